From an optimization exercise on the open Yosys and OpenROAD flow, aimed at small area and a short achievable clock period; shortcuts taken in it are not production practice.
In this exercise RTL edits were held to simulation tests only and were not proved equivalent to the original.
Runs are listed by start time; runs that overlapped did not see each other's results, and the first one shown may already differ from the original design.
The series may have gaps, and a smaller design here may also do less where the tests do not look.
Power figures rest on the tool's default switching activity, not on a simulated workload.

`design/flow/config.mk`:
```
export PLATFORM = sky130hd
export DESIGN_NAME = cpu
export DESIGN_NICKNAME = cpu
export VERILOG_FILES = /design/flow/design.v
export SDC_FILE = /design/flow/constraint.sdc
export NUM_CORES = 4
export LEC_CHECK = 0
export CAP_MARGIN = 40
export CORE_MARGIN = 2
export CORE_UTILIZATION = 25
export PLACE_DENSITY = 0.4
export SLEW_MARGIN = 20
```
`design/flow/constraint.sdc`:
```
create_clock -name core_clock -period 12.0 [get_ports {clk}]
set_input_delay 2.4000 -clock core_clock [delete_from_list [all_inputs] [get_ports {clk}]]
set_output_delay 2.4000 -clock core_clock [all_outputs]
set_load 0.01 [all_outputs]
```
`design/flow/design.v`:
```
module cpu (
    input clk, 
    input reset,
    output reg [31:0] iaddr,
    input [31:0] idata,
    output reg [31:0] daddr,
    input [31:0] drdata,
    output reg [31:0] dwdata,
    output reg [3:0] dwe,
    output [32*32-1:0] registers
);
localparam case0 = 3'd0,
            case1 = 3'd1,
            case2 = 3'd2,
            case3 = 3'd3,
            case4 = 3'd4,
            case5 = 3'd5,
            case6 = 3'd6,
            case7 = 3'd7;
    reg [31:0] iaddr_b;
    reg [31:0] iaddr_q;
    reg [31:0] daddr_q;
    reg [31:0] dwdata_q;
    reg [3:0]  dwe_q;
    reg [31:0] gpr_data_in;
    reg [4:0] gpr_rd_add;
    reg [31:0] gpr_registers [0:31];
    reg [31:0] gpr_data_in_q;
    reg [4:0] gpr_rd_add_q;
    assign registers = {gpr_registers[31], gpr_registers[30], gpr_registers[29], gpr_registers[28], gpr_registers[27], gpr_registers[26], gpr_registers[25], gpr_registers[24], gpr_registers[23], gpr_registers[22], gpr_registers[21], gpr_registers[20], gpr_registers[19], gpr_registers[18], gpr_registers[17], gpr_registers[16], gpr_registers[15], gpr_registers[14], gpr_registers[13], gpr_registers[12], gpr_registers[11], gpr_registers[10], gpr_registers[9], gpr_registers[8], gpr_registers[7], gpr_registers[6], gpr_registers[5], gpr_registers[4], gpr_registers[3], gpr_registers[2], gpr_registers[1], gpr_registers[0]};
    integer i;
    reg we;
    reg we_q;
    reg flag_i;
    reg flag_r;
    reg flag_s;
    reg flag_b;
    reg flag_u;
    reg flag_i_q;
    reg flag_r_q;
    reg flag_s_q;
    reg flag_b_q;
    reg flag_u_q;
    always @(*) begin
        daddr = daddr_q;
        dwdata = dwdata_q;
        dwe = dwe_q;
        iaddr = iaddr_q;
        iaddr_b = iaddr_q;
        gpr_data_in = gpr_data_in_q;
        gpr_rd_add = gpr_rd_add_q;
        flag_i = flag_i_q;
        flag_r = flag_r_q;
        flag_s = flag_s_q;
        flag_b = flag_b_q;
        flag_u = flag_u_q;
        we = we_q;
        if (idata[6:0] == 7'b0000011 || ((idata[6:0] == 7'b0010011) && (idata[14:12] != 3'b001) && (idata[14:12] != 3'b101))) begin
            flag_i = 1;
            flag_r = 0;
            flag_s = 0;
            flag_b = 0;
            flag_u = 0;
        end
        else if (idata[6:4] == 3'b010) begin
            flag_s = 1;
            flag_i = 0;
            flag_r = 0;
            flag_b = 0;
            flag_u = 0;
        end
        else if (idata[6:0] == 7'b0010011 || idata[6:0] == 7'b0110011) begin
            flag_r = 1;
            flag_i = 0;
            flag_s = 0;
            flag_b = 0;
            flag_u = 0;
        end
        else if (idata[6:0] == 7'b1100011) begin
            flag_b = 1;
            flag_i = 0;
            flag_r = 0;
            flag_s = 0;
            flag_u = 0;
        end
        else if (idata[6:0] == 7'b0110111 || idata[6:0] == 7'b0010111) begin
            flag_b = 0;
            flag_i = 0;
            flag_r = 0;
            flag_s = 0;
            flag_u = 1;
        end
        else begin
            flag_b = 0;
            flag_i = 0;
            flag_r = 0;
            flag_s = 0;
            flag_u = 0;
        end
        if (flag_i == 1 && idata[6:4] == 3'b000) begin
            dwe = 0;
            case (idata[14:12])
                case0: begin
                    gpr_rd_add = idata[11:7];
                    daddr = gpr_registers[idata[19:15]] + {{20{idata[31]}}, idata[31:20]};
                    gpr_data_in = drdata >> {daddr[1:0], 3'b000};
                    gpr_data_in = {{24{gpr_data_in[7]}},gpr_data_in[7:0]};
                    we = 1;
                end
                case1: begin
                    gpr_rd_add = idata[11:7];
                    daddr = gpr_registers[idata[19:15]] + {{20{idata[31]}}, idata[31:20]};
                    gpr_data_in = drdata >> {daddr[1], 4'b0000};
                    gpr_data_in = {{16{gpr_data_in[15]}},gpr_data_in[15:0]};
                    we = 1;
                end
                case2: begin
                    gpr_rd_add = idata[11:7];
                    daddr = gpr_registers[idata[19:15]] + {{20{idata[31]}}, idata[31:20]};
                    gpr_data_in = drdata;
                    we = 1;
                end
                case4: begin
                    gpr_rd_add = idata[11:7];
                    daddr = gpr_registers[idata[19:15]] + {{20{idata[31]}}, idata[31:20]};
                    gpr_data_in = drdata >> {daddr[1:0], 3'b000};
                    gpr_data_in = {{24{1'b0}},gpr_data_in[7:0]};
                    we = 1;
                end
                case5: begin
                    gpr_rd_add = idata[11:7];
                    daddr = gpr_registers[idata[19:15]] + {{20{idata[31]}}, idata[31:20]};
                    gpr_data_in = drdata >> {daddr[1], 4'b0000};
                    gpr_data_in = {{16{1'b0}},gpr_data_in[15:0]};
                    we = 1;
                end
            endcase
        end
        else if (flag_i == 1 && idata[6:4] == 3'b001) begin
            dwe = 0;
            case (idata[14:12])
                case0: begin
                    gpr_rd_add = idata[11:7];
                    gpr_data_in = gpr_registers[idata[19:15]] + {{20{idata[31]}}, idata[31:20]};
                    we = 1;
                end
                case2: begin
                    gpr_rd_add = idata[11:7];
                    we = 1;
                    if(gpr_registers[idata[19:15]][31] == 0 && idata[31] == 0) begin
                        gpr_data_in = (gpr_registers[idata[19:15]] <  {{20{idata[31]}}, idata[31:20]}) ? 1 : 0;
                    end
                    else if(gpr_registers[idata[19:15]][31] == 0 && idata[31] == 1) begin
                        gpr_data_in = 0;
                    end
                    else if(gpr_registers[idata[19:15]][31] == 1 && idata[31] == 0) begin
                        gpr_data_in = 1;
                    end
                    else begin
                        gpr_data_in = (gpr_registers[idata[19:15]] <  {{20{idata[31]}}, idata[31:20]}) ? 1 : 0;
                    end
                end
                case3: begin
                    gpr_rd_add = idata[11:7];
                    we = 1;
                    gpr_data_in = (gpr_registers[idata[19:15]] <  {{20{idata[31]}}, idata[31:20]}) ? 1 : 0;
                end
                case4: begin
                    we = 1;
                    gpr_rd_add = idata[11:7];
                    gpr_data_in = (gpr_registers[idata[19:15]] ^  {{20{idata[31]}}, idata[31:20]});
                end
                case6: begin
                    we = 1;
                    gpr_rd_add = idata[11:7];
                    gpr_data_in = (gpr_registers[idata[19:15]] |  {{20{idata[31]}}, idata[31:20]});
                end
                case7: begin
                    we = 1;
                    gpr_rd_add = idata[11:7];
                    gpr_data_in = (gpr_registers[idata[19:15]] &  {{20{idata[31]}}, idata[31:20]});
                end
            endcase
        end
        else if (flag_s == 1) begin
            case(idata[14:12])
                case0: begin
                    we = 0;
                    daddr = gpr_registers[idata[19:15]] + {{20{idata[31]}}, idata[31:25], idata[11:7]};
                    dwdata = gpr_registers[idata[24:20]] << {daddr[1:0], 3'b000};
                    case(daddr[1:0])
                        0: dwe = 4'b0001;
                        1: dwe = 4'b0010;
                        2: dwe = 4'b0100;
                        3: dwe = 4'b1000;
                    endcase
                end
                case1: begin
                    we = 0;
                    daddr = gpr_registers[idata[19:15]] + {{20{idata[31]}}, idata[31:25], idata[11:7]};
                    dwdata = gpr_registers[idata[24:20]] << {daddr[1], 4'b0000};
                    dwe = 4'b0011;
                    case(daddr[1])
                        0: dwe = 4'b0011;
                        1: dwe = 4'b1100;
                    endcase
                end
                case2: begin
                    we = 0;
                    daddr = gpr_registers[idata[19:15]] + {{20{idata[31]}}, idata[31:25], idata[11:7]};
                    dwdata = gpr_registers[idata[24:20]];
                    dwe = 4'b1111;
                end
            endcase
        end
        else if (flag_r == 1) begin
            dwe = 0;
            if (idata[6:4] == 3'b001) begin
                case (idata[14:12])
                    case1: begin
                        gpr_rd_add = idata[11:7];
                        gpr_data_in = gpr_registers[idata[19:15]] << (idata[24:20]);
                        we = 1;
                    end
                    case5: begin
                        if(idata[30] == 0) begin
                            gpr_rd_add = idata[11:7];
                            gpr_data_in = gpr_registers[idata[19:15]] >> (idata[24:20]);
                            we = 1;
                        end
                        else begin
                            gpr_rd_add = idata[11:7];
                            gpr_data_in = $signed(gpr_registers[idata[19:15]]) >>> (idata[24:20]);
                            we = 1;
                        end
                    end
                endcase
            end
            else if(idata[6:4] == 3'b011) begin
                case(idata[14:12])
                    case0: begin
                        if(idata[30] == 0) begin
                            gpr_rd_add = idata[11:7];
                            gpr_data_in = gpr_registers[idata[19:15]] + gpr_registers[idata[24:20]];
                            we = 1;
                        end
                        else begin
                            gpr_rd_add = idata[11:7];
                            gpr_data_in = gpr_registers[idata[19:15]] - gpr_registers[idata[24:20]];
                            we = 1;
                        end
                    end
                    case1: begin
                        gpr_rd_add = idata[11:7];
                        gpr_data_in = gpr_registers[idata[19:15]] << (gpr_registers[idata[24:20]][4:0]);
                        we = 1;
                    end
                    case2: begin
                        we = 1;
                        gpr_rd_add = idata[11:7];
                        if(gpr_registers[idata[19:15]][31] == 0 && gpr_registers[idata[24:20]][31] == 0) begin
                            gpr_data_in = (gpr_registers[idata[19:15]] <  gpr_registers[idata[24:20]]) ? 1 : 0;
                        end
                        else if(gpr_registers[idata[19:15]][31] == 0 && gpr_registers[idata[24:20]][31] == 1) begin
                            gpr_data_in = 0;
                        end
                        else if(gpr_registers[idata[19:15]][31] == 1 && gpr_registers[idata[24:20]][31] == 0) begin
                            gpr_data_in = 1;
                        end
                        else begin
                            gpr_data_in = (gpr_registers[idata[19:15]] <  gpr_registers[idata[24:20]]) ? 1 : 0;
                        end
                    end
                    case3: begin
                        we = 1;
                        gpr_rd_add = idata[11:7];
                        gpr_data_in = (gpr_registers[idata[19:15]] <  gpr_registers[idata[24:20]]) ? 1 : 0;
                    end
                    case4: begin
                        we = 1;
                        gpr_rd_add = idata[11:7];
                        gpr_data_in = (gpr_registers[idata[19:15]] ^  gpr_registers[idata[24:20]]);
                    end
                    case5: begin
                        if(idata[30] == 0) begin
                            we = 1;
                            gpr_rd_add = idata[11:7];
                            gpr_data_in = gpr_registers[idata[19:15]] >>  (gpr_registers[idata[24:20]][4:0]);
                        end
                        else begin
                            we = 1;
                            gpr_rd_add = idata[11:7];
                            gpr_data_in = $signed(gpr_registers[idata[19:15]]) >>>  (gpr_registers[idata[24:20]][4:0]);
                        end
                    end
                    case6: begin
                        we = 1;
                        gpr_rd_add = idata[11:7];
                        gpr_data_in = (gpr_registers[idata[19:15]] |  gpr_registers[idata[24:20]]);
                    end
                    case7: begin
                        we = 1;
                        gpr_rd_add = idata[11:7];
                        gpr_data_in = (gpr_registers[idata[19:15]] & gpr_registers[idata[24:20]]);
                    end
                endcase
            end
        end
        else if (flag_b == 1) begin
            dwe = 0;
            case(idata[14:12])
                case0: begin
                    we = 0;
                    if(gpr_registers[idata[19:15]] == gpr_registers[idata[24:20]]) begin
                        iaddr_b = iaddr_q + {{20{idata[31]}}, idata[7], idata[30:25], idata[11:8], 1'b0};
                    end
                    else begin
                        iaddr_b = iaddr_q + 4;
                    end
                end
                case1: begin
                    we = 0;
                    if(gpr_registers[idata[19:15]] != gpr_registers[idata[24:20]]) begin
                        iaddr_b = iaddr_q + {{20{idata[31]}}, idata[7], idata[30:25], idata[11:8], 1'b0};
                    end
                    else begin
                        iaddr_b = iaddr_q + 4;
                    end
                end
                case4: begin
                    we = 0;
                    if(gpr_registers[idata[19:15]][31] == 0 && gpr_registers[idata[24:20]][31] == 0) begin
                        iaddr_b = (gpr_registers[idata[19:15]] <  gpr_registers[idata[24:20]]) ? (iaddr_q + {{20{idata[31]}}, idata[7], idata[30:25], idata[11:8], 1'b0}) : iaddr_q + 4;
                    end
                    else if(gpr_registers[idata[19:15]][31] == 1 && gpr_registers[idata[24:20]][31] == 0) begin
                        iaddr_b = iaddr_q + {{20{idata[31]}}, idata[7], idata[30:25], idata[11:8], 1'b0};
                    end
                    else if(gpr_registers[idata[19:15]][31] == 0 && gpr_registers[idata[24:20]][31] == 1) begin
                        iaddr_b = iaddr_q + 4;
                    end
                    else begin
                        iaddr_b = (gpr_registers[idata[19:15]] <  gpr_registers[idata[24:20]]) ? (iaddr_q + {{20{idata[31]}}, idata[7], idata[30:25], idata[11:8], 1'b0}) : iaddr_q + 4;
                    end
                end
                case5: begin
                    we = 0;
                    if(gpr_registers[idata[19:15]][31] == 0 && gpr_registers[idata[24:20]][31] == 0) begin
                        iaddr_b = (gpr_registers[idata[19:15]] >=  gpr_registers[idata[24:20]]) ? (iaddr_q + {{20{idata[31]}}, idata[7], idata[30:25], idata[11:8], 1'b0}) : iaddr_q + 4;
                    end
                    else if(gpr_registers[idata[19:15]][31] == 0 && gpr_registers[idata[24:20]][31] == 1) begin
                        iaddr_b = iaddr_q + {{20{idata[31]}}, idata[7], idata[30:25], idata[11:8], 1'b0};
                    end
                    else if(gpr_registers[idata[19:15]][31] == 1 && gpr_registers[idata[24:20]][31] == 0) begin
                        iaddr_b = iaddr_q + 4;
                    end
                    else begin
                        iaddr_b = (gpr_registers[idata[19:15]] >=  gpr_registers[idata[24:20]]) ? (iaddr_q + {{20{idata[31]}}, idata[7], idata[30:25], idata[11:8], 1'b0}) : iaddr_q + 4;
                    end
                end
                case6: begin
                    we = 0;
                    iaddr_b = (gpr_registers[idata[19:15]] <  gpr_registers[idata[24:20]]) ? (iaddr_q + {{20{idata[31]}}, idata[7], idata[30:25], idata[11:8], 1'b0}) : iaddr_q + 4;
                end
                case7: begin
                    we = 0;
                    iaddr_b = (gpr_registers[idata[19:15]] >=  gpr_registers[idata[24:20]]) ? (iaddr_q + {{20{idata[31]}}, idata[7], idata[30:25], idata[11:8], 1'b0}) : iaddr_q + 4;
                end
            endcase
        end
        else if (flag_u == 1) begin
            dwe = 0;
            if (idata[6:0] == 7'b0110111) begin
                gpr_rd_add = idata[11:7];
                gpr_data_in = {idata[31:12],{12{1'b0}}};
                we = 1;
            end
            else begin
                gpr_rd_add = idata[11:7];
                gpr_data_in = {idata[31:12],{12{1'b0}}} + iaddr_q;
                we = 1;
            end
        end
        else  if (idata[6:0] == 7'b1101111 || idata[6:0] == 7'b1100111) begin
            flag_b = 1;
            dwe = 0;
            if (idata[6:0] == 7'b1101111) begin
                gpr_rd_add = idata[11:7];
                gpr_data_in = iaddr_q + 4;
                iaddr_b = iaddr_q + ({{12{idata[31]}}, idata[19:12], idata[20], idata[30:21], 1'b0});
                we = 1;
            end
            else begin
                gpr_rd_add = idata[11:7];
                gpr_data_in = iaddr_q + 4;
                iaddr_b = (gpr_registers[idata[19:15]] + {{20{idata[31]}}, idata[31:20]})&(~(32'd1));
                we = 1;
            end
        end
    end
    always @(posedge clk) begin
        if (reset) begin
            daddr_q <= 0;
            dwdata_q <= 0;
            dwe_q <= 0;
            iaddr_q <= 0;
            gpr_data_in_q <= 0;
            gpr_rd_add_q <= 0;
            flag_i_q <= 0;
            flag_r_q <= 0;
            flag_s_q <= 0;
            flag_b_q <= 0;
            flag_u_q <= 0;
            we_q <= 0;
            for (i = 0; i < 32; i = i + 1) begin
                gpr_registers[i] <= 0;
            end
        end
        else begin
            if (flag_b == 0) begin
                iaddr_q <= iaddr + 4;
            end
            else begin
                iaddr_q <= iaddr_b;
            end
            if(gpr_rd_add == 0) begin
                gpr_registers[gpr_rd_add] <= 0;
            end
            else if (we) begin
                gpr_registers[gpr_rd_add] <= gpr_data_in;
            end
            else begin
            end           
            daddr_q <= daddr;
            dwdata_q <= dwdata;
            dwe_q <= dwe;
            gpr_data_in_q <= gpr_data_in;
            gpr_rd_add_q <= gpr_rd_add;
            flag_i_q <= flag_i;
            flag_r_q <= flag_r;
            flag_s_q <= flag_s;
            flag_b_q <= flag_b;
            flag_u_q <= flag_u;
            we_q <= we;
        end
    end
endmodule
```
`design/flow/run.sh`:
```
#!/bin/bash
# synth_recipe.tcl (not shown) runs the flow's synth.tcl, then flattens the netlist and writes it again
# the make line also repeats each setting of config.mk as NAME=value (left out here)
make -C /OpenROAD-flow-scripts/flow DESIGN_CONFIG=/design/flow/config.mk WORK_HOME=/design/flow/orfs CLKGATE_MAP_FILE= SYNTH_SCRIPT=/design/flow/synth_recipe.tcl finish
```
==> results of run 1 <==
[worst max-delay path: cells and delay by family]
kind,cells,cell delay (ns)
compound gates,7,2.54
xor+xnor,1,0.20
fa+ha+maj,1,0.56
buf+inv,9,2.92
simple gates,2,0.66
[cells in the final DEF (no fill, tap or decap), drive strengths merged, types with 279 or more instances in the layout]
cell type / synthesis / layout
nand2: 551 / 551
edfxtp: 1024 / 1024
a21oi: 606 / 606
mux2i: 542 / 542
ha: 279 / 279
o21ai: 472 / 472
clkdlybuf4s50: 0 / 1172
buf: 326 / 648
nor2: 1334 / 1334
mux4: 430 / 430
[per-layer routing]
layer	GRT usage, %	wire, microns
met2	59.2	309000
met5	0	462
met4	21.5	46400
met1	48.5	272000
met3	12.0	79600
[worst min-delay path by stage]
| stage | from | to | slack, ns | cells past startpoint |
|---|---|---|---|---|
| 2_1_floorplan | daddr_q[0] | daddr_q[0] | 0.48 | 2 |
| 3_3_place_gp | daddr_q[1] | daddr_q[1] | 0.49 | 2 |
| 3_5_place_dp | daddr_q[1] | daddr_q[1] | 0.50 | 2 |
| 4_1_cts | daddr_q[1] | daddr_q[1] | 0.51 | 2 |
| 5_1_grt | daddr_q[1] | daddr_q[1] | 0.54 | 2 |
| 6_report | daddr_q[1] | daddr_q[1] | 0.51 | 2 |
[what timing repair did]
| action | CTS | global route |
|---|---|---|
| hold buffers | 0 | 0 |
| gates resized for setup | 0 | 1 |
| setup endpoints to repair | 0 | 1 |
[logic make-up after synthesis]
| family | synth area share (%) |
|---|---|
| flip-flops | 38.7 |
| AND/OR/NAND/NOR | 14.4 |
| AO/OA/AOI/OAI | 18.0 |
| adder cells (fa/ha/maj) | 4.20 |
| XOR/XNOR | 1.79 |
| buffers and inverters | 5.15 |
| multiplexers | 17.8 |
| other | 0.00433 |
[area by class of cell]
| type | instances | area (sq um) |
|---|---|---|
| fill | 35600 | 233000 |
| multi-input combinational | 6644 | 49600 |
| sequential | 1161 | 33500 |
| timing repair buffer | 1827 | 17900 |
| tap | 4578 | 5730 |
| clock buffer | 187 | 4050 |
| clock inverter | 90 | 898 |
| inverter | 168 | 641 |
| antenna | 29 | 72.6 |
[flip-flops by register name, summed over array words and instances, names as in the netlist]
register / count
dwdata_q: 32
iaddr_q: 31
dwe_q: 4
gpr_rd_add_q: 5
gpr_registers: 1024
we_q: 1
gpr_data_in_q: 32
daddr_q: 32
[per-stage QoR]
stage	util, %	setup WS (ns)	instance area, sq um
after floorplan	-	2.81	86600
after global placement	30.6	-0.0403	106000
after detailed placement	31.0	0.102	107000
after CTS	32.5	0.0946	112000
after global routing	32.5	0.218	112000
final	32.5	0.211	112000
[power by group through the flow]
stage	logic (W)	registers [W]	clock network (W)
6_report	0.00511	0.00481	0.00483
5_1_grt	0.00517	0.00480	0.00497
4_1_cts	0.00492	0.00480	0.00486
3_5_place_dp	0.00489	0.00488	0
3_3_place_gp	0.00484	0.00489	0
2_1_floorplan	0.00228	0.00477	0
==> results_tabular.tex, run 1 <==
\begin{tabular}{lr}
\hline
Metric & Value \\
\hline
\multicolumn{2}{l}{\textbf{Synthesis}} \\
\quad Ys async rst share & 0\% \\
\quad Primary FF master, synth & sky130\_fd\_sc\_hd\_\_edfxtp\_1 \\
\quad Mapped Avg Cell Area & 9.86 sq um \\
\quad Most frequent cell after synthesis & sky130\_fd\_sc\_hd\_\_nor2\_1 \\
\quad Mapped cell area & a little under 90000 sq um \\
\quad Cell taking the most area after synthesis & sky130\_fd\_sc\_hd\_\_edfxtp\_1 \\
\quad Total of flip-flops plus latches after synthesis & around 1200 \\
\quad Yosys top cell area share & between 30\% and 40\% \\
\quad Synth unique cells & 110 \\
\quad Number of standard cells after synthesis & 8778 \\
\quad Number of enable flip-flop cells after synthesis & 1024 \\
\quad Yosys warnings & 1 \\
\quad Synth top area cells & sky130\_fd\_sc\_hd\_\_edfxtp\_1, sky130\_fd\_sc\_hd\_\_mux4\_2, sky130\_fd\_sc\_hd\_\_mux2i\_1 \\
\quad Sequential-to-total area share from yosys stat & between 30 and 40\% \\
\quad Commonest cells post-synth & sky130\_fd\_sc\_hd\_\_nor2\_1, sky130\_fd\_sc\_hd\_\_edfxtp\_1, sky130\_fd\_sc\_hd\_\_a21oi\_1 \\
\multicolumn{2}{l}{\textbf{Clock tree}} \\
\quad Clock buffers created by TritonCTS & 154 \\
\quad Clock H-tree levels & 4 \\
\quad Number of clock sinks & around 1200 \\
\quad Post-CTS setup buffer count & 0 \\
\quad CTS tree & done \\
\quad Clock transition at the registers of the reported paths & approximately 0.060 ns \\
\quad Skew-Pair Late Insertion Delay & $\sim$0.9 ns \\
\quad Clock Tree Root & sky130\_fd\_sc\_hd\_\_clkbuf\_16 \\
\quad Max Buffers Root-to-Sink & 4 \\
\multicolumn{2}{l}{\textbf{Critical path}} \\
\quad Worst reg-to-reg setup slack & approximately 4.3 ns \\
\quad Startpoint-to-endpoint class of the critical path & in2out \\
\quad Maximum net fanout on the critical path & 13 \\
\quad Sort of element at the end of the critical path & primary output \\
\quad Reg-to-Reg End & gpr\_registers[13][18] \\
\quad CP peak stage delay & 0.57 ns \\
\quad Critical Path Start Type & primary input \\
\quad CP required & $\sim$9.6 ns \\
\quad Arrival time of data at the critical path endpoint & $\sim$9.4 ns \\
\quad Timing startpoint of the critical path & idata[15] \\
\quad Worst setup path endpoint & daddr[29] \\
\quad Worst path cell trace & clkdlybuf4s50\_1 -> buf\_4 -> nor3b\_2 -> buf\_4 -> a22oi\_1 -> nand4\_1 -> buf\_4 -> inv\_1 -> ha\_1 -> a21oi\_1 -> o21ai\_0 -> a21oi\_1 -> inv\_1 -> a31oi\_1 -> buf\_4 -> o21ai\_0 -> xnor2\_1 -> a221oi\_1 -> buf\_4 -> clkdlybuf4s50\_1 \\
\quad Standard cell with the maximum stage delay on the critical path & sky130\_fd\_sc\_hd\_\_a221oi\_1 \\
\quad Worst r2r path cells & 21 \\
\quad Most Frequent Cell on Critical Path & sky130\_fd\_sc\_hd\_\_buf\_4 \\
\quad Worst R2R Start & gpr\_registers[4][0] \\
\multicolumn{2}{l}{\textbf{Layout}} \\
\quad Fraction of final layout cells with drive strength greater than 1 & roughly 16\% \\
\quad Number of nets in the layout & about 10000 \\
\quad Area Overhead vs Synth & 29.9\% \\
\quad Number of non-filler instances in the completed layout & between 10000 and 15000 \\
\multicolumn{2}{l}{\textbf{Floorplanning}} \\
\quad Starting density of the core & between 20\% and 30\% \\
\quad Height of the die & between 500 and 600 microns \\
\quad Floorplan die width & between 500 and 600 microns \\
\quad Area inside the core boundary & 345000 sq um \\
\quad Overall die area & 351000 sq um \\
\quad Boundary Pins & roughly 1200 \\
\quad Row count & roughly 220 \\
\multicolumn{2}{l}{\textbf{Global routing}} \\
\quad Maximum number of pins on one net before global-route repair & 124 \\
\quad Global router's overall resource usage & 38.8\% \\
\quad Global route total overflow & 0 \\
\quad Global-route wire length before repair & 905000 microns \\
\quad Number of antenna violations at the first check in global routing & 59 \\
\quad Number of global-route vias before repair & between 80000 and 90000 \\
\multicolumn{2}{l}{\textbf{Pwr}} \\
\quad P per Cell Area & between 100 and 150 nW/um\^{}2 \\
\quad Clock network fraction of total power & between 30 and 40\% \\
\quad Switching pwr & $\sim$0.006 W \\
\quad Post-layout power & around 0.015 W \\
\quad Proportion of total power due to net switching & 40.1\% \\
\quad Flop pwr share & approximately 33\% \\
\quad Max VDD drop & a little under 0.1 mV \\
\quad Part of the total power dissipated in combinational logic & between 30\% and 40\% \\
\quad Leak Pwr & 40.4 nW \\
\quad Internal cell power & 0.00883 W \\
\multicolumn{2}{l}{\textbf{STA}} \\
\quad Setup TNS Final & 0 ns \\
\quad Max Clk Rate & 84.8 MHz \\
\quad Actual transition at the worst max-transition pin & 1.14 ns \\
\quad Shortest period the worst path allows & 11.79 ns \\
\quad WHS & a little over 0.5 ns \\
\quad Worst Skew & $\sim$0.1 ns \\
\quad Unrepaired setup endpoints after global routing & false \\
\quad Headroom to the max-slew limit & $\sim$24\% \\
\quad Number of failing setup endpoints in the final timing report & 0 \\
\quad Final Hold Fails & 0 \\
\quad Share of the cycle needed by the critical path after routing & 98.2\% \\
\quad Final Max Slew Viols & 0 \\
\multicolumn{2}{l}{\textbf{Worst hold path}} \\
\quad Worst hold-check path type & reg2reg \\
\multicolumn{2}{l}{\textbf{Route}} \\
\quad Remaining DRCs & 0 \\
\quad Antenna violation net count after detailed routing & 0 \\
\quad Drt wl/cell & approximately 48 microns \\
\quad Drt first-iter violations & 14500 \\
\quad Total iterations of the first detailed-routing run & 9 \\
\quad Detailed-route wire length & around 710000 microns \\
\quad DR vias & slightly above 90000 \\
\quad Drt via density & between 6 and 7 \\
\multicolumn{2}{l}{\textbf{Run status}} \\
\quad Result of the run & timing/DRC/antenna clean \\
\multicolumn{2}{l}{\textbf{Placed design}} \\
\quad HPWL after detailed placement & 539000 microns \\
\quad Number of port buffers & approximately 1200 \\
\quad Total instance count after detailed placement & around 14000 \\
\quad Final RePlAce weighted congestion & about 1.0 \\
\multicolumn{2}{l}{\textbf{Flow run}} \\
\quad Max\_cap viols & 0 \\
\hline
\end{tabular}
==> run 2: changes to the inputs <==
==> design/flow/design.v (replaced) <==
module cpu (
    input clk,
    input reset,
    output reg [31:0] iaddr,
    input [31:0] idata,
    output reg [31:0] daddr,
    input [31:0] drdata,
    output reg [31:0] dwdata,
    output reg [3:0] dwe,
    output [32*32-1:0] registers
);
    genvar r, c;
    reg  [31:0] pc;
    wire [31:0] x [0:31];        
    generate
        for (r = 0; r < 32; r = r + 1) begin : g_out
            assign registers[32*r +: 32] = x[r];
        end
    endgenerate
    wire [4:0] op  = idata[6:2];
    wire [2:0] f3  = idata[14:12];
    wire       f7b = idata[30];
    wire [4:0] rd  = idata[11:7];
    wire [4:0] ra  = idata[19:15];
    wire [4:0] rb  = idata[24:20];
    wire is_load   = ~op[4] & ~op[3] & ~op[2];
    wire is_store  = ~op[4] &  op[3] & ~op[2];
    wire is_branch =  op[4] & ~op[0];
    wire is_jal    =  op[4] &  op[1];
    wire is_jalr   =  op[4] &  op[0] & ~op[1];
    wire is_alu    = ~op[4] &  op[2] & ~op[0];    
    wire is_op     = is_alu & op[3];
    wire is_lui    = ~op[4] &  op[3] & op[2] & op[0];
    wire is_auipc  = ~op[4] & ~op[3] & op[2] & op[0];
    wire writes_rd = ~(is_store | is_branch);
    wire [31:0] imm_i = {{20{idata[31]}}, idata[31:20]};
    wire [31:0] imm_s = {{20{idata[31]}}, idata[31:25], idata[11:7]};
    wire [31:0] imm_b = {{20{idata[31]}}, idata[7], idata[30:25], idata[11:8], 1'b0};
    wire [31:0] imm_u = {idata[31:12], 12'b0};
    wire [31:0] imm_j = {{12{idata[31]}}, idata[19:12], idata[20], idata[30:21], 1'b0};
    wire [31:0] rs1, rs2;
    wire [31:1] sa, sb;          
    generate
        for (r = 1; r < 32; r = r + 1) begin : g_sel
            assign sa[r] = (ra == r);
            assign sb[r] = (rb == r);
        end
        for (r = 0; r < 32; r = r + 1) begin : g_rd
            wire [31:1] col;
            for (c = 1; c < 32; c = c + 1) begin : g_col
                assign col[c] = x[c][r];
            end
            wire [3:0] oa, ob;
            wire [1:0] ma, mb;
            for (c = 0; c < 3; c = c + 1) begin : g_oct
                rf_read_oct u_a (.d(col[8*c+8:8*c+1]), .s(sa[8*c+8:8*c+1]), .y(oa[c]));
                rf_read_oct u_b (.d(col[8*c+8:8*c+1]), .s(sb[8*c+8:8*c+1]), .y(ob[c]));
            end
            rf_read_oct7 u_a3 (.d(col[31:25]), .s(sa[31:25]), .y(oa[3]));
            rf_read_oct7 u_b3 (.d(col[31:25]), .s(sb[31:25]), .y(ob[3]));
            rf_read_nor u_ma0 (.a(oa[0]), .b(oa[1]), .y(ma[0]));
            rf_read_nor u_ma1 (.a(oa[2]), .b(oa[3]), .y(ma[1]));
            rf_read_nor u_mb0 (.a(ob[0]), .b(ob[1]), .y(mb[0]));
            rf_read_nor u_mb1 (.a(ob[2]), .b(ob[3]), .y(mb[1]));
            rf_read_nand u_ya (.a(ma[0]), .b(ma[1]), .y(rs1[r]));
            rf_read_nand u_yb (.a(mb[0]), .b(mb[1]), .y(rs2[r]));
        end
    endgenerate
    wire [11:0] imm_ls = is_store ? {idata[31:25], idata[11:7]} : idata[31:20];
    wire [31:0] addr;
    add_imm12 u_addr (.a(rs1), .imm(imm_ls), .s(addr));
    wire [1:0] alo = {rs1[1] ^ imm_ls[1] ^ (rs1[0] & imm_ls[0]), rs1[0] ^ imm_ls[0]};
    wire [31:0] b   = (is_op | is_branch) ? rs2 : imm_i;
    wire        sub = is_branch | (f3[2:1] == 2'b01) | (is_op & (f3 == 3'b000) & f7b);
    wire [31:0] sum, ap, ag;
    wire        cout;
    add_sklansky u_alu (.a(rs1), .b(b ^ {32{sub}}), .cin(sub),
                        .s(sum), .cout(cout), .p(ap), .g(ag));
    wire        ltu = ~cout;
    wire        lt  = (rs1[31] ^ b[31]) ? rs1[31] : ltu;
    wire        eq  = (rs1 == rs2);
    wire [4:0]  shamt = b[4:0];
    wire [31:0] rs1_rev, sh_rev;
    wire [31:0] sh_in  = f3[2] ? rs1 : rs1_rev;
    wire        sh_ext = f3[2] & f7b & rs1[31];
    wire [32:0] sh_full = $signed({sh_ext, sh_in}) >>> shamt;
    wire [31:0] sh_out = sh_full[31:0];
    generate
        for (c = 0; c < 32; c = c + 1) begin : g_rev
            assign rs1_rev[c] = rs1[31-c];
            assign sh_rev[c]  = sh_out[31-c];
        end
    endgenerate
    reg [31:0] alu;
    always @(*) begin
        case (f3)
            3'b000: alu = sum;
            3'b001: alu = sh_rev;
            3'b010: alu = {31'b0, lt};
            3'b011: alu = {31'b0, ltu};
            3'b100: alu = ap;
            3'b101: alu = sh_out;
            3'b110: alu = ap | ag;
            default: alu = ag;
        endcase
    end
    wire [15:0] half  = alo[1] ? drdata[31:16] : drdata[15:0];
    wire [7:0]  byte_ = alo[0] ? half[15:8] : half[7:0];
    reg  [31:0] ld;
    always @(*) begin
        if (f3[1])      ld = drdata;
        else if (f3[0]) ld = {{16{~f3[2] & half[15]}}, half};
        else            ld = {{24{~f3[2] & byte_[7]}}, byte_};
    end
    always @(*) begin
        daddr = addr;
        if (f3[1])      dwdata = rs2;
        else if (f3[0]) dwdata = {2{rs2[15:0]}};
        else            dwdata = {4{rs2[7:0]}};
        if (~is_store)  dwe = 4'b0000;
        else if (f3[1]) dwe = 4'b1111;
        else if (f3[0]) dwe = alo[1] ? 4'b1100 : 4'b0011;
        else            dwe = 4'b0001 << alo;
    end
    wire [31:0] pc4 = pc + 32'd4;
    wire [31:0] pc_imm;
    add_brent_kung u_pc (.a(pc), .b(is_auipc ? imm_u : is_jal ? imm_j : imm_b),
                         .s(pc_imm));
    wire        cond  = f3[2] ? (f3[1] ? ltu : lt) : eq;
    wire        taken = is_branch & (cond ^ f3[0]);
    reg [31:0] npc;
    always @(*) begin
        if (is_jalr)              npc = {addr[31:1], 1'b0};
        else if (is_jal | taken)  npc = pc_imm;
        else                      npc = pc4;
    end
    reg [31:0] wd;
    always @(*) begin
        if (is_load)        wd = ld;
        else if (is_alu)    wd = alu;
        else if (is_lui)    wd = imm_u;
        else if (is_auipc)  wd = pc_imm;
        else                wd = pc4;
    end
    always @(*) iaddr = pc;
    wire [31:0] wd_r = reset ? 32'b0 : wd;
    always @(posedge clk) begin
        if (reset) pc <= 32'b0;
        else       pc <= npc;
    end
    assign x[0] = 32'b0;
    generate
        for (r = 1; r < 32; r = r + 1) begin : g_rf
            reg  [31:0] q;
            wire [31:0] d;
            wire we_r   = reset | (writes_rd & (rd == r));
            wire hold_r = ~we_r;
            for (c = 0; c < 32; c = c + 1) begin : g_bit
                rf_write_bit u_w (.q(q[c]), .wd(wd_r[c]), .we(we_r), .hold(hold_r), .d(d[c]));
            end
            always @(posedge clk) q <= d;
            assign x[r] = q;
        end
    endgenerate
endmodule
module rf_read_oct (
    input  [7:0] d,
    input  [7:0] s,
    output       y
);
    assign y = |(d & s);
endmodule
module rf_read_oct7 (
    input  [6:0] d,
    input  [6:0] s,
    output       y
);
    assign y = |(d & s);
endmodule
module rf_read_nor (
    input  a,
    input  b,
    output y
);
    assign y = ~(a | b);
endmodule
module rf_read_nand (
    input  a,
    input  b,
    output y
);
    assign y = ~(a & b);
endmodule
module rf_write_bit (
    input  q,
    input  wd,
    input  we,
    input  hold,
    output d
);
    assign d = (wd & we) | (q & hold);
endmodule
module add_imm12 (
    input  [31:0] a,
    input  [11:0] imm,
    output [31:0] s
);
    wire [11:0] p, g, c;
    bit_xor #(12) u_p (.a(a[11:0]), .b(imm), .y(p));
    bit_and #(12) u_g (.a(a[11:0]), .b(imm), .y(g));
    prefix_sklansky #(12, 4) u_c (.p(p), .g(g), .cin(1'b0), .c(c));
    bit_xor #(12) u_s (.a(p), .b({c[10:0], 1'b0}), .y(s[11:0]));
    add_imm12_hi u_hi (.h(a[31:12]), .sgn(imm[11]), .c12(c[11]), .s(s[31:12]));
endmodule
module add_imm12_hi (
    input  [19:0] h,
    input         sgn,
    input         c12,
    output [19:0] s
);
    wire [19:0] ones, zeros;     
    genvar i;
    generate
        for (i = 0; i < 20; i = i + 1) begin : g_hi
            if (i == 0) begin : g_0
                assign ones[i]  = 1'b1;
                assign zeros[i] = 1'b1;
            end else begin : g_n
                assign ones[i]  = &h[i-1:0];
                assign zeros[i] = ~|h[i-1:0];
            end
        end
    endgenerate
    wire [19:0] inc = h ^ ones;
    wire [19:0] dec = h ^ zeros;
    wire [19:0] hi_c0 = sgn ? dec : h;
    wire [19:0] hi_c1 = sgn ? h : inc;
    assign s = c12 ? hi_c1 : hi_c0;
endmodule
module add_sklansky (
    input  [31:0] a,
    input  [31:0] b,
    input         cin,
    output [31:0] s,
    output        cout,
    output [31:0] p,
    output [31:0] g
);
    wire [31:0] c;
    bit_xor #(32) u_p (.a(a), .b(b), .y(p));
    bit_and #(32) u_g (.a(a), .b(b), .y(g));
    prefix_sklansky #(32, 5) u_c (.p(p), .g(g), .cin(cin), .c(c));
    bit_xor #(32) u_s (.a(p), .b({c[30:0], cin}), .y(s));
    assign cout = c[31];
endmodule
module add_brent_kung (
    input  [31:0] a,
    input  [31:0] b,
    output [31:0] s
);
    wire [31:0] p, g, c;
    bit_xor #(32) u_p (.a(a), .b(b), .y(p));
    bit_and #(32) u_g (.a(a), .b(b), .y(g));
    prefix_brent_kung u_c (.p(p), .g(g), .c(c));
    bit_xor #(32) u_s (.a(p), .b({c[30:0], 1'b0}), .y(s));
endmodule
module bit_xor #(parameter W = 32) (
    input  [W-1:0] a,
    input  [W-1:0] b,
    output [W-1:0] y
);
    assign y = a ^ b;
endmodule
module bit_and #(parameter W = 32) (
    input  [W-1:0] a,
    input  [W-1:0] b,
    output [W-1:0] y
);
    assign y = a & b;
endmodule
module prefix_sklansky #(parameter W = 32, parameter L = 5) (
    input  [W-1:0] p,
    input  [W-1:0] g,
    input          cin,
    output [W-1:0] c
);
    wire [W-1:0] gl [0:L];
    wire [W-1:0] pl [0:L];
    assign gl[0] = {g[W-1:1], g[0] | (p[0] & cin)};
    assign pl[0] = p;
    genvar l, i;
    generate
        for (l = 0; l < L; l = l + 1) begin : g_lvl
            for (i = 0; i < W; i = i + 1) begin : g_bit
                if ((i >> l) & 1) begin : g_op
                    localparam integer J = ((i >> l) << l) - 1;
                    assign gl[l+1][i] = gl[l][i] | (pl[l][i] & gl[l][J]);
                    assign pl[l+1][i] = pl[l][i] & pl[l][J];
                end else begin : g_pass
                    assign gl[l+1][i] = gl[l][i];
                    assign pl[l+1][i] = pl[l][i];
                end
            end
        end
    endgenerate
    assign c = gl[L];
endmodule
module prefix_brent_kung (
    input  [31:0] p,
    input  [31:0] g,
    output [31:0] c
);
    wire [31:0] gl [0:9];
    wire [31:0] pl [0:9];
    assign gl[0] = g;
    assign pl[0] = p;
    genvar l, i;
    generate
        for (l = 0; l < 5; l = l + 1) begin : g_up
            for (i = 0; i < 32; i = i + 1) begin : g_bit
                if ((i % (1 << (l + 1))) == (1 << (l + 1)) - 1) begin : g_op
                    assign gl[l+1][i] = gl[l][i] | (pl[l][i] & gl[l][i - (1 << l)]);
                    assign pl[l+1][i] = pl[l][i] & pl[l][i - (1 << l)];
                end else begin : g_pass
                    assign gl[l+1][i] = gl[l][i];
                    assign pl[l+1][i] = pl[l][i];
                end
            end
        end
        for (l = 3; l >= 0; l = l - 1) begin : g_dn
            for (i = 0; i < 32; i = i + 1) begin : g_bit
                if (i >= (3 << l) - 1 && (i % (1 << (l + 1))) == (1 << l) - 1) begin : g_op
                    assign gl[9-l][i] = gl[8-l][i] | (pl[8-l][i] & gl[8-l][i - (1 << l)]);
                    assign pl[9-l][i] = pl[8-l][i] & pl[8-l][i - (1 << l)];
                end else begin : g_pass
                    assign gl[9-l][i] = gl[8-l][i];
                    assign pl[9-l][i] = pl[8-l][i];
                end
            end
        end
    endgenerate
    assign c = gl[9];
endmodule
==> design/flow/flow/run.sh (new file) <==
#!/bin/bash
# Standard ORFS layout (standard.sh), with the port buffers made of
# the smallest buffer cell instead of the default choice.
set -euo pipefail
bash standard.sh BUFFER_PORTS_ARGS="-buffer_cell sky130_fd_sc_hd__buf_1" finish > make_finish.log 2>&1
==> design/flow/standard.sh (new file) <==
#!/bin/bash
# synth_recipe.tcl (not shown) runs the flow's synth.tcl, then flattens the netlist and writes it again
# the make line also repeats each setting of config.mk as NAME=value (left out here)
make -C /OpenROAD-flow-scripts/flow DESIGN_CONFIG=/design/flow/config.mk WORK_HOME=/design/flow/orfs CLKGATE_MAP_FILE= SYNTH_SCRIPT=/design/flow/synth_recipe.tcl "${@:-finish}"
--- a/design/flow/config.mk
+++ b/design/flow/config.mk
@@ -7,6 +7,10 @@
 export LEC_CHECK = 0
 export CAP_MARGIN = 40
 export CORE_MARGIN = 2
-export CORE_UTILIZATION = 25
-export PLACE_DENSITY = 0.4
+export CORE_UTILIZATION = 32
+export CTS_BUF_LIST = sky130_fd_sc_hd__clkbuf_8
+export PLACE_DENSITY = 0.5
+export SETUP_SLACK_MARGIN = 5
 export SLEW_MARGIN = 20
+export SYNTH_HIERARCHICAL = 1
+export TNS_END_PERCENT = 5
removed: design/flow/run.sh
==> run 2 against run 1 <==
- still clean
- non-clock buffer count shrank 40
- final cell count down 32%
- global-route usage increased by 8.1 points
- sequential cell count decreased by 137
- combinational power decreased by 16%
- highest routed layer unchanged
==> results_tabular.tex, run 2 <==
\begin{tabular}{lr}
\hline
Metric & Value \\
\hline
\multicolumn{2}{l}{\textbf{Floorplanning}} \\
\quad Floorplan die width & 412 microns \\
\quad Starting density of the core & about a third \\
\quad Area inside the core boundary & between 150000 and 200000 sq um \\
\quad Height of the die & 412 microns \\
\quad Row count & between 100 and 150 \\
\quad Overall die area & 170000 sq um \\
\quad Boundary Pins & $\sim$1200 \\
\multicolumn{2}{l}{\textbf{Layout}} \\
\quad Final-layout fill cell count & $\sim$17000 \\
\quad Number of nets in the layout & 7682 \\
\quad Post-layout util & between 40\% and 50\% \\
\quad Commonest cells after routing, fill and taps aside & sky130\_fd\_sc\_hd\_\_buf\_1, sky130\_fd\_sc\_hd\_\_dfxtp\_1, sky130\_fd\_sc\_hd\_\_a22o\_1 \\
\quad Biggest registers after layout & g\_rf.q x992, pc x31 \\
\quad Area of the multi-input gates & between 30000 and 40000 sq um \\
\quad Area Overhead vs Synth & 37.3\% \\
\quad Fraction of final layout cells with drive strength greater than 1 & roughly a fifth \\
\quad Number of flip-flops under the largest register name & slightly below 1000 \\
\quad Register Area & around 20000 sq um \\
\quad Most common cell after layout, fill and taps aside & sky130\_fd\_sc\_hd\_\_buf\_1 \\
\quad Register ranked first by flip-flop count & g\_rf.q \\
\quad Number of non-filler instances in the completed layout & between 9000 and 10000 \\
\multicolumn{2}{l}{\textbf{Placed design}} \\
\quad Final RePlAce weighted congestion & around 1.0 \\
\quad HPWL after detailed placement & around 310000 microns \\
\quad Number of port buffers & between 1000 and 1500 \\
\quad Total instance count after detailed placement & a little over 9000 \\
\multicolumn{2}{l}{\textbf{Clock tree}} \\
\quad Number of clock sinks & slightly above 1000 \\
\quad Skew-Pair Late Insertion Delay & 1.02 ns \\
\quad Clock transition at the registers of the reported paths & 0.06 ns \\
\quad Cts hold-fix bufs & 0 \\
\quad Clock Tree Root & sky130\_fd\_sc\_hd\_\_clkbuf\_8 \\
\quad Clock buffers created by TritonCTS & roughly 180 \\
\quad Max Buffers Root-to-Sink & 3 \\
\quad Clock H-tree levels & 4 \\
\quad CTS tree & done \\
\multicolumn{2}{l}{\textbf{Synthesis}} \\
\quad Number of standard cells after synthesis & $\sim$5800 \\
\quad Yosys warnings & 10 \\
\quad Mapped Avg Cell Area & between 9 and 10 sq um \\
\quad Mapped cell area & between 50000 and 60000 sq um \\
\multicolumn{2}{l}{\textbf{Global routing}} \\
\quad Maximum number of pins on one net before global-route repair & 46 \\
\quad Number of global-route vias before repair & between 60000 and 70000 \\
\quad Global router's overall resource usage & approximately 47\% \\
\quad Global-route wire length before repair & between 500000 and 600000 microns \\
\quad Global route total overflow & 0 \\
\quad Number of antenna violations at the first check in global routing & 20 \\
\multicolumn{2}{l}{\textbf{STA}} \\
\quad Number of failing setup endpoints in the final timing report & 0 \\
\quad Unrepaired setup endpoints after global routing & true \\
\quad Shortest period the worst path allows & between 9 and 10 ns \\
\quad Max Clk Rate & about 110 MHz \\
\quad Setup TNS Final & 0 ns \\
\quad Share of the cycle needed by the critical path after routing & 78.8\% \\
\quad Final Max Slew Viols & 0 \\
\quad Headroom to the max-slew limit & between 20\% and 30\% \\
\quad Actual transition at the worst max-transition pin & between 1 and 1.5 ns \\
\quad Worst Skew & approximately 0.074 ns \\
\quad Final Hold Fails & 0 \\
\multicolumn{2}{l}{\textbf{Pwr}} \\
\quad Leak Pwr & 28.3 nW \\
\quad Max VDD drop & between 0.1 and 0.15 mV \\
\quad P per Cell Area & 169 nW/um\^{}2 \\
\multicolumn{2}{l}{\textbf{Critical path}} \\
\quad Startpoint-to-endpoint class of the critical path & in2out \\
\quad Critical Path Start Type & primary input \\
\quad CP required & 9.60 ns \\
\quad Sort of element at the end of the critical path & primary output \\
\quad CP peak stage delay & roughly 0.64 ns \\
\quad Most Frequent Cell on Critical Path & sky130\_fd\_sc\_hd\_\_buf\_4 \\
\quad Worst path cell trace & buf\_16 -> buf\_4 -> inv\_2 -> or3\_4 -> nor2\_4 -> buf\_4 -> a22oi\_1 -> nand4\_1 -> nor2\_1 -> nand2\_2 -> xor2\_2 -> nand2\_1 -> o31ai\_4 -> o21ai\_2 -> a32oi\_2 -> nand2b\_1 -> or4\_4 -> o22ai\_4 -> xor2\_4 -> buf\_6 \\
\quad Maximum net fanout on the critical path & 6 \\
\quad Standard cell with the maximum stage delay on the critical path & sky130\_fd\_sc\_hd\_\_or4\_4 \\
\quad Arrival time of data at the critical path endpoint & 7.06 ns \\
\multicolumn{2}{l}{\textbf{Flow run}} \\
\quad Max\_cap viols & 0 \\
\multicolumn{2}{l}{\textbf{Route}} \\
\quad Drt via density & 6.97 \\
\quad Remaining DRCs & 0 \\
\quad Drt wl/cell & 42.9 microns \\
\quad Antenna violation net count after detailed routing & 0 \\
\quad DR vias & just under 70000 \\
\quad Total iterations of the first detailed-routing run & 13 \\
\quad Detailed-route wire length & 427000 microns \\
\quad Drt first-iter violations & between 10000 and 15000 \\
\multicolumn{2}{l}{\textbf{Worst hold path}} \\
\quad Worst hold-check path type & reg2reg \\
\multicolumn{2}{l}{\textbf{Run status}} \\
\quad Result of the run & timing/DRC/antenna clean \\
\hline
\end{tabular}
[run 2: changes by cell type in the layout (fill, tap and decap cells not counted), moves of 422 or more]
cell / change
sky130_fd_sc_hd__a21oi_1: -452
sky130_fd_sc_hd__a22o_1: +956
sky130_fd_sc_hd__a22oi_1: +658
sky130_fd_sc_hd__buf_1: +1113
sky130_fd_sc_hd__clkdlybuf4s50_1: -1172
sky130_fd_sc_hd__dfxtp_1: +887
sky130_fd_sc_hd__edfxtp_1: -1024
sky130_fd_sc_hd__mux2i_1: -493
sky130_fd_sc_hd__mux4_2: -422
sky130_fd_sc_hd__nor2_1: -1103
[run 2: repair_timing]
item | 4_1_cts | 5_1_grt
gates resized for setup | 299 | 291
setup endpoints to repair | 1092 | 1092
buffers inserted | 173 | 124
cloned | 7 | 9
pin swaps | 133 | 124
[run 2: power by group]
part | leakage [nW] | internal, W | switching, W
clock network | 2.19 | 0.00193 | 0.00167
registers | 8.39 | 0.00385 | 0.000609
logic | 17.7 | 0.00140 | 0.00291
total | 28.3 | 0.00718 | 0.00519
[run 2: area by class of cell]
type / count / share of cell area (%)
sequential: 1024 / 28.0
clock buffer: 228 / 4.29
tap: 2189 / 3.74
multi-input combinational: 4525 / 47.6
timing repair buffer: 1787 / 14.8
antenna: 14 / 0.0479
inverter: 88 / 0.477
clock inverter: 98 / 1.04
[run 2: worst paths after layout]
check,startpoint,to,slack [ns],cells after the start
hold reg to reg,g_rf[8].q[13],g_rf[8].q[13],0.52,1
setup / recovery,idata[16],daddr[25],2.54,20
hold / removal,g_rf[8].q[13],g_rf[8].q[13],0.52,1
setup reg to reg,g_rf[25].q[31],g_rf[20].q[30],5.49,14
[run 2: routing by layer]
layer  vias to the layer above  routed length, microns  GRT usage (%)
met1                     34200                  147000           55.6
met2                      6382                  166000           65.3
li1                      27200                       -              -
met3                      1599                   67200           20.9
met4                        14                   46000           37.2
met5                         -                     194          0.509
[run 2: critical path, delay by kind of cell]
family,cells,cell delay (ns)
buf+inv,5,0.69
simple gates,8,2.25
compound gates,5,1.14
xor+xnor,2,0.55
[run 2: metrics by stage]
stage,cell area [sq um],worst slack [ns],total power (W),hold WS [ns]
2_1_floorplan,54600,3.59,0.00618,0.551
3_3_place_gp,63100,0.823,0.00810,0.505
3_5_place_dp,63700,0.845,0.00816,0.506
4_1_cts,70500,2.82,0.0119,0.527
5_1_grt,73100,2.58,0.0126,0.542
6_report,73100,2.54,0.0124,0.525
==> run 3: changes to the inputs <==
--- a/design/flow/design.v
+++ b/design/flow/design.v
@@ -78,7 +78,7 @@
                         .s(sum), .cout(cout), .p(ap), .g(ag));
     wire        ltu = ~cout;
     wire        lt  = (rs1[31] ^ b[31]) ? rs1[31] : ltu;
-    wire        eq  = (rs1 == rs2);
+    wire        eq  = &ap;       
     wire [4:0]  shamt = b[4:0];
     wire [31:0] rs1_rev, sh_rev;
     wire [31:0] sh_in  = f3[2] ? rs1 : rs1_rev;
@@ -91,19 +91,6 @@
             assign sh_rev[c]  = sh_out[31-c];
         end
     endgenerate
-    reg [31:0] alu;
-    always @(*) begin
-        case (f3)
-            3'b000: alu = sum;
-            3'b001: alu = sh_rev;
-            3'b010: alu = {31'b0, lt};
-            3'b011: alu = {31'b0, ltu};
-            3'b100: alu = ap;
-            3'b101: alu = sh_out;
-            3'b110: alu = ap | ag;
-            default: alu = ag;
-        endcase
-    end
     wire [15:0] half  = alo[1] ? drdata[31:16] : drdata[15:0];
     wire [7:0]  byte_ = alo[0] ? half[15:8] : half[7:0];
     reg  [31:0] ld;
@@ -122,7 +109,11 @@
         else if (f3[0]) dwe = alo[1] ? 4'b1100 : 4'b0011;
         else            dwe = 4'b0001 << alo;
     end
-    wire [31:0] pc4 = pc + 32'd4;
+    wire [31:0] pc4;
+    wire [29:0] pc_ones;
+    prefix_and #(30, 5) u_pc4c (.x(pc[31:2]), .y(pc_ones));
+    bit_xor #(30) u_pc4 (.a(pc[31:2]), .b(pc_ones), .y(pc4[31:2]));
+    assign pc4[1:0] = pc[1:0];
     wire [31:0] pc_imm;
     add_brent_kung u_pc (.a(pc), .b(is_auipc ? imm_u : is_jal ? imm_j : imm_b),
                          .s(pc_imm));
@@ -134,16 +125,33 @@
         else if (is_jal | taken)  npc = pc_imm;
         else                      npc = pc4;
     end
-    reg [31:0] wd;
+    wire s_sum = is_alu & (f3 == 3'b000);
+    wire s_slt = is_alu & (f3[2:1] == 2'b01);
+    wire s_shr = is_alu & (f3 == 3'b101);
+    wire s_shl = is_alu & (f3 == 3'b001);
+    reg [31:0] rest;
     always @(*) begin
-        if (is_load)        wd = ld;
-        else if (is_alu)    wd = alu;
-        else if (is_lui)    wd = imm_u;
-        else if (is_auipc)  wd = pc_imm;
-        else                wd = pc4;
+        if (is_load)        rest = ld;
+        else if (is_alu)    case (f3)
+                                3'b100:  rest = ap;
+                                3'b110:  rest = ap | ag;
+                                3'b111:  rest = ag;
+                                default: rest = 32'b0;
+                            endcase
+        else if (is_lui)    rest = imm_u;
+        else if (is_auipc)  rest = pc_imm;
+        else                rest = pc4;
     end
+    wire [31:0] wsum = {sum[31:1], s_sum ? sum[0] : (f3[0] ? ltu : lt)};
+    wire [31:0] wd;
+    generate
+        for (c = 0; c < 32; c = c + 1) begin : g_wb
+            wb_bit u_wb (.a(wsum[c]), .sa(c == 0 ? (s_sum | s_slt) : s_sum),
+                         .b(sh_out[c]), .sb(s_shr), .c(sh_rev[c]), .sc(s_shl),
+                         .d(rest[c]), .y(wd[c]));
+        end
+    endgenerate
     always @(*) iaddr = pc;
-    wire [31:0] wd_r = reset ? 32'b0 : wd;
     always @(posedge clk) begin
         if (reset) pc <= 32'b0;
         else       pc <= npc;
@@ -153,10 +161,11 @@
         for (r = 1; r < 32; r = r + 1) begin : g_rf
             reg  [31:0] q;
             wire [31:0] d;
-            wire we_r   = reset | (writes_rd & (rd == r));
-            wire hold_r = ~we_r;
+            wire wr_r   = writes_rd & (rd == r);
+            wire we_r   = ~reset & wr_r;
+            wire hold_r = ~reset & ~wr_r;
             for (c = 0; c < 32; c = c + 1) begin : g_bit
-                rf_write_bit u_w (.q(q[c]), .wd(wd_r[c]), .we(we_r), .hold(hold_r), .d(d[c]));
+                rf_write_bit u_w (.q(q[c]), .wd(wd[c]), .we(we_r), .hold(hold_r), .d(d[c]));
             end
             always @(posedge clk) q <= d;
             assign x[r] = q;
@@ -205,10 +214,9 @@
     input  [11:0] imm,
     output [31:0] s
 );
-    wire [11:0] p, g, c;
+    wire [11:0] p, c;
     bit_xor #(12) u_p (.a(a[11:0]), .b(imm), .y(p));
-    bit_and #(12) u_g (.a(a[11:0]), .b(imm), .y(g));
-    prefix_sklansky #(12, 4) u_c (.p(p), .g(g), .cin(1'b0), .c(c));
+    carry_sk12 u_c (.a(a[11:0]), .b(imm), .c(c));
     bit_xor #(12) u_s (.a(p), .b({c[10:0], 1'b0}), .y(s[11:0]));
     add_imm12_hi u_hi (.h(a[31:12]), .sgn(imm[11]), .c12(c[11]), .s(s[31:12]));
 endmodule
@@ -219,23 +227,52 @@
     output [19:0] s
 );
     wire [19:0] ones, zeros;     
-    genvar i;
+    prefix_and #(20, 5) u_o (.x(h), .y(ones));
+    prefix_and #(20, 5) u_z (.x(~h), .y(zeros));
+    wire [19:0] hi_c0, hi_c1;
+    bit_xor #(20) u_x0 (.a(h), .b(zeros & {20{sgn}}), .y(hi_c0));
+    bit_xor #(20) u_x1 (.a(h), .b(ones & {20{~sgn}}), .y(hi_c1));
+    bit_mux #(20) u_m (.a(hi_c0), .b(hi_c1), .s(c12), .y(s));
+endmodule
+module prefix_and #(parameter W = 32, parameter L = 5) (
+    input  [W-1:0] x,
+    output [W-1:0] y
+);
+    wire [W-1:0] al [0:L];
+    assign al[0] = x;
+    genvar l, i;
     generate
-        for (i = 0; i < 20; i = i + 1) begin : g_hi
-            if (i == 0) begin : g_0
-                assign ones[i]  = 1'b1;
-                assign zeros[i] = 1'b1;
-            end else begin : g_n
-                assign ones[i]  = &h[i-1:0];
-                assign zeros[i] = ~|h[i-1:0];
+        for (l = 0; l < L; l = l + 1) begin : g_lvl
+            for (i = 0; i < W; i = i + 1) begin : g_bit
+                if ((i >> l) & 1) begin : g_op
+                    assign al[l+1][i] = al[l][i] & al[l][((i >> l) << l) - 1];
+                end else begin : g_pass
+                    assign al[l+1][i] = al[l][i];
+                end
             end
         end
     endgenerate
-    wire [19:0] inc = h ^ ones;
-    wire [19:0] dec = h ^ zeros;
-    wire [19:0] hi_c0 = sgn ? dec : h;
-    wire [19:0] hi_c1 = sgn ? h : inc;
-    assign s = c12 ? hi_c1 : hi_c0;
+    assign y = {al[L][W-2:0], 1'b1};
+endmodule
+module bit_mux #(parameter W = 32) (
+    input  [W-1:0] a,
+    input  [W-1:0] b,
+    input          s,
+    output [W-1:0] y
+);
+    assign y = s ? b : a;
+endmodule
+module wb_bit (
+    input  a,
+    input  sa,
+    input  b,
+    input  sb,
+    input  c,
+    input  sc,
+    input  d,
+    output y
+);
+    assign y = (a & sa) | (b & sb) | (c & sc) | d;
 endmodule
 module add_sklansky (
     input  [31:0] a,
@@ -249,7 +286,7 @@
     wire [31:0] c;
     bit_xor #(32) u_p (.a(a), .b(b), .y(p));
     bit_and #(32) u_g (.a(a), .b(b), .y(g));
-    prefix_sklansky #(32, 5) u_c (.p(p), .g(g), .cin(cin), .c(c));
+    carry_sk32 u_c (.a(a), .b(b), .cin(cin), .c(c));
     bit_xor #(32) u_s (.a(p), .b({c[30:0], cin}), .y(s));
     assign cout = c[31];
 endmodule
@@ -278,33 +315,6 @@
 );
     assign y = a & b;
 endmodule
-module prefix_sklansky #(parameter W = 32, parameter L = 5) (
-    input  [W-1:0] p,
-    input  [W-1:0] g,
-    input          cin,
-    output [W-1:0] c
-);
-    wire [W-1:0] gl [0:L];
-    wire [W-1:0] pl [0:L];
-    assign gl[0] = {g[W-1:1], g[0] | (p[0] & cin)};
-    assign pl[0] = p;
-    genvar l, i;
-    generate
-        for (l = 0; l < L; l = l + 1) begin : g_lvl
-            for (i = 0; i < W; i = i + 1) begin : g_bit
-                if ((i >> l) & 1) begin : g_op
-                    localparam integer J = ((i >> l) << l) - 1;
-                    assign gl[l+1][i] = gl[l][i] | (pl[l][i] & gl[l][J]);
-                    assign pl[l+1][i] = pl[l][i] & pl[l][J];
-                end else begin : g_pass
-                    assign gl[l+1][i] = gl[l][i];
-                    assign pl[l+1][i] = pl[l][i];
-                end
-            end
-        end
-    endgenerate
-    assign c = gl[L];
-endmodule
 module prefix_brent_kung (
     input  [31:0] p,
     input  [31:0] g,
@@ -341,3 +351,518 @@
     endgenerate
     assign c = gl[9];
 endmodule
+module carry_sk12 (
+    input  [11:0] a,
+    input  [11:0] b,
+    output [11:0] c
+);
+    wire g0_0, t0_0;
+    g_nand2 u_g0_0 (.a(a[0]), .b(b[0]), .y(g0_0));
+    g_nor2  u_t0_0 (.a(a[0]), .b(b[0]), .y(t0_0));
+    wire g0_1, t0_1;
+    g_nand2 u_g0_1 (.a(a[1]), .b(b[1]), .y(g0_1));
+    g_nor2  u_t0_1 (.a(a[1]), .b(b[1]), .y(t0_1));
+    wire g0_2, t0_2;
+    g_nand2 u_g0_2 (.a(a[2]), .b(b[2]), .y(g0_2));
+    g_nor2  u_t0_2 (.a(a[2]), .b(b[2]), .y(t0_2));
+    wire g0_3, t0_3;
+    g_nand2 u_g0_3 (.a(a[3]), .b(b[3]), .y(g0_3));
+    g_nor2  u_t0_3 (.a(a[3]), .b(b[3]), .y(t0_3));
+    wire g0_4, t0_4;
+    g_nand2 u_g0_4 (.a(a[4]), .b(b[4]), .y(g0_4));
+    g_nor2  u_t0_4 (.a(a[4]), .b(b[4]), .y(t0_4));
+    wire g0_5, t0_5;
+    g_nand2 u_g0_5 (.a(a[5]), .b(b[5]), .y(g0_5));
+    g_nor2  u_t0_5 (.a(a[5]), .b(b[5]), .y(t0_5));
+    wire g0_6, t0_6;
+    g_nand2 u_g0_6 (.a(a[6]), .b(b[6]), .y(g0_6));
+    g_nor2  u_t0_6 (.a(a[6]), .b(b[6]), .y(t0_6));
+    wire g0_7, t0_7;
+    g_nand2 u_g0_7 (.a(a[7]), .b(b[7]), .y(g0_7));
+    g_nor2  u_t0_7 (.a(a[7]), .b(b[7]), .y(t0_7));
+    wire g0_8, t0_8;
+    g_nand2 u_g0_8 (.a(a[8]), .b(b[8]), .y(g0_8));
+    g_nor2  u_t0_8 (.a(a[8]), .b(b[8]), .y(t0_8));
+    wire g0_9, t0_9;
+    g_nand2 u_g0_9 (.a(a[9]), .b(b[9]), .y(g0_9));
+    g_nor2  u_t0_9 (.a(a[9]), .b(b[9]), .y(t0_9));
+    wire g0_10, t0_10;
+    g_nand2 u_g0_10 (.a(a[10]), .b(b[10]), .y(g0_10));
+    g_nor2  u_t0_10 (.a(a[10]), .b(b[10]), .y(t0_10));
+    wire g0_11, t0_11;
+    g_nand2 u_g0_11 (.a(a[11]), .b(b[11]), .y(g0_11));
+    g_nor2  u_t0_11 (.a(a[11]), .b(b[11]), .y(t0_11));
+    wire g1_1, t1_1;
+    g_oai21 u_g1_1 (.a1(t0_1), .a2(g0_0), .b1(g0_1), .y(g1_1));
+    wire g1_3, t1_3;
+    g_oai21 u_g1_3 (.a1(t0_3), .a2(g0_2), .b1(g0_3), .y(g1_3));
+    g_nor2  u_t1_3 (.a(t0_3), .b(t0_2), .y(t1_3));
+    wire g1_5, t1_5;
+    g_oai21 u_g1_5 (.a1(t0_5), .a2(g0_4), .b1(g0_5), .y(g1_5));
+    g_nor2  u_t1_5 (.a(t0_5), .b(t0_4), .y(t1_5));
+    wire g1_7, t1_7;
+    g_oai21 u_g1_7 (.a1(t0_7), .a2(g0_6), .b1(g0_7), .y(g1_7));
+    g_nor2  u_t1_7 (.a(t0_7), .b(t0_6), .y(t1_7));
+    wire g1_9, t1_9;
+    g_oai21 u_g1_9 (.a1(t0_9), .a2(g0_8), .b1(g0_9), .y(g1_9));
+    g_nor2  u_t1_9 (.a(t0_9), .b(t0_8), .y(t1_9));
+    wire g1_11, t1_11;
+    g_oai21 u_g1_11 (.a1(t0_11), .a2(g0_10), .b1(g0_11), .y(g1_11));
+    g_nor2  u_t1_11 (.a(t0_11), .b(t0_10), .y(t1_11));
+    wire n_g1_1;
+    g_inv   u_n_g1_1 (.a(g1_1), .y(n_g1_1));
+    wire g2_2, t2_2;
+    g_oai21 u_g2_2 (.a1(t0_2), .a2(n_g1_1), .b1(g0_2), .y(g2_2));
+    wire g2_3, t2_3;
+    g_aoi21 u_g2_3 (.a1(t1_3), .a2(g1_1), .b1(g1_3), .y(g2_3));
+    wire n_g1_5;
+    g_inv   u_n_g1_5 (.a(g1_5), .y(n_g1_5));
+    wire g2_6, t2_6;
+    g_oai21 u_g2_6 (.a1(t0_6), .a2(n_g1_5), .b1(g0_6), .y(g2_6));
+    wire n_t1_5;
+    g_inv   u_n_t1_5 (.a(t1_5), .y(n_t1_5));
+    g_nor2  u_t2_6 (.a(t0_6), .b(n_t1_5), .y(t2_6));
+    wire g2_7, t2_7;
+    g_aoi21 u_g2_7 (.a1(t1_7), .a2(g1_5), .b1(g1_7), .y(g2_7));
+    g_nand2 u_t2_7 (.a(t1_7), .b(t1_5), .y(t2_7));
+    wire n_g1_9;
+    g_inv   u_n_g1_9 (.a(g1_9), .y(n_g1_9));
+    wire g2_10, t2_10;
+    g_oai21 u_g2_10 (.a1(t0_10), .a2(n_g1_9), .b1(g0_10), .y(g2_10));
+    wire n_t1_9;
+    g_inv   u_n_t1_9 (.a(t1_9), .y(n_t1_9));
+    g_nor2  u_t2_10 (.a(t0_10), .b(n_t1_9), .y(t2_10));
+    wire g2_11, t2_11;
+    g_aoi21 u_g2_11 (.a1(t1_11), .a2(g1_9), .b1(g1_11), .y(g2_11));
+    g_nand2 u_t2_11 (.a(t1_11), .b(t1_9), .y(t2_11));
+    wire g3_4, t3_4;
+    g_oai21 u_g3_4 (.a1(t0_4), .a2(g2_3), .b1(g0_4), .y(g3_4));
+    wire n_g2_3;
+    g_inv   u_n_g2_3 (.a(g2_3), .y(n_g2_3));
+    wire g3_5, t3_5;
+    g_aoi21 u_g3_5 (.a1(t1_5), .a2(n_g2_3), .b1(g1_5), .y(g3_5));
+    wire g3_6, t3_6;
+    g_aoi21 u_g3_6 (.a1(t2_6), .a2(n_g2_3), .b1(g2_6), .y(g3_6));
+    wire g3_7, t3_7;
+    g_oai21 u_g3_7 (.a1(t2_7), .a2(g2_3), .b1(g2_7), .y(g3_7));
+    wire n_g3_7;
+    g_inv   u_n_g3_7 (.a(g3_7), .y(n_g3_7));
+    wire g4_8, t4_8;
+    g_oai21 u_g4_8 (.a1(t0_8), .a2(n_g3_7), .b1(g0_8), .y(g4_8));
+    wire g4_9, t4_9;
+    g_aoi21 u_g4_9 (.a1(t1_9), .a2(g3_7), .b1(g1_9), .y(g4_9));
+    wire g4_10, t4_10;
+    g_aoi21 u_g4_10 (.a1(t2_10), .a2(g3_7), .b1(g2_10), .y(g4_10));
+    wire g4_11, t4_11;
+    g_oai21 u_g4_11 (.a1(t2_11), .a2(n_g3_7), .b1(g2_11), .y(g4_11));
+    wire n_g4_10;
+    g_inv   u_n_g4_10 (.a(g4_10), .y(n_g4_10));
+    wire n_g4_9;
+    g_inv   u_n_g4_9 (.a(g4_9), .y(n_g4_9));
+    wire n_g3_6;
+    g_inv   u_n_g3_6 (.a(g3_6), .y(n_g3_6));
+    wire n_g3_5;
+    g_inv   u_n_g3_5 (.a(g3_5), .y(n_g3_5));
+    wire n_g0_0;
+    g_inv   u_n_g0_0 (.a(g0_0), .y(n_g0_0));
+    assign c = {g4_11, n_g4_10, n_g4_9, g4_8, g3_7, n_g3_6, n_g3_5, g3_4, n_g2_3, g2_2, g1_1, n_g0_0};
+endmodule
+module carry_sk32 (
+    input  [31:0] a,
+    input  [31:0] b,
+    input         cin,
+    output [31:0] c
+);
+    wire g0_0, t0_0;
+    g_maj3n u_g0_0 (.a(a[0]), .b(b[0]), .c(cin), .y(g0_0));
+    g_nor2  u_t0_0 (.a(a[0]), .b(b[0]), .y(t0_0));
+    wire g0_1, t0_1;
+    g_nand2 u_g0_1 (.a(a[1]), .b(b[1]), .y(g0_1));
+    g_nor2  u_t0_1 (.a(a[1]), .b(b[1]), .y(t0_1));
+    wire g0_2, t0_2;
+    g_nand2 u_g0_2 (.a(a[2]), .b(b[2]), .y(g0_2));
+    g_nor2  u_t0_2 (.a(a[2]), .b(b[2]), .y(t0_2));
+    wire g0_3, t0_3;
+    g_nand2 u_g0_3 (.a(a[3]), .b(b[3]), .y(g0_3));
+    g_nor2  u_t0_3 (.a(a[3]), .b(b[3]), .y(t0_3));
+    wire g0_4, t0_4;
+    g_nand2 u_g0_4 (.a(a[4]), .b(b[4]), .y(g0_4));
+    g_nor2  u_t0_4 (.a(a[4]), .b(b[4]), .y(t0_4));
+    wire g0_5, t0_5;
+    g_nand2 u_g0_5 (.a(a[5]), .b(b[5]), .y(g0_5));
+    g_nor2  u_t0_5 (.a(a[5]), .b(b[5]), .y(t0_5));
+    wire g0_6, t0_6;
+    g_nand2 u_g0_6 (.a(a[6]), .b(b[6]), .y(g0_6));
+    g_nor2  u_t0_6 (.a(a[6]), .b(b[6]), .y(t0_6));
+    wire g0_7, t0_7;
+    g_nand2 u_g0_7 (.a(a[7]), .b(b[7]), .y(g0_7));
+    g_nor2  u_t0_7 (.a(a[7]), .b(b[7]), .y(t0_7));
+    wire g0_8, t0_8;
+    g_nand2 u_g0_8 (.a(a[8]), .b(b[8]), .y(g0_8));
+    g_nor2  u_t0_8 (.a(a[8]), .b(b[8]), .y(t0_8));
+    wire g0_9, t0_9;
+    g_nand2 u_g0_9 (.a(a[9]), .b(b[9]), .y(g0_9));
+    g_nor2  u_t0_9 (.a(a[9]), .b(b[9]), .y(t0_9));
+    wire g0_10, t0_10;
+    g_nand2 u_g0_10 (.a(a[10]), .b(b[10]), .y(g0_10));
+    g_nor2  u_t0_10 (.a(a[10]), .b(b[10]), .y(t0_10));
+    wire g0_11, t0_11;
+    g_nand2 u_g0_11 (.a(a[11]), .b(b[11]), .y(g0_11));
+    g_nor2  u_t0_11 (.a(a[11]), .b(b[11]), .y(t0_11));
+    wire g0_12, t0_12;
+    g_nand2 u_g0_12 (.a(a[12]), .b(b[12]), .y(g0_12));
+    g_nor2  u_t0_12 (.a(a[12]), .b(b[12]), .y(t0_12));
+    wire g0_13, t0_13;
+    g_nand2 u_g0_13 (.a(a[13]), .b(b[13]), .y(g0_13));
+    g_nor2  u_t0_13 (.a(a[13]), .b(b[13]), .y(t0_13));
+    wire g0_14, t0_14;
+    g_nand2 u_g0_14 (.a(a[14]), .b(b[14]), .y(g0_14));
+    g_nor2  u_t0_14 (.a(a[14]), .b(b[14]), .y(t0_14));
+    wire g0_15, t0_15;
+    g_nand2 u_g0_15 (.a(a[15]), .b(b[15]), .y(g0_15));
+    g_nor2  u_t0_15 (.a(a[15]), .b(b[15]), .y(t0_15));
+    wire g0_16, t0_16;
+    g_nand2 u_g0_16 (.a(a[16]), .b(b[16]), .y(g0_16));
+    g_nor2  u_t0_16 (.a(a[16]), .b(b[16]), .y(t0_16));
+    wire g0_17, t0_17;
+    g_nand2 u_g0_17 (.a(a[17]), .b(b[17]), .y(g0_17));
+    g_nor2  u_t0_17 (.a(a[17]), .b(b[17]), .y(t0_17));
+    wire g0_18, t0_18;
+    g_nand2 u_g0_18 (.a(a[18]), .b(b[18]), .y(g0_18));
+    g_nor2  u_t0_18 (.a(a[18]), .b(b[18]), .y(t0_18));
+    wire g0_19, t0_19;
+    g_nand2 u_g0_19 (.a(a[19]), .b(b[19]), .y(g0_19));
+    g_nor2  u_t0_19 (.a(a[19]), .b(b[19]), .y(t0_19));
+    wire g0_20, t0_20;
+    g_nand2 u_g0_20 (.a(a[20]), .b(b[20]), .y(g0_20));
+    g_nor2  u_t0_20 (.a(a[20]), .b(b[20]), .y(t0_20));
+    wire g0_21, t0_21;
+    g_nand2 u_g0_21 (.a(a[21]), .b(b[21]), .y(g0_21));
+    g_nor2  u_t0_21 (.a(a[21]), .b(b[21]), .y(t0_21));
+    wire g0_22, t0_22;
+    g_nand2 u_g0_22 (.a(a[22]), .b(b[22]), .y(g0_22));
+    g_nor2  u_t0_22 (.a(a[22]), .b(b[22]), .y(t0_22));
+    wire g0_23, t0_23;
+    g_nand2 u_g0_23 (.a(a[23]), .b(b[23]), .y(g0_23));
+    g_nor2  u_t0_23 (.a(a[23]), .b(b[23]), .y(t0_23));
+    wire g0_24, t0_24;
+    g_nand2 u_g0_24 (.a(a[24]), .b(b[24]), .y(g0_24));
+    g_nor2  u_t0_24 (.a(a[24]), .b(b[24]), .y(t0_24));
+    wire g0_25, t0_25;
+    g_nand2 u_g0_25 (.a(a[25]), .b(b[25]), .y(g0_25));
+    g_nor2  u_t0_25 (.a(a[25]), .b(b[25]), .y(t0_25));
+    wire g0_26, t0_26;
+    g_nand2 u_g0_26 (.a(a[26]), .b(b[26]), .y(g0_26));
+    g_nor2  u_t0_26 (.a(a[26]), .b(b[26]), .y(t0_26));
+    wire g0_27, t0_27;
+    g_nand2 u_g0_27 (.a(a[27]), .b(b[27]), .y(g0_27));
+    g_nor2  u_t0_27 (.a(a[27]), .b(b[27]), .y(t0_27));
+    wire g0_28, t0_28;
+    g_nand2 u_g0_28 (.a(a[28]), .b(b[28]), .y(g0_28));
+    g_nor2  u_t0_28 (.a(a[28]), .b(b[28]), .y(t0_28));
+    wire g0_29, t0_29;
+    g_nand2 u_g0_29 (.a(a[29]), .b(b[29]), .y(g0_29));
+    g_nor2  u_t0_29 (.a(a[29]), .b(b[29]), .y(t0_29));
+    wire g0_30, t0_30;
+    g_nand2 u_g0_30 (.a(a[30]), .b(b[30]), .y(g0_30));
+    g_nor2  u_t0_30 (.a(a[30]), .b(b[30]), .y(t0_30));
+    wire g0_31, t0_31;
+    g_nand2 u_g0_31 (.a(a[31]), .b(b[31]), .y(g0_31));
+    g_nor2  u_t0_31 (.a(a[31]), .b(b[31]), .y(t0_31));
+    wire g1_1, t1_1;
+    g_oai21 u_g1_1 (.a1(t0_1), .a2(g0_0), .b1(g0_1), .y(g1_1));
+    wire g1_3, t1_3;
+    g_oai21 u_g1_3 (.a1(t0_3), .a2(g0_2), .b1(g0_3), .y(g1_3));
+    g_nor2  u_t1_3 (.a(t0_3), .b(t0_2), .y(t1_3));
+    wire g1_5, t1_5;
+    g_oai21 u_g1_5 (.a1(t0_5), .a2(g0_4), .b1(g0_5), .y(g1_5));
+    g_nor2  u_t1_5 (.a(t0_5), .b(t0_4), .y(t1_5));
+    wire g1_7, t1_7;
+    g_oai21 u_g1_7 (.a1(t0_7), .a2(g0_6), .b1(g0_7), .y(g1_7));
+    g_nor2  u_t1_7 (.a(t0_7), .b(t0_6), .y(t1_7));
+    wire g1_9, t1_9;
+    g_oai21 u_g1_9 (.a1(t0_9), .a2(g0_8), .b1(g0_9), .y(g1_9));
+    g_nor2  u_t1_9 (.a(t0_9), .b(t0_8), .y(t1_9));
+    wire g1_11, t1_11;
+    g_oai21 u_g1_11 (.a1(t0_11), .a2(g0_10), .b1(g0_11), .y(g1_11));
+    g_nor2  u_t1_11 (.a(t0_11), .b(t0_10), .y(t1_11));
+    wire g1_13, t1_13;
+    g_oai21 u_g1_13 (.a1(t0_13), .a2(g0_12), .b1(g0_13), .y(g1_13));
+    g_nor2  u_t1_13 (.a(t0_13), .b(t0_12), .y(t1_13));
+    wire g1_15, t1_15;
+    g_oai21 u_g1_15 (.a1(t0_15), .a2(g0_14), .b1(g0_15), .y(g1_15));
+    g_nor2  u_t1_15 (.a(t0_15), .b(t0_14), .y(t1_15));
+    wire g1_17, t1_17;
+    g_oai21 u_g1_17 (.a1(t0_17), .a2(g0_16), .b1(g0_17), .y(g1_17));
+    g_nor2  u_t1_17 (.a(t0_17), .b(t0_16), .y(t1_17));
+    wire g1_19, t1_19;
+    g_oai21 u_g1_19 (.a1(t0_19), .a2(g0_18), .b1(g0_19), .y(g1_19));
+    g_nor2  u_t1_19 (.a(t0_19), .b(t0_18), .y(t1_19));
+    wire g1_21, t1_21;
+    g_oai21 u_g1_21 (.a1(t0_21), .a2(g0_20), .b1(g0_21), .y(g1_21));
+    g_nor2  u_t1_21 (.a(t0_21), .b(t0_20), .y(t1_21));
+    wire g1_23, t1_23;
+    g_oai21 u_g1_23 (.a1(t0_23), .a2(g0_22), .b1(g0_23), .y(g1_23));
+    g_nor2  u_t1_23 (.a(t0_23), .b(t0_22), .y(t1_23));
+    wire g1_25, t1_25;
+    g_oai21 u_g1_25 (.a1(t0_25), .a2(g0_24), .b1(g0_25), .y(g1_25));
+    g_nor2  u_t1_25 (.a(t0_25), .b(t0_24), .y(t1_25));
+    wire g1_27, t1_27;
+    g_oai21 u_g1_27 (.a1(t0_27), .a2(g0_26), .b1(g0_27), .y(g1_27));
+    g_nor2  u_t1_27 (.a(t0_27), .b(t0_26), .y(t1_27));
+    wire g1_29, t1_29;
+    g_oai21 u_g1_29 (.a1(t0_29), .a2(g0_28), .b1(g0_29), .y(g1_29));
+    g_nor2  u_t1_29 (.a(t0_29), .b(t0_28), .y(t1_29));
+    wire g1_31, t1_31;
+    g_oai21 u_g1_31 (.a1(t0_31), .a2(g0_30), .b1(g0_31), .y(g1_31));
+    g_nor2  u_t1_31 (.a(t0_31), .b(t0_30), .y(t1_31));
+    wire n_g1_1;
+    g_inv   u_n_g1_1 (.a(g1_1), .y(n_g1_1));
+    wire g2_2, t2_2;
+    g_oai21 u_g2_2 (.a1(t0_2), .a2(n_g1_1), .b1(g0_2), .y(g2_2));
+    wire g2_3, t2_3;
+    g_aoi21 u_g2_3 (.a1(t1_3), .a2(g1_1), .b1(g1_3), .y(g2_3));
+    wire n_g1_5;
+    g_inv   u_n_g1_5 (.a(g1_5), .y(n_g1_5));
+    wire g2_6, t2_6;
+    g_oai21 u_g2_6 (.a1(t0_6), .a2(n_g1_5), .b1(g0_6), .y(g2_6));
+    wire n_t1_5;
+    g_inv   u_n_t1_5 (.a(t1_5), .y(n_t1_5));
+    g_nor2  u_t2_6 (.a(t0_6), .b(n_t1_5), .y(t2_6));
+    wire g2_7, t2_7;
+    g_aoi21 u_g2_7 (.a1(t1_7), .a2(g1_5), .b1(g1_7), .y(g2_7));
+    g_nand2 u_t2_7 (.a(t1_7), .b(t1_5), .y(t2_7));
+    wire n_g1_9;
+    g_inv   u_n_g1_9 (.a(g1_9), .y(n_g1_9));
+    wire g2_10, t2_10;
+    g_oai21 u_g2_10 (.a1(t0_10), .a2(n_g1_9), .b1(g0_10), .y(g2_10));
+    wire n_t1_9;
+    g_inv   u_n_t1_9 (.a(t1_9), .y(n_t1_9));
+    g_nor2  u_t2_10 (.a(t0_10), .b(n_t1_9), .y(t2_10));
+    wire g2_11, t2_11;
+    g_aoi21 u_g2_11 (.a1(t1_11), .a2(g1_9), .b1(g1_11), .y(g2_11));
+    g_nand2 u_t2_11 (.a(t1_11), .b(t1_9), .y(t2_11));
+    wire n_g1_13;
+    g_inv   u_n_g1_13 (.a(g1_13), .y(n_g1_13));
+    wire g2_14, t2_14;
+    g_oai21 u_g2_14 (.a1(t0_14), .a2(n_g1_13), .b1(g0_14), .y(g2_14));
+    wire n_t1_13;
+    g_inv   u_n_t1_13 (.a(t1_13), .y(n_t1_13));
+    g_nor2  u_t2_14 (.a(t0_14), .b(n_t1_13), .y(t2_14));
+    wire g2_15, t2_15;
+    g_aoi21 u_g2_15 (.a1(t1_15), .a2(g1_13), .b1(g1_15), .y(g2_15));
+    g_nand2 u_t2_15 (.a(t1_15), .b(t1_13), .y(t2_15));
+    wire n_g1_17;
+    g_inv   u_n_g1_17 (.a(g1_17), .y(n_g1_17));
+    wire g2_18, t2_18;
+    g_oai21 u_g2_18 (.a1(t0_18), .a2(n_g1_17), .b1(g0_18), .y(g2_18));
+    wire n_t1_17;
+    g_inv   u_n_t1_17 (.a(t1_17), .y(n_t1_17));
+    g_nor2  u_t2_18 (.a(t0_18), .b(n_t1_17), .y(t2_18));
+    wire g2_19, t2_19;
+    g_aoi21 u_g2_19 (.a1(t1_19), .a2(g1_17), .b1(g1_19), .y(g2_19));
+    g_nand2 u_t2_19 (.a(t1_19), .b(t1_17), .y(t2_19));
+    wire n_g1_21;
+    g_inv   u_n_g1_21 (.a(g1_21), .y(n_g1_21));
+    wire g2_22, t2_22;
+    g_oai21 u_g2_22 (.a1(t0_22), .a2(n_g1_21), .b1(g0_22), .y(g2_22));
+    wire n_t1_21;
+    g_inv   u_n_t1_21 (.a(t1_21), .y(n_t1_21));
+    g_nor2  u_t2_22 (.a(t0_22), .b(n_t1_21), .y(t2_22));
+    wire g2_23, t2_23;
+    g_aoi21 u_g2_23 (.a1(t1_23), .a2(g1_21), .b1(g1_23), .y(g2_23));
+    g_nand2 u_t2_23 (.a(t1_23), .b(t1_21), .y(t2_23));
+    wire n_g1_25;
+    g_inv   u_n_g1_25 (.a(g1_25), .y(n_g1_25));
+    wire g2_26, t2_26;
+    g_oai21 u_g2_26 (.a1(t0_26), .a2(n_g1_25), .b1(g0_26), .y(g2_26));
+    wire n_t1_25;
+    g_inv   u_n_t1_25 (.a(t1_25), .y(n_t1_25));
+    g_nor2  u_t2_26 (.a(t0_26), .b(n_t1_25), .y(t2_26));
+    wire g2_27, t2_27;
+    g_aoi21 u_g2_27 (.a1(t1_27), .a2(g1_25), .b1(g1_27), .y(g2_27));
+    g_nand2 u_t2_27 (.a(t1_27), .b(t1_25), .y(t2_27));
+    wire n_g1_29;
+    g_inv   u_n_g1_29 (.a(g1_29), .y(n_g1_29));
+    wire g2_30, t2_30;
+    g_oai21 u_g2_30 (.a1(t0_30), .a2(n_g1_29), .b1(g0_30), .y(g2_30));
+    wire n_t1_29;
+    g_inv   u_n_t1_29 (.a(t1_29), .y(n_t1_29));
+    g_nor2  u_t2_30 (.a(t0_30), .b(n_t1_29), .y(t2_30));
+    wire g2_31, t2_31;
+    g_aoi21 u_g2_31 (.a1(t1_31), .a2(g1_29), .b1(g1_31), .y(g2_31));
+    g_nand2 u_t2_31 (.a(t1_31), .b(t1_29), .y(t2_31));
+    wire g3_4, t3_4;
+    g_oai21 u_g3_4 (.a1(t0_4), .a2(g2_3), .b1(g0_4), .y(g3_4));
+    wire n_g2_3;
+    g_inv   u_n_g2_3 (.a(g2_3), .y(n_g2_3));
+    wire g3_5, t3_5;
+    g_aoi21 u_g3_5 (.a1(t1_5), .a2(n_g2_3), .b1(g1_5), .y(g3_5));
+    wire g3_6, t3_6;
+    g_aoi21 u_g3_6 (.a1(t2_6), .a2(n_g2_3), .b1(g2_6), .y(g3_6));
+    wire g3_7, t3_7;
+    g_oai21 u_g3_7 (.a1(t2_7), .a2(g2_3), .b1(g2_7), .y(g3_7));
+    wire g3_12, t3_12;
+    g_oai21 u_g3_12 (.a1(t0_12), .a2(g2_11), .b1(g0_12), .y(g3_12));
+    g_nor2  u_t3_12 (.a(t0_12), .b(t2_11), .y(t3_12));
+    wire n_g2_11;
+    g_inv   u_n_g2_11 (.a(g2_11), .y(n_g2_11));
+    wire g3_13, t3_13;
+    g_aoi21 u_g3_13 (.a1(t1_13), .a2(n_g2_11), .b1(g1_13), .y(g3_13));
+    wire n_t2_11;
+    g_inv   u_n_t2_11 (.a(t2_11), .y(n_t2_11));
+    g_nand2 u_t3_13 (.a(t1_13), .b(n_t2_11), .y(t3_13));
+    wire g3_14, t3_14;
+    g_aoi21 u_g3_14 (.a1(t2_14), .a2(n_g2_11), .b1(g2_14), .y(g3_14));
+    g_nand2 u_t3_14 (.a(t2_14), .b(n_t2_11), .y(t3_14));
+    wire g3_15, t3_15;
+    g_oai21 u_g3_15 (.a1(t2_15), .a2(g2_11), .b1(g2_15), .y(g3_15));
+    g_nor2  u_t3_15 (.a(t2_15), .b(t2_11), .y(t3_15));
+    wire g3_20, t3_20;
+    g_oai21 u_g3_20 (.a1(t0_20), .a2(g2_19), .b1(g0_20), .y(g3_20));
+    g_nor2  u_t3_20 (.a(t0_20), .b(t2_19), .y(t3_20));
+    wire n_g2_19;
+    g_inv   u_n_g2_19 (.a(g2_19), .y(n_g2_19));
+    wire g3_21, t3_21;
+    g_aoi21 u_g3_21 (.a1(t1_21), .a2(n_g2_19), .b1(g1_21), .y(g3_21));
+    wire n_t2_19;
+    g_inv   u_n_t2_19 (.a(t2_19), .y(n_t2_19));
+    g_nand2 u_t3_21 (.a(t1_21), .b(n_t2_19), .y(t3_21));
+    wire g3_22, t3_22;
+    g_aoi21 u_g3_22 (.a1(t2_22), .a2(n_g2_19), .b1(g2_22), .y(g3_22));
+    g_nand2 u_t3_22 (.a(t2_22), .b(n_t2_19), .y(t3_22));
+    wire g3_23, t3_23;
+    g_oai21 u_g3_23 (.a1(t2_23), .a2(g2_19), .b1(g2_23), .y(g3_23));
+    g_nor2  u_t3_23 (.a(t2_23), .b(t2_19), .y(t3_23));
+    wire g3_28, t3_28;
+    g_oai21 u_g3_28 (.a1(t0_28), .a2(g2_27), .b1(g0_28), .y(g3_28));
+    g_nor2  u_t3_28 (.a(t0_28), .b(t2_27), .y(t3_28));
+    wire n_g2_27;
+    g_inv   u_n_g2_27 (.a(g2_27), .y(n_g2_27));
+    wire g3_29, t3_29;
+    g_aoi21 u_g3_29 (.a1(t1_29), .a2(n_g2_27), .b1(g1_29), .y(g3_29));
+    wire n_t2_27;
+    g_inv   u_n_t2_27 (.a(t2_27), .y(n_t2_27));
+    g_nand2 u_t3_29 (.a(t1_29), .b(n_t2_27), .y(t3_29));
+    wire g3_30, t3_30;
+    g_aoi21 u_g3_30 (.a1(t2_30), .a2(n_g2_27), .b1(g2_30), .y(g3_30));
+    g_nand2 u_t3_30 (.a(t2_30), .b(n_t2_27), .y(t3_30));
+    wire g3_31, t3_31;
+    g_oai21 u_g3_31 (.a1(t2_31), .a2(g2_27), .b1(g2_31), .y(g3_31));
+    g_nor2  u_t3_31 (.a(t2_31), .b(t2_27), .y(t3_31));
+    wire n_g3_7;
+    g_inv   u_n_g3_7 (.a(g3_7), .y(n_g3_7));
+    wire g4_8, t4_8;
+    g_oai21 u_g4_8 (.a1(t0_8), .a2(n_g3_7), .b1(g0_8), .y(g4_8));
+    wire g4_9, t4_9;
+    g_aoi21 u_g4_9 (.a1(t1_9), .a2(g3_7), .b1(g1_9), .y(g4_9));
+    wire g4_10, t4_10;
+    g_aoi21 u_g4_10 (.a1(t2_10), .a2(g3_7), .b1(g2_10), .y(g4_10));
+    wire g4_11, t4_11;
+    g_oai21 u_g4_11 (.a1(t2_11), .a2(n_g3_7), .b1(g2_11), .y(g4_11));
+    wire g4_12, t4_12;
+    g_aoi21 u_g4_12 (.a1(t3_12), .a2(g3_7), .b1(g3_12), .y(g4_12));
+    wire g4_13, t4_13;
+    g_oai21 u_g4_13 (.a1(t3_13), .a2(n_g3_7), .b1(g3_13), .y(g4_13));
+    wire g4_14, t4_14;
+    g_oai21 u_g4_14 (.a1(t3_14), .a2(n_g3_7), .b1(g3_14), .y(g4_14));
+    wire g4_15, t4_15;
+    g_aoi21 u_g4_15 (.a1(t3_15), .a2(g3_7), .b1(g3_15), .y(g4_15));
+    wire n_g3_23;
+    g_inv   u_n_g3_23 (.a(g3_23), .y(n_g3_23));
+    wire g4_24, t4_24;
+    g_oai21 u_g4_24 (.a1(t0_24), .a2(n_g3_23), .b1(g0_24), .y(g4_24));
+    wire n_t3_23;
+    g_inv   u_n_t3_23 (.a(t3_23), .y(n_t3_23));
+    g_nor2  u_t4_24 (.a(t0_24), .b(n_t3_23), .y(t4_24));
+    wire g4_25, t4_25;
+    g_aoi21 u_g4_25 (.a1(t1_25), .a2(g3_23), .b1(g1_25), .y(g4_25));
+    g_nand2 u_t4_25 (.a(t1_25), .b(t3_23), .y(t4_25));
+    wire g4_26, t4_26;
+    g_aoi21 u_g4_26 (.a1(t2_26), .a2(g3_23), .b1(g2_26), .y(g4_26));
+    g_nand2 u_t4_26 (.a(t2_26), .b(t3_23), .y(t4_26));
+    wire g4_27, t4_27;
+    g_oai21 u_g4_27 (.a1(t2_27), .a2(n_g3_23), .b1(g2_27), .y(g4_27));
+    g_nor2  u_t4_27 (.a(t2_27), .b(n_t3_23), .y(t4_27));
+    wire g4_28, t4_28;
+    g_aoi21 u_g4_28 (.a1(t3_28), .a2(g3_23), .b1(g3_28), .y(g4_28));
+    g_nand2 u_t4_28 (.a(t3_28), .b(t3_23), .y(t4_28));
+    wire g4_29, t4_29;
+    g_oai21 u_g4_29 (.a1(t3_29), .a2(n_g3_23), .b1(g3_29), .y(g4_29));
+    g_nor2  u_t4_29 (.a(t3_29), .b(n_t3_23), .y(t4_29));
+    wire g4_30, t4_30;
+    g_oai21 u_g4_30 (.a1(t3_30), .a2(n_g3_23), .b1(g3_30), .y(g4_30));
+    g_nor2  u_t4_30 (.a(t3_30), .b(n_t3_23), .y(t4_30));
+    wire g4_31, t4_31;
+    g_aoi21 u_g4_31 (.a1(t3_31), .a2(g3_23), .b1(g3_31), .y(g4_31));
+    g_nand2 u_t4_31 (.a(t3_31), .b(t3_23), .y(t4_31));
+    wire g5_16, t5_16;
+    g_oai21 u_g5_16 (.a1(t0_16), .a2(g4_15), .b1(g0_16), .y(g5_16));
+    wire n_g4_15;
+    g_inv   u_n_g4_15 (.a(g4_15), .y(n_g4_15));
+    wire g5_17, t5_17;
+    g_aoi21 u_g5_17 (.a1(t1_17), .a2(n_g4_15), .b1(g1_17), .y(g5_17));
+    wire g5_18, t5_18;
+    g_aoi21 u_g5_18 (.a1(t2_18), .a2(n_g4_15), .b1(g2_18), .y(g5_18));
+    wire g5_19, t5_19;
+    g_oai21 u_g5_19 (.a1(t2_19), .a2(g4_15), .b1(g2_19), .y(g5_19));
+    wire g5_20, t5_20;
+    g_aoi21 u_g5_20 (.a1(t3_20), .a2(n_g4_15), .b1(g3_20), .y(g5_20));
+    wire g5_21, t5_21;
+    g_oai21 u_g5_21 (.a1(t3_21), .a2(g4_15), .b1(g3_21), .y(g5_21));
+    wire g5_22, t5_22;
+    g_oai21 u_g5_22 (.a1(t3_22), .a2(g4_15), .b1(g3_22), .y(g5_22));
+    wire g5_23, t5_23;
+    g_aoi21 u_g5_23 (.a1(t3_23), .a2(n_g4_15), .b1(g3_23), .y(g5_23));
+    wire g5_24, t5_24;
+    g_aoi21 u_g5_24 (.a1(t4_24), .a2(n_g4_15), .b1(g4_24), .y(g5_24));
+    wire g5_25, t5_25;
+    g_oai21 u_g5_25 (.a1(t4_25), .a2(g4_15), .b1(g4_25), .y(g5_25));
+    wire g5_26, t5_26;
+    g_oai21 u_g5_26 (.a1(t4_26), .a2(g4_15), .b1(g4_26), .y(g5_26));
+    wire g5_27, t5_27;
+    g_aoi21 u_g5_27 (.a1(t4_27), .a2(n_g4_15), .b1(g4_27), .y(g5_27));
+    wire g5_28, t5_28;
+    g_oai21 u_g5_28 (.a1(t4_28), .a2(g4_15), .b1(g4_28), .y(g5_28));
+    wire g5_29, t5_29;
+    g_aoi21 u_g5_29 (.a1(t4_29), .a2(n_g4_15), .b1(g4_29), .y(g5_29));
+    wire g5_30, t5_30;
+    g_aoi21 u_g5_30 (.a1(t4_30), .a2(n_g4_15), .b1(g4_30), .y(g5_30));
+    wire g5_31, t5_31;
+    g_oai21 u_g5_31 (.a1(t4_31), .a2(g4_15), .b1(g4_31), .y(g5_31));
+    wire n_g5_30;
+    g_inv   u_n_g5_30 (.a(g5_30), .y(n_g5_30));
+    wire n_g5_29;
+    g_inv   u_n_g5_29 (.a(g5_29), .y(n_g5_29));
+    wire n_g5_27;
+    g_inv   u_n_g5_27 (.a(g5_27), .y(n_g5_27));
+    wire n_g5_24;
+    g_inv   u_n_g5_24 (.a(g5_24), .y(n_g5_24));
+    wire n_g5_23;
+    g_inv   u_n_g5_23 (.a(g5_23), .y(n_g5_23));
+    wire n_g5_20;
+    g_inv   u_n_g5_20 (.a(g5_20), .y(n_g5_20));
+    wire n_g5_18;
+    g_inv   u_n_g5_18 (.a(g5_18), .y(n_g5_18));
+    wire n_g5_17;
+    g_inv   u_n_g5_17 (.a(g5_17), .y(n_g5_17));
+    wire n_g4_12;
+    g_inv   u_n_g4_12 (.a(g4_12), .y(n_g4_12));
+    wire n_g4_10;
+    g_inv   u_n_g4_10 (.a(g4_10), .y(n_g4_10));
+    wire n_g4_9;
+    g_inv   u_n_g4_9 (.a(g4_9), .y(n_g4_9));
+    wire n_g3_6;
+    g_inv   u_n_g3_6 (.a(g3_6), .y(n_g3_6));
+    wire n_g3_5;
+    g_inv   u_n_g3_5 (.a(g3_5), .y(n_g3_5));
+    wire n_g0_0;
+    g_inv   u_n_g0_0 (.a(g0_0), .y(n_g0_0));
+    assign c = {g5_31, n_g5_30, n_g5_29, g5_28, n_g5_27, g5_26, g5_25, n_g5_24, n_g5_23, g5_22, g5_21, n_g5_20, g5_19, n_g5_18, n_g5_17, g5_16, n_g4_15, g4_14, g4_13, n_g4_12, g4_11, n_g4_10, n_g4_9, g4_8, g3_7, n_g3_6, n_g3_5, g3_4, n_g2_3, g2_2, g1_1, n_g0_0};
+endmodule
+module g_inv   (input a, output y);                    assign y = ~a;                    endmodule
+module g_nand2 (input a, input b, output y);           assign y = ~(a & b);              endmodule
+module g_nor2  (input a, input b, output y);           assign y = ~(a | b);              endmodule
+module g_aoi21 (input a1, input a2, input b1, output y); assign y = ~((a1 & a2) | b1);  endmodule
+module g_oai21 (input a1, input a2, input b1, output y); assign y = ~((a1 | a2) & b1);  endmodule
+module g_maj3n (input a, input b, input c, output y);  assign y = ~((a & b) | (c & (a | b))); endmodule
==> design/flow/flow/run.sh (replaced) <==
#!/bin/bash
# Standard ORFS layout (standard.sh) with two changes: the port
# buffers use the smallest buffer cell, and global routing reserves more of
# met1/met2 (flow/fastroute.tcl) so that detailed routing converges sooner.
set -euo pipefail
HERE=$(pwd)
bash standard.sh BUFFER_PORTS_ARGS="-buffer_cell sky130_fd_sc_hd__buf_1" \
    FASTROUTE_TCL="$HERE/flow/fastroute.tcl" finish > make_finish.log 2>&1
==> design/flow/flow/fastroute.tcl (new file) <==
# Global routing resources: leave more of met1 and met2 free than the
# platform default, so that more wiring goes to the upper layers.
set_global_routing_layer_adjustment met1 0.5
set_global_routing_layer_adjustment met2 0.3
set_global_routing_layer_adjustment met3-$::env(MAX_ROUTING_LAYER) 0.15

set_routing_layers -clock $::env(MIN_CLK_ROUTING_LAYER)-$::env(MAX_ROUTING_LAYER)
set_routing_layers -signal $::env(MIN_ROUTING_LAYER)-$::env(MAX_ROUTING_LAYER)
--- a/design/flow/config.mk
+++ b/design/flow/config.mk
@@ -7,10 +7,10 @@
 export LEC_CHECK = 0
 export CAP_MARGIN = 40
 export CORE_MARGIN = 2
-export CORE_UTILIZATION = 32
+export CORE_UTILIZATION = 30
 export CTS_BUF_LIST = sky130_fd_sc_hd__clkbuf_8
 export PLACE_DENSITY = 0.5
-export SETUP_SLACK_MARGIN = 5
+export SETUP_SLACK_MARGIN = 4.5
 export SLEW_MARGIN = 20
 export SYNTH_HIERARCHICAL = 1
-export TNS_END_PERCENT = 5
+export TNS_END_PERCENT = 10
==> run 3 against run 2 <==
- clock-buffer cell count increased by 15
- clock skew increased by 0.017 ns
- critical endpoint is now daddr[16]
- still clean on timing, DRC and antenna
- largest power group is now the clock network
- sequential cell count unchanged
==> results_tabular.tex, run 3 <==
\begin{tabular}{lr}
\hline
Metric & Value \\
\hline
\multicolumn{2}{l}{\textbf{Run status}} \\
\quad Result of the run & timing/DRC/antenna clean \\
\multicolumn{2}{l}{\textbf{Pwr}} \\
\quad Switching pwr & $\sim$0.0030 W \\
\quad Max VDD drop & 0.0845 mV \\
\quad Proportion of total power due to net switching & between 30\% and 40\% \\
\quad Internal cell power & 0.00588 W \\
\quad Clock network fraction of total power & a little over two fifths \\
\quad Part of the total power dissipated in combinational logic & a little under a fifth \\
\quad Flop pwr share & just under 40\% \\
\quad Leak Pwr & about 28 nW \\
\quad P per Cell Area & 122 nW/um\^{}2 \\
\multicolumn{2}{l}{\textbf{Clock tree}} \\
\quad Number of clock sinks & roughly 1000 \\
\quad Cts hold-fix bufs & 0 \\
\quad Clock Tree Root & sky130\_fd\_sc\_hd\_\_clkbuf\_8 \\
\quad Clock H-tree levels & 4 \\
\quad Clock buffers created by TritonCTS & about 190 \\
\quad Clock transition at the registers of the reported paths & around 0.060 ns \\
\quad CTS tree & done \\
\quad Max Buffers Root-to-Sink & 3 \\
\quad Skew-Pair Late Insertion Delay & about 1.0 ns \\
\multicolumn{2}{l}{\textbf{Route}} \\
\quad Total iterations of the first detailed-routing run & 9 \\
\quad Drt first-iter violations & 6188 \\
\quad Drt wl/cell & $\sim$43 microns \\
\quad Remaining DRCs & 0 \\
\quad Detailed-route wire length & approximately 420000 microns \\
\quad Antenna violation net count after detailed routing & 0 \\
\quad DR vias & $\sim$64000 \\
\quad Drt via density & 6.54 \\
\multicolumn{2}{l}{\textbf{Synthesis}} \\
\quad Mapped Avg Cell Area & 9.38 sq um \\
\quad Yosys warnings & 10 \\
\quad Number of standard cells after synthesis & 5638 \\
\quad Mapped cell area & about 53000 sq um \\
\multicolumn{2}{l}{\textbf{Layout}} \\
\quad Most common cell after layout, fill and taps aside & sky130\_fd\_sc\_hd\_\_buf\_1 \\
\quad Register ranked first by flip-flop count & g\_rf.q \\
\quad Non-Filler Cell Area, Final & 72600 sq um \\
\quad Biggest registers after layout & g\_rf.q x992, pc x32 \\
\quad Number of nets in the layout & 7404 \\
\quad Area Overhead vs Synth & 37.2\% \\
\quad Commonest cells after routing, fill and taps aside & sky130\_fd\_sc\_hd\_\_buf\_1, sky130\_fd\_sc\_hd\_\_dfxtp\_1, sky130\_fd\_sc\_hd\_\_a22o\_1 \\
\quad Post-layout util & 41.3\% \\
\quad Number of flip-flops under the largest register name & around 990 \\
\quad Fraction of final layout cells with drive strength greater than 1 & around a fifth \\
\multicolumn{2}{l}{\textbf{STA}} \\
\quad Shortest period the worst path allows & around 8.5 ns \\
\quad Share of the cycle needed by the critical path after routing & between 70 and 80\% \\
\quad Setup TNS Final & 0 ns \\
\quad Max Clk Rate & 117 MHz \\
\quad Final Max Slew Viols & 0 \\
\quad Headroom to the max-slew limit & 36.5\% \\
\quad Number of failing setup endpoints in the final timing report & 0 \\
\quad Actual transition at the worst max-transition pin & around 0.96 ns \\
\quad Unrepaired setup endpoints after global routing & true \\
\quad Final Hold Fails & 0 \\
\quad Worst Skew & between 0.09 and 0.1 ns \\
\multicolumn{2}{l}{\textbf{Critical path}} \\
\quad CP peak stage delay & $\sim$0.57 ns \\
\quad Standard cell with the maximum stage delay on the critical path & sky130\_fd\_sc\_hd\_\_nand4\_1 \\
\quad Startpoint-to-endpoint class of the critical path & in2out \\
\quad CP delay by family, top & simple AND/OR/NAND/NOR gates \\
\quad Sort of element at the end of the critical path & primary output \\
\quad Reg-to-Reg End & g\_rf[22].q[19] \\
\quad Worst reg-to-reg setup slack & approximately 6.1 ns \\
\quad Maximum net fanout on the critical path & 32 \\
\quad Most Frequent Cell on Critical Path & sky130\_fd\_sc\_hd\_\_buf\_12 \\
\quad CP required & about 9.6 ns \\
\quad Worst r2r path cells & 21 \\
\quad Worst path cell trace & buf\_4 -> buf\_12 -> nand2b\_4 -> buf\_4 -> nor2\_2 -> buf\_8 -> a22oi\_1 -> nand4\_1 -> nor2\_4 -> nand2\_8 -> nor2\_2 -> nor2\_1 -> a21oi\_2 -> o21ai\_4 -> inv\_2 -> o21ai\_4 -> buf\_12 -> buf\_12 -> mux2\_4 -> buf\_6 \\
\quad Crit path depth & 20 \\
\quad Worst R2R Start & g\_rf[6].q[2] \\
\quad Buf/Inv on CP & 8 \\
\quad Arrival time of data at the critical path endpoint & $\sim$6 ns \\
\quad Critical Path Start Type & primary input \\
\multicolumn{2}{l}{\textbf{Floorplanning}} \\
\quad Height of the die & $\sim$420 microns \\
\quad Row count & 154 \\
\quad Floorplan die width & 424 microns \\
\quad Boundary Pins & $\sim$1200 \\
\quad Area inside the core boundary & 176000 sq um \\
\quad Starting density of the core & a little under a third \\
\quad Overall die area & about 180000 sq um \\
\multicolumn{2}{l}{\textbf{Global routing}} \\
\quad Global route total overflow & 0 \\
\quad Global router's overall resource usage & 52.8\% \\
\quad Number of antenna violations at the first check in global routing & 12 \\
\quad Maximum number of pins on one net before global-route repair & between 40 and 50 \\
\quad Number of global-route vias before repair & between 60000 and 70000 \\
\quad Global-route wire length before repair & between 500000 and 600000 microns \\
\multicolumn{2}{l}{\textbf{Worst hold path}} \\
\quad Sink of the worst hold path & g\_rf[12].q[16] \\
\quad HP Start & g\_rf[12].q[16] \\
\quad Depth of the worst hold-timing path & 1 \\
\quad Worst hold-check path type & reg2reg \\
\multicolumn{2}{l}{\textbf{Flow run}} \\
\quad Max\_cap viols & 0 \\
\multicolumn{2}{l}{\textbf{Placed design}} \\
\quad Number of port buffers & 1155 \\
\quad Total placed instance area & 62900 sq um \\
\quad HPWL after detailed placement & about 300000 microns \\
\quad Final RePlAce weighted congestion & 1.14 \\
\hline
\end{tabular}
-- run 3: what timing repair did --
item | CTS | global route
resized for setup | 561 | 182
buffers inserted | 189 | 72
setup endpoints to repair | 1073 | 680
gates cloned | 17 | 3
pin swaps | 153 | 87
-- run 3: layout make-up --
cell class | count | area (sq um)
clock inverters | 93 | 694
diodes | 12 | 30.0
clock buffers | 243 | 3340
inverters | 89 | 362
multi-input cells | 4346 | 34100
fillers | 17800 | 103000
well taps | 2340 | 2930
repair buffers | 1689 | 10700
flip-flops and latches | 1024 | 20500
-- run 3: how the worst max path moves through the flow --
stage,from,endpoint
floorplan,idata[17],daddr[12]
global placement,idata[22],g_rf[6].q[0]
detailed placement,idata[23],g_rf[9].q[18]
CTS,idata[17],daddr[12]
global route,idata[16],daddr[31]
finish,idata[17],daddr[16]
-- run 3: metrics by stage --
stage	cells	setup WS, ns	hold WS [ns]	total power, W
after floorplan	5671	4.11	0.532	0.00430
after global placement	9169	1.50	0.505	0.00498
after detailed placement	9202	1.99	0.504	0.00504
after CTS	9744	3.65	0.524	0.00875
after global routing	9829	3.47	0.547	0.00904
final	9836	3.46	0.527	0.00885
-- run 3: power groups by stage --
stage          registers (W)  logic (W)  clock network (W)
2_1_floorplan        0.00358   0.000715                  0
3_3_place_gp         0.00358    0.00140                  0
3_5_place_dp         0.00359    0.00146                  0
4_1_cts              0.00351    0.00155            0.00369
5_1_grt              0.00352    0.00168            0.00383
6_report             0.00351    0.00165            0.00369
-- run 3: per-layer routing --
layer | track usage, % | wire length, microns | vias to the layer above
met5 | 9.49 | 2110 | -
met3 | 36.2 | 75100 | 1962
li1 | - | - | 26100
met1 | 62.1 | 128000 | 30800
met4 | 44.3 | 54700 | 38
met2 | 69.3 | 161000 | 5417
==> run 4: changes to the inputs <==
--- a/design/flow/design.v
+++ b/design/flow/design.v
@@ -39,14 +39,22 @@
     wire [31:0] imm_u = {idata[31:12], 12'b0};
     wire [31:0] imm_j = {{12{idata[31]}}, idata[19:12], idata[20], idata[30:21], 1'b0};
     wire [31:0] rs1, rs2;
-    wire [31:1] sa, sb;          
+    wire [31:1] sa0, sb0, sa1, sb1;  
+    wire [7:0]  ra_hi_n, rb_hi_n;
+    wire [3:0]  ra_lo_n, rb_lo_n;
+    rf_predecode u_pa (.r(ra), .hi_n(ra_hi_n), .lo_n(ra_lo_n));
+    rf_predecode u_pb (.r(rb), .hi_n(rb_hi_n), .lo_n(rb_lo_n));
     generate
         for (r = 1; r < 32; r = r + 1) begin : g_sel
-            assign sa[r] = (ra == r);
-            assign sb[r] = (rb == r);
+            g_nor2 u_sa0 (.a(ra_hi_n[r >> 2]), .b(ra_lo_n[r & 3]), .y(sa0[r]));
+            g_nor2 u_sb0 (.a(rb_hi_n[r >> 2]), .b(rb_lo_n[r & 3]), .y(sb0[r]));
+            g_nor2_hi u_sa1 (.a(ra_hi_n[r >> 2]), .b(ra_lo_n[r & 3]), .y(sa1[r]));
+            g_nor2_hi u_sb1 (.a(rb_hi_n[r >> 2]), .b(rb_lo_n[r & 3]), .y(sb1[r]));
         end
         for (r = 0; r < 32; r = r + 1) begin : g_rd
             wire [31:1] col;
+            wire [31:1] sa = (r < 16) ? sa0 : sa1;
+            wire [31:1] sb = (r < 16) ? sb0 : sb1;
             for (c = 1; c < 32; c = c + 1) begin : g_col
                 assign col[c] = x[c][r];
             end
@@ -76,8 +84,7 @@
     wire        cout;
     add_sklansky u_alu (.a(rs1), .b(b ^ {32{sub}}), .cin(sub),
                         .s(sum), .cout(cout), .p(ap), .g(ag));
-    wire        ltu = ~cout;
-    wire        lt  = (rs1[31] ^ b[31]) ? rs1[31] : ltu;
+    wire        sdiff = rs1[31] ^ b[31];
     wire        eq  = &ap;       
     wire [4:0]  shamt = b[4:0];
     wire [31:0] rs1_rev, sh_rev;
@@ -111,14 +118,17 @@
     end
     wire [31:0] pc4;
     wire [29:0] pc_ones;
-    prefix_and #(30, 5) u_pc4c (.x(pc[31:2]), .y(pc_ones));
+    pfx_and30 u_pc4c (.x(pc[31:2]), .y(pc_ones));
     bit_xor #(30) u_pc4 (.a(pc[31:2]), .b(pc_ones), .y(pc4[31:2]));
     assign pc4[1:0] = pc[1:0];
     wire [31:0] pc_imm;
     add_brent_kung u_pc (.a(pc), .b(is_auipc ? imm_u : is_jal ? imm_j : imm_b),
                          .s(pc_imm));
-    wire        cond  = f3[2] ? (f3[1] ? ltu : lt) : eq;
-    wire        taken = is_branch & (cond ^ f3[0]);
+    wire        br_c  = is_branch & f3[2] & ~(~f3[1] & sdiff);
+    wire        br_e  = is_branch & ((f3[2] & ~f3[1] & sdiff & (rs1[31] ^ f3[0])) |
+                                     (~f3[2] & (eq ^ f3[0])));
+    wire        taken;
+    late_sel u_taken (.c_n(cout), .sel(br_c), .inv(f3[0]), .e(br_e), .y(taken));
     reg [31:0] npc;
     always @(*) begin
         if (is_jalr)              npc = {addr[31:1], 1'b0};
@@ -142,11 +152,15 @@
         else if (is_auipc)  rest = pc_imm;
         else                rest = pc4;
     end
-    wire [31:0] wsum = {sum[31:1], s_sum ? sum[0] : (f3[0] ? ltu : lt)};
+    wire        slt_c = s_slt & ~(~f3[0] & sdiff);
+    wire        slt_e = (s_slt & ~f3[0] & sdiff & rs1[31]) | (s_sum & sum[0]);
+    wire        slt0;
+    late_sel u_slt (.c_n(cout), .sel(slt_c), .inv(1'b0), .e(slt_e), .y(slt0));
+    wire [31:0] wsum = {sum[31:1], slt0};
     wire [31:0] wd;
     generate
         for (c = 0; c < 32; c = c + 1) begin : g_wb
-            wb_bit u_wb (.a(wsum[c]), .sa(c == 0 ? (s_sum | s_slt) : s_sum),
+            wb_bit u_wb (.a(wsum[c]), .sa(c == 0 ? 1'b1 : s_sum),
                          .b(sh_out[c]), .sb(s_shr), .c(sh_rev[c]), .sc(s_shl),
                          .d(rest[c]), .y(wd[c]));
         end
@@ -172,6 +186,26 @@
         end
     endgenerate
 endmodule
+module rf_predecode (
+    input  [4:0] r,
+    output [7:0] hi_n,
+    output [3:0] lo_n
+);
+    wire [4:0] rn;
+    genvar k;
+    generate
+        for (k = 0; k < 5; k = k + 1) begin : g_inv
+            g_inv u_i (.a(r[k]), .y(rn[k]));
+        end
+        for (k = 0; k < 8; k = k + 1) begin : g_hi
+            g_nand3 u_h (.a(k & 4 ? r[4] : rn[4]), .b(k & 2 ? r[3] : rn[3]),
+                         .c(k & 1 ? r[2] : rn[2]), .y(hi_n[k]));
+        end
+        for (k = 0; k < 4; k = k + 1) begin : g_lo
+            g_nand2 u_l (.a(k & 2 ? r[1] : rn[1]), .b(k & 1 ? r[0] : rn[0]), .y(lo_n[k]));
+        end
+    endgenerate
+endmodule
 module rf_read_oct (
     input  [7:0] d,
     input  [7:0] s,
@@ -227,40 +261,36 @@
     output [19:0] s
 );
     wire [19:0] ones, zeros;     
-    prefix_and #(20, 5) u_o (.x(h), .y(ones));
-    prefix_and #(20, 5) u_z (.x(~h), .y(zeros));
-    wire [19:0] hi_c0, hi_c1;
-    bit_xor #(20) u_x0 (.a(h), .b(zeros & {20{sgn}}), .y(hi_c0));
-    bit_xor #(20) u_x1 (.a(h), .b(ones & {20{~sgn}}), .y(hi_c1));
-    bit_mux #(20) u_m (.a(hi_c0), .b(hi_c1), .s(c12), .y(s));
+    pfx_and20 u_o (.x(h), .y(ones));
+    pfx_nor20 u_z (.x(h), .y(zeros));
+    wire [19:0] hi_c0_n, hi_c1_n;
+    bit_xnor #(20) u_x0 (.a(h), .b(zeros & {20{sgn}}), .y(hi_c0_n));
+    bit_xnor #(20) u_x1 (.a(h), .b(ones & {20{~sgn}}), .y(hi_c1_n));
+    bit_muxi #(20) u_m (.a(hi_c0_n), .b(hi_c1_n), .s(c12), .y(s));
 endmodule
-module prefix_and #(parameter W = 32, parameter L = 5) (
-    input  [W-1:0] x,
-    output [W-1:0] y
+module late_sel (
+    input  c_n,
+    input  sel,
+    input  inv,
+    input  e,
+    output y
 );
-    wire [W-1:0] al [0:L];
-    assign al[0] = x;
-    genvar l, i;
-    generate
-        for (l = 0; l < L; l = l + 1) begin : g_lvl
-            for (i = 0; i < W; i = i + 1) begin : g_bit
-                if ((i >> l) & 1) begin : g_op
-                    assign al[l+1][i] = al[l][i] & al[l][((i >> l) << l) - 1];
-                end else begin : g_pass
-                    assign al[l+1][i] = al[l][i];
-                end
-            end
-        end
-    endgenerate
-    assign y = {al[L][W-2:0], 1'b1};
+    assign y = (sel & (c_n ~^ inv)) | e;
 endmodule
-module bit_mux #(parameter W = 32) (
+module bit_muxi #(parameter W = 32) (
     input  [W-1:0] a,
     input  [W-1:0] b,
     input          s,
     output [W-1:0] y
 );
-    assign y = s ? b : a;
+    assign y = ~(s ? b : a);
+endmodule
+module bit_xnor #(parameter W = 32) (
+    input  [W-1:0] a,
+    input  [W-1:0] b,
+    output [W-1:0] y
+);
+    assign y = ~(a ^ b);
 endmodule
 module wb_bit (
     input  a,
@@ -860,9 +890,451 @@
     g_inv   u_n_g0_0 (.a(g0_0), .y(n_g0_0));
     assign c = {g5_31, n_g5_30, n_g5_29, g5_28, n_g5_27, g5_26, g5_25, n_g5_24, n_g5_23, g5_22, g5_21, n_g5_20, g5_19, n_g5_18, n_g5_17, g5_16, n_g4_15, g4_14, g4_13, n_g4_12, g4_11, n_g4_10, n_g4_9, g4_8, g3_7, n_g3_6, n_g3_5, g3_4, n_g2_3, g2_2, g1_1, n_g0_0};
 endmodule
+module pfx_and20 (
+    input  [19:0] x,
+    output [19:0] y
+);
+    wire a1_1;
+    g_nand2 u_a1_1 (.a(x[1]), .b(x[0]), .y(a1_1));
+    wire a1_3;
+    g_nand2 u_a1_3 (.a(x[3]), .b(x[2]), .y(a1_3));
+    wire a1_5;
+    g_nand2 u_a1_5 (.a(x[5]), .b(x[4]), .y(a1_5));
+    wire a1_7;
+    g_nand2 u_a1_7 (.a(x[7]), .b(x[6]), .y(a1_7));
+    wire a1_9;
+    g_nand2 u_a1_9 (.a(x[9]), .b(x[8]), .y(a1_9));
+    wire a1_11;
+    g_nand2 u_a1_11 (.a(x[11]), .b(x[10]), .y(a1_11));
+    wire a1_13;
+    g_nand2 u_a1_13 (.a(x[13]), .b(x[12]), .y(a1_13));
+    wire a1_15;
+    g_nand2 u_a1_15 (.a(x[15]), .b(x[14]), .y(a1_15));
+    wire a1_17;
+    g_nand2 u_a1_17 (.a(x[17]), .b(x[16]), .y(a1_17));
+    wire a1_19;
+    g_nand2 u_a1_19 (.a(x[19]), .b(x[18]), .y(a1_19));
+    wire n_a1_1;
+    g_inv   u_n_a1_1 (.a(a1_1), .y(n_a1_1));
+    wire a2_2;
+    g_nand2 u_a2_2 (.a(x[2]), .b(n_a1_1), .y(a2_2));
+    wire a2_3;
+    g_nor2  u_a2_3 (.a(a1_3), .b(a1_1), .y(a2_3));
+    wire n_a1_5;
+    g_inv   u_n_a1_5 (.a(a1_5), .y(n_a1_5));
+    wire a2_6;
+    g_nand2 u_a2_6 (.a(x[6]), .b(n_a1_5), .y(a2_6));
+    wire a2_7;
+    g_nor2  u_a2_7 (.a(a1_7), .b(a1_5), .y(a2_7));
+    wire n_a1_9;
+    g_inv   u_n_a1_9 (.a(a1_9), .y(n_a1_9));
+    wire a2_10;
+    g_nand2 u_a2_10 (.a(x[10]), .b(n_a1_9), .y(a2_10));
+    wire a2_11;
+    g_nor2  u_a2_11 (.a(a1_11), .b(a1_9), .y(a2_11));
+    wire n_a1_13;
+    g_inv   u_n_a1_13 (.a(a1_13), .y(n_a1_13));
+    wire a2_14;
+    g_nand2 u_a2_14 (.a(x[14]), .b(n_a1_13), .y(a2_14));
+    wire a2_15;
+    g_nor2  u_a2_15 (.a(a1_15), .b(a1_13), .y(a2_15));
+    wire n_a1_17;
+    g_inv   u_n_a1_17 (.a(a1_17), .y(n_a1_17));
+    wire a2_18;
+    g_nand2 u_a2_18 (.a(x[18]), .b(n_a1_17), .y(a2_18));
+    wire a2_19;
+    g_nor2  u_a2_19 (.a(a1_19), .b(a1_17), .y(a2_19));
+    wire a3_4;
+    g_nand2 u_a3_4 (.a(x[4]), .b(a2_3), .y(a3_4));
+    wire n_a2_3;
+    g_inv   u_n_a2_3 (.a(a2_3), .y(n_a2_3));
+    wire a3_5;
+    g_nor2  u_a3_5 (.a(a1_5), .b(n_a2_3), .y(a3_5));
+    wire a3_6;
+    g_nor2  u_a3_6 (.a(a2_6), .b(n_a2_3), .y(a3_6));
+    wire a3_7;
+    g_nand2 u_a3_7 (.a(a2_7), .b(a2_3), .y(a3_7));
+    wire a3_12;
+    g_nand2 u_a3_12 (.a(x[12]), .b(a2_11), .y(a3_12));
+    wire n_a2_11;
+    g_inv   u_n_a2_11 (.a(a2_11), .y(n_a2_11));
+    wire a3_13;
+    g_nor2  u_a3_13 (.a(a1_13), .b(n_a2_11), .y(a3_13));
+    wire a3_14;
+    g_nor2  u_a3_14 (.a(a2_14), .b(n_a2_11), .y(a3_14));
+    wire a3_15;
+    g_nand2 u_a3_15 (.a(a2_15), .b(a2_11), .y(a3_15));
+    wire n_a3_7;
+    g_inv   u_n_a3_7 (.a(a3_7), .y(n_a3_7));
+    wire a4_8;
+    g_nand2 u_a4_8 (.a(x[8]), .b(n_a3_7), .y(a4_8));
+    wire a4_9;
+    g_nor2  u_a4_9 (.a(a1_9), .b(a3_7), .y(a4_9));
+    wire a4_10;
+    g_nor2  u_a4_10 (.a(a2_10), .b(a3_7), .y(a4_10));
+    wire a4_11;
+    g_nand2 u_a4_11 (.a(a2_11), .b(n_a3_7), .y(a4_11));
+    wire a4_12;
+    g_nor2  u_a4_12 (.a(a3_12), .b(a3_7), .y(a4_12));
+    wire a4_13;
+    g_nand2 u_a4_13 (.a(a3_13), .b(n_a3_7), .y(a4_13));
+    wire a4_14;
+    g_nand2 u_a4_14 (.a(a3_14), .b(n_a3_7), .y(a4_14));
+    wire a4_15;
+    g_nor2  u_a4_15 (.a(a3_15), .b(a3_7), .y(a4_15));
+    wire a5_16;
+    g_nand2 u_a5_16 (.a(x[16]), .b(a4_15), .y(a5_16));
+    wire n_a4_15;
+    g_inv   u_n_a4_15 (.a(a4_15), .y(n_a4_15));
+    wire a5_17;
+    g_nor2  u_a5_17 (.a(a1_17), .b(n_a4_15), .y(a5_17));
+    wire a5_18;
+    g_nor2  u_a5_18 (.a(a2_18), .b(n_a4_15), .y(a5_18));
+    wire a5_19;
+    g_nand2 u_a5_19 (.a(a2_19), .b(a4_15), .y(a5_19));
+    wire n_a5_16;
+    g_inv   u_n_a5_16 (.a(a5_16), .y(n_a5_16));
+    wire n_a4_14;
+    g_inv   u_n_a4_14 (.a(a4_14), .y(n_a4_14));
+    wire n_a4_13;
+    g_inv   u_n_a4_13 (.a(a4_13), .y(n_a4_13));
+    wire n_a4_11;
+    g_inv   u_n_a4_11 (.a(a4_11), .y(n_a4_11));
+    wire n_a4_8;
+    g_inv   u_n_a4_8 (.a(a4_8), .y(n_a4_8));
+    wire n_a3_4;
+    g_inv   u_n_a3_4 (.a(a3_4), .y(n_a3_4));
+    wire n_a2_2;
+    g_inv   u_n_a2_2 (.a(a2_2), .y(n_a2_2));
+    assign y = {a5_18, a5_17, n_a5_16, a4_15, n_a4_14, n_a4_13, a4_12, n_a4_11, a4_10, a4_9, n_a4_8, n_a3_7, a3_6, a3_5, n_a3_4, a2_3, n_a2_2, n_a1_1, x[0], 1'b1};
+endmodule
+module pfx_nor20 (
+    input  [19:0] x,
+    output [19:0] y
+);
+    wire a1_1;
+    g_nor2  u_a1_1 (.a(x[1]), .b(x[0]), .y(a1_1));
+    wire a1_3;
+    g_nor2  u_a1_3 (.a(x[3]), .b(x[2]), .y(a1_3));
+    wire a1_5;
+    g_nor2  u_a1_5 (.a(x[5]), .b(x[4]), .y(a1_5));
+    wire a1_7;
+    g_nor2  u_a1_7 (.a(x[7]), .b(x[6]), .y(a1_7));
+    wire a1_9;
+    g_nor2  u_a1_9 (.a(x[9]), .b(x[8]), .y(a1_9));
+    wire a1_11;
+    g_nor2  u_a1_11 (.a(x[11]), .b(x[10]), .y(a1_11));
+    wire a1_13;
+    g_nor2  u_a1_13 (.a(x[13]), .b(x[12]), .y(a1_13));
+    wire a1_15;
+    g_nor2  u_a1_15 (.a(x[15]), .b(x[14]), .y(a1_15));
+    wire a1_17;
+    g_nor2  u_a1_17 (.a(x[17]), .b(x[16]), .y(a1_17));
+    wire a1_19;
+    g_nor2  u_a1_19 (.a(x[19]), .b(x[18]), .y(a1_19));
+    wire n_a1_1;
+    g_inv   u_n_a1_1 (.a(a1_1), .y(n_a1_1));
+    wire a2_2;
+    g_nor2  u_a2_2 (.a(x[2]), .b(n_a1_1), .y(a2_2));
+    wire a2_3;
+    g_nand2 u_a2_3 (.a(a1_3), .b(a1_1), .y(a2_3));
+    wire n_a1_5;
+    g_inv   u_n_a1_5 (.a(a1_5), .y(n_a1_5));
+    wire a2_6;
+    g_nor2  u_a2_6 (.a(x[6]), .b(n_a1_5), .y(a2_6));
+    wire a2_7;
+    g_nand2 u_a2_7 (.a(a1_7), .b(a1_5), .y(a2_7));
+    wire n_a1_9;
+    g_inv   u_n_a1_9 (.a(a1_9), .y(n_a1_9));
+    wire a2_10;
+    g_nor2  u_a2_10 (.a(x[10]), .b(n_a1_9), .y(a2_10));
+    wire a2_11;
+    g_nand2 u_a2_11 (.a(a1_11), .b(a1_9), .y(a2_11));
+    wire n_a1_13;
+    g_inv   u_n_a1_13 (.a(a1_13), .y(n_a1_13));
+    wire a2_14;
+    g_nor2  u_a2_14 (.a(x[14]), .b(n_a1_13), .y(a2_14));
+    wire a2_15;
+    g_nand2 u_a2_15 (.a(a1_15), .b(a1_13), .y(a2_15));
+    wire n_a1_17;
+    g_inv   u_n_a1_17 (.a(a1_17), .y(n_a1_17));
+    wire a2_18;
+    g_nor2  u_a2_18 (.a(x[18]), .b(n_a1_17), .y(a2_18));
+    wire a2_19;
+    g_nand2 u_a2_19 (.a(a1_19), .b(a1_17), .y(a2_19));
+    wire a3_4;
+    g_nor2  u_a3_4 (.a(x[4]), .b(a2_3), .y(a3_4));
+    wire n_a2_3;
+    g_inv   u_n_a2_3 (.a(a2_3), .y(n_a2_3));
+    wire a3_5;
+    g_nand2 u_a3_5 (.a(a1_5), .b(n_a2_3), .y(a3_5));
+    wire a3_6;
+    g_nand2 u_a3_6 (.a(a2_6), .b(n_a2_3), .y(a3_6));
+    wire a3_7;
+    g_nor2  u_a3_7 (.a(a2_7), .b(a2_3), .y(a3_7));
+    wire a3_12;
+    g_nor2  u_a3_12 (.a(x[12]), .b(a2_11), .y(a3_12));
+    wire n_a2_11;
+    g_inv   u_n_a2_11 (.a(a2_11), .y(n_a2_11));
+    wire a3_13;
+    g_nand2 u_a3_13 (.a(a1_13), .b(n_a2_11), .y(a3_13));
+    wire a3_14;
+    g_nand2 u_a3_14 (.a(a2_14), .b(n_a2_11), .y(a3_14));
+    wire a3_15;
+    g_nor2  u_a3_15 (.a(a2_15), .b(a2_11), .y(a3_15));
+    wire n_a3_7;
+    g_inv   u_n_a3_7 (.a(a3_7), .y(n_a3_7));
+    wire a4_8;
+    g_nor2  u_a4_8 (.a(x[8]), .b(n_a3_7), .y(a4_8));
+    wire a4_9;
+    g_nand2 u_a4_9 (.a(a1_9), .b(a3_7), .y(a4_9));
+    wire a4_10;
+    g_nand2 u_a4_10 (.a(a2_10), .b(a3_7), .y(a4_10));
+    wire a4_11;
+    g_nor2  u_a4_11 (.a(a2_11), .b(n_a3_7), .y(a4_11));
+    wire a4_12;
+    g_nand2 u_a4_12 (.a(a3_12), .b(a3_7), .y(a4_12));
+    wire a4_13;
+    g_nor2  u_a4_13 (.a(a3_13), .b(n_a3_7), .y(a4_13));
+    wire a4_14;
+    g_nor2  u_a4_14 (.a(a3_14), .b(n_a3_7), .y(a4_14));
+    wire a4_15;
+    g_nand2 u_a4_15 (.a(a3_15), .b(a3_7), .y(a4_15));
+    wire a5_16;
+    g_nor2  u_a5_16 (.a(x[16]), .b(a4_15), .y(a5_16));
+    wire n_a4_15;
+    g_inv   u_n_a4_15 (.a(a4_15), .y(n_a4_15));
+    wire a5_17;
+    g_nand2 u_a5_17 (.a(a1_17), .b(n_a4_15), .y(a5_17));
+    wire a5_18;
+    g_nand2 u_a5_18 (.a(a2_18), .b(n_a4_15), .y(a5_18));
+    wire a5_19;
+    g_nor2  u_a5_19 (.a(a2_19), .b(a4_15), .y(a5_19));
+    wire n_a5_18;
+    g_inv   u_n_a5_18 (.a(a5_18), .y(n_a5_18));
+    wire n_a5_17;
+    g_inv   u_n_a5_17 (.a(a5_17), .y(n_a5_17));
+    wire n_a4_12;
+    g_inv   u_n_a4_12 (.a(a4_12), .y(n_a4_12));
+    wire n_a4_10;
+    g_inv   u_n_a4_10 (.a(a4_10), .y(n_a4_10));
+    wire n_a4_9;
+    g_inv   u_n_a4_9 (.a(a4_9), .y(n_a4_9));
+    wire n_a3_6;
+    g_inv   u_n_a3_6 (.a(a3_6), .y(n_a3_6));
+    wire n_a3_5;
+    g_inv   u_n_a3_5 (.a(a3_5), .y(n_a3_5));
+    wire n_x_0;
+    g_inv   u_n_x_0 (.a(x[0]), .y(n_x_0));
+    assign y = {n_a5_18, n_a5_17, a5_16, n_a4_15, a4_14, a4_13, n_a4_12, a4_11, n_a4_10, n_a4_9, a4_8, a3_7, n_a3_6, n_a3_5, a3_4, n_a2_3, a2_2, a1_1, n_x_0, 1'b1};
+endmodule
+module pfx_and30 (
+    input  [29:0] x,
+    output [29:0] y
+);
+    wire a1_1;
+    g_nand2 u_a1_1 (.a(x[1]), .b(x[0]), .y(a1_1));
+    wire a1_3;
+    g_nand2 u_a1_3 (.a(x[3]), .b(x[2]), .y(a1_3));
+    wire a1_5;
+    g_nand2 u_a1_5 (.a(x[5]), .b(x[4]), .y(a1_5));
+    wire a1_7;
+    g_nand2 u_a1_7 (.a(x[7]), .b(x[6]), .y(a1_7));
+    wire a1_9;
+    g_nand2 u_a1_9 (.a(x[9]), .b(x[8]), .y(a1_9));
+    wire a1_11;
+    g_nand2 u_a1_11 (.a(x[11]), .b(x[10]), .y(a1_11));
+    wire a1_13;
+    g_nand2 u_a1_13 (.a(x[13]), .b(x[12]), .y(a1_13));
+    wire a1_15;
+    g_nand2 u_a1_15 (.a(x[15]), .b(x[14]), .y(a1_15));
+    wire a1_17;
+    g_nand2 u_a1_17 (.a(x[17]), .b(x[16]), .y(a1_17));
+    wire a1_19;
+    g_nand2 u_a1_19 (.a(x[19]), .b(x[18]), .y(a1_19));
+    wire a1_21;
+    g_nand2 u_a1_21 (.a(x[21]), .b(x[20]), .y(a1_21));
+    wire a1_23;
+    g_nand2 u_a1_23 (.a(x[23]), .b(x[22]), .y(a1_23));
+    wire a1_25;
+    g_nand2 u_a1_25 (.a(x[25]), .b(x[24]), .y(a1_25));
+    wire a1_27;
+    g_nand2 u_a1_27 (.a(x[27]), .b(x[26]), .y(a1_27));
+    wire a1_29;
+    g_nand2 u_a1_29 (.a(x[29]), .b(x[28]), .y(a1_29));
+    wire n_a1_1;
+    g_inv   u_n_a1_1 (.a(a1_1), .y(n_a1_1));
+    wire a2_2;
+    g_nand2 u_a2_2 (.a(x[2]), .b(n_a1_1), .y(a2_2));
+    wire a2_3;
+    g_nor2  u_a2_3 (.a(a1_3), .b(a1_1), .y(a2_3));
+    wire n_a1_5;
+    g_inv   u_n_a1_5 (.a(a1_5), .y(n_a1_5));
+    wire a2_6;
+    g_nand2 u_a2_6 (.a(x[6]), .b(n_a1_5), .y(a2_6));
+    wire a2_7;
+    g_nor2  u_a2_7 (.a(a1_7), .b(a1_5), .y(a2_7));
+    wire n_a1_9;
+    g_inv   u_n_a1_9 (.a(a1_9), .y(n_a1_9));
+    wire a2_10;
+    g_nand2 u_a2_10 (.a(x[10]), .b(n_a1_9), .y(a2_10));
+    wire a2_11;
+    g_nor2  u_a2_11 (.a(a1_11), .b(a1_9), .y(a2_11));
+    wire n_a1_13;
+    g_inv   u_n_a1_13 (.a(a1_13), .y(n_a1_13));
+    wire a2_14;
+    g_nand2 u_a2_14 (.a(x[14]), .b(n_a1_13), .y(a2_14));
+    wire a2_15;
+    g_nor2  u_a2_15 (.a(a1_15), .b(a1_13), .y(a2_15));
+    wire n_a1_17;
+    g_inv   u_n_a1_17 (.a(a1_17), .y(n_a1_17));
+    wire a2_18;
+    g_nand2 u_a2_18 (.a(x[18]), .b(n_a1_17), .y(a2_18));
+    wire a2_19;
+    g_nor2  u_a2_19 (.a(a1_19), .b(a1_17), .y(a2_19));
+    wire n_a1_21;
+    g_inv   u_n_a1_21 (.a(a1_21), .y(n_a1_21));
+    wire a2_22;
+    g_nand2 u_a2_22 (.a(x[22]), .b(n_a1_21), .y(a2_22));
+    wire a2_23;
+    g_nor2  u_a2_23 (.a(a1_23), .b(a1_21), .y(a2_23));
+    wire n_a1_25;
+    g_inv   u_n_a1_25 (.a(a1_25), .y(n_a1_25));
+    wire a2_26;
+    g_nand2 u_a2_26 (.a(x[26]), .b(n_a1_25), .y(a2_26));
+    wire a2_27;
+    g_nor2  u_a2_27 (.a(a1_27), .b(a1_25), .y(a2_27));
+    wire a3_4;
+    g_nand2 u_a3_4 (.a(x[4]), .b(a2_3), .y(a3_4));
+    wire n_a2_3;
+    g_inv   u_n_a2_3 (.a(a2_3), .y(n_a2_3));
+    wire a3_5;
+    g_nor2  u_a3_5 (.a(a1_5), .b(n_a2_3), .y(a3_5));
+    wire a3_6;
+    g_nor2  u_a3_6 (.a(a2_6), .b(n_a2_3), .y(a3_6));
+    wire a3_7;
+    g_nand2 u_a3_7 (.a(a2_7), .b(a2_3), .y(a3_7));
+    wire a3_12;
+    g_nand2 u_a3_12 (.a(x[12]), .b(a2_11), .y(a3_12));
+    wire n_a2_11;
+    g_inv   u_n_a2_11 (.a(a2_11), .y(n_a2_11));
+    wire a3_13;
+    g_nor2  u_a3_13 (.a(a1_13), .b(n_a2_11), .y(a3_13));
+    wire a3_14;
+    g_nor2  u_a3_14 (.a(a2_14), .b(n_a2_11), .y(a3_14));
+    wire a3_15;
+    g_nand2 u_a3_15 (.a(a2_15), .b(a2_11), .y(a3_15));
+    wire a3_20;
+    g_nand2 u_a3_20 (.a(x[20]), .b(a2_19), .y(a3_20));
+    wire n_a2_19;
+    g_inv   u_n_a2_19 (.a(a2_19), .y(n_a2_19));
+    wire a3_21;
+    g_nor2  u_a3_21 (.a(a1_21), .b(n_a2_19), .y(a3_21));
+    wire a3_22;
+    g_nor2  u_a3_22 (.a(a2_22), .b(n_a2_19), .y(a3_22));
+    wire a3_23;
+    g_nand2 u_a3_23 (.a(a2_23), .b(a2_19), .y(a3_23));
+    wire a3_28;
+    g_nand2 u_a3_28 (.a(x[28]), .b(a2_27), .y(a3_28));
+    wire n_a2_27;
+    g_inv   u_n_a2_27 (.a(a2_27), .y(n_a2_27));
+    wire a3_29;
+    g_nor2  u_a3_29 (.a(a1_29), .b(n_a2_27), .y(a3_29));
+    wire n_a3_7;
+    g_inv   u_n_a3_7 (.a(a3_7), .y(n_a3_7));
+    wire a4_8;
+    g_nand2 u_a4_8 (.a(x[8]), .b(n_a3_7), .y(a4_8));
+    wire a4_9;
+    g_nor2  u_a4_9 (.a(a1_9), .b(a3_7), .y(a4_9));
+    wire a4_10;
+    g_nor2  u_a4_10 (.a(a2_10), .b(a3_7), .y(a4_10));
+    wire a4_11;
+    g_nand2 u_a4_11 (.a(a2_11), .b(n_a3_7), .y(a4_11));
+    wire a4_12;
+    g_nor2  u_a4_12 (.a(a3_12), .b(a3_7), .y(a4_12));
+    wire a4_13;
+    g_nand2 u_a4_13 (.a(a3_13), .b(n_a3_7), .y(a4_13));
+    wire a4_14;
+    g_nand2 u_a4_14 (.a(a3_14), .b(n_a3_7), .y(a4_14));
+    wire a4_15;
+    g_nor2  u_a4_15 (.a(a3_15), .b(a3_7), .y(a4_15));
+    wire n_a3_23;
+    g_inv   u_n_a3_23 (.a(a3_23), .y(n_a3_23));
+    wire a4_24;
+    g_nand2 u_a4_24 (.a(x[24]), .b(n_a3_23), .y(a4_24));
+    wire a4_25;
+    g_nor2  u_a4_25 (.a(a1_25), .b(a3_23), .y(a4_25));
+    wire a4_26;
+    g_nor2  u_a4_26 (.a(a2_26), .b(a3_23), .y(a4_26));
+    wire a4_27;
+    g_nand2 u_a4_27 (.a(a2_27), .b(n_a3_23), .y(a4_27));
+    wire a4_28;
+    g_nor2  u_a4_28 (.a(a3_28), .b(a3_23), .y(a4_28));
+    wire a4_29;
+    g_nand2 u_a4_29 (.a(a3_29), .b(n_a3_23), .y(a4_29));
+    wire a5_16;
+    g_nand2 u_a5_16 (.a(x[16]), .b(a4_15), .y(a5_16));
+    wire n_a4_15;
+    g_inv   u_n_a4_15 (.a(a4_15), .y(n_a4_15));
+    wire a5_17;
+    g_nor2  u_a5_17 (.a(a1_17), .b(n_a4_15), .y(a5_17));
+    wire a5_18;
+    g_nor2  u_a5_18 (.a(a2_18), .b(n_a4_15), .y(a5_18));
+    wire a5_19;
+    g_nand2 u_a5_19 (.a(a2_19), .b(a4_15), .y(a5_19));
+    wire a5_20;
+    g_nor2  u_a5_20 (.a(a3_20), .b(n_a4_15), .y(a5_20));
+    wire a5_21;
+    g_nand2 u_a5_21 (.a(a3_21), .b(a4_15), .y(a5_21));
+    wire a5_22;
+    g_nand2 u_a5_22 (.a(a3_22), .b(a4_15), .y(a5_22));
+    wire a5_23;
+    g_nor2  u_a5_23 (.a(a3_23), .b(n_a4_15), .y(a5_23));
+    wire a5_24;
+    g_nor2  u_a5_24 (.a(a4_24), .b(n_a4_15), .y(a5_24));
+    wire a5_25;
+    g_nand2 u_a5_25 (.a(a4_25), .b(a4_15), .y(a5_25));
+    wire a5_26;
+    g_nand2 u_a5_26 (.a(a4_26), .b(a4_15), .y(a5_26));
+    wire a5_27;
+    g_nor2  u_a5_27 (.a(a4_27), .b(n_a4_15), .y(a5_27));
+    wire a5_28;
+    g_nand2 u_a5_28 (.a(a4_28), .b(a4_15), .y(a5_28));
+    wire a5_29;
+    g_nor2  u_a5_29 (.a(a4_29), .b(n_a4_15), .y(a5_29));
+    wire n_a5_28;
+    g_inv   u_n_a5_28 (.a(a5_28), .y(n_a5_28));
+    wire n_a5_26;
+    g_inv   u_n_a5_26 (.a(a5_26), .y(n_a5_26));
+    wire n_a5_25;
+    g_inv   u_n_a5_25 (.a(a5_25), .y(n_a5_25));
+    wire n_a5_22;
+    g_inv   u_n_a5_22 (.a(a5_22), .y(n_a5_22));
+    wire n_a5_21;
+    g_inv   u_n_a5_21 (.a(a5_21), .y(n_a5_21));
+    wire n_a5_19;
+    g_inv   u_n_a5_19 (.a(a5_19), .y(n_a5_19));
+    wire n_a5_16;
+    g_inv   u_n_a5_16 (.a(a5_16), .y(n_a5_16));
+    wire n_a4_14;
+    g_inv   u_n_a4_14 (.a(a4_14), .y(n_a4_14));
+    wire n_a4_13;
+    g_inv   u_n_a4_13 (.a(a4_13), .y(n_a4_13));
+    wire n_a4_11;
+    g_inv   u_n_a4_11 (.a(a4_11), .y(n_a4_11));
+    wire n_a4_8;
+    g_inv   u_n_a4_8 (.a(a4_8), .y(n_a4_8));
+    wire n_a3_4;
+    g_inv   u_n_a3_4 (.a(a3_4), .y(n_a3_4));
+    wire n_a2_2;
+    g_inv   u_n_a2_2 (.a(a2_2), .y(n_a2_2));
+    assign y = {n_a5_28, a5_27, n_a5_26, n_a5_25, a5_24, a5_23, n_a5_22, n_a5_21, a5_20, n_a5_19, a5_18, a5_17, n_a5_16, a4_15, n_a4_14, n_a4_13, a4_12, n_a4_11, a4_10, a4_9, n_a4_8, n_a3_7, a3_6, a3_5, n_a3_4, a2_3, n_a2_2, n_a1_1, x[0], 1'b1};
+endmodule
 module g_inv   (input a, output y);                    assign y = ~a;                    endmodule
 module g_nand2 (input a, input b, output y);           assign y = ~(a & b);              endmodule
 module g_nor2  (input a, input b, output y);           assign y = ~(a | b);              endmodule
+module g_nor2_hi (input a, input b, output y);         assign y = ~(a | b);              endmodule
+module g_nand3 (input a, input b, input c, output y);  assign y = ~(a & b & c);          endmodule
 module g_aoi21 (input a1, input a2, input b1, output y); assign y = ~((a1 & a2) | b1);  endmodule
 module g_oai21 (input a1, input a2, input b1, output y); assign y = ~((a1 | a2) & b1);  endmodule
 module g_maj3n (input a, input b, input c, output y);  assign y = ~((a & b) | (c & (a | b))); endmodule
==> design/flow/flow/run.sh (replaced) <==
#!/bin/bash
# Standard ORFS layout (standard.sh) with four changes: the port
# buffers use the smallest buffer cell, global routing reserves more of
# met1/met2 (flow/fastroute.tcl) so that detailed routing converges sooner,
# clock tree synthesis adds no dummy loads, and timing repair may resize
# cells to other footprints at every stage (the platform allows that only
# after global routing).
set -euo pipefail
HERE=$(pwd)
bash standard.sh BUFFER_PORTS_ARGS="-buffer_cell sky130_fd_sc_hd__buf_1" \
    FASTROUTE_TCL="$HERE/flow/fastroute.tcl" \
    CTS_ARGS="-sink_clustering_enable -repair_clock_nets -dont_use_dummy_load -buf_list sky130_fd_sc_hd__clkbuf_8 -sink_clustering_size 16 -sink_clustering_max_diameter 50" \
    MATCH_CELL_FOOTPRINT=0 \
    finish > make_finish.log 2>&1
--- a/design/flow/config.mk
+++ b/design/flow/config.mk
@@ -9,6 +9,8 @@
 export CORE_MARGIN = 2
 export CORE_UTILIZATION = 30
 export CTS_BUF_LIST = sky130_fd_sc_hd__clkbuf_8
+export CTS_CLUSTER_DIAMETER = 50
+export CTS_CLUSTER_SIZE = 16
 export PLACE_DENSITY = 0.5
 export SETUP_SLACK_MARGIN = 4.5
 export SLEW_MARGIN = 20
==> run 4 against run 3 <==
- non-clock buffer count down 38
- fmax increased by 3.1%
- global-route usage shrank 2.1 points
- clock power fell by 38%
- critical endpoint is now daddr[22]
==> results_tabular.tex, run 4 <==
\begin{tabular}{lr}
\hline
Metric & Value \\
\hline
\multicolumn{2}{l}{\textbf{Run status}} \\
\quad Result of the run & timing/DRC/antenna clean \\
\multicolumn{2}{l}{\textbf{Layout}} \\
\quad Register ranked first by flip-flop count & g\_rf.q \\
\quad Final-layout fill cell count & roughly 18000 \\
\quad Area of the multi-input gates & 34300 sq um \\
\quad Fraction of final layout cells with drive strength greater than 1 & between 15 and 20\% \\
\quad Post-layout util & 39.1\% \\
\quad Number of non-filler instances in the completed layout & slightly below 10000 \\
\quad Commonest cells after routing, fill and taps aside & sky130\_fd\_sc\_hd\_\_buf\_1, sky130\_fd\_sc\_hd\_\_dfxtp\_1, sky130\_fd\_sc\_hd\_\_a22o\_1 \\
\quad Biggest registers after layout & g\_rf.q x992, pc x32 \\
\quad Number of nets in the layout & approximately 7500 \\
\quad Area Overhead vs Synth & 29.4\% \\
\quad Most common cell after layout, fill and taps aside & sky130\_fd\_sc\_hd\_\_buf\_1 \\
\quad Register Area & 20500 sq um \\
\quad Number of flip-flops under the largest register name & roughly 990 \\
\multicolumn{2}{l}{\textbf{Critical path}} \\
\quad Buf/Inv on CP & 9 \\
\quad Arrival time of data at the critical path endpoint & approximately 6 ns \\
\quad CP required & $\sim$9.6 ns \\
\quad CP peak stage delay & about 0.44 ns \\
\quad Startpoint-to-endpoint class of the critical path & in2out \\
\quad Standard cell with the maximum stage delay on the critical path & sky130\_fd\_sc\_hd\_\_nand4\_1 \\
\quad Maximum net fanout on the critical path & 9 \\
\quad Worst path cell trace & buf\_8 -> buf\_12 -> clkinvlp\_4 -> nand3\_2 -> buf\_12 -> nor2\_4 -> buf\_12 -> buf\_12 -> a22oi\_2 -> nand4\_1 -> nor2\_2 -> nand2\_4 -> nor2\_4 -> nand2\_4 -> nor2\_4 -> buf\_4 -> nand2\_1 -> inv\_1 -> and2\_1 -> xnor2\_1 -> mux2i\_4 -> buf\_2 \\
\quad Critical Path Start Type & primary input \\
\quad Most Frequent Cell on Critical Path & sky130\_fd\_sc\_hd\_\_buf\_12 \\
\quad CP delay by family, top & simple AND/OR/NAND/NOR gates \\
\quad Sort of element at the end of the critical path & primary output \\
\multicolumn{2}{l}{\textbf{Floorplanning}} \\
\quad Floorplan die width & 428 microns \\
\quad Starting density of the core & a little under a third \\
\quad Area inside the core boundary & about 180000 sq um \\
\quad Height of the die & approximately 430 microns \\
\quad Overall die area & 183000 sq um \\
\quad Row count & roughly 160 \\
\quad Boundary Pins & $\sim$1200 \\
\multicolumn{2}{l}{\textbf{Global routing}} \\
\quad Number of global-route vias before repair & approximately 64000 \\
\quad Global route total overflow & 0 \\
\quad Global-route wire length before repair & between 500000 and 600000 microns \\
\quad Maximum number of pins on one net before global-route repair & 60 \\
\quad Global router's overall resource usage & 50.7\% \\
\quad Number of antenna violations at the first check in global routing & 9 \\
\multicolumn{2}{l}{\textbf{Route}} \\
\quad Drt wl/cell & a little over 40 microns \\
\quad Total iterations of the first detailed-routing run & 12 \\
\quad Drt first-iter violations & between 6000 and 7000 \\
\quad Detailed-route wire length & 408000 microns \\
\quad DR vias & roughly 65000 \\
\quad Antenna violation net count after detailed routing & 0 \\
\quad Drt via density & $\sim$6.6 \\
\quad Remaining DRCs & 0 \\
\multicolumn{2}{l}{\textbf{Clock tree}} \\
\quad Clock transition at the registers of the reported paths & 0.06 ns \\
\quad Clock buffers created by TritonCTS & 130 \\
\quad Number of clock sinks & 1024 \\
\quad Clock H-tree levels & 4 \\
\quad CTS tree & done \\
\quad Max Buffers Root-to-Sink & 3 \\
\quad Skew-Pair Late Insertion Delay & 1.03 ns \\
\quad Cts hold-fix bufs & 0 \\
\quad Clock Tree Root & sky130\_fd\_sc\_hd\_\_clkbuf\_8 \\
\multicolumn{2}{l}{\textbf{STA}} \\
\quad Headroom to the max-slew limit & between 30\% and 40\% \\
\quad Number of failing setup endpoints in the final timing report & 0 \\
\quad Shortest period the worst path allows & around 8.3 ns \\
\quad Max Clk Rate & about 120 MHz \\
\quad WHS & roughly 0.52 ns \\
\quad Unrepaired setup endpoints after global routing & true \\
\quad Actual transition at the worst max-transition pin & around 0.92 ns \\
\quad Worst Skew & around 0.22 ns \\
\quad Final Max Slew Viols & 0 \\
\quad Share of the cycle needed by the critical path after routing & around 69\% \\
\quad Final Hold Fails & 0 \\
\quad Setup TNS Final & 0 ns \\
\multicolumn{2}{l}{\textbf{Worst hold path}} \\
\quad Worst hold-check path type & reg2reg \\
\multicolumn{2}{l}{\textbf{Synthesis}} \\
\quad Yosys warnings & 8 \\
\quad Mapped Avg Cell Area & 9.06 sq um \\
\quad Number of standard cells after synthesis & 5941 \\
\quad Mapped cell area & around 54000 sq um \\
\multicolumn{2}{l}{\textbf{Placed design}} \\
\quad Final RePlAce weighted congestion & around 1.1 \\
\quad HPWL after detailed placement & 297000 microns \\
\quad Number of port buffers & between 1000 and 1500 \\
\quad Total instance count after detailed placement & 9524 \\
\multicolumn{2}{l}{\textbf{Pwr}} \\
\quad P per Cell Area & 108 nW/um\^{}2 \\
\quad Leak Pwr & between 20 and 30 nW \\
\quad Max VDD drop & just under 0.1 mV \\
\multicolumn{2}{l}{\textbf{Flow run}} \\
\quad Max\_cap viols & 0 \\
\hline
\end{tabular}
run 4: layer usage:
layer | GRT usage [%] | vias up | wire length [microns]
met1 | 63.7 | 30900 | 130000
met3 | 33.5 | 1820 | 70200
met2 | 64.5 | 5433 | 153000
met4 | 42.9 | 28 | 54200
met5 | 4.58 | - | 1080
li1 | - | 26400 | -
run 4: repair_timing:
item | in CTS | in global routing
pin swaps | 124 | 87
endpoints found under the hold margin | 0 | 0
gates resized for setup | 528 | 203
cloned | 6 | 0
setup endpoints to repair | 1092 | 1064
setup buffers | 125 | 35
run 4: where the power goes:
group / leakage (nW) / total [W] / switching, W / internal (W)
Sequential: 8.26 / 0.00352 / 0.0000729 / 0.00344
Clock: 0.935 / 0.00230 / 0.00134 / 0.000957
Combinational: 16.7 / 0.00172 / 0.00124 / 0.000478
run 4: path summary, 6_finish.rpt:
check / start / endpoint / cells past startpoint / slack, ns
min: g_rf[29].q[3] / g_rf[29].q[3] / 1 / 0.52
max reg2reg: g_rf[28].q[4] / g_rf[17].q[22] / 20 / 6.42
min reg2reg: g_rf[29].q[3] / g_rf[29].q[3] / 1 / 0.52
max: idata[18] / daddr[22] / 22 / 3.71
run 4: cell type report:
type	count	area share, %
multi-input combinational	4538	49.3
sequential	1024	29.4
timing repair buffer	1651	13.7
tap	2355	4.23
clock buffer	130	2.57
inverter	127	0.731
antenna	9	0.0323
run 4: through the flow:
stage | worst slack (ns) | power (W) | cell area [sq um]
6_report | 3.71 | 0.00754 | 69700
5_1_grt | 3.65 | 0.00772 | 69700
4_1_cts | 3.86 | 0.00744 | 68500
3_5_place_dp | 1.73 | 0.00514 | 63400
3_3_place_gp | 1.69 | 0.00505 | 62500
2_1_floorplan | 4.32 | 0.00435 | 54100
run 4: worst register-to-register path: cells and delay by family, from the launching register on:
family | cells | cell delay, ns
buf+inv | 4 | 1.14
flops | 1 | 0.40
mux | 1 | 0.18
compound gates | 6 | 1.67
xor+xnor | 2 | 0.38
simple gates | 7 | 1.64
==> run 5: changes to the inputs <==
--- a/design/flow/config.mk
+++ b/design/flow/config.mk
@@ -7,11 +7,11 @@
 export LEC_CHECK = 0
 export CAP_MARGIN = 40
 export CORE_MARGIN = 2
-export CORE_UTILIZATION = 30
+export CORE_UTILIZATION = 36
 export CTS_BUF_LIST = sky130_fd_sc_hd__clkbuf_8
 export CTS_CLUSTER_DIAMETER = 50
 export CTS_CLUSTER_SIZE = 16
-export PLACE_DENSITY = 0.5
+export PLACE_DENSITY = 0.6
 export SETUP_SLACK_MARGIN = 4.5
 export SLEW_MARGIN = 20
 export SYNTH_HIERARCHICAL = 1
==> run 5 against run 4 <==
- total power down 3.3%
- wire length down 5.4%
- sequential power about the same
- fmax down 0.74%
- sequential cell count unchanged
- design area down 0.93%
- synthesized cell count unchanged
==> results_tabular.tex, run 5 <==
\begin{tabular}{lr}
\hline
Metric & Value \\
\hline
\multicolumn{2}{l}{\textbf{Run status}} \\
\quad Result of the run & timing/DRC/antenna clean \\
\multicolumn{2}{l}{\textbf{Layout}} \\
\quad Commonest cells after routing, fill and taps aside & sky130\_fd\_sc\_hd\_\_buf\_1, sky130\_fd\_sc\_hd\_\_dfxtp\_1, sky130\_fd\_sc\_hd\_\_a22o\_1 \\
\quad Most common cell after layout, fill and taps aside & sky130\_fd\_sc\_hd\_\_buf\_1 \\
\quad Fraction of final layout cells with drive strength greater than 1 & between 15 and 20\% \\
\quad Post-layout util & between 40\% and 50\% \\
\quad Final-layout fill cell count & 14600 \\
\quad Number of nets in the layout & $\sim$7500 \\
\quad Number of flip-flops under the largest register name & $\sim$990 \\
\quad Number of non-filler instances in the completed layout & approximately 9400 \\
\quad Register ranked first by flip-flop count & g\_rf.q \\
\quad Biggest registers after layout & g\_rf.q x992, pc x32 \\
\quad Area Overhead vs Synth & 28.2\% \\
\multicolumn{2}{l}{\textbf{Placed design}} \\
\quad Number of port buffers & approximately 1200 \\
\quad Total instance count after detailed placement & 9089 \\
\quad HPWL after detailed placement & between 200000 and 300000 microns \\
\quad Final RePlAce weighted congestion & between 1 and 1.5 \\
\multicolumn{2}{l}{\textbf{Clock tree}} \\
\quad Skew-Pair Late Insertion Delay & between 0.9 and 1 ns \\
\quad Number of clock sinks & just over 1000 \\
\quad Clock transition at the registers of the reported paths & 0.05 ns \\
\quad Clock buffers created by TritonCTS & around 110 \\
\quad Clock Tree Root & sky130\_fd\_sc\_hd\_\_clkbuf\_8 \\
\quad Clock H-tree levels & 3 \\
\quad Max Buffers Root-to-Sink & 3 \\
\quad CTS tree & done \\
\quad Cts hold-fix bufs & 0 \\
\multicolumn{2}{l}{\textbf{STA}} \\
\quad WHS & roughly 0.53 ns \\
\quad Share of the cycle needed by the critical path after routing & a little over two thirds \\
\quad Max Clk Rate & 120 MHz \\
\quad Unrepaired setup endpoints after global routing & true \\
\quad Number of failing setup endpoints in the final timing report & 0 \\
\quad Final Max Slew Viols & 0 \\
\quad Shortest period the worst path allows & between 8 and 9 ns \\
\quad Actual transition at the worst max-transition pin & just under 0.9 ns \\
\quad Final Hold Fails & 0 \\
\quad Headroom to the max-slew limit & between 40\% and 50\% \\
\quad Setup TNS Final & 0 ns \\
\quad Worst Skew & 0.223 ns \\
\multicolumn{2}{l}{\textbf{Route}} \\
\quad DR vias & between 60000 and 70000 \\
\quad Detailed-route wire length & approximately 390000 microns \\
\quad Drt first-iter violations & around 6600 \\
\quad Drt via density & $\sim$7 \\
\quad Drt wl/cell & roughly 40 microns \\
\quad Antenna violation net count after detailed routing & 0 \\
\quad Remaining DRCs & 0 \\
\quad Total iterations of the first detailed-routing run & 10 \\
\multicolumn{2}{l}{\textbf{Critical path}} \\
\quad CP required & between 9 and 10 ns \\
\quad Startpoint-to-endpoint class of the critical path & in2out \\
\quad Critical Path Start Type & primary input \\
\quad Sort of element at the end of the critical path & primary output \\
\quad Arrival time of data at the critical path endpoint & 5.95 ns \\
\quad Maximum net fanout on the critical path & 16 \\
\multicolumn{2}{l}{\textbf{Floorplanning}} \\
\quad Area inside the core boundary & 148000 sq um \\
\quad Floorplan die width & $\sim$390 microns \\
\quad Row count & $\sim$140 \\
\quad Starting density of the core & 36.3\% \\
\quad Overall die area & about 150000 sq um \\
\quad Height of the die & approximately 390 microns \\
\quad Boundary Pins & roughly 1200 \\
\multicolumn{2}{l}{\textbf{Pwr}} \\
\quad Leak Pwr & about 26 nW \\
\quad Max VDD drop & just under 0.1 mV \\
\quad P per Cell Area & between 100 and 150 nW/um\^{}2 \\
\multicolumn{2}{l}{\textbf{Flow run}} \\
\quad Max\_cap viols & 0 \\
\multicolumn{2}{l}{\textbf{Worst hold path}} \\
\quad Worst hold-check path type & reg2reg \\
\multicolumn{2}{l}{\textbf{Synthesis}} \\
\quad Mapped Avg Cell Area & a little over 9 sq um \\
\quad Number of standard cells after synthesis & 5941 \\
\quad Yosys warnings & 8 \\
\quad Mapped cell area & approximately 54000 sq um \\
\multicolumn{2}{l}{\textbf{Global routing}} \\
\quad Maximum number of pins on one net before global-route repair & 60 \\
\quad Global route total overflow & 0 \\
\quad Number of antenna violations at the first check in global routing & 19 \\
\quad Global-route wire length before repair & between 500000 and 600000 microns \\
\quad Number of global-route vias before repair & 63900 \\
\quad Global router's overall resource usage & between 50\% and 60\% \\
\hline
\end{tabular}
## run 5: cell count changes in the layout (fill, tap and decap cells not counted), sizes merged
cell / change
nand2: -1
clkinvlp: -1
inv: +1
buf: +2
clkbuf: -15
diode: +2
## run 5: where the power goes
part           switching [W]  leakage, nW  total (W)  internal, W
sequential         0.0000712         8.26    0.00351      0.00344
combinational        0.00124         16.8    0.00169     0.000452
clock                0.00125        0.820    0.00209     0.000832
total                0.00257         25.8    0.00729      0.00473
## run 5: final timing paths
| check | cells after the start | to | slack, ns | from |
|---|---|---|---|---|
| setup reg to reg | 21 | g_rf[7].q[20] | 6.31 | g_rf[17].q[0] |
| hold reg to reg | 1 | g_rf[25].q[12] | 0.53 | g_rf[25].q[12] |
| hold / removal | 1 | g_rf[25].q[12] | 0.53 | g_rf[25].q[12] |
| setup / recovery | 20 | daddr[18] | 3.65 | idata[18] |
## run 5: per-stage QoR
step | total power, W | setup slack, ns | instance area (sq um)
finish | 0.00729 | 3.65 | 69000
global placement | 0.00502 | 1.30 | 61900
global route | 0.00744 | 3.68 | 69000
CTS | 0.00716 | 3.84 | 67700
detailed placement | 0.00508 | 1.22 | 62600
floorplan | 0.00435 | 4.32 | 54100
## run 5: critical path, stage by stage
cell	delay (ns)
sky130_fd_sc_hd__buf_6	0.19
sky130_fd_sc_hd__inv_2	0.15
sky130_fd_sc_hd__nand3_4	0.13
sky130_fd_sc_hd__buf_6	0.20
sky130_fd_sc_hd__nor2_2	0.07
sky130_fd_sc_hd__buf_12	0.16
sky130_fd_sc_hd__a22oi_2	0.13
sky130_fd_sc_hd__nand4_1	0.41
sky130_fd_sc_hd__nor2_4	0.40
sky130_fd_sc_hd__nand2_4	0.17
sky130_fd_sc_hd__nor2_4	0.19
sky130_fd_sc_hd__o21ai_2	0.10
sky130_fd_sc_hd__a21oi_4	0.16
sky130_fd_sc_hd__o21ai_4	0.09
sky130_fd_sc_hd__inv_2	0.09
sky130_fd_sc_hd__o21ai_4	0.06
sky130_fd_sc_hd__buf_12	0.15
sky130_fd_sc_hd__buf_12	0.16
sky130_fd_sc_hd__mux2i_4	0.28
sky130_fd_sc_hd__buf_2	0.19
## run 5: repair_timing
item / in CTS / in global routing
pin swaps: 119 / 104
endpoints found under the setup margin: 1092 / 955
gates resized for setup: 588 / 220
setup buffers: 126 / 48
gates cloned: 5 / 0
## run 5: layout make-up
type / count / area, sq um / area share, %
multi-input combinational: 4537 / 34500 / 50.0
clock buffer: 114 / 1570 / 2.27
timing repair buffer: 1654 / 9490 / 13.7
tap: 1930 / 2410 / 3.50
antenna: 11 / 27.5 / 0.0399
sequential: 1024 / 20500 / 29.7
inverter: 127 / 508 / 0.736
## run 5: routing by layer
layer	wire, microns	share of wire, %	GRT usage (%)
met1	119000	31	68.8
met2	142000	37	72.5
met3	75500	20	41.7
met4	48200	12	46.3
met5	1380	0.36	8.77
==> run 6: changes to the inputs <==
--- a/design/flow/design.v
+++ b/design/flow/design.v
@@ -39,7 +39,7 @@
     wire [31:0] imm_u = {idata[31:12], 12'b0};
     wire [31:0] imm_j = {{12{idata[31]}}, idata[19:12], idata[20], idata[30:21], 1'b0};
     wire [31:0] rs1, rs2;
-    wire [31:1] sa0, sb0, sa1, sb1;  
+    wire [31:1] sa0, sb0, sa1, sb1, sa2, sb2, sa3, sb3;  
     wire [7:0]  ra_hi_n, rb_hi_n;
     wire [3:0]  ra_lo_n, rb_lo_n;
     rf_predecode u_pa (.r(ra), .hi_n(ra_hi_n), .lo_n(ra_lo_n));
@@ -48,13 +48,17 @@
         for (r = 1; r < 32; r = r + 1) begin : g_sel
             g_nor2 u_sa0 (.a(ra_hi_n[r >> 2]), .b(ra_lo_n[r & 3]), .y(sa0[r]));
             g_nor2 u_sb0 (.a(rb_hi_n[r >> 2]), .b(rb_lo_n[r & 3]), .y(sb0[r]));
-            g_nor2_hi u_sa1 (.a(ra_hi_n[r >> 2]), .b(ra_lo_n[r & 3]), .y(sa1[r]));
-            g_nor2_hi u_sb1 (.a(rb_hi_n[r >> 2]), .b(rb_lo_n[r & 3]), .y(sb1[r]));
+            g_nor2_c1 u_sa1 (.a(ra_hi_n[r >> 2]), .b(ra_lo_n[r & 3]), .y(sa1[r]));
+            g_nor2_c1 u_sb1 (.a(rb_hi_n[r >> 2]), .b(rb_lo_n[r & 3]), .y(sb1[r]));
+            g_nor2_c2 u_sa2 (.a(ra_hi_n[r >> 2]), .b(ra_lo_n[r & 3]), .y(sa2[r]));
+            g_nor2_c2 u_sb2 (.a(rb_hi_n[r >> 2]), .b(rb_lo_n[r & 3]), .y(sb2[r]));
+            g_nor2_c3 u_sa3 (.a(ra_hi_n[r >> 2]), .b(ra_lo_n[r & 3]), .y(sa3[r]));
+            g_nor2_c3 u_sb3 (.a(rb_hi_n[r >> 2]), .b(rb_lo_n[r & 3]), .y(sb3[r]));
         end
         for (r = 0; r < 32; r = r + 1) begin : g_rd
             wire [31:1] col;
-            wire [31:1] sa = (r < 16) ? sa0 : sa1;
-            wire [31:1] sb = (r < 16) ? sb0 : sb1;
+            wire [31:1] sa = (r < 8) ? sa0 : (r < 16) ? sa1 : (r < 24) ? sa2 : sa3;
+            wire [31:1] sb = (r < 8) ? sb0 : (r < 16) ? sb1 : (r < 24) ? sb2 : sb3;
             for (c = 1; c < 32; c = c + 1) begin : g_col
                 assign col[c] = x[c][r];
             end
@@ -1333,7 +1337,9 @@
 module g_inv   (input a, output y);                    assign y = ~a;                    endmodule
 module g_nand2 (input a, input b, output y);           assign y = ~(a & b);              endmodule
 module g_nor2  (input a, input b, output y);           assign y = ~(a | b);              endmodule
-module g_nor2_hi (input a, input b, output y);         assign y = ~(a | b);              endmodule
+module g_nor2_c1 (input a, input b, output y);         assign y = ~(a | b);              endmodule
+module g_nor2_c2 (input a, input b, output y);         assign y = ~(a | b);              endmodule
+module g_nor2_c3 (input a, input b, output y);         assign y = ~(a | b);              endmodule
 module g_nand3 (input a, input b, input c, output y);  assign y = ~(a & b & c);          endmodule
 module g_aoi21 (input a1, input a2, input b1, output y); assign y = ~((a1 & a2) | b1);  endmodule
 module g_oai21 (input a1, input a2, input b1, output y); assign y = ~((a1 | a2) & b1);  endmodule
==> run 6 against run 5 <==
- largest power group unchanged
- synthesized cell count is 2.1% higher
- wire length is 4.2% higher
- die area is 0.85% higher
- fmax is 0.65% higher
- sequential power hardly changed
- global-route usage is 2.1 points higher
- critical path depth is 5 lower
- via count is 1.2% lower
- critical endpoint is now daddr[4]
- critical path type unchanged
- sequential share of layout area is 0.19 points lower
- final cell count is 1.0% higher
==> results_tabular.tex, run 6 <==
\begin{tabular}{lr}
\hline
Metric & Value \\
\hline
\multicolumn{2}{l}{\textbf{Run status}} \\
\quad Result of the run & timing/DRC/antenna clean \\
\multicolumn{2}{l}{\textbf{Placed design}} \\
\quad Final RePlAce weighted congestion & around 1.1 \\
\quad Number of port buffers & between 1000 and 1500 \\
\quad HPWL after detailed placement & between 300000 and 400000 microns \\
\quad Post-Place Setup Slack & roughly 1.6 ns \\
\multicolumn{2}{l}{\textbf{Route}} \\
\quad Drt wl/cell & 42.4 microns \\
\quad Remaining DRCs & 0 \\
\quad Total iterations of the first detailed-routing run & 14 \\
\quad Drt via density & 6.79 \\
\quad Detailed-route wire length & slightly above 400000 microns \\
\quad DR vias & between 60000 and 70000 \\
\quad Drt first-iter violations & between 5000 and 6000 \\
\quad Antenna violation net count after detailed routing & 0 \\
\multicolumn{2}{l}{\textbf{STA}} \\
\quad Number of failing setup endpoints in the final timing report & 0 \\
\quad Max Clk Rate & 121 MHz \\
\quad Final Hold Fails & 0 \\
\quad Worst setup slack after layout & $\sim$3.7 ns \\
\quad Final Max Slew Viols & 0 \\
\quad Worst Skew & approximately 0.14 ns \\
\quad WHS & between 0.5 and 0.6 ns \\
\quad Setup TNS Final & 0 ns \\
\quad Unrepaired setup endpoints after global routing & true \\
\quad Actual transition at the worst max-transition pin & between 0.9 and 1 ns \\
\quad Share of the cycle needed by the critical path after routing & between 60 and 70\% \\
\quad Headroom to the max-slew limit & a little under two fifths \\
\quad Shortest period the worst path allows & between 8 and 9 ns \\
\multicolumn{2}{l}{\textbf{Global routing}} \\
\quad Number of global-route vias before repair & 63400 \\
\quad Number of antenna violations at the first check in global routing & 22 \\
\quad Global router's overall resource usage & about three fifths \\
\quad Maximum number of pins on one net before global-route repair & a little under 70 \\
\quad Global-route wire length before repair & 532000 microns \\
\quad Global route total overflow & 0 \\
\multicolumn{2}{l}{\textbf{Synthesis}} \\
\quad Mapped Avg Cell Area & 8.95 sq um \\
\quad Yosys warnings & 8 \\
\quad Number of standard cells after synthesis & around 6100 \\
\quad Mapped cell area & between 50000 and 60000 sq um \\
\multicolumn{2}{l}{\textbf{Clock tree}} \\
\quad Clock Tree Root & sky130\_fd\_sc\_hd\_\_clkbuf\_8 \\
\quad CTS tree & done \\
\quad Clock transition at the registers of the reported paths & roughly 0.050 ns \\
\quad Clock buffers created by TritonCTS & 118 \\
\quad Skew-Pair Late Insertion Delay & 0.93 ns \\
\quad Max Buffers Root-to-Sink & 3 \\
\quad Clock H-tree levels & 3 \\
\quad Cts hold-fix bufs & 0 \\
\quad Number of clock sinks & between 1000 and 1500 \\
\multicolumn{2}{l}{\textbf{Layout}} \\
\quad Biggest registers after layout & g\_rf.q x992, pc x32 \\
\quad Fraction of final layout cells with drive strength greater than 1 & about 17\% \\
\quad Commonest cells after routing, fill and taps aside & sky130\_fd\_sc\_hd\_\_buf\_1, sky130\_fd\_sc\_hd\_\_dfxtp\_1, sky130\_fd\_sc\_hd\_\_a22o\_1 \\
\quad Number of nets in the layout & about 7500 \\
\quad Area Overhead vs Synth & 27.9\% \\
\quad Most common cell after layout, fill and taps aside & sky130\_fd\_sc\_hd\_\_buf\_1 \\
\quad Final-layout fill cell count & between 15000 and 20000 \\
\quad Number of flip-flops under the largest register name & $\sim$990 \\
\quad Register ranked first by flip-flop count & g\_rf.q \\
\multicolumn{2}{l}{\textbf{Worst hold path}} \\
\quad Worst hold-check path type & reg2reg \\
\quad Sink of the worst hold path & g\_rf[31].q[8] \\
\quad Depth of the worst hold-timing path & 1 \\
\quad HP Start & g\_rf[31].q[8] \\
\multicolumn{2}{l}{\textbf{Pwr}} \\
\quad Flop pwr share & a little under half \\
\quad Leak Pwr & about 25 nW \\
\quad P per Cell Area & 107 nW/um\^{}2 \\
\quad Max VDD drop & between 0.08 and 0.09 mV \\
\quad Proportion of total power due to net switching & between 30\% and 40\% \\
\quad Clock network fraction of total power & 28.7\% \\
\quad Internal cell power & 0.00478 W \\
\quad Switching pwr & roughly 0.0027 W \\
\quad Post-layout power & approximately 0.0074 W \\
\quad Part of the total power dissipated in combinational logic & between 20\% and 30\% \\
\multicolumn{2}{l}{\textbf{Critical path}} \\
\quad Arrival time of data at the critical path endpoint & around 5.9 ns \\
\quad Standard cell with the maximum stage delay on the critical path & sky130\_fd\_sc\_hd\_\_xor2\_1 \\
\quad Most Frequent Cell on Critical Path & sky130\_fd\_sc\_hd\_\_nor2\_4 \\
\quad CP required & 9.60 ns \\
\quad Worst path cell trace & buf\_8 -> nand2\_4 -> buf\_12 -> buf\_12 -> nor2\_4 -> a22oi\_1 -> nand4\_1 -> nor2\_4 -> nand2\_8 -> nor2\_4 -> nor2\_1 -> a21oi\_2 -> inv\_1 -> xor2\_1 -> clkbuf\_2 \\
\quad Worst R2R Start & g\_rf[11].q[1] \\
\quad Critical Path Start Type & primary input \\
\quad Startpoint-to-endpoint class of the critical path & in2out \\
\quad Maximum net fanout on the critical path & 10 \\
\quad Buf/Inv on CP & 5 \\
\quad CP delay by family, top & simple AND/OR/NAND/NOR gates \\
\quad Sort of element at the end of the critical path & primary output \\
\quad CP peak stage delay & approximately 0.45 ns \\
\quad Worst r2r path cells & 16 \\
\quad Worst reg-to-reg setup slack & 6.31 ns \\
\quad Reg-to-Reg End & g\_rf[4].q[3] \\
\multicolumn{2}{l}{\textbf{Flow run}} \\
\quad Max\_cap viols & 0 \\
\multicolumn{2}{l}{\textbf{Floorplanning}} \\
\quad Starting density of the core & 36.3\% \\
\quad Boundary Pins & 1190 \\
\quad Height of the die & $\sim$400 microns \\
\quad Row count & 142 \\
\quad Area inside the core boundary & 150000 sq um \\
\quad Overall die area & 154000 sq um \\
\quad Floorplan die width & 392 microns \\
\hline
\end{tabular}
## run 6: cell types whose count changed in the layout (fill, tap and decap cells not counted), moves of 16 or more
cell and change:
sky130_fd_sc_hd__buf_4 -106, sky130_fd_sc_hd__nor2_2 +76, sky130_fd_sc_hd__a22oi_1 -16, sky130_fd_sc_hd__nor2_4 +75, sky130_fd_sc_hd__buf_6 -25, sky130_fd_sc_hd__nor2_1 -27, sky130_fd_sc_hd__a22oi_2 +16
## run 6: power by group through the flow
stage / Clock (W) / Combinational, W / Sequential (W)
global route: 0.00226 / 0.00183 / 0.00352
detailed placement: 0 / 0.00153 / 0.00359
CTS: 0.00214 / 0.00164 / 0.00351
floorplan: 0 / 0.000769 / 0.00359
finish: 0.00213 / 0.00178 / 0.00352
global placement: 0 / 0.00146 / 0.00359
## run 6: metrics by stage
| stage | std cells | utilization (%) | area (sq um) |
|---|---|---|---|
| after floorplan | 6099 | - | 54600 |
| after global placement | 9145 | 41.2 | 61600 |
| after detailed placement | 9185 | 41.7 | 62400 |
| after CTS | 9404 | 45.0 | 67400 |
| after global routing | 9488 | 46.4 | 69500 |
| final | 9492 | 46.4 | 69500 |
## run 6: how the worst max path moves through the flow
stage,start,end,slack (ns),cells after the start
floorplan,idata[20],g_rf[2].q[24],4.51,27
global placement,idata[19],daddr[31],1.53,16
detailed placement,idata[20],g_rf[17].q[30],1.62,26
CTS,idata[18],daddr[21],3.92,23
global route,idata[18],daddr[21],3.68,21
finish,idata[16],daddr[4],3.71,15
## run 6: metal layers
metal | track usage, % | vias to the layer above | wire length [microns]
met5 | 6.41 | - | 1190
met4 | 51.9 | 42 | 53100
met3 | 40.8 | 1837 | 73400
met2 | 76.0 | 5167 | 152000
met1 | 70.6 | 30800 | 123000
li1 | - | 26600 | -
## run 6: repair_timing
item	in CTS	in global routing
resized for setup	609	340
setup endpoints to repair	1092	1056
pin swaps	109	80
buffers inserted	89	63
cloned	12	2
## run 6: final cells by class
type / count / area (sq um) / share of cell area, %
antenna: 13 / 32.5 / 0.0468
clock buffer: 118 / 1620 / 2.34
inverter: 127 / 510 / 0.735
multi-input combinational: 4666 / 35600 / 51.2
sequential: 1024 / 20500 / 29.5
tap: 2016 / 2520 / 3.63
timing repair buffer: 1528 / 8700 / 12.5
## run 6: worst register-to-register path, cell delays in order, from the launching register on
cell	delay [ns]
sky130_fd_sc_hd__dfxtp_1	0.37
sky130_fd_sc_hd__a22oi_1	0.31
sky130_fd_sc_hd__nand4_1	0.31
sky130_fd_sc_hd__nor2_4	0.35
sky130_fd_sc_hd__nand2_4	0.20
sky130_fd_sc_hd__nor2b_1	0.20
sky130_fd_sc_hd__nand2_1	0.08
sky130_fd_sc_hd__buf_4	0.24
sky130_fd_sc_hd__nand2_1	0.45
sky130_fd_sc_hd__a32oi_1	0.74
sky130_fd_sc_hd__mux2i_1	0.15
sky130_fd_sc_hd__o21ai_0	0.35
sky130_fd_sc_hd__o221ai_1	0.20
sky130_fd_sc_hd__a22oi_1	0.72
sky130_fd_sc_hd__nand2_1	0.15
sky130_fd_sc_hd__buf_4	0.33
sky130_fd_sc_hd__a22o_1	0.39
==> run 7: changes to the inputs <==
--- a/design/flow/design.v
+++ b/design/flow/design.v
@@ -253,15 +253,17 @@
     output [31:0] s
 );
     wire [11:0] p, c;
+    wire        c12b;
     bit_xor #(12) u_p (.a(a[11:0]), .b(imm), .y(p));
-    carry_sk12 u_c (.a(a[11:0]), .b(imm), .c(c));
+    carry_sk12 u_c (.a(a[11:0]), .b(imm), .c(c), .c_top_b(c12b));
     bit_xor #(12) u_s (.a(p), .b({c[10:0], 1'b0}), .y(s[11:0]));
-    add_imm12_hi u_hi (.h(a[31:12]), .sgn(imm[11]), .c12(c[11]), .s(s[31:12]));
+    add_imm12_hi u_hi (.h(a[31:12]), .sgn(imm[11]), .c12(c[11]), .c12b(c12b), .s(s[31:12]));
 endmodule
 module add_imm12_hi (
     input  [19:0] h,
     input         sgn,
     input         c12,
+    input         c12b,      
     output [19:0] s
 );
     wire [19:0] ones, zeros;     
@@ -270,7 +272,8 @@
     wire [19:0] hi_c0_n, hi_c1_n;
     bit_xnor #(20) u_x0 (.a(h), .b(zeros & {20{sgn}}), .y(hi_c0_n));
     bit_xnor #(20) u_x1 (.a(h), .b(ones & {20{~sgn}}), .y(hi_c1_n));
-    bit_muxi #(20) u_m (.a(hi_c0_n), .b(hi_c1_n), .s(c12), .y(s));
+    bit_muxi #(10) u_m0 (.a(hi_c0_n[9:0]), .b(hi_c1_n[9:0]), .s(c12), .y(s[9:0]));
+    bit_muxi #(10) u_m1 (.a(hi_c0_n[19:10]), .b(hi_c1_n[19:10]), .s(c12b), .y(s[19:10]));
 endmodule
 module late_sel (
     input  c_n,
@@ -388,7 +391,8 @@
 module carry_sk12 (
     input  [11:0] a,
     input  [11:0] b,
-    output [11:0] c
+    output [11:0] c,
+    output        c_top_b    
 );
     wire g0_0, t0_0;
     g_nand2 u_g0_0 (.a(a[0]), .b(b[0]), .y(g0_0));
@@ -489,6 +493,8 @@
     g_aoi21 u_g4_10 (.a1(t2_10), .a2(g3_7), .b1(g2_10), .y(g4_10));
     wire g4_11, t4_11;
     g_oai21 u_g4_11 (.a1(t2_11), .a2(n_g3_7), .b1(g2_11), .y(g4_11));
+    wire g4_11_b;
+    g_oai21_c u_g4_11_b (.a1(t2_11), .a2(n_g3_7), .b1(g2_11), .y(g4_11_b));
     wire n_g4_10;
     g_inv   u_n_g4_10 (.a(g4_10), .y(n_g4_10));
     wire n_g4_9;
@@ -500,6 +506,7 @@
     wire n_g0_0;
     g_inv   u_n_g0_0 (.a(g0_0), .y(n_g0_0));
     assign c = {g4_11, n_g4_10, n_g4_9, g4_8, g3_7, n_g3_6, n_g3_5, g3_4, n_g2_3, g2_2, g1_1, n_g0_0};
+    assign c_top_b = g4_11_b;
 endmodule
 module carry_sk32 (
     input  [31:0] a,
@@ -1344,3 +1351,5 @@
 module g_aoi21 (input a1, input a2, input b1, output y); assign y = ~((a1 & a2) | b1);  endmodule
 module g_oai21 (input a1, input a2, input b1, output y); assign y = ~((a1 | a2) & b1);  endmodule
 module g_maj3n (input a, input b, input c, output y);  assign y = ~((a & b) | (c & (a | b))); endmodule
+module g_aoi21_c (input a1, input a2, input b1, output y); assign y = ~((a1 & a2) | b1); endmodule
+module g_oai21_c (input a1, input a2, input b1, output y); assign y = ~((a1 | a2) & b1); endmodule
--- a/design/flow/config.mk
+++ b/design/flow/config.mk
@@ -7,11 +7,11 @@
 export LEC_CHECK = 0
 export CAP_MARGIN = 40
 export CORE_MARGIN = 2
-export CORE_UTILIZATION = 36
+export CORE_UTILIZATION = 30
 export CTS_BUF_LIST = sky130_fd_sc_hd__clkbuf_8
 export CTS_CLUSTER_DIAMETER = 50
 export CTS_CLUSTER_SIZE = 16
-export PLACE_DENSITY = 0.6
+export PLACE_DENSITY = 0.5
 export SETUP_SLACK_MARGIN = 4.5
 export SLEW_MARGIN = 20
 export SYNTH_HIERARCHICAL = 1
==> run 7 against run 6 <==
- area after synthesis barely moved
- core utilization fell by 7.3 points
- fmax rose by 0.74%
- setup slack improved by 0.061 ns
- critical path type unchanged
- largest power group unchanged
==> results_tabular.tex, run 7 <==
\begin{tabular}{lr}
\hline
Metric & Value \\
\hline
\multicolumn{2}{l}{\textbf{Layout}} \\
\quad Number of nets in the layout & 7597 \\
\quad Number of flip-flops under the largest register name & approximately 990 \\
\quad Area of the multi-input gates & between 30000 and 40000 sq um \\
\quad Register ranked first by flip-flop count & g\_rf.q \\
\quad Commonest cells after routing, fill and taps aside & sky130\_fd\_sc\_hd\_\_buf\_1, sky130\_fd\_sc\_hd\_\_dfxtp\_1, sky130\_fd\_sc\_hd\_\_a22o\_1 \\
\quad Biggest registers after layout & g\_rf.q x992, pc x32 \\
\quad Most common cell after layout, fill and taps aside & sky130\_fd\_sc\_hd\_\_buf\_1 \\
\quad Area Overhead vs Synth & 29.7\% \\
\quad Register Area & about 20000 sq um \\
\quad Fraction of final layout cells with drive strength greater than 1 & 17.6\% \\
\quad Number of non-filler instances in the completed layout & approximately 10000 \\
\quad Final-layout fill cell count & $\sim$19000 \\
\multicolumn{2}{l}{\textbf{Route}} \\
\quad Drt first-iter violations & 5276 \\
\quad Met2 layer wire length in the routed design & between 150000 and 200000 microns \\
\quad DR vias & between 60000 and 70000 \\
\quad Antenna violation net count after detailed routing & 0 \\
\quad Length of routed wiring on met1 & about 140000 microns \\
\quad Drt wl/cell & 42.4 microns \\
\quad Routed length on met3 & $\sim$70000 microns \\
\quad Total iterations of the first detailed-routing run & 7 \\
\quad Highest signal layer in the routed design & met5 \\
\quad Remaining DRCs & 0 \\
\quad Drt via density & 6.47 \\
\quad Detailed-route wire length & around 420000 microns \\
\multicolumn{2}{l}{\textbf{Clock tree}} \\
\quad Clock transition at the registers of the reported paths & about 0.040 ns \\
\quad Clock Tree Root & sky130\_fd\_sc\_hd\_\_clkbuf\_8 \\
\quad Clock H-tree levels & 4 \\
\quad Clock buffers created by TritonCTS & 140 \\
\quad Cts hold-fix bufs & 0 \\
\quad Skew-Pair Late Insertion Delay & roughly 1 ns \\
\quad CTS tree & done \\
\quad Max Buffers Root-to-Sink & 3 \\
\quad Number of clock sinks & 1024 \\
\multicolumn{2}{l}{\textbf{Placed design}} \\
\quad Total instance count after detailed placement & around 9600 \\
\quad Number of port buffers & $\sim$1200 \\
\quad Final RePlAce weighted congestion & $\sim$1.1 \\
\quad HPWL after detailed placement & 313000 microns \\
\multicolumn{2}{l}{\textbf{STA}} \\
\quad Share of the cycle needed by the critical path after routing & roughly two thirds \\
\quad Worst Skew & roughly 0.13 ns \\
\quad Shortest period the worst path allows & between 8 and 9 ns \\
\quad Max Clk Rate & 121 MHz \\
\quad Number of failing setup endpoints in the final timing report & 0 \\
\quad Unrepaired setup endpoints after global routing & true \\
\quad Final Hold Fails & 0 \\
\quad WHS & 0.527 ns \\
\quad Actual transition at the worst max-transition pin & around 0.95 ns \\
\quad Final Max Slew Viols & 0 \\
\quad Headroom to the max-slew limit & between 30\% and 40\% \\
\quad Setup TNS Final & 0 ns \\
\multicolumn{2}{l}{\textbf{Global routing}} \\
\quad Global router's overall resource usage & about half \\
\quad Number of global-route vias before repair & 63500 \\
\quad Number of antenna violations at the first check in global routing & 7 \\
\quad Maximum number of pins on one net before global-route repair & 60 \\
\quad Global-route wire length before repair & 558000 microns \\
\quad Global route total overflow & 0 \\
\multicolumn{2}{l}{\textbf{Pwr}} \\
\quad Max VDD drop & between 0.08 and 0.09 mV \\
\quad P per Cell Area & between 100 and 150 nW/um\^{}2 \\
\quad Post-layout power & just under 0.008 W \\
\quad Leak Pwr & between 20 and 30 nW \\
\multicolumn{2}{l}{\textbf{Floorplanning}} \\
\quad Floorplan die width & approximately 430 microns \\
\quad Row count & roughly 160 \\
\quad Boundary Pins & between 1000 and 1500 \\
\quad Height of the die & between 400 and 500 microns \\
\quad Starting density of the core & between 30 and 40\% \\
\quad Area inside the core boundary & 180000 sq um \\
\quad Overall die area & about 180000 sq um \\
\multicolumn{2}{l}{\textbf{Critical path}} \\
\quad Arrival time of data at the critical path endpoint & approximately 5.8 ns \\
\quad CP required & between 9 and 10 ns \\
\quad Startpoint-to-endpoint class of the critical path & in2out \\
\quad Critical Path Start Type & primary input \\
\quad Maximum net fanout on the critical path & 7 \\
\quad Sort of element at the end of the critical path & primary output \\
\multicolumn{2}{l}{\textbf{Worst hold path}} \\
\quad Worst hold-check path type & reg2reg \\
\multicolumn{2}{l}{\textbf{Synthesis}} \\
\quad Yosys warnings & 8 \\
\quad Mapped cell area & about 54000 sq um \\
\quad Number of standard cells after synthesis & 6066 \\
\quad Mapped Avg Cell Area & a little under 9 sq um \\
\multicolumn{2}{l}{\textbf{Flow run}} \\
\quad Max\_cap viols & 0 \\
\multicolumn{2}{l}{\textbf{Run status}} \\
\quad Result of the run & timing/DRC/antenna clean \\
\hline
\end{tabular}
[run 7: final cells by class]
class / instances / share of cell area, %
flip-flops and latches: 1024 / 29.1
inverters: 127 / 0.723
multi-input cells: 4664 / 50.4
well taps: 2370 / 4.21
diodes: 3 / 0.0107
repair buffers: 1573 / 12.8
clock buffers: 140 / 2.73
[run 7: per-layer routing]
layer,up-vias,track usage [%]
met5,-,0.677
li1,26700,-
met2,4633,66.1
met4,14,40.0
met1,31200,69.0
met3,1440,33.0
[run 7: what timing repair did]
item                                    4_1_cts  5_1_grt
setup buffers                               111       36
endpoints found under the setup margin     1092      793
pin swaps                                   158       94
cloned                                       11        0
resized for setup                           818      142
endpoints found under the hold margin         0        0
[run 7: final timing paths]
| kind | start | end | slack, ns | cells after the start |
|---|---|---|---|---|
| max | idata[15] | daddr[31] | 3.77 | 20 |
| min | g_rf[13].q[23] | g_rf[13].q[23] | 0.53 | 1 |
| max reg2reg | g_rf[17].q[1] | g_rf[11].q[28] | 6.50 | 16 |
| min reg2reg | g_rf[13].q[23] | g_rf[13].q[23] | 0.53 | 1 |
[run 7: through the flow]
step           area (sq um)  setup WS (ns)  utilization (%)
6_report              70500           3.77             39.1
3_5_place_dp          63300           2.01             35.1
2_1_floorplan         54600           4.49                -
4_1_cts               69500           3.96             38.6
5_1_grt               70500           3.71             39.1
3_3_place_gp          62700           1.83             34.8
[run 7: critical path, stage by stage]
cell                         delay [ns]
sky130_fd_sc_hd__buf_12            0.12
sky130_fd_sc_hd__clkinvlp_4        0.07
sky130_fd_sc_hd__buf_6             0.11
sky130_fd_sc_hd__nand2_8           0.14
sky130_fd_sc_hd__buf_12            0.17
sky130_fd_sc_hd__buf_16            0.15
sky130_fd_sc_hd__nor2_4            0.27
sky130_fd_sc_hd__a22oi_1           0.16
sky130_fd_sc_hd__nand4_1           0.32
sky130_fd_sc_hd__nor2_4            0.10
sky130_fd_sc_hd__nand2_4           0.19
sky130_fd_sc_hd__nor2_1            0.12
sky130_fd_sc_hd__nor2_2            0.14
sky130_fd_sc_hd__nand2_2           0.08
sky130_fd_sc_hd__o21ai_4           0.20
sky130_fd_sc_hd__inv_4             0.08
sky130_fd_sc_hd__o21ai_4           0.31
sky130_fd_sc_hd__buf_12            0.20
sky130_fd_sc_hd__mux2i_4           0.31
sky130_fd_sc_hd__buf_6             0.16
[run 7: report_power, final]
| part | total [W] | switching (W) | internal [W] | leakage, nW |
|---|---|---|---|---|
| clock | 0.00240 | 0.00138 | 0.00102 | 1.01 |
| combinational | 0.00179 | 0.00133 | 0.000463 | 16.6 |
| sequential | 0.00352 | 0.0000748 | 0.00344 | 8.26 |
==> run 8: changes to the inputs <==
--- a/design/flow/config.mk
+++ b/design/flow/config.mk
@@ -5,7 +5,7 @@
 export SDC_FILE = /design/flow/constraint.sdc
 export NUM_CORES = 4
 export LEC_CHECK = 0
-export CAP_MARGIN = 40
+export CAP_MARGIN = 20
 export CORE_MARGIN = 2
 export CORE_UTILIZATION = 30
 export CTS_BUF_LIST = sky130_fd_sc_hd__clkbuf_8
==> run 8 against run 7 <==
- non-clock buffer count grew 4
- first-iteration DRC count down 4.0%
- largest cell class unchanged
- still clean
- area after synthesis unchanged
- critical path type unchanged
- setup slack got worse by 0.086 ns
- global-route usage grew 0.26 points
- critical endpoint unchanged
- highest routed layer unchanged
- wire length is 0.60% higher
- largest power group unchanged
==> results_tabular.tex, run 8 <==
\begin{tabular}{lr}
\hline
Metric & Value \\
\hline
\multicolumn{2}{l}{\textbf{Run status}} \\
\quad Result of the run & timing/DRC/antenna clean \\
\multicolumn{2}{l}{\textbf{Clock tree}} \\
\quad Clock H-tree levels & 4 \\
\quad Cts hold-fix bufs & 0 \\
\quad Number of clock sinks & between 1000 and 1500 \\
\quad CTS tree & done \\
\quad Clock buffers created by TritonCTS & 142 \\
\quad Clock Tree Root & sky130\_fd\_sc\_hd\_\_clkbuf\_8 \\
\quad Max Buffers Root-to-Sink & 3 \\
\quad Skew-Pair Late Insertion Delay & 0.99 ns \\
\quad Clock transition at the registers of the reported paths & 0.06 ns \\
\multicolumn{2}{l}{\textbf{Critical path}} \\
\quad Worst path cell trace & buf\_16 -> clkinvlp\_4 -> buf\_12 -> nand2\_8 -> buf\_6 -> buf\_6 -> nor2\_4 -> buf\_4 -> a22oi\_2 -> nand4\_1 -> nor2\_4 -> nand2\_4 -> nor2\_4 -> o21ai\_4 -> a21oi\_4 -> o21ai\_4 -> inv\_4 -> o21ai\_4 -> buf\_12 -> mux2i\_4 -> buf\_6 \\
\quad Maximum net fanout on the critical path & 7 \\
\quad Arrival time of data at the critical path endpoint & about 5.9 ns \\
\quad CP required & 9.60 ns \\
\quad Worst setup path endpoint & daddr[31] \\
\quad Startpoint-to-endpoint class of the critical path & in2out \\
\quad Timing startpoint of the critical path & idata[16] \\
\quad Worst reg-to-reg setup slack & $\sim$6.4 ns \\
\quad CP peak stage delay & between 0.3 and 0.4 ns \\
\quad Reg-to-Reg End & g\_rf[15].q[11] \\
\quad Critical Path Start Type & primary input \\
\quad Standard cell with the maximum stage delay on the critical path & sky130\_fd\_sc\_hd\_\_nand4\_1 \\
\quad Worst R2R Start & g\_rf[4].q[6] \\
\quad Worst r2r path cells & 17 \\
\quad Sort of element at the end of the critical path & primary output \\
\multicolumn{2}{l}{\textbf{Route}} \\
\quad Drt wl/cell & $\sim$43 microns \\
\quad Drt first-iter violations & 5066 \\
\quad Drt via density & 6.45 \\
\quad Antenna violation net count after detailed routing & 0 \\
\quad DR vias & about 64000 \\
\quad Remaining DRCs & 0 \\
\quad Total iterations of the first detailed-routing run & 6 \\
\quad Detailed-route wire length & 422000 microns \\
\multicolumn{2}{l}{\textbf{STA}} \\
\quad Shortest period the worst path allows & 8.32 ns \\
\quad Unrepaired setup endpoints after global routing & true \\
\quad Setup TNS Final & 0 ns \\
\quad Max Clk Rate & 120 MHz \\
\quad Actual transition at the worst max-transition pin & 1.18 ns \\
\quad Final Max Slew Viols & 0 \\
\quad Number of failing setup endpoints in the final timing report & 0 \\
\quad Worst setup slack after layout & 3.68 ns \\
\quad Worst Skew & around 0.15 ns \\
\quad Share of the cycle needed by the critical path after routing & about 69\% \\
\quad Final Hold Fails & 0 \\
\quad Headroom to the max-slew limit & 21.1\% \\
\multicolumn{2}{l}{\textbf{Floorplanning}} \\
\quad Boundary Pins & $\sim$1200 \\
\quad Overall die area & 184000 sq um \\
\quad Floorplan die width & between 400 and 500 microns \\
\quad Height of the die & 429 microns \\
\quad Row count & roughly 160 \\
\quad Starting density of the core & between 30\% and 40\% \\
\quad Area inside the core boundary & 180000 sq um \\
\multicolumn{2}{l}{\textbf{Global routing}} \\
\quad Global-route wire length before repair & approximately 560000 microns \\
\quad Global route total overflow & 0 \\
\quad Global router's overall resource usage & between 50\% and 60\% \\
\quad Number of global-route vias before repair & about 63000 \\
\quad Number of antenna violations at the first check in global routing & 6 \\
\quad Maximum number of pins on one net before global-route repair & 60 \\
\multicolumn{2}{l}{\textbf{Placed design}} \\
\quad Post-Place Setup Slack & 1.83 ns \\
\quad HPWL after detailed placement & between 300000 and 400000 microns \\
\quad Final RePlAce weighted congestion & 1.06 \\
\quad Number of port buffers & approximately 1200 \\
\multicolumn{2}{l}{\textbf{Pwr}} \\
\quad P per Cell Area & about 110 nW/um\^{}2 \\
\quad Max VDD drop & roughly 0.084 mV \\
\quad Flop pwr share & a little under half \\
\quad Clock network fraction of total power & around a third \\
\quad Part of the total power dissipated in combinational logic & between 20\% and 30\% \\
\quad Internal cell power & a little under 0.005 W \\
\quad Switching pwr & about 0.0028 W \\
\quad Proportion of total power due to net switching & 36.2\% \\
\quad Leak Pwr & $\sim$26 nW \\
\multicolumn{2}{l}{\textbf{Synthesis}} \\
\quad Mapped Avg Cell Area & between 8 and 9 sq um \\
\quad Number of standard cells after synthesis & approximately 6100 \\
\quad Mapped cell area & between 50000 and 60000 sq um \\
\quad Yosys warnings & 8 \\
\multicolumn{2}{l}{\textbf{Layout}} \\
\quad Biggest registers after layout & g\_rf.q x992, pc x32 \\
\quad Area Overhead vs Synth & 29.9\% \\
\quad Commonest cells after routing, fill and taps aside & sky130\_fd\_sc\_hd\_\_buf\_1, sky130\_fd\_sc\_hd\_\_dfxtp\_1, sky130\_fd\_sc\_hd\_\_a22o\_1 \\
\quad Most common cell after layout, fill and taps aside & sky130\_fd\_sc\_hd\_\_buf\_1 \\
\quad Number of nets in the layout & 7606 \\
\quad Post-layout util & 39.1\% \\
\quad Fraction of final layout cells with drive strength greater than 1 & between 10\% and 20\% \\
\quad Number of flip-flops under the largest register name & a little under 1000 \\
\quad Register ranked first by flip-flop count & g\_rf.q \\
\multicolumn{2}{l}{\textbf{Flow run}} \\
\quad Max\_cap viols & 0 \\
\multicolumn{2}{l}{\textbf{Worst hold path}} \\
\quad Depth of the worst hold-timing path & 1 \\
\quad Worst hold-check path type & reg2reg \\
\hline
\end{tabular}
run 8: cell count changes in the layout (fill, tap and decap cells not counted), moves of 5 or more:
cell,before,now
sky130_fd_sc_hd__nor2_1,279,269
sky130_fd_sc_hd__buf_16,15,10
sky130_fd_sc_hd__buf_4,297,306
sky130_fd_sc_hd__clkbuf_2,14,9
sky130_fd_sc_hd__nor2_2,145,157
sky130_fd_sc_hd__a22oi_2,23,31
sky130_fd_sc_hd__buf_6,61,55
sky130_fd_sc_hd__a22oi_1,950,942
sky130_fd_sc_hd__buf_12,54,64
sky130_fd_sc_hd__buf_8,14,6
sky130_fd_sc_hd__nand3_2,11,6
sky130_fd_sc_hd__buf_2,11,20
run 8: critical path, delay by kind of cell:
kind / cells / cell delay (ns)
AND/OR/NAND/NOR: 6 / 1.38
buffers and inverters: 9 / 1.29
multiplexers: 1 / 0.23
AO/OA/AOI/OAI: 5 / 0.59
run 8: timing repair:
| action | in CTS | in global routing |
|---|---|---|
| endpoints found under the setup margin | 1092 | 741 |
| gates cloned | 14 | 0 |
| buffers inserted | 153 | 32 |
| pin swaps | 145 | 70 |
| resized for setup | 884 | 93 |
run 8: worst min path at each step:
stage / startpoint / endpoint / slack (ns)
6_report: g_rf[13].q[25] / g_rf[13].q[25] / 0.53
5_1_grt: g_rf[16].q[26] / g_rf[16].q[26] / 0.54
4_1_cts: g_rf[13].q[25] / g_rf[13].q[25] / 0.53
3_5_place_dp: g_rf[12].q[30] / g_rf[12].q[30] / 0.51
3_3_place_gp: g_rf[10].q[17] / g_rf[10].q[17] / 0.51
2_1_floorplan: pc[0] / pc[0] / 0.48
run 8: final cells by class:
class / instances / area (sq um)
inverter: 127 / 512
multi-input combinational: 4667 / 35600
fill: 18700 / 110000
sequential: 1024 / 20500
clock buffer: 142 / 1950
tap: 2370 / 2970
antenna: 4 / 10.0
timing repair buffer: 1577 / 9000
run 8: per-stage QoR:
step | cell area, sq um | total power [W] | cells | hold slack [ns]
floorplan | 54600 | 0.00436 | 6100 | 0.476
global placement | 62700 | 0.00516 | 9560 | 0.507
detailed placement | 62800 | 0.00516 | 9563 | 0.511
CTS | 69800 | 0.00768 | 9872 | 0.527
global route | 70500 | 0.00795 | 9909 | 0.545
finish | 70500 | 0.00775 | 9911 | 0.533
run 8: power by group through the flow:
stage	logic, W	clock network [W]	registers (W)
2_1_floorplan	0.000770	0	0.00359
3_3_place_gp	0.00157	0	0.00359
3_5_place_dp	0.00157	0	0.00359
4_1_cts	0.00172	0.00245	0.00352
5_1_grt	0.00186	0.00257	0.00352
6_report	0.00180	0.00243	0.00352
run 8: per-layer routing:
layer / share of wire, % / wire length, microns / vias to the layer above / global-route usage (%)
met5: 0.043 / 180 / - / 0.729
met4: 12 / 49800 / 10 / 39.6
met3: 16 / 69500 / 1383 / 32.9
met2: 38 / 160000 / 4503 / 67.4
met1: 34 / 143000 / 31300 / 69.0
li1: - / - / 26800 / -
==> run 9: changes to the inputs <==
==> design/flow/design.v: back to that of run 4 <==
==> run 9 against run 8 <==
- final cell count decreased by 1.3%
- wire length decreased by 3.0%
- via count increased by 0.63%
- sequential share of layout area increased by 0.75 points
- hold slack got worse by 0.0033 ns
- clock-buffer cell count decreased by 10
- largest cell class unchanged
==> results_tabular.tex, run 9 <==
\begin{tabular}{lr}
\hline
Metric & Value \\
\hline
\multicolumn{2}{l}{\textbf{Run status}} \\
\quad Result of the run & timing/DRC/antenna clean \\
\multicolumn{2}{l}{\textbf{Pwr}} \\
\quad P per Cell Area & approximately 110 nW/um\^{}2 \\
\quad Leak Pwr & 25.4 nW \\
\quad Max VDD drop & roughly 0.096 mV \\
\quad Post-layout power & around 0.0075 W \\
\multicolumn{2}{l}{\textbf{Placed design}} \\
\quad HPWL after detailed placement & between 200000 and 300000 microns \\
\quad Final RePlAce weighted congestion & 1.06 \\
\quad Post-Place Setup Slack & between 1.5 and 2 ns \\
\quad Number of port buffers & 1155 \\
\multicolumn{2}{l}{\textbf{Floorplanning}} \\
\quad Floorplan die width & between 400 and 500 microns \\
\quad Height of the die & roughly 430 microns \\
\quad Row count & $\sim$160 \\
\quad Boundary Pins & about 1200 \\
\quad Starting density of the core & between 30\% and 40\% \\
\quad Area inside the core boundary & 178000 sq um \\
\quad Overall die area & approximately 180000 sq um \\
\multicolumn{2}{l}{\textbf{Synthesis}} \\
\quad Mapped Avg Cell Area & slightly above 9 sq um \\
\quad Yosys warnings & 8 \\
\quad Number of standard cells after synthesis & around 5900 \\
\quad Mapped cell area & about 54000 sq um \\
\multicolumn{2}{l}{\textbf{Critical path}} \\
\quad CP required & between 9 and 10 ns \\
\quad Most Frequent Cell on Critical Path & sky130\_fd\_sc\_hd\_\_buf\_12 \\
\quad Worst path cell trace & buf\_12 -> buf\_12 -> clkinvlp\_4 -> nand3\_2 -> buf\_12 -> nor2\_4 -> buf\_12 -> buf\_12 -> a22oi\_2 -> nand4\_1 -> nor2\_4 -> nand2\_8 -> nor2\_4 -> o21ai\_1 -> a21oi\_2 -> o21ai\_4 -> buf\_12 -> clkbuf\_16 -> mux2i\_4 -> buf\_2 \\
\quad Worst r2r path cells & 17 \\
\quad Startpoint-to-endpoint class of the critical path & in2out \\
\quad Standard cell with the maximum stage delay on the critical path & sky130\_fd\_sc\_hd\_\_nand4\_1 \\
\quad CP peak stage delay & $\sim$0.52 ns \\
\quad Arrival time of data at the critical path endpoint & 6.01 ns \\
\quad Critical Path Start Type & primary input \\
\quad CP delay by family, top & simple AND/OR/NAND/NOR gates \\
\quad Maximum net fanout on the critical path & 9 \\
\quad Buf/Inv on CP & 9 \\
\quad Sort of element at the end of the critical path & primary output \\
\quad Crit path depth & 20 \\
\multicolumn{2}{l}{\textbf{STA}} \\
\quad Number of failing setup endpoints in the final timing report & 0 \\
\quad Shortest period the worst path allows & 8.41 ns \\
\quad Worst setup slack after layout & $\sim$3.6 ns \\
\quad Unrepaired setup endpoints after global routing & true \\
\quad Final Max Slew Viols & 0 \\
\quad Final Hold Fails & 0 \\
\quad Share of the cycle needed by the critical path after routing & a little over two thirds \\
\quad Max Clk Rate & 119 MHz \\
\quad Setup TNS Final & 0 ns \\
\quad Actual transition at the worst max-transition pin & around 1.2 ns \\
\quad WHS & approximately 0.53 ns \\
\quad Headroom to the max-slew limit & 22.7\% \\
\quad Worst Skew & 0.171 ns \\
\multicolumn{2}{l}{\textbf{Clock tree}} \\
\quad Max Buffers Root-to-Sink & 3 \\
\quad Number of clock sinks & 1024 \\
\quad Skew-Pair Late Insertion Delay & $\sim$1.0 ns \\
\quad Cts hold-fix bufs & 0 \\
\quad Clock buffers created by TritonCTS & 132 \\
\quad Clock transition at the registers of the reported paths & 0.04 ns \\
\quad Clock H-tree levels & 4 \\
\quad CTS tree & done \\
\quad Clock Tree Root & sky130\_fd\_sc\_hd\_\_clkbuf\_8 \\
\multicolumn{2}{l}{\textbf{Global routing}} \\
\quad Maximum number of pins on one net before global-route repair & 60 \\
\quad Global route total overflow & 0 \\
\quad Global-route wire length before repair & around 540000 microns \\
\quad Global router's overall resource usage & about half \\
\quad Number of antenna violations at the first check in global routing & 8 \\
\quad Number of global-route vias before repair & 63500 \\
\multicolumn{2}{l}{\textbf{Layout}} \\
\quad Final-layout fill cell count & about 18000 \\
\quad Number of flip-flops under the largest register name & between 900 and 1000 \\
\quad Fraction of final layout cells with drive strength greater than 1 & roughly 16\% \\
\quad Commonest cells after routing, fill and taps aside & sky130\_fd\_sc\_hd\_\_buf\_1, sky130\_fd\_sc\_hd\_\_dfxtp\_1, sky130\_fd\_sc\_hd\_\_a22o\_1 \\
\quad Post-layout util & about two fifths \\
\quad Biggest registers after layout & g\_rf.q x992, pc x32 \\
\quad Number of nets in the layout & $\sim$7500 \\
\quad Area Overhead vs Synth & 27.7\% \\
\quad Most common cell after layout, fill and taps aside & sky130\_fd\_sc\_hd\_\_buf\_1 \\
\quad Register ranked first by flip-flop count & g\_rf.q \\
\multicolumn{2}{l}{\textbf{Route}} \\
\quad DR vias & 64400 \\
\quad Drt via density & 6.58 \\
\quad Detailed-route wire length & 410000 microns \\
\quad Antenna violation net count after detailed routing & 0 \\
\quad Total iterations of the first detailed-routing run & 8 \\
\quad Drt wl/cell & between 40 and 50 microns \\
\quad Drt first-iter violations & roughly 6000 \\
\quad Remaining DRCs & 0 \\
\multicolumn{2}{l}{\textbf{Flow run}} \\
\quad Max\_cap viols & 0 \\
\multicolumn{2}{l}{\textbf{Worst hold path}} \\
\quad Worst hold-check path type & reg2reg \\
\quad Depth of the worst hold-timing path & 1 \\
\hline
\end{tabular}
run 9: area by class of cell:
type	instances	area, sq um	area share, %
Antenna cell	7	17.5	0.0255
Inverter	127	512	0.744
Timing Repair Buffer	1594	8730	12.7
Sequential cell	1024	20500	29.8
Clock buffer	132	1820	2.64
Multi-Input combinational cell	4542	34200	49.8
Tap cell	2355	2950	4.29
run 9: path summary, 6_finish.rpt:
| check | startpoint | end | slack, ns |
|---|---|---|---|
| hold / removal | g_rf[16].q[22] | g_rf[16].q[22] | 0.53 |
| setup reg to reg | g_rf[17].q[1] | g_rf[9].q[23] | 6.27 |
| setup / recovery | idata[19] | daddr[25] | 3.59 |
| hold reg to reg | g_rf[16].q[22] | g_rf[16].q[22] | 0.53 |
run 9: per-stage QoR:
| stage | instances | area, sq um |
|---|---|---|
| floorplan | 5975 | 54100 |
| global placement | 9481 | 62500 |
| detailed placement | 9482 | 62600 |
| CTS | 9749 | 67900 |
| global route | 9779 | 68800 |
| finish | 9781 | 68800 |
run 9: per-layer routing:
layer / track usage, % / vias up / share of wire, %
met4: 42.8 / 16 / 13
met3: 34.1 / 1870 / 18
met5: 1.15 / - / 0.070
met1: 63.2 / 30700 / 32
met2: 64.6 / 5416 / 38
li1: - / 26300 / -
run 9: what timing repair did:
item / 4_1_cts / 5_1_grt
buffers inserted: 126 / 22
pin swaps: 120 / 42
resized for setup: 548 / 150
endpoints found under the setup margin: 1092 / 1058
gates cloned: 9 / 1
run 9: power breakdown:
| group | total, W | leakage [nW] | internal, W | switching (W) |
|---|---|---|---|---|
| Sequential | 0.00352 | 8.26 | 0.00344 | 0.0000727 |
| Clock | 0.00233 | 0.949 | 0.000971 | 0.00136 |
| Combinational | 0.00166 | 16.2 | 0.000412 | 0.00124 |
| Total | 0.00750 | 25.4 | 0.00483 | 0.00268 |
==> run 10: changes to the inputs <==
--- a/design/flow/config.mk
+++ b/design/flow/config.mk
@@ -5,13 +5,14 @@
 export SDC_FILE = /design/flow/constraint.sdc
 export NUM_CORES = 4
 export LEC_CHECK = 0
-export CAP_MARGIN = 20
+export CAP_MARGIN = 40
 export CORE_MARGIN = 2
 export CORE_UTILIZATION = 30
 export CTS_BUF_LIST = sky130_fd_sc_hd__clkbuf_8
 export CTS_CLUSTER_DIAMETER = 50
 export CTS_CLUSTER_SIZE = 16
-export PLACE_DENSITY = 0.5
+export GPL_ROUTABILITY_DRIVEN = 0
+export PLACE_DENSITY = 0.55
 export SETUP_SLACK_MARGIN = 4.5
 export SLEW_MARGIN = 20
 export SYNTH_HIERARCHICAL = 1
==> run 10 against run 9 <==
- register-to-register slack improved by 0.14 ns
- area after synthesis unchanged
- combinational power increased by 4%
- largest cell class unchanged
- fmax decreased by 0.35%
- core utilization increased by 0.68 points
- wire length decreased by 4.9%
- sequential cell count unchanged
- setup slack got worse by 0.029 ns
- critical path depth increased by 3
- still clean
- die area unchanged
- final cell count increased by 0.85%
==> results_tabular.tex, run 10 <==
\begin{tabular}{lr}
\hline
Metric & Value \\
\hline
\multicolumn{2}{l}{\textbf{Run status}} \\
\quad Result of the run & timing/DRC/antenna clean \\
\multicolumn{2}{l}{\textbf{Pwr}} \\
\quad Leak Pwr & between 20 and 30 nW \\
\quad Proportion of total power due to net switching & about 35\% \\
\quad Max VDD drop & 0.0894 mV \\
\quad Internal cell power & between 0.004 and 0.005 W \\
\quad P per Cell Area & 105 nW/um\^{}2 \\
\quad Part of the total power dissipated in combinational logic & between 20\% and 30\% \\
\quad Switching pwr & 0.00262 W \\
\quad Flop pwr share & 47.6\% \\
\quad Clock network fraction of total power & between 20\% and 30\% \\
\multicolumn{2}{l}{\textbf{Critical path}} \\
\quad CP delay by family, top & simple AND/OR/NAND/NOR gates \\
\quad Critical Path Start Type & primary input \\
\quad CP required & between 9 and 10 ns \\
\quad Reg-to-Reg End & g\_rf[29].q[3] \\
\quad Worst path cell trace & buf\_1 -> buf\_6 -> clkinvlp\_4 -> nand2\_4 -> buf\_12 -> nor2\_4 -> buf\_8 -> buf\_4 -> a222oi\_1 -> nand3\_2 -> nor2\_4 -> nand2\_8 -> nor2\_1 -> nand2\_2 -> nor2\_2 -> nand2\_2 -> inv\_2 -> nand2\_1 -> inv\_1 -> and2\_4 -> xnor2\_1 -> mux2i\_1 -> buf\_2 \\
\quad Worst R2R Start & g\_rf[1].q[1] \\
\quad Sort of element at the end of the critical path & primary output \\
\quad Startpoint-to-endpoint class of the critical path & in2out \\
\quad Maximum net fanout on the critical path & 8 \\
\quad Buf/Inv on CP & 9 \\
\quad Worst r2r path cells & 15 \\
\quad Standard cell with the maximum stage delay on the critical path & sky130\_fd\_sc\_hd\_\_a222oi\_1 \\
\quad Worst reg-to-reg setup slack & between 6 and 7 ns \\
\quad Arrival time of data at the critical path endpoint & 6.04 ns \\
\quad CP peak stage delay & approximately 0.41 ns \\
\multicolumn{2}{l}{\textbf{Synthesis}} \\
\quad Mapped Avg Cell Area & about 9.1 sq um \\
\quad Number of standard cells after synthesis & between 5000 and 6000 \\
\quad Yosys warnings & 8 \\
\quad Mapped cell area & 53800 sq um \\
\multicolumn{2}{l}{\textbf{Layout}} \\
\quad Most common cell after layout, fill and taps aside & sky130\_fd\_sc\_hd\_\_buf\_1 \\
\quad Final-layout fill cell count & between 15000 and 20000 \\
\quad Non-Filler Cell Area, Final & 70000 sq um \\
\quad Commonest cells after routing, fill and taps aside & sky130\_fd\_sc\_hd\_\_buf\_1, sky130\_fd\_sc\_hd\_\_dfxtp\_1, sky130\_fd\_sc\_hd\_\_a22o\_1 \\
\quad Biggest registers after layout & g\_rf.q x992, pc x32 \\
\quad Number of non-filler instances in the completed layout & around 9900 \\
\quad Register ranked first by flip-flop count & g\_rf.q \\
\quad Number of nets in the layout & 7566 \\
\quad Fraction of final layout cells with drive strength greater than 1 & between 15 and 20\% \\
\quad Number of flip-flops under the largest register name & about 990 \\
\quad Area Overhead vs Synth & 30.0\% \\
\multicolumn{2}{l}{\textbf{STA}} \\
\quad Final Max Slew Viols & 0 \\
\quad Setup TNS Final & 0 ns \\
\quad Worst Skew & between 0.2 and 0.25 ns \\
\quad Headroom to the max-slew limit & between 30\% and 40\% \\
\quad Max Clk Rate & around 120 MHz \\
\quad Number of failing setup endpoints in the final timing report & 0 \\
\quad Unrepaired setup endpoints after global routing & true \\
\quad Share of the cycle needed by the critical path after routing & between 70 and 80\% \\
\quad Final Hold Fails & 0 \\
\quad Actual transition at the worst max-transition pin & about 0.94 ns \\
\quad Shortest period the worst path allows & $\sim$8.4 ns \\
\multicolumn{2}{l}{\textbf{Placed design}} \\
\quad HPWL after detailed placement & between 200000 and 300000 microns \\
\quad Total placed instance area & 63200 sq um \\
\quad Number of port buffers & approximately 1200 \\
\quad Total instance count after detailed placement & 9512 \\
\multicolumn{2}{l}{\textbf{Global routing}} \\
\quad Global router's overall resource usage & slightly below 50\% \\
\quad Met1 usage & a little under three fifths \\
\quad Maximum number of pins on one net before global-route repair & 60 \\
\quad Most used routing layer & met2 \\
\quad Met3 track utilization from global routing & 36.2\% \\
\quad Global route total overflow & 0 \\
\quad Number of global-route vias before repair & around 64000 \\
\quad Met2 Use GR & around 61\% \\
\quad Global-route wire length before repair & between 500000 and 600000 microns \\
\quad Number of antenna violations at the first check in global routing & 17 \\
\multicolumn{2}{l}{\textbf{Worst hold path}} \\
\quad Worst hold-check path type & reg2reg \\
\quad HP Start & g\_rf[29].q[4] \\
\quad Sink of the worst hold path & g\_rf[29].q[4] \\
\quad Depth of the worst hold-timing path & 1 \\
\multicolumn{2}{l}{\textbf{Clock tree}} \\
\quad Skew-Pair Late Insertion Delay & 1.03 ns \\
\quad Clock H-tree levels & 3 \\
\quad CTS tree & done \\
\quad Max Buffers Root-to-Sink & 3 \\
\quad Clock transition at the registers of the reported paths & around 0.060 ns \\
\quad Clock Tree Root & sky130\_fd\_sc\_hd\_\_clkbuf\_8 \\
\quad Clock buffers created by TritonCTS & 115 \\
\quad Cts hold-fix bufs & 0 \\
\quad Number of clock sinks & a little over 1000 \\
\multicolumn{2}{l}{\textbf{Route}} \\
\quad Total iterations of the first detailed-routing run & 8 \\
\quad Remaining DRCs & 0 \\
\quad Antenna violation net count after detailed routing & 0 \\
\quad Drt via density & between 6 and 7 \\
\quad DR vias & between 60000 and 70000 \\
\quad Drt wl/cell & between 30 and 40 microns \\
\quad Detailed-route wire length & between 300000 and 400000 microns \\
\quad Drt first-iter violations & 6184 \\
\multicolumn{2}{l}{\textbf{Floorplanning}} \\
\quad Boundary Pins & between 1000 and 1500 \\
\quad Starting density of the core & 30.2\% \\
\quad Overall die area & around 180000 sq um \\
\quad Area inside the core boundary & 178000 sq um \\
\quad Row count & about 160 \\
\quad Floorplan die width & between 400 and 500 microns \\
\quad Height of the die & 428 microns \\
\multicolumn{2}{l}{\textbf{Flow run}} \\
\quad Max\_cap viols & 0 \\
\hline
\end{tabular}
==> run 10: cell count changes in the layout (fill, tap and decap cells not counted), sizes merged <==
cell      before   now
nand2        432   429
nor2         499   501
inv          119   121
buf         1582  1668
diode          7    12
clkbuf       144   137
clkinvlp       8     6
==> run 10: how the worst max path moves through the flow <==
| stage | start | endpoint | slack (ns) | depth (start not counted) |
|---|---|---|---|---|
| floorplan | idata[15] | daddr[30] | 4.32 | 17 |
| global placement | idata[18] | daddr[22] | 1.70 | 16 |
| detailed placement | idata[19] | daddr[30] | 1.67 | 17 |
| CTS | idata[17] | daddr[27] | 3.82 | 21 |
| global route | idata[16] | daddr[26] | 3.49 | 21 |
| finish | idata[16] | daddr[31] | 3.56 | 23 |
==> run 10: cell type report <==
cell class | instances | area, sq um | share of cell area [%]
Antenna cell | 12 | 30.0 | 0.0429
Clock buffer | 115 | 1580 | 2.26
Inverter | 127 | 509 | 0.728
Multi-Input combinational cell | 4541 | 34500 | 49.3
Sequential cell | 1024 | 20500 | 29.3
Tap cell | 2355 | 2950 | 4.21
Timing Repair Buffer | 1690 | 9900 | 14.1
==> run 10: repair_timing <==
action	4_1_cts	5_1_grt
setup buffers	121	82
gates resized for setup	570	222
setup endpoints to repair	1092	1016
pin swaps	136	88
cloned	9	1
==> run 10: metrics by stage <==
stage | total power [W] | util [%] | worst slack [ns] | hold slack, ns
finish | 0.00738 | 39.2 | 3.56 | 0.527
detailed placement | 0.00509 | 35.4 | 1.67 | 0.505
CTS | 0.00722 | 38.2 | 3.82 | 0.527
global route | 0.00754 | 39.2 | 3.49 | 0.545
floorplan | 0.00435 | - | 4.32 | 0.476
global placement | 0.00501 | 35.0 | 1.70 | 0.504
==> run 10: power groups by stage <==
stage	Clock (W)	Sequential, W	Combinational, W
6_report	0.00213	0.00351	0.00173
2_1_floorplan	0	0.00359	0.000760
5_1_grt	0.00224	0.00352	0.00178
3_3_place_gp	0	0.00359	0.00143
4_1_cts	0.00212	0.00351	0.00159
3_5_place_dp	0	0.00359	0.00151
==> run 10: layer usage <==
layer,vias up,share of wire [%]
li1,26500,-
met5,-,0.33
met2,5972,37
met1,30900,30
met4,36,13
met3,2022,19
==> run 10: worst register-to-register path: stages, from the launching register on <==
cell and delay, ns:
sky130_fd_sc_hd__dfxtp_1 0.37, sky130_fd_sc_hd__a22oi_1 0.22, sky130_fd_sc_hd__nand4_1 0.38, sky130_fd_sc_hd__nor2_4 0.30, sky130_fd_sc_hd__nand2_4 0.21, sky130_fd_sc_hd__nor2b_1 0.22, sky130_fd_sc_hd__nand2_1 0.50, sky130_fd_sc_hd__nand2_2 0.50
sky130_fd_sc_hd__a32oi_1 0.62, sky130_fd_sc_hd__mux2i_1 0.14, sky130_fd_sc_hd__o21ai_0 0.44, sky130_fd_sc_hd__o221ai_1 0.28, sky130_fd_sc_hd__a22oi_1 0.30, sky130_fd_sc_hd__nand2_2 0.33, sky130_fd_sc_hd__buf_12 0.30, sky130_fd_sc_hd__a22o_1 0.25
==> run 11: changes to the inputs <==
--- a/design/flow/config.mk
+++ b/design/flow/config.mk
@@ -11,9 +11,8 @@
 export CTS_BUF_LIST = sky130_fd_sc_hd__clkbuf_8
 export CTS_CLUSTER_DIAMETER = 50
 export CTS_CLUSTER_SIZE = 16
-export GPL_ROUTABILITY_DRIVEN = 0
-export PLACE_DENSITY = 0.55
-export SETUP_SLACK_MARGIN = 4.5
+export PLACE_DENSITY = 0.5
+export SETUP_SLACK_MARGIN = 5
 export SLEW_MARGIN = 20
 export SYNTH_HIERARCHICAL = 1
-export TNS_END_PERCENT = 10
+export TNS_END_PERCENT = 25
==> run 11 against run 10 <==
- clock-buffer cell count up 21
- design area rose by 9.9%
- global-route usage increased by 4.8 points
- hold slack barely moved
- synthesized cell count is the same
- first-iteration DRC count is 4.5% lower
- final cell count up 3.8%
- clock skew fell by 0.11 ns
- largest cell class unchanged
- highest routed layer unchanged
==> results_tabular.tex, run 11 <==
\begin{tabular}{lr}
\hline
Metric & Value \\
\hline
\multicolumn{2}{l}{\textbf{Run status}} \\
\quad Result of the run & timing/DRC/antenna clean \\
\multicolumn{2}{l}{\textbf{Critical path}} \\
\quad Worst r2r path cells & 14 \\
\quad Sort of element at the end of the critical path & primary output \\
\quad Startpoint-to-endpoint class of the critical path & in2out \\
\quad Worst reg-to-reg setup slack & 6.81 ns \\
\quad Critical Path Start Type & primary input \\
\quad CP required & between 9 and 10 ns \\
\quad Maximum net fanout on the critical path & 6 \\
\quad Reg-to-Reg End & g\_rf[3].q[7] \\
\quad Worst R2R Start & g\_rf[25].q[27] \\
\quad Arrival time of data at the critical path endpoint & just under 6 ns \\
\multicolumn{2}{l}{\textbf{Route}} \\
\quad Detailed-route wire length & 432000 microns \\
\quad DR vias & 66700 \\
\quad Met2 layer wire length in the routed design & 158000 microns \\
\quad Remaining DRCs & 0 \\
\quad Drt first-iter violations & 5904 \\
\quad Length of routed wiring on met1 & between 100000 and 150000 microns \\
\quad Highest signal layer in the routed design & met5 \\
\quad Drt via density & 6.51 \\
\quad Routed length on met3 & 80100 microns \\
\quad Total iterations of the first detailed-routing run & 7 \\
\quad Antenna violation net count after detailed routing & 0 \\
\quad Drt wl/cell & approximately 42 microns \\
\multicolumn{2}{l}{\textbf{Worst hold path}} \\
\quad Depth of the worst hold-timing path & 1 \\
\quad Worst hold-check path type & reg2reg \\
\quad Sink of the worst hold path & g\_rf[30].q[7] \\
\quad HP Start & g\_rf[30].q[7] \\
\multicolumn{2}{l}{\textbf{Layout}} \\
\quad Most common cell after layout, fill and taps aside & sky130\_fd\_sc\_hd\_\_buf\_1 \\
\quad Fraction of final layout cells with drive strength greater than 1 & 24.7\% \\
\quad Register ranked first by flip-flop count & g\_rf.q \\
\quad Register Area & about 20000 sq um \\
\quad Commonest cells after routing, fill and taps aside & sky130\_fd\_sc\_hd\_\_buf\_1, sky130\_fd\_sc\_hd\_\_dfxtp\_1, sky130\_fd\_sc\_hd\_\_a22o\_1 \\
\quad Number of nets in the layout & $\sim$8000 \\
\quad Area Overhead vs Synth & 42.8\% \\
\quad Area of the multi-input gates & around 37000 sq um \\
\quad Number of flip-flops under the largest register name & about 990 \\
\quad Biggest registers after layout & g\_rf.q x992, pc x32 \\
\quad Final-layout fill cell count & between 15000 and 20000 \\
\multicolumn{2}{l}{\textbf{Floorplanning}} \\
\quad Height of the die & 428 microns \\
\quad Starting density of the core & between 30\% and 40\% \\
\quad Overall die area & around 180000 sq um \\
\quad Area inside the core boundary & about 180000 sq um \\
\quad Boundary Pins & around 1200 \\
\quad Floorplan die width & 428 microns \\
\quad Row count & 155 \\
\multicolumn{2}{l}{\textbf{STA}} \\
\quad Share of the cycle needed by the critical path after routing & 69.6\% \\
\quad Worst Skew & 0.122 ns \\
\quad Shortest period the worst path allows & approximately 8.4 ns \\
\quad Final Max Slew Viols & 0 \\
\quad Setup TNS Final & 0 ns \\
\quad Final Hold Fails & 0 \\
\quad Max Clk Rate & around 120 MHz \\
\quad Unrepaired setup endpoints after global routing & true \\
\quad WHS & 0.527 ns \\
\quad Actual transition at the worst max-transition pin & between 1 and 1.5 ns \\
\quad Number of failing setup endpoints in the final timing report & 0 \\
\quad Headroom to the max-slew limit & between 30\% and 40\% \\
\multicolumn{2}{l}{\textbf{Placed design}} \\
\quad Number of port buffers & $\sim$1200 \\
\quad Final RePlAce weighted congestion & $\sim$1.1 \\
\quad HPWL after detailed placement & between 300000 and 400000 microns \\
\multicolumn{2}{l}{\textbf{Global routing}} \\
\quad Global-route wire length before repair & $\sim$560000 microns \\
\quad Maximum number of pins on one net before global-route repair & 60 \\
\quad Global router's overall resource usage & between 50\% and 60\% \\
\quad Global route total overflow & 0 \\
\quad Number of antenna violations at the first check in global routing & 8 \\
\quad Number of global-route vias before repair & about 65000 \\
\multicolumn{2}{l}{\textbf{Pwr}} \\
\quad P per Cell Area & between 100 and 150 nW/um\^{}2 \\
\quad Max VDD drop & around 0.12 mV \\
\quad Leak Pwr & 29.3 nW \\
\multicolumn{2}{l}{\textbf{Clock tree}} \\
\quad Cts hold-fix bufs & 0 \\
\quad CTS tree & done \\
\quad Number of clock sinks & roughly 1000 \\
\quad Clock buffers created by TritonCTS & 136 \\
\quad Clock H-tree levels & 4 \\
\quad Max Buffers Root-to-Sink & 3 \\
\quad Clock transition at the registers of the reported paths & approximately 0.05 ns \\
\quad Skew-Pair Late Insertion Delay & $\sim$1 ns \\
\quad Clock Tree Root & sky130\_fd\_sc\_hd\_\_clkbuf\_8 \\
\multicolumn{2}{l}{\textbf{Synthesis}} \\
\quad Yosys warnings & 8 \\
\quad Mapped cell area & 53800 sq um \\
\quad Mapped Avg Cell Area & roughly 9.1 sq um \\
\quad Number of standard cells after synthesis & 5941 \\
\multicolumn{2}{l}{\textbf{Flow run}} \\
\quad Max\_cap viols & 0 \\
\hline
\end{tabular}
-- run 11: layout make-up --
cell class	count	share of cell area, %
Tap cell	2355	3.83
Antenna cell	2	0.00651
Clock buffer	136	2.43
Sequential cell	1024	26.7
Multi-Input combinational cell	4555	47.6
Inverter	127	0.678
Timing Repair Buffer	2043	18.8
-- run 11: report_power, final --
part | internal (W) | total (W) | switching [W]
clock | 0.000999 | 0.00236 | 0.00136
sequential | 0.00344 | 0.00352 | 0.0000718
combinational | 0.000594 | 0.00198 | 0.00139
-- run 11: worst max-delay path by stage --
stage	start	endpoint	slack, ns	depth (start not counted)
3_3_place_gp	idata[24]	g_rf[11].q[6]	1.83	20
4_1_cts	idata[19]	daddr[16]	3.84	21
6_report	idata[19]	daddr[16]	3.64	22
5_1_grt	idata[19]	daddr[29]	3.64	22
3_5_place_dp	idata[16]	daddr[14]	1.94	17
2_1_floorplan	idata[18]	daddr[12]	4.78	16
-- run 11: timing repair --
item,in CTS,in global routing
pin swaps,254,252
gates cloned,20,11
setup buffers,470,170
resized for setup,725,476
setup endpoints to repair,1092,1041
-- run 11: per-stage QoR --
step	setup WS, ns	util, %	cell area, sq um	total power, W	cells
global route	3.64	43.1	76900	0.00804	10200
global placement	1.83	35.4	63100	0.00514	9401
floorplan	4.78	-	55200	0.00438	5975
finish	3.64	43.1	76900	0.00785	10200
detailed placement	1.94	35.6	63600	0.00518	9427
CTS	3.84	41.0	73100	0.00765	10100
-- run 11: routing by layer --
metal  up-vias  global-route usage (%)
met4        40                    42.2
met2      5462                    66.5
met1     32000                    66.7
li1      27300                       -
met5         -                    4.64
met3      1871                    37.9
-- run 11: critical path: stages --
cell,delay (ns)
sky130_fd_sc_hd__buf_8,0.09
sky130_fd_sc_hd__buf_12,0.14
sky130_fd_sc_hd__buf_12,0.12
sky130_fd_sc_hd__nand3_4,0.09
sky130_fd_sc_hd__buf_12,0.15
sky130_fd_sc_hd__clkbuf_16,0.17
sky130_fd_sc_hd__buf_6,0.12
sky130_fd_sc_hd__nor2_4,0.29
sky130_fd_sc_hd__a222oi_1,0.18
sky130_fd_sc_hd__nand3_2,0.21
sky130_fd_sc_hd__nor2_4,0.10
sky130_fd_sc_hd__nand2_4,0.18
sky130_fd_sc_hd__nor2_1,0.11
sky130_fd_sc_hd__nor2_2,0.18
sky130_fd_sc_hd__nand2_2,0.09
sky130_fd_sc_hd__o21ai_4,0.18
sky130_fd_sc_hd__inv_2,0.08
sky130_fd_sc_hd__o21ai_4,0.25
sky130_fd_sc_hd__buf_12,0.18
sky130_fd_sc_hd__buf_12,0.11
sky130_fd_sc_hd__mux2i_4,0.30
sky130_fd_sc_hd__buf_2,0.19
==> run 12: changes to the inputs <==
--- a/design/flow/config.mk
+++ b/design/flow/config.mk
@@ -7,12 +7,12 @@
 export LEC_CHECK = 0
 export CAP_MARGIN = 40
 export CORE_MARGIN = 2
-export CORE_UTILIZATION = 30
+export CORE_UTILIZATION = 26
 export CTS_BUF_LIST = sky130_fd_sc_hd__clkbuf_8
 export CTS_CLUSTER_DIAMETER = 50
 export CTS_CLUSTER_SIZE = 16
 export PLACE_DENSITY = 0.5
-export SETUP_SLACK_MARGIN = 5
+export SETUP_SLACK_MARGIN = 4.5
 export SLEW_MARGIN = 20
 export SYNTH_HIERARCHICAL = 1
-export TNS_END_PERCENT = 25
+export TNS_END_PERCENT = 10
==> run 12 against run 11 <==
- area after synthesis unchanged
- total power down 2.0%
- final cell count about the same
- synthesized cell count unchanged
- fmax down 2.2%
- clock skew up 0.056 ns
- global-route usage down 6.2 points
- core utilization down 8.8 points
- still clean
- sequential cell count unchanged
- sequential share of layout area up 2.3 points
- non-clock buffer count down 331
==> results_tabular.tex, run 12 <==
\begin{tabular}{lr}
\hline
Metric & Value \\
\hline
\multicolumn{2}{l}{\textbf{Route}} \\
\quad Drt via density & approximately 6.3 \\
\quad Drt wl/cell & around 42 microns \\
\quad Total iterations of the first detailed-routing run & 10 \\
\quad Antenna violation net count after detailed routing & 0 \\
\quad DR vias & between 60000 and 70000 \\
\quad Remaining DRCs & 0 \\
\quad Detailed-route wire length & approximately 430000 microns \\
\quad Drt first-iter violations & around 6000 \\
\multicolumn{2}{l}{\textbf{STA}} \\
\quad Setup TNS Final & 0 ns \\
\quad Final Hold Fails & 0 \\
\quad Actual transition at the worst max-transition pin & about 1.0 ns \\
\quad Shortest period the worst path allows & approximately 8.5 ns \\
\quad Worst Skew & 0.178 ns \\
\quad Max Clk Rate & about 120 MHz \\
\quad Number of failing setup endpoints in the final timing report & 0 \\
\quad Share of the cycle needed by the critical path after routing & 71.2\% \\
\quad Final Max Slew Viols & 0 \\
\quad Worst setup slack after layout & approximately 3.5 ns \\
\quad Unrepaired setup endpoints after global routing & true \\
\quad Headroom to the max-slew limit & a little under a third \\
\multicolumn{2}{l}{\textbf{Global routing}} \\
\quad Number of antenna violations at the first check in global routing & 12 \\
\quad Maximum number of pins on one net before global-route repair & 60 \\
\quad Global router's overall resource usage & around 47\% \\
\quad Number of global-route vias before repair & roughly 64000 \\
\quad Global route total overflow & 0 \\
\quad Global-route wire length before repair & 572000 microns \\
\multicolumn{2}{l}{\textbf{Synthesis}} \\
\quad Number of standard cells after synthesis & 5941 \\
\quad Mapped Avg Cell Area & 9.06 sq um \\
\quad Mapped cell area & between 50000 and 60000 sq um \\
\quad Yosys warnings & 8 \\
\multicolumn{2}{l}{\textbf{Floorplanning}} \\
\quad Starting density of the core & between 20\% and 30\% \\
\quad Overall die area & about 210000 sq um \\
\quad Floorplan die width & $\sim$460 microns \\
\quad Boundary Pins & 1190 \\
\quad Height of the die & 459 microns \\
\quad Area inside the core boundary & just over 200000 sq um \\
\quad Row count & between 150 and 200 \\
\multicolumn{2}{l}{\textbf{Clock tree}} \\
\quad Cts hold-fix bufs & 0 \\
\quad Clock Tree Root & sky130\_fd\_sc\_hd\_\_clkbuf\_8 \\
\quad Clock buffers created by TritonCTS & 140 \\
\quad CTS tree & done \\
\quad Clock H-tree levels & 4 \\
\quad Max Buffers Root-to-Sink & 3 \\
\quad Clock transition at the registers of the reported paths & 0.05 ns \\
\quad Number of clock sinks & 1024 \\
\quad Skew-Pair Late Insertion Delay & between 1 and 1.5 ns \\
\multicolumn{2}{l}{\textbf{Pwr}} \\
\quad P per Cell Area & $\sim$110 nW/um\^{}2 \\
\quad Leak Pwr & $\sim$26 nW \\
\quad Max VDD drop & roughly 0.12 mV \\
\multicolumn{2}{l}{\textbf{Run status}} \\
\quad Result of the run & timing/DRC/antenna clean \\
\multicolumn{2}{l}{\textbf{Critical path}} \\
\quad Startpoint-to-endpoint class of the critical path & in2out \\
\quad Maximum net fanout on the critical path & 7 \\
\quad Arrival time of data at the critical path endpoint & between 6 and 7 ns \\
\quad CP required & around 9.6 ns \\
\quad Sort of element at the end of the critical path & primary output \\
\quad Critical Path Start Type & primary input \\
\multicolumn{2}{l}{\textbf{Layout}} \\
\quad Commonest cells after routing, fill and taps aside & sky130\_fd\_sc\_hd\_\_buf\_1, sky130\_fd\_sc\_hd\_\_dfxtp\_1, sky130\_fd\_sc\_hd\_\_a22o\_1 \\
\quad Biggest registers after layout & g\_rf.q x992, pc x32 \\
\quad Number of nets in the layout & 7613 \\
\quad Final-layout fill cell count & about 22000 \\
\quad Area Overhead vs Synth & 31.4\% \\
\quad Most common cell after layout, fill and taps aside & sky130\_fd\_sc\_hd\_\_buf\_1 \\
\quad Number of flip-flops under the largest register name & about 990 \\
\quad Fraction of final layout cells with drive strength greater than 1 & between 10\% and 20\% \\
\quad Register ranked first by flip-flop count & g\_rf.q \\
\multicolumn{2}{l}{\textbf{Worst hold path}} \\
\quad Worst hold-check path type & reg2reg \\
\multicolumn{2}{l}{\textbf{Placed design}} \\
\quad HPWL after detailed placement & $\sim$320000 microns \\
\quad Final RePlAce weighted congestion & $\sim$1.1 \\
\quad Number of port buffers & between 1000 and 1500 \\
\quad Post-Place Setup Slack & between 1 and 1.5 ns \\
\multicolumn{2}{l}{\textbf{Flow run}} \\
\quad Max\_cap viols & 0 \\
\hline
\end{tabular}
[run 12: area by class of cell]
| type | count | area [sq um] | area share (%) |
|---|---|---|---|
| Sequential cell | 1024 | 20500 | 29.0 |
| Tap cell | 2704 | 3380 | 4.78 |
| Antenna cell | 4 | 10.0 | 0.0141 |
| Clock buffer | 140 | 1930 | 2.72 |
| Multi-Input combinational cell | 4541 | 34400 | 48.6 |
| Timing Repair Buffer | 1712 | 10000 | 14.2 |
| Inverter | 127 | 514 | 0.727 |
[run 12: what timing repair did]
action | 4_1_cts | 5_1_grt
gates cloned | 12 | 0
gates resized for setup | 746 | 73
endpoints found under the setup margin | 1092 | 824
pin swaps | 182 | 46
buffers inserted | 181 | 22
[run 12: power breakdown]
part	total [W]	internal, W	switching, W
Combinational	0.00177	0.000458	0.00132
Sequential	0.00352	0.00344	0.0000746
Clock	0.00241	0.00103	0.00138
Total	0.00770	0.00493	0.00277
[run 12: final timing paths]
| check | startpoint | endpoint | slack [ns] | depth (start not counted) |
|---|---|---|---|---|
| worst min-delay path | g_rf[1].q[18] | g_rf[1].q[18] | 0.53 | 1 |
| worst min register to register | g_rf[1].q[18] | g_rf[1].q[18] | 0.53 | 1 |
| worst max-delay path | idata[15] | daddr[28] | 3.46 | 18 |
| worst max register to register | g_rf[25].q[1] | g_rf[20].q[24] | 6.11 | 22 |
[run 12: layer usage]
| layer | part of all wire [%] | global-route usage, % | up-vias | wire length (microns) |
|---|---|---|---|---|
| met5 | 0.21 | 2.09 | - | 915 |
| met4 | 12 | 36.6 | 12 | 53300 |
| met3 | 19 | 34.0 | 1629 | 82200 |
| met2 | 36 | 58.8 | 5374 | 158000 |
| met1 | 32 | 58.9 | 31200 | 140000 |
| li1 | - | - | 26600 | - |
[run 12: worst max-delay path: stages]
cell                         delay [ns]
sky130_fd_sc_hd__buf_12            0.11
sky130_fd_sc_hd__clkinvlp_4        0.18
sky130_fd_sc_hd__nand2_8           0.24
sky130_fd_sc_hd__nor2_4            0.14
sky130_fd_sc_hd__a222oi_1          0.85
sky130_fd_sc_hd__nand3_1           0.29
sky130_fd_sc_hd__nor2_4            0.32
sky130_fd_sc_hd__nand2_4           0.17
sky130_fd_sc_hd__nor2_4            0.14
sky130_fd_sc_hd__o21ai_4           0.07
sky130_fd_sc_hd__a21oi_4           0.16
sky130_fd_sc_hd__o21ai_4           0.09
sky130_fd_sc_hd__inv_2             0.09
sky130_fd_sc_hd__o21ai_4           0.06
sky130_fd_sc_hd__buf_12            0.15
sky130_fd_sc_hd__clkbuf_16         0.18
sky130_fd_sc_hd__mux2i_4           0.28
sky130_fd_sc_hd__buf_6             0.16
[run 12: per-stage QoR]
step / utilization, % / cells / instance area [sq um] / hold slack (ns) / power [W]
2_1_floorplan: - / 5975 / 54100 / 0.476 / 0.00435
5_1_grt: 34.3 / 10300 / 70800 / 0.542 / 0.00788
3_3_place_gp: 30.6 / 9856 / 63200 / 0.505 / 0.00516
3_5_place_dp: 30.8 / 9884 / 63600 / 0.509 / 0.00517
4_1_cts: 34.0 / 10200 / 70100 / 0.527 / 0.00762
6_report: 34.3 / 10300 / 70800 / 0.530 / 0.00770

## separate check: timing with driven ports
The results above use ideal ports. As a check the final layouts listed here were re-extracted and re-timed, cells and wires unchanged. Step 1: set_driving_cell puts a clkbuf_16 on clk and a buf_2 on each other input, an assumption about the parent block. Step 2 times the ports against the registers' clock, not the clock port: input delays grow and output delays shrink by t, the midpoint of the rising clock arrivals with the driver on. Slacks: no drivers / after step 1 / after step 2; pairs: no drivers / after step 1.
run | shift t [ns] | setup WS [ns] | clock arrival spread, ns | pins driven straight from the clock port
run 1 | 0.976 | 0.211 / 0.185 / 0.185 | 0.099 / 0.099 | 1
run 2 | 1.085 | 2.543 / 2.462 / 2.354 | 0.075 / 0.075 | 1
run 3 | 1.058 | 3.459 / 3.413 / 2.883 | 0.092 / 0.091 | 1
run 4 | 1.018 | 3.714 / 3.659 / 3.373 | 0.221 / 0.221 | 1
run 5 | 0.961 | 3.652 / 3.579 / 3.399 | 0.223 / 0.223 | 1
run 6 | 0.948 | 3.706 / 3.652 / 3.334 | 0.144 / 0.145 | 1
run 7 | 1.059 | 3.767 / 3.676 / 3.439 | 0.134 / 0.134 | 1
run 8 | 1.011 | 3.681 / 3.590 / 3.413 | 0.146 / 0.146 | 1
run 9 | 1.022 | 3.587 / 3.521 / 3.287 | 0.171 / 0.171 | 1
run 10 | 0.995 | 3.558 / 3.531 / 3.366 | 0.235 / 0.235 | 1
run 11 | 1.029 | 3.645 / 3.587 / 3.587 | 0.122 / 0.122 | 1
run 12 | 1.054 | 3.461 / 3.390 / 3.241 | 0.178 / 0.179 | 1
After both steps setup and hold are still met in every run listed. The setup slack of run 3, which loses most, moves by -0.046 ns with the drivers and by -0.576 ns with both steps.
